Context: an optimization exercise on an open-source flow, tuned for small area, a short achievable clock period and few clock cycles per item. The choices shown serve that exercise and are no tape-out recipe. Where RTL was checked, it was by simulation tests only, not by an equivalence proof against the original. Order is by start time. A run may have started before the one above it ended, and the first run may already hold edits. Not every run is shown, and edits may drop behaviour that the tests do not exercise. Function not checked in runs 3, 4 and 15: the RTL went through the layout flow alone. No activity file was given, so power comes from the tool's default toggle rates.

[design.v]
`timescale 1ns / 1ps
`default_nettype none
module fpu_expand (
    input wire [31:0] i,
    output reg o_sign,
    output reg [8:0] o_exp,
    output reg [22:0] o_frac,
    output reg o_is_zero,
    output reg o_is_inf,
    output reg o_is_nan
);
    wire [7:0] i_exp = i[30:23];
    assign o_sign = i[31];
    assign o_exp = i_exp - 8'd127;
    assign o_frac = i[22:0];
    wire is_frac_zero = (o_frac == 23'd0);
    wire is_exp_zero = (i_exp == 8'd0);
    wire is_exp_max = (i_exp == 8'hff);
    assign o_is_zero = (is_exp_zero) && (is_frac_zero);
    assign o_is_inf = (is_exp_max) && (is_frac_zero);
    assign o_is_nan = (is_exp_max) && (!is_frac_zero);
endmodule
`timescale 1ns / 1ps
`default_nettype none
module fpu_rsh #(
    parameter WIDTH = 32,
    parameter SWIDTH = 5
) (
    input wire [WIDTH-1:0] data,
    input wire [SWIDTH-1:0] shamt,
    output reg [WIDTH-1:0] shifted
);
    reg [WIDTH-1:0] residual;
    integer i;
    always @(*) begin
        residual[0] = data[0];
        for (i = 1; i < WIDTH; i = i + 1) begin
            residual[i] = residual[i-1] | data[i];
        end
    end
    localparam SWIDTH_BOUNDED = $clog2(WIDTH);
    wire [SWIDTH_BOUNDED-1:0] shamt_bounded = shamt[SWIDTH_BOUNDED-1:0];
    assign shifted = (shamt >= WIDTH) ?
        {{(WIDTH - 1) {1'b0}}, residual[WIDTH-1]} : {data[WIDTH-1:1] >> shamt_bounded, residual[shamt_bounded]};
endmodule
`timescale 1ns / 1ps
`default_nettype none
module fpu_clz #(
    parameter WIDTH = 32,
    localparam SWIDTH = $clog2(WIDTH)
) (
    input wire [WIDTH-1:0] data,
    output reg [SWIDTH-1:0] count
);
    reg [WIDTH-1:0] reversed;
    integer i;
    always @(*) begin
        for (i = 0; i < WIDTH; i = i + 1) reversed[WIDTH-1-i] = data[i];
    end
    wire [WIDTH-1:0] reversed_lsb = reversed & (-reversed);
    /*verilator lint_off WIDTH*/
    always @(*) begin
        count = 0;
        for (i = 0; i < WIDTH; i = i + 1) count |= reversed_lsb[i] ? i : 0;
    end
    /*verilator lint_on WIDTH*/
endmodule
`timescale 1ns / 1ps
`default_nettype none
module fpu_fmul (
    input wire ven,   
    input wire i_valid,
    input wire [4:0] i_tag,
    input wire a_sign,
    input wire [8:0] a_exp,
    input wire [22:0] a_frac,
    input wire a_is_zero,
    input wire a_is_inf,
    input wire a_is_nan,
    input wire b_sign,
    input wire [8:0] b_exp,
    input wire [22:0] b_frac,
    input wire b_is_zero,
    input wire b_is_inf,
    input wire b_is_nan,
    output wire o_valid,
    output wire [4:0] o_tag,
    output wire o_sign,
    output wire [9:0] o_exp,
    output wire [46:0] o_frac,
    output wire o_is_zero,
    output wire o_is_inf,
    output wire o_is_nan,
    output wire invalid
);
    wire signed [9:0] x_exp = $signed(a_exp) + $signed(b_exp);
    wire [47:0] x_frac = {1'b1, a_frac} * {1'b1, b_frac};
    wire [9:0] x_exp_norm = x_exp + (x_frac[47] ? 10'd1 : 10'd0);
    wire [46:0] x_frac_norm = x_frac[47] ? x_frac[46:0] : {x_frac[45:0], 1'b0};
    wire a_is_snan = a_is_nan && a_frac[22];
    wire b_is_snan = b_is_nan && b_frac[22];
    wire invalid_int = a_is_snan || b_is_snan || ((a_is_inf || b_is_inf) && (a_is_zero || b_is_zero));
    assign invalid = invalid_int && ven;
    assign o_valid = i_valid;
    assign o_tag = i_tag;
    assign o_is_nan = a_is_nan || b_is_nan || invalid_int;
    assign o_is_inf = !o_is_nan && (a_is_inf || b_is_inf);
    assign o_is_zero = !o_is_nan && (a_is_zero || b_is_zero);
    assign o_sign = a_sign ^ b_sign;
    assign o_exp = x_exp_norm;   
    assign o_frac = x_frac_norm;
endmodule
`timescale 1ns / 1ps
`default_nettype none
module fpu_fadd (
    input wire ven,   
    input wire i_valid,
    input wire [4:0] i_tag,
    input wire a_sign,
    input wire [9:0] a_exp,
    input wire [24:0] a_frac,
    input wire a_is_zero,
    input wire a_is_inf,
    input wire a_is_nan,
    input wire b_sign,
    input wire [9:0] b_exp,
    input wire [24:0] b_frac,
    input wire b_is_zero,
    input wire b_is_inf,
    input wire b_is_nan,
    output wire o_valid,
    output wire [4:0] o_tag,
    output wire o_sign,
    output wire [10:0] o_exp,
    output wire [24:0] o_frac,
    output wire o_is_zero,
    output wire o_is_inf,
    output wire o_is_nan,
    output wire invalid
);
    wire signed [10:0] exp_diff = $signed(a_exp) - $signed(b_exp);
    wire signed [10:0] neg_exp_diff = -exp_diff;
    wire [25:0] a_frac_ext = {1'b1, a_frac};
    wire [25:0] b_frac_ext = {1'b1, b_frac};
    wire [25:0] a_frac_shifted;
    wire [25:0] b_frac_shifted;
    fpu_rsh #(
        .WIDTH(26),
        .SWIDTH(11)
    ) rsh_a (   
        .data(a_frac_ext),
        .shamt(neg_exp_diff),
        .shifted(a_frac_shifted)
    );
    fpu_rsh #(
        .WIDTH(26),
        .SWIDTH(11)
    ) rsh_b (   
        .data(b_frac_ext),
        .shamt(exp_diff),
        .shifted(b_frac_shifted)
    );
    wire swap_operand = (exp_diff < 0) || ((exp_diff == 0) && (a_frac < b_frac));
    wire [25:0] aa_frac_norm = swap_operand ? b_frac_ext : a_frac_ext;
    wire [25:0] bb_frac_norm = swap_operand ? a_frac_shifted : b_frac_shifted;
    wire same_sign = a_sign == b_sign;
    wire [26:0] frac_sum = same_sign ? (aa_frac_norm + bb_frac_norm) : (aa_frac_norm - bb_frac_norm);
    wire [25:0] frac_sum_truncate = {frac_sum[26:2], frac_sum[1] | frac_sum[0]};
    wire [4:0] frac_shamt;
    fpu_clz #(
        .WIDTH(26)
    ) clz (
        .data(frac_sum_truncate),
        .count(frac_shamt)
    );
    wire [25:0] frac_norm = frac_sum_truncate << frac_shamt;
    wire frac_norm_is_zero = frac_norm == 0;
    wire [10:0] exp_norm = (swap_operand ? b_exp : a_exp) + 1 - frac_shamt;
    wire a_is_snan = a_is_nan && a_frac[22];
    wire b_is_snan = b_is_nan && b_frac[22];
    wire invalid_int = a_is_snan || b_is_snan || (a_is_inf && b_is_inf && !same_sign);
    assign invalid = invalid_int && ven;
    assign o_valid = i_valid;
    assign o_tag = i_tag;
    assign o_sign = a_is_zero ? b_sign : b_is_zero ? a_sign : frac_norm_is_zero ? 1'b0 : swap_operand ? b_sign : a_sign;
    assign o_exp = a_is_zero ? b_exp : b_is_zero ? a_exp : exp_norm;
    assign o_frac = a_is_zero ? b_frac : b_is_zero ? a_frac : frac_norm[24:0];   
    assign o_is_zero = !o_is_nan && ((a_is_zero && b_is_zero) || (frac_norm_is_zero));
    assign o_is_inf = a_is_inf || b_is_inf;   
    assign o_is_nan = a_is_nan || b_is_nan;
endmodule
`timescale 1ns / 1ps
`default_nettype none
module fpu_fcmp (
    input wire ven,
    input wire i_valid,
    input wire a_sign,
    input wire [7:0] a_exp,
    input wire [22:0] a_frac,
    input wire a_is_zero,
    input wire a_is_inf,
    input wire a_is_nan,
    input wire b_sign,
    input wire [7:0] b_exp,
    input wire [22:0] b_frac,
    input wire b_is_zero,
    input wire b_is_inf,
    input wire b_is_nan,
    output wire eq,
    output wire gt,
    output wire invalid,
    output wire unordered
);
    wire exp_eq = a_exp == b_exp;
    wire exp_gt = a_exp > b_exp;
    wire frac_eq = a_frac == b_frac;
    wire frac_gt = a_frac > b_frac;
    wire exp_frac_eq = exp_eq && frac_eq;
    wire exp_frac_gt = exp_gt && frac_gt;
    reg cmp_eq;
    reg cmp_gt;
    always @(*) begin
        cmp_eq = 1'b0;
        cmp_gt = 1'b0;
        if (a_is_zero && b_is_zero) begin
            cmp_eq = 1'b1;
        end else if (a_is_zero) begin
            cmp_gt = b_sign;
        end else if (b_is_zero) begin
            cmp_gt = !a_sign;
        end else if (a_sign != b_sign) begin
            cmp_gt = b_sign;
        end else if (a_is_inf && b_is_inf) begin
            cmp_eq = a_sign == b_sign;
            cmp_gt = a_sign && !b_sign;
        end else if (a_is_inf) begin
            cmp_gt = !a_sign;
        end else if (b_is_inf) begin
            cmp_gt = b_sign;
        end else if (exp_frac_eq) begin
            cmp_eq = 1'b1;
        end else begin
            cmp_gt = exp_frac_gt ^ b_sign;
        end
    end
    wire a_is_snan = a_is_nan && a_frac[22];
    wire b_is_snan = b_is_nan && b_frac[22];
    assign invalid = (a_is_snan || b_is_snan) && ven & i_valid;
    assign unordered = (a_is_nan || b_is_nan) & i_valid;
    assign eq = cmp_eq & i_valid;
    assign gt = cmp_gt & i_valid;
endmodule
`timescale 1ns / 1ps
`default_nettype none
module fpu_round (
    input wire rm,
    input wire i_sign,
    input wire [10:0] i_exp,
    input wire [24:0] i_frac,
    input wire i_is_zero,
    input wire i_is_inf,
    input wire i_is_nan,
    output wire [31:0] o_val,
    output reg overflow,
    output reg underflow,
    output reg inexact
);
    wire signed [11:0] exp_biased = $signed(i_exp) + $signed(11'd127);
    reg o_sign;
    reg [7:0] o_exp;
    reg [22:0] o_frac;
    always @(*) begin
        overflow = 1'b0;
        underflow = 1'b0;
        inexact = 1'b0;
        o_sign = i_sign;
        o_exp = exp_biased[7:0];
        o_frac = i_frac[24:2];
        if (i_is_zero || i_is_inf) begin
        end else if (i_is_nan) begin
            o_exp = 8'hff;
            o_frac = 23'h3fffff;
        end else if (exp_biased[11:8] != 0) begin
            overflow = 1'b1;
            inexact = 1'b1;   
            o_exp = 8'hff;
            o_frac = 23'd0;
        end else if ((o_frac == 23'd0) && (i_frac[1:0] != 0)) begin
            inexact = 1'b1;
            if (o_exp == 8'd127) begin
                underflow = 1'b1;
            end
        end
    end
    assign o_val = {o_sign, o_exp, o_frac};
endmodule
`timescale 1ns / 1ps
`default_nettype none
module fpu_fma (
    input wire clk,
    input wire rst,
    input wire ven,
    input wire i_valid,
    input wire [4:0] i_tag,
    input wire a_sign,
    input wire [8:0] a_exp,
    input wire [22:0] a_frac,
    input wire a_is_zero,
    input wire a_is_inf,
    input wire a_is_nan,
    input wire b_sign,
    input wire [8:0] b_exp,
    input wire [22:0] b_frac,
    input wire b_is_zero,
    input wire b_is_inf,
    input wire b_is_nan,
    input wire c_sign,
    input wire [8:0] c_exp,
    input wire [22:0] c_frac,
    input wire c_is_zero,
    input wire c_is_inf,
    input wire c_is_nan,
    output reg o_valid,
    output reg [4:0] o_tag,
    output reg o_sign,
    output reg [10:0] o_exp,
    output reg [24:0] o_frac,
    output reg o_is_zero,
    output reg o_is_inf,
    output reg o_is_nan,
    output wire invalid
);
    wire mul_invalid;
    wire mul_o_sign;
    wire [9:0] mul_o_exp;
    wire [46:0] mul_o_frac;
    wire mul_o_is_zero;
    wire mul_o_is_inf;
    wire mul_o_is_nan;
    wire mul_o_valid;
    wire [4:0] mul_o_tag;
    fpu_fmul fmul (
        .ven(ven),
        .i_valid(i_valid),
        .i_tag(i_tag),
        .a_sign(a_sign),
        .a_exp(a_exp),
        .a_frac(a_frac),
        .a_is_zero(a_is_zero),
        .a_is_inf(a_is_inf),
        .a_is_nan(a_is_nan),
        .b_sign(b_sign),
        .b_exp(b_exp),
        .b_frac(b_frac),
        .b_is_zero(b_is_zero),
        .b_is_inf(b_is_inf),
        .b_is_nan(b_is_nan),
        .o_valid(mul_o_valid),
        .o_tag(mul_o_tag),
        .o_sign(mul_o_sign),
        .o_exp(mul_o_exp),
        .o_frac(mul_o_frac),
        .o_is_zero(mul_o_is_zero),
        .o_is_inf(mul_o_is_inf),
        .o_is_nan(mul_o_is_nan),
        .invalid(mul_invalid)
    );
    reg adder_a_sign;
    reg [9:0] adder_a_exp;
    reg [24:0] adder_a_frac;
    reg adder_a_is_zero;
    reg adder_a_is_inf;
    reg adder_a_is_nan;
    reg adder_b_sign;
    reg [9:0] adder_b_exp;
    reg [24:0] adder_b_frac;
    reg adder_b_is_zero;
    reg adder_b_is_inf;
    reg adder_b_is_nan;
    reg adder_i_valid;
    reg [4:0] adder_i_tag;
    always @(posedge clk) begin
        adder_i_valid <= mul_o_valid;
        if (mul_o_valid) begin
            adder_a_sign <= mul_o_sign;
            adder_a_exp <= mul_o_exp;
            adder_a_frac <= {mul_o_frac[46:23], |mul_o_frac[22:0]};
            adder_a_is_zero <= mul_o_is_zero;
            adder_a_is_inf <= mul_o_is_inf;
            adder_a_is_nan <= mul_o_is_nan;
            adder_b_sign <= c_sign;
            adder_b_exp <= {c_exp[8], c_exp};
            adder_b_frac <= {c_frac, 2'b0};
            adder_b_is_zero <= c_is_zero;
            adder_b_is_inf <= c_is_inf;
            adder_b_is_nan <= c_is_nan;
            adder_i_tag <= mul_o_tag;
        end
        if (rst) begin
            adder_i_valid <= 1'b0;
        end
    end
    wire adder_o_valid;
    wire [4:0] adder_o_tag;
    wire adder_o_sign;
    wire [10:0] adder_o_exp;
    wire [24:0] adder_o_frac;
    wire adder_o_is_zero;
    wire adder_o_is_inf;
    wire adder_o_is_nan;
    wire adder_invalid;
    fpu_fadd fadd (
        .ven(ven),
        .i_valid(adder_i_valid),
        .i_tag(adder_i_tag),
        .a_sign(adder_a_sign),
        .a_exp(adder_a_exp),
        .a_frac(adder_a_frac),
        .a_is_zero(adder_a_is_zero),
        .a_is_inf(adder_a_is_inf),
        .a_is_nan(adder_a_is_nan),
        .b_sign(adder_b_sign),
        .b_exp(adder_b_exp),
        .b_frac(adder_b_frac),
        .b_is_zero(adder_b_is_zero),
        .b_is_inf(adder_b_is_inf),
        .b_is_nan(adder_b_is_nan),
        .o_valid(adder_o_valid),
        .o_tag(adder_o_tag),
        .o_sign(adder_o_sign),
        .o_exp(adder_o_exp),
        .o_frac(adder_o_frac),
        .o_is_zero(adder_o_is_zero),
        .o_is_inf(adder_o_is_inf),
        .o_is_nan(adder_o_is_nan),
        .invalid(adder_invalid)
    );
    always @(posedge clk) begin
        o_valid <= adder_o_valid;
        if (adder_o_valid) begin
            o_sign <= adder_o_sign;
            o_exp <= adder_o_exp;
            o_frac <= adder_o_frac;
            o_is_zero <= adder_o_is_zero;
            o_is_inf <= adder_o_is_inf;
            o_is_nan <= adder_o_is_nan;
            o_tag <= adder_o_tag;
        end
        if (rst) begin
            o_valid <= 1'b0;
        end
    end
    assign invalid = adder_invalid;   
endmodule
`timescale 1ns / 1ps
`default_nettype none
module fpu (
    input wire clk,
    input wire rst,
    input wire [31:0] fpscr,
    input wire in_valid,
    input wire [15:0] in_raw,
    input wire [3:0] in_fop,
    input wire [31:0] in_frl,
    input wire [31:0] in_frh,
    input wire [31:0] in_fr0,
    output reg out_valid,
    output reg out_t,
    output reg out_t_wen,
    output reg [31:0] out_fpul,
    output reg out_fpul_wen,
    output reg out_wen,
    output reg [3:0] out_wdst,
    output reg out_wbank,
    output reg [31:0] out_wdata
);
    wire fpscr_fr = fpscr[21];
    wire fpscr_v_en = fpscr[11];
    wire fpscr_rm = fpscr[0];
    wire [3:0] rn = in_raw[11:8];
    wire in_l_sign;
    wire [8:0] in_l_exp;
    wire [22:0] in_l_frac;
    wire in_l_is_zero;
    wire in_l_is_inf;
    wire in_l_is_nan;
    wire in_h_sign;
    wire [8:0] in_h_exp;
    wire [22:0] in_h_frac;
    wire in_h_is_zero;
    wire in_h_is_inf;
    wire in_h_is_nan;
    wire in_0_sign;
    wire [8:0] in_0_exp;
    wire [22:0] in_0_frac;
    wire in_0_is_zero;
    wire in_0_is_inf;
    wire in_0_is_nan;
    fpu_expand expand_l (
        .i(in_frl),
        .o_sign(in_l_sign),
        .o_exp(in_l_exp),
        .o_frac(in_l_frac),
        .o_is_zero(in_l_is_zero),
        .o_is_inf(in_l_is_inf),
        .o_is_nan(in_l_is_nan)
    );
    fpu_expand expand_h (
        .i(in_frh),
        .o_sign(in_h_sign),
        .o_exp(in_h_exp),
        .o_frac(in_h_frac),
        .o_is_zero(in_h_is_zero),
        .o_is_inf(in_h_is_inf),
        .o_is_nan(in_h_is_nan)
    );
    fpu_expand expand_0 (
        .i(in_fr0),
        .o_sign(in_0_sign),
        .o_exp(in_0_exp),
        .o_frac(in_0_frac),
        .o_is_zero(in_0_is_zero),
        .o_is_inf(in_0_is_inf),
        .o_is_nan(in_0_is_nan)
    );
    wire const_zero_sign;
    wire [8:0] const_zero_exp;
    wire [22:0] const_zero_frac;
    wire const_zero_is_zero;
    wire const_zero_is_inf;
    wire const_zero_is_nan;
    wire const_one_sign;
    wire [8:0] const_one_exp;
    wire [22:0] const_one_frac;
    wire const_one_is_zero;
    wire const_one_is_inf;
    wire const_one_is_nan;
    fpu_expand const_zero_expand (
        .i(32'h00000000),
        .o_sign(const_zero_sign),
        .o_exp(const_zero_exp),
        .o_frac(const_zero_frac),
        .o_is_zero(const_zero_is_zero),
        .o_is_inf(const_zero_is_inf),
        .o_is_nan(const_zero_is_nan)
    );
    fpu_expand const_one_expand (
        .i(32'h3f800000),
        .o_sign(const_one_sign),
        .o_exp(const_one_exp),
        .o_frac(const_one_frac),
        .o_is_zero(const_one_is_zero),
        .o_is_inf(const_one_is_inf),
        .o_is_nan(const_one_is_nan)
    );
    reg fma_i_valid;
    reg [4:0] fma_i_tag;
    reg fma_a_sign;
    reg [8:0] fma_a_exp;
    reg [22:0] fma_a_frac;
    reg fma_a_is_zero;
    reg fma_a_is_inf;
    reg fma_a_is_nan;
    reg fma_b_sign;
    reg [8:0] fma_b_exp;
    reg [22:0] fma_b_frac;
    reg fma_b_is_zero;
    reg fma_b_is_inf;
    reg fma_b_is_nan;
    reg fma_c_sign;
    reg [8:0] fma_c_exp;
    reg [22:0] fma_c_frac;
    reg fma_c_is_zero;
    reg fma_c_is_inf;
    reg fma_c_is_nan;
    wire fma_o_valid;
    wire [4:0] fma_o_tag;
    wire fma_o_sign;
    wire [10:0] fma_o_exp;
    wire [24:0] fma_o_frac;
    wire fma_o_is_zero;
    wire fma_o_is_inf;
    wire fma_o_is_nan;
    wire fma_invalid;
    fpu_fma fpu_fma (
        .clk(clk),
        .rst(rst),
        .ven(fpscr_v_en),
        .i_valid(fma_i_valid),
        .i_tag(fma_i_tag),
        .a_sign(fma_a_sign),
        .a_exp(fma_a_exp),
        .a_frac(fma_a_frac),
        .a_is_zero(fma_a_is_zero),
        .a_is_inf(fma_a_is_inf),
        .a_is_nan(fma_a_is_nan),
        .b_sign(fma_b_sign),
        .b_exp(fma_b_exp),
        .b_frac(fma_b_frac),
        .b_is_zero(fma_b_is_zero),
        .b_is_inf(fma_b_is_inf),
        .b_is_nan(fma_b_is_nan),
        .c_sign(fma_c_sign),
        .c_exp(fma_c_exp),
        .c_frac(fma_c_frac),
        .c_is_zero(fma_c_is_zero),
        .c_is_inf(fma_c_is_inf),
        .c_is_nan(fma_c_is_nan),
        .o_valid(fma_o_valid),
        .o_tag(fma_o_tag),
        .o_sign(fma_o_sign),
        .o_exp(fma_o_exp),
        .o_frac(fma_o_frac),
        .o_is_zero(fma_o_is_zero),
        .o_is_inf(fma_o_is_inf),
        .o_is_nan(fma_o_is_nan),
        .invalid(fma_invalid)
    );
    wire fma_overflow;
    wire fma_underflow;
    wire fma_inexact;
    wire [31:0] fma_rounded;
    fpu_round fma_round (
        .rm(fpscr_rm),
        .i_sign(fma_o_sign),
        .i_exp(fma_o_exp),
        .i_frac(fma_o_frac),
        .i_is_zero(fma_o_is_zero),
        .i_is_inf(fma_o_is_inf),
        .i_is_nan(fma_o_is_nan),
        .o_val(fma_rounded),
        .overflow(fma_overflow),
        .underflow(fma_underflow),
        .inexact(fma_inexact)
    );
    reg fcmp_i_valid;
    wire fcmp_eq;
    wire fcmp_gt;
    wire fcmp_invalid;
    wire fcmp_unordered;
    fpu_fcmp fpu_fcmp (
        .ven(fpscr_v_en),
        .i_valid(fcmp_i_valid),
        .a_sign(in_h_sign),
        .a_exp(in_h_exp),
        .a_frac(in_h_frac),
        .a_is_zero(in_h_is_zero),
        .a_is_inf(in_h_is_inf),
        .a_is_nan(in_h_is_nan),
        .b_sign(in_l_sign),
        .b_exp(in_l_exp),
        .b_frac(in_l_frac),
        .b_is_zero(in_l_is_zero),
        .b_is_inf(in_l_is_inf),
        .b_is_nan(in_l_is_nan),
        .eq(fcmp_eq),
        .gt(fcmp_gt),
        .invalid(fcmp_invalid),
        .unordered(fcmp_unordered)
    );
    always @(*) begin
        fma_i_valid = 1'b0;
        fma_i_tag = {fpscr_fr, rn};
        fma_a_sign = const_zero_sign;
        fma_a_exp = const_zero_exp;
        fma_a_frac = const_zero_frac;
        fma_a_is_zero = const_zero_is_zero;
        fma_a_is_inf = const_zero_is_inf;
        fma_a_is_nan = const_zero_is_nan;
        fma_b_sign = const_one_sign;
        fma_b_exp = const_one_exp;
        fma_b_frac = const_one_frac;
        fma_b_is_zero = const_one_is_zero;
        fma_b_is_inf = const_one_is_inf;
        fma_b_is_nan = const_one_is_nan;
        fma_c_sign = const_zero_sign;
        fma_c_exp = const_zero_exp;
        fma_c_frac = const_zero_frac;
        fma_c_is_zero = const_zero_is_zero;
        fma_c_is_inf = const_zero_is_inf;
        fma_c_is_nan = const_zero_is_nan;
        out_t = 1'bx;
        out_t_wen = 1'b0;
        fcmp_i_valid = 1'b0;
        if (in_valid) begin
            case (in_fop)
                4'd0: begin
                    fma_i_valid = 1'b1;
                    fma_a_sign = in_h_sign;
                    fma_a_exp = in_h_exp;
                    fma_a_frac = in_h_frac;
                    fma_a_is_zero = in_h_is_zero;
                    fma_a_is_inf = in_h_is_inf;
                    fma_a_is_nan = in_h_is_nan;
                    fma_c_sign = in_l_sign;
                    fma_c_exp = in_l_exp;
                    fma_c_frac = in_l_frac;
                    fma_c_is_zero = in_l_is_zero;
                    fma_c_is_inf = in_l_is_inf;
                    fma_c_is_nan = in_l_is_nan;
                end
                4'd1: begin
                    fcmp_i_valid = 1'b1;
                    out_t = fcmp_eq;
                    out_t_wen = 1'b1;
                end
                4'd2: begin
                    fcmp_i_valid = 1'b1;
                    out_t = fcmp_gt;
                    out_t_wen = 1'b1;
                end
                4'd3: begin
                end
                4'd4: begin
                end
                4'd5: begin
                    fma_i_valid = 1'b1;
                    fma_a_sign = in_0_sign;
                    fma_a_exp = in_0_exp;
                    fma_a_frac = in_0_frac;
                    fma_a_is_zero = in_0_is_zero;
                    fma_a_is_inf = in_0_is_inf;
                    fma_a_is_nan = in_0_is_nan;
                    fma_b_sign = in_l_sign;
                    fma_b_exp = in_l_exp;
                    fma_b_frac = in_l_frac;
                    fma_b_is_zero = in_l_is_zero;
                    fma_b_is_inf = in_l_is_inf;
                    fma_b_is_nan = in_l_is_nan;
                    fma_c_sign = in_h_sign;
                    fma_c_exp = in_h_exp;
                    fma_c_frac = in_h_frac;
                    fma_c_is_zero = in_h_is_zero;
                    fma_c_is_inf = in_h_is_inf;
                    fma_c_is_nan = in_h_is_nan;
                end
                4'd6: begin
                    fma_i_valid = 1'b1;
                    fma_a_sign = in_h_sign;
                    fma_a_exp = in_h_exp;
                    fma_a_frac = in_h_frac;
                    fma_a_is_zero = in_h_is_zero;
                    fma_a_is_inf = in_h_is_inf;
                    fma_a_is_nan = in_h_is_nan;
                    fma_b_sign = in_l_sign;
                    fma_b_exp = in_l_exp;
                    fma_b_frac = in_l_frac;
                    fma_b_is_zero = in_l_is_zero;
                    fma_b_is_inf = in_l_is_inf;
                    fma_b_is_nan = in_l_is_nan;
                    fma_c_sign = fma_a_sign ^ fma_b_sign;   
                end
                4'd7: begin
                end
                4'd8: begin
                    fma_i_valid = 1'b1;
                    fma_a_sign = in_h_sign;
                    fma_a_exp = in_h_exp;
                    fma_a_frac = in_h_frac;
                    fma_a_is_zero = in_h_is_zero;
                    fma_a_is_inf = in_h_is_inf;
                    fma_a_is_nan = in_h_is_nan;
                    fma_c_sign = in_l_sign;
                    fma_c_exp = in_l_exp;
                    fma_c_frac = in_l_frac;
                    fma_c_is_zero = in_l_is_zero;
                    fma_c_is_inf = in_l_is_inf;
                    fma_c_is_nan = in_l_is_nan;
                    fma_c_sign = !fma_c_sign;   
                end
                4'd9: begin
                end
                4'd10: begin
                end
                4'd11: begin
                end
                4'd12: begin
                end
                4'd13: begin
                end
                default: begin
                end
            endcase
        end
    end
    always @(*) begin
        out_fpul_wen = 1'b0;
        out_fpul = 32'b0;
        out_valid = fma_o_valid;
        out_wen = 1'b1;
        out_wdst = fma_o_tag[3:0];
        out_wbank = fma_o_tag[4];
        out_wdata = fma_rounded;
    end
endmodule
[run.sh]
#!/bin/bash
# synth_recipe.tcl (not shown) runs the flow's synth.tcl, then flattens the netlist and writes it again
# the make line also repeats each setting of config.mk as NAME=value (left out here)
make -C /OpenROAD-flow-scripts/flow DESIGN_CONFIG=/design/flow/config.mk WORK_HOME=/design/flow/orfs CLKGATE_MAP_FILE= SYNTH_SCRIPT=/design/flow/synth_recipe.tcl finish
[config.mk]
export PLATFORM = sky130hd
export DESIGN_NAME = fpu
export DESIGN_NICKNAME = fpu
export VERILOG_FILES = /design/flow/design.v
export SDC_FILE = /design/flow/constraint.sdc
export NUM_CORES = 4
export LEC_CHECK = 0
export CAP_MARGIN = 20
export CORE_MARGIN = 2
export CORE_UTILIZATION = 40
export PLACE_DENSITY = 0.6
export SLEW_MARGIN = 20
[constraint.sdc]
create_clock -name core_clock -period 25.0 [get_ports {clk}]
set_input_delay 5.0000 -clock core_clock [delete_from_list [all_inputs] [get_ports {clk}]]
set_output_delay 5.0000 -clock core_clock [all_outputs]
set_load 0.01 [all_outputs]
==> results of run 1 <==
==> through the flow <==
step           setup slack, ns  instances  power, W  hold WS [ns]  instance area, sq um
2_1_floorplan             7.02       4284   0.00103         0.400                 35300
3_3_place_gp              6.96       5425   0.00136         0.403                 37700
3_5_place_dp              6.83       5425   0.00136         0.407                 37700
4_1_cts                   7.28       5457   0.00162         0.424                 38300
5_1_grt                   6.45       5458   0.00174         0.430                 38300
6_report                  7.17       5461   0.00164         0.421                 38300
==> metal layers <==
metal | up-vias | wire (um)
met5 | - | 70
met4 | 10 | 6230
met3 | 303 | 12300
met2 | 1435 | 57200
met1 | 15300 | 51300
li1 | 14200 | -
==> worst reg2reg max path: cells and delay by family (launching register included) <==
kind                       cells  cell delay (ns)
DFF                            1             0.45
and+or+nand+nor                8             1.86
xor gates and xnor gates       3             0.54
muxes                          3             0.86
adders and majority gates      8             3.14
AOI/OAI and AO/OA             18             4.21
buffers and inverters          7             1.96
==> registers in the layout, summed over array words and instances (netlist names) <==
signal	cells
fpu_fma.adder_a_is_zero	1
fpu_fma.o_frac	23
fpu_fma.adder_a_is_nan	1
fpu_fma.o_is_inf	1
fpu_fma.adder_i_valid	1
fpu_fma.adder_b_is_zero	1
fpu_fma.adder_b_sign	1
fpu_fma.adder_i_tag	5
fpu_fma.adder_a_exp	10
fpu_fma.adder_b_is_nan	1
fpu_fma.adder_b_exp	9
fpu_fma.adder_b_is_inf	1
fpu_fma.adder_b_frac	23
fpu_fma.adder_a_frac	25
fpu_fma.adder_a_sign	1
fpu_fma.o_valid	1
fpu_fma.adder_a_is_inf	1
fpu_fma.o_is_zero	1
fpu_fma.o_exp	11
fpu_fma.o_sign	1
fpu_fma.o_tag	5
fpu_fma.o_is_nan	1
==> worst max path at each step <==
stage | from | to | slack (ns)
5_1_grt | in_fop[0] | fpu_fma.adder_a_exp[8]$_DFFE_PP_ | 6.45
4_1_cts | in_fop[0] | fpu_fma.adder_a_exp[8]$_DFFE_PP_ | 7.28
2_1_floorplan | in_fop[2] | fpu_fma.adder_a_exp[8]$_DFFE_PP_ | 7.02
3_5_place_dp | in_fop[0] | fpu_fma.adder_a_exp[8]$_DFFE_PP_ | 6.83
3_3_place_gp | in_fop[0] | fpu_fma.adder_a_exp[8]$_DFFE_PP_ | 6.96
6_report | in_fop[0] | fpu_fma.adder_a_exp[8]$_DFFE_PP_ | 7.17
==> Yosys cell counts (6+ instances only) <==
cell type	n
nor3_1	58
nor4_1	34
o211ai_1	22
or3_1	22
a21o_1	63
and2_1	23
nand4_1	29
buf_4	43
o22ai_1	20
nor3b_1	7
nor2_1	403
clkbuf_1	147
inv_1	628
edfxtp_1	123
a22oi_1	48
mux2i_1	96
mux4_2	16
o21ai_0	188
o31ai_1	13
xnor2_1	80
buf_1	22
mux2_2	50
xor2_1	55
a21oi_1	183
ha_1	297
nor2b_1	32
fa_1	487
o21a_1	16
o31a_1	7
o2111ai_1	7
and3_1	23
a221o_1	7
nand2_1	614
a31oi_1	19
buf_2	15
o211a_1	9
a22o_1	28
nand3b_1	6
a221oi_1	18
a211oi_1	22
a211o_1	8
o21bai_1	12
nand3_1	70
nand2b_1	33
or2_2	18
==> power groups by stage <==
stage	clock [W]	sequential, W	combinational (W)
floorplan	0	0.000270	0.000760
global placement	0	0.000275	0.00109
detailed placement	0	0.000276	0.00108
CTS	0.000255	0.000272	0.00109
global route	0.000264	0.000273	0.00120
finish	0.000250	0.000272	0.00112
==> cell families (layout without fill, tap and decap cells) <==
family / after synthesis / after routing / share of synthesized area
AOI/OAI and AO/OA: 774 / 774 / 0.147
xor gates and xnor gates: 137 / 137 / 0.0346
adders and majority gates: 784 / 784 / 0.383
buffers and inverters: 864 / 883 / 0.0985
DFF: 125 / 125 / 0.106
muxes: 163 / 163 / 0.0540
other: 2 / 37 / 0.000214
and+or+nand+nor: 1403 / 1403 / 0.176
==> area by class of cell <==
| type | instances | share of cell area |
|---|---|---|
| Antenna cell | 3 | 0.000196 |
| Timing Repair Buffer | 220 | 0.0529 |
| Multi-Input combinational cell | 3295 | 0.734 |
| Sequential cell | 125 | 0.0974 |
| Inverter | 631 | 0.0619 |
| Clock buffer | 19 | 0.0116 |
| Tap cell | 1155 | 0.0377 |
| Clock inverter | 13 | 0.00402 |
==> flow_metrics.tcl, run 1 <==
set metrics [dict create \
    status "timing/DRC/antenna clean" \
    max_cap_violations 0 \
    slowest_delay_ns 0.86 \
    routed_via_density 5.72 \
    insertion_delay_ns 0.44 \
    cts_root_buf "clkbuf_16" \
    cts-hold-fix-buffers 0 \
    seq_area_frac_synth 0.106 \
    p_leak_nw 17.0 \
    period_share 0.713 \
    fin_setup_tns_ns 0 \
    grt_start_max_net_pins 71 \
    grt_pass1_vias 31000 \
    die_area_sq_um 90300 \
    async_flop_share 0 \
    grt_overflow 0 \
    clock_path_buffers 2 \
    r2r_setup_slack_ns 11.75 \
    drc 0 \
    r2r-start "fpu_fma.adder_a_exp[0]$_DFFE_PP_" \
    min_period_ns 17.83 \
    cp-start-kind "primary input" \
    clk_pin_slew_worst_paths_ns 0.06 \
    p_comb_frac 0.681 \
    final_common_cell "inv_1" \
    synth.avg_cell_area_sq_um 8.27 \
    rows 108 \
    slowest_stage "inv_1" \
    p_per_area_nw_per_um2 42.7 \
    timing.fmax_ghz 0.0561 \
    critical_path_required_ns 25.19 \
    synth_warnings 15 \
    final_cell_mix "627 x inv_1, 614 x nand2_1, 487 x fa_1, 400 x nor2_1, 296 x ha_1" \
    dr.pass1.iters 6 \
    cts-resized-gates 0 \
    power.share.switching 0.507 \
    grt_usage 0.281 \
    crit_cells 45 \
    cts.htree.levels 4 \
    drtAntennaViolNets 0 \
    post_cts_buffers 0 \
    hold_class "reg2reg" \
    internal_power_w 0.000808 \
    final_layout_size_suffix_gt1_frac 0.0567 \
    grt_pass1_wl_mm 192 \
    cts_tree "built" \
    place_congestion 1.02 \
    setup_viol 0 \
    ys_seq_elements 125 \
    met2_usage 0.449 \
    hold_viol 0 \
    min_path_cells 0 \
    end_kind "flop" \
    finClkSkew_ns 0.0195 \
    hold_end "fpu_fma.o_tag[1]$_DFFE_PP_" \
    relSlewSlack 0.184 \
    critPathKind "in2reg" \
    clock-sinks 125 \
    peakVddDrop_v 0.0000648 \
    dp_hpwl_mm 104 \
    ys_types 109 \
    seq_area_sq_um 3730 \
    rsz0062_at_grt "false" \
    cp_top_family "adder cells" \
    synthTopCellsByArea "fa_1 28%, ha_1 11%, edfxtp_1 11%, inv_1 6.7%, nand2_1 6.6%" \
    maxSlewViolCount 0 \
    grt_antenna_before_repair 10 \
    io_buffers 147 \
    wire_per_inst_um 23.3 \
    synthFlopType "edfxtp_1" \
    syn_to_final_growth_pct 9.04 \
    drt-initial-drc-count 3017 \
    holdCritStartpoint "fpu_fma.adder_i_tag[1]$_DFFE_PP_" \
    busiest_layer "met2" \
    arrival_ns 18.02 \
    finalWirelength_mm 127 \
    synth_top_cell_by_area "fa_1" \
    path_common_cell "fa_1" \
    synth_cells 4252 \
    path_buf_inv 8 \
    vias 31200 \
    synth-edff-count 123 \
    numCtsBuffers 17 \
    p_clk_frac 0.153 \
    p_seq_frac 0.166 \
    met3_usage 0.0651 \
    finish.utilization 0.441 \
    finalNetCount 5225 \
    met1_usage 0.367 \
    p_switching_w 0.000829 \
    fillers 8779 \
    core_area_sq_um 86900 \
    syn_area_sq_um 35200 \
    die_w_um 300 \
    max_slew.worst_pin.slew_ns 1.22 \
    rr_worst_depth 47 \
    fp.dieH_um 300 \
    rr_endpoint "fpu_fma.o_exp[9]$_DFFE_PP_" \
    start_util 0.405 \
    io_pins 225 \
    multi_input_area_sq_um 28100 \
    worstPathMaxFanout 23 \
    synth_top_area_frac 0.277 \
]
Testbench counts, summed over its fixed seeds: cycles 4,104, ops 2,048.
==> inputs of run 2 (changes only) <==
--- a/design.v
+++ b/design.v
@@ -383,3 +383,3 @@
         adder_i_valid <= mul_o_valid;
-        if (mul_o_valid) begin
+        begin
             adder_a_sign <= mul_o_sign;
@@ -437,16 +437,11 @@
     );
-    always @(posedge clk) begin
-        o_valid <= adder_o_valid;
-        if (adder_o_valid) begin
-            o_sign <= adder_o_sign;
-            o_exp <= adder_o_exp;
-            o_frac <= adder_o_frac;
-            o_is_zero <= adder_o_is_zero;
-            o_is_inf <= adder_o_is_inf;
-            o_is_nan <= adder_o_is_nan;
-            o_tag <= adder_o_tag;
-        end
-        if (rst) begin
-            o_valid <= 1'b0;
-        end
+    always @(*) begin
+        o_valid = adder_i_valid;
+        o_sign = adder_o_sign;
+        o_exp = adder_o_exp;
+        o_frac = adder_o_frac;
+        o_is_zero = adder_o_is_zero;
+        o_is_inf = adder_o_is_inf;
+        o_is_nan = adder_o_is_nan;
+        o_tag = adder_o_tag;
     end
==> flow_metrics.tcl, run 2 <==
set metrics [dict create \
    reg_top3 "fpu_fma.adder_a_frac: 25 flops, fpu_fma.adder_b_frac: 23 flops, fpu_fma.adder_a_exp: 10 flops" \
    yosys.area_share.adder 0.408 \
    ys_seq_elements 81 \
    clk_pin_slew_worst_paths_ns 0.07 \
    dr.pass1.iters 6 \
    largest_register "fpu_fma.adder_a_frac" \
    io_buffers 147 \
    timing.fmax_ghz 0.0475 \
    synth_mux_area_frac 0.0470 \
    hold_class "in2reg" \
    max_cap_violations 0 \
    cts_tree "built" \
    routed_via_density 5.75 \
    synth_top_family_by_area "adder cells" \
    min_path_cells 1 \
    grt_pass1_vias 30700 \
    fillers 8345 \
    status "timing/DRC/antenna clean" \
    clock-sinks 81 \
    path_common_cell "ha_1" \
    final_cell_mix "646 x nand2_1, 636 x inv_1, 486 x fa_1, 403 x nor2_1, 296 x ha_1" \
    rows 105 \
    synth_cells 4241 \
    fp.dieH_um 291 \
    drt-initial-drc-count 2624 \
    end_kind "primary output" \
    synthTopCellsByArea "fa_1 30%, ha_1 11%, nand2_1 7.4%, inv_1 7.2%, dfxtp_1 4.9%" \
    numCtsBuffers 9 \
    critPathKind "reg2out" \
    grt_overflow 0 \
    final_layout_size_suffix_gt1_frac 0.0467 \
    maxSlewViolCount 0 \
    synth-simple-area-share 0.188 \
    cp-start-kind "flop" \
    ys_types 99 \
    grt_antenna_before_repair 7 \
    synth_warnings 15 \
    fin_setup_tns_ns 0 \
    cts_root_buf "clkbuf_16" \
    p_per_area_nw_per_um2 26.3 \
    synth_top_cell_by_area "fa_1" \
    hold_viol 0 \
    place_congestion 1.01 \
    power_w 0.000940 \
    start_util 0.403 \
    seq_area_sq_um 1620 \
    synth_top_area_frac 0.296 \
    finalWirelength_mm 119 \
    rsz0062_at_grt "false" \
    finish.utilization 0.436 \
    holdCritStartpoint "in_raw[11]" \
    io_pins 225 \
    drc 0 \
    drtAntennaViolNets 0 \
    final_common_cell "nand2_1" \
    finalNetCount 5194 \
    setup_viol 0 \
    min_period_ns 21.05 \
    die_w_um 291 \
    die_area_sq_um 84700 \
    cts-resized-gates 0 \
    grt_start_max_net_pins 60 \
    syn_to_final_growth_pct 8.24 \
    p_leak_nw 16.0 \
    period_share 0.842 \
    peakVddDrop_v 0.0000371 \
    synth-edff-count 0 \
    syn_area_sq_um 33000 \
    clock_path_buffers 2 \
    arrival_ns 16.05 \
    hold_ws_ns 5.08 \
    wire_per_inst_um 22.4 \
    async_flop_share 0 \
    hold_end "fpu_fma.adder_i_tag[3]$_DFF_P_" \
    largest_reg_flops 25 \
    relSlewSlack 0.167 \
    post_cts_buffers 0 \
    synth.avg_cell_area_sq_um 7.77 \
    synthFlopType "dfxtp_1" \
    worstPathMaxFanout 49 \
    dp_hpwl_mm 96.1 \
    synth_compound_area_frac 0.164 \
    synthXorXnorAreaFrac 0.0357 \
    slowest_stage "a211oi_4" \
    seq_area_frac_synth 0.0492 \
    cts.htree.levels 3 \
    yosysMostFrequentCell "nand2_1" \
    slowest_delay_ns 0.80 \
    grt_usage 0.283 \
    max_slew.worst_pin.slew_ns 1.25 \
    critical_path_required_ns 20.00 \
    grt_pass1_wl_mm 184 \
    core_area_sq_um 81800 \
    multi_input_area_sq_um 28000 \
    synth_commonest_cells "646 x nand2_1, 636 x inv_1, 487 x fa_1" \
    vias 30700 \
    cts-hold-fix-buffers 0 \
]
run 2: final cells by class:
class	count	area share
multi-input cells	3303	0.783
inverters	640	0.0674
repair buffers	224	0.0574
flip-flops and latches	81	0.0455
well taps	1070	0.0375
clock buffers	9	0.00631
clock inverters	7	0.00214
diodes	5	0.000351
run 2: logic make-up after synthesis:
kind of cell	count (synthesis)
AOI/OAI and AO/OA	806
muxes	123
xor gates and xnor gates	131
and+or+nand+nor	1425
adders and majority gates	784
DFF	81
other	2
buffers and inverters	889
run 2: worst max path at each step:
| stage | endpoint | slack (ns) | startpoint |
|---|---|---|---|
| after floorplan | out_wdata[18] | 8.39 | fpu_fma.adder_a_exp[0]$_DFF_P_ |
| after global placement | out_wdata[15] | 4.59 | fpu_fma.adder_b_exp[0]$_SDFF_PN1_ |
| after detailed placement | out_wdata[15] | 4.57 | fpu_fma.adder_b_exp[0]$_SDFF_PN1_ |
| after CTS | out_wdata[15] | 4.15 | fpu_fma.adder_b_exp[0]$_SDFF_PN1_ |
| after global routing | out_wdata[15] | 2.90 | fpu_fma.adder_b_exp[0]$_SDFF_PN1_ |
| final | out_wdata[15] | 3.95 | fpu_fma.adder_b_exp[0]$_SDFF_PN1_ |
run 2: per-layer routing:
metal  global-route usage  wire [um]  up-vias
li1                     -          -    14000
met1                0.368      48600    15000
met2                0.456      54100     1405
met3               0.0324       8710      341
met4                0.163       7950        2
met5                    0         13        -
run 2: critical path, delay by kind of cell, from the launching register on:
kind                       cells  cell delay, ns
muxes                          1            0.20
AOI/OAI and AO/OA             19            5.15
xor gates and xnor gates       3            0.59
and+or+nand+nor               15            4.22
adders and majority gates      8            2.75
buffers and inverters          7            2.36
DFF                            1            0.37
run 2: where the power goes:
group	internal, W	total (W)	leakage [nW]	switching (W)
Combinational	0.000232	0.000658	15.2	0.000426
Sequential	0.000136	0.000149	0.660	0.0000133
Clock	0.0000710	0.000132	0.149	0.0000614
run 2: metrics by stage:
stage / instances / setup WS [ns] / instance area, sq um
after global routing: 5338 / 2.90 / 35700
after floorplan: 4273 / 8.39 / 33100
final: 5339 / 3.95 / 35700
after CTS: 5332 / 4.15 / 35700
after detailed placement: 5316 / 4.57 / 35400
after global placement: 5314 / 4.59 / 35300
Testbench counts for the RTL of run 2, summed over its fixed seeds: cycles 2,056, ops 2,048.
==> run 3: too many edits to list; what changed since run 2 <==
design.v: 790 -> 4017 lines; modules unchanged: 1
  fpu_rsh: edited, 21 -> 15 lines
  fpu_clz: edited, 20 -> 43 lines
  fpu_mul: new, 3634 lines, shown in part
  fpu_fadd: edited, 77 -> 73 lines
  fpu_fcmp: edited, 59 -> 37 lines
  fpu_padd: new, 40 lines
  fpu_lt: new, 20 lines
  fpu: edited, 339 -> 119 lines
  removed: fpu_fmul, fpu_round, fpu_fma
  code outside the modules changed too, not shown
==> module fpu_rsh as of run 3 <==
module fpu_rsh (
    input wire [25:0] data,
    input wire [4:0] shamt,
    output wire [25:0] shifted
);
    wire [25:0] sh = data >> shamt;
    wire [25:0] mask;   
    genvar i;
    generate
        for (i = 0; i < 26; i = i + 1) begin : m
            assign mask[i] = (shamt >= i);
        end
    endgenerate
    assign shifted = {sh[25:1], |(data & mask)};
endmodule
==> module fpu_clz as of run 3 <==
module fpu_clz (
    input wire [25:0] data,
    output wire [4:0] count,
    output wire zero
);
    wire [31:0] d = {data, 6'b0};
    wire [15:0] v1;
    wire [15:0] c1;
    genvar i;
    generate
        for (i = 0; i < 16; i = i + 1) begin : l1
            assign v1[i] = d[2*i+1] | d[2*i];
            assign c1[i] = !d[2*i+1];
        end
    endgenerate
    wire [7:0] v2;
    wire [15:0] c2;
    generate
        for (i = 0; i < 8; i = i + 1) begin : l2
            assign v2[i] = v1[2*i+1] | v1[2*i];
            assign c2[2*i+:2] = v1[2*i+1] ? {1'b0, c1[2*i+1]} : {1'b1, c1[2*i]};
        end
    endgenerate
    wire [3:0] v3;
    wire [11:0] c3;
    generate
        for (i = 0; i < 4; i = i + 1) begin : l3
            assign v3[i] = v2[2*i+1] | v2[2*i];
            assign c3[3*i+:3] = v2[2*i+1] ? {1'b0, c2[4*i+2+:2]} : {1'b1, c2[4*i+:2]};
        end
    endgenerate
    wire [1:0] v4;
    wire [7:0] c4;
    generate
        for (i = 0; i < 2; i = i + 1) begin : l4
            assign v4[i] = v3[2*i+1] | v3[2*i];
            assign c4[4*i+:4] = v3[2*i+1] ? {1'b0, c3[6*i+3+:3]} : {1'b1, c3[6*i+:3]};
        end
    endgenerate
    wire [4:0] c5 = v4[1] ? {1'b0, c4[7:4]} : {1'b1, c4[3:0]};
    assign zero = !(v4[1] | v4[0]);
    assign count = zero ? 5'd0 : c5;
endmodule
==> module fpu_mul as of run 3, first 117 of 3634 lines <==
module fpu_mul (
    input wire [23:0] a,
    input wire [23:0] b,
    output wire [25:0] hi,
    output wire sticky
);
    wire pp1;
    wire pp2;
    wire pp3;
    wire pp4;
    wire pp5;
    wire pp6;
    wire pp7;
    wire pp8;
    wire pp9;
    wire pp10;
    wire pp11;
    wire pp12;
    wire pp13;
    wire pp14;
    wire pp15;
    wire pp16;
    wire pp17;
    wire pp18;
    wire pp19;
    wire pp20;
    wire pp21;
    wire pp22;
    wire pp23;
    wire pp24;
    wire pp25;
    wire pp26;
    wire pp27;
    wire pp28;
    wire pp29;
    wire pp30;
    wire pp31;
    wire pp32;
    wire pp33;
    wire pp34;
    wire pp35;
    wire pp36;
    wire pp37;
    wire pp38;
    wire pp39;
    wire pp40;
    wire pp41;
    wire pp42;
    wire pp43;
    wire pp44;
    wire pp45;
    wire pp46;
    wire pp47;
    wire pp48;
    wire pp49;
    wire pp50;
    wire pp51;
    wire pp52;
    wire pp53;
    wire pp54;
    wire pp55;
    wire pp56;
    wire pp57;
    wire pp58;
    wire pp59;
    wire pp60;
    wire pp61;
    wire pp62;
    wire pp63;
    wire pp64;
    wire pp65;
    wire pp66;
    wire pp67;
    wire pp68;
    wire pp69;
    wire pp70;
    wire pp71;
    wire pp72;
    wire pp73;
    wire pp74;
    wire pp75;
    wire pp76;
    wire pp77;
    wire pp78;
    wire pp79;
    wire pp80;
    wire pp81;
    wire pp82;
    wire pp83;
    wire pp84;
    wire pp85;
    wire pp86;
    wire pp87;
    wire pp88;
    wire pp89;
    wire pp90;
    wire pp91;
    wire pp92;
    wire pp93;
    wire pp94;
    wire pp95;
    wire pp96;
    wire pp97;
    wire pp98;
    wire pp99;
    wire pp100;
    wire pp101;
    wire pp102;
    wire pp103;
    wire pp104;
    wire pp105;
    wire pp106;
    wire pp107;
    wire pp108;
    wire pp109;
    wire pp110;
    wire pp111;
==> module fpu_fadd as of run 3 <==
module fpu_fadd (
    input wire [25:0] xh,       
    input wire xs,              
    input wire [9:0] me,        
    input wire ms,
    input wire mz,
    input wire mi,
    input wire mn,
    input wire cs,
    input wire [8:0] ce,
    input wire [22:0] cf,
    input wire cz,
    input wire ci,
    input wire cn,
    input wire neg0,            
    input wire neg1,            
    input wire ez0,             
    input wire ez1,
    input wire [4:0] sh0,       
    input wire [4:0] sh1,
    output wire [31:0] result
);
    wire x47 = xh[25];
    wire [24:0] af = x47 ? {xh[24:1], xh[0] | xs} : {xh[23:0], xs};
    wire [9:0] ae = me + {9'd0, x47};
    wire [9:0] be = {ce[8], ce};
    wire neg = x47 ? neg1 : neg0;
    wire ez = x47 ? ez1 : ez0;
    wire [4:0] sh = x47 ? sh1 : sh0;
    wire [25:0] a_ext = {1'b1, af};
    wire [25:0] b_ext = {1'b1, cf, 2'b00};
    wire flt, feq_unused;
    fpu_lt #(.W(25)) cmp (.a(af), .b({cf, 2'b00}), .lt(flt), .eq(feq_unused));
    wire swap = neg | (ez & flt);
    wire [25:0] shd;
    fpu_rsh rsh (.data(neg ? a_ext : b_ext), .shamt(sh), .shifted(shd));
    wire [25:0] aa = swap ? b_ext : a_ext;
    wire [25:0] bb = (ez & flt) ? a_ext : shd;
    wire same = (ms == cs);
    wire [26:0] sum;
    wire cout_unused;
    fpu_padd #(.W(27)) add (
        .a({1'b0, aa}),
        .b(same ? {1'b0, bb} : {1'b1, ~bb}),
        .cin(!same),
        .s(sum),
        .cout(cout_unused)
    );
    wire [25:0] trunc = {sum[26:2], sum[1] | sum[0]};
    wire [4:0] cnt;
    wire normzero;
    fpu_clz clz (.data(trunc), .count(cnt), .zero(normzero));
    wire [25:0] norm = trunc << cnt;
    wire [9:0] base = swap ? be : ae;
    wire signed [12:0] tg = $signed({3'b0, base}) + 13'sd1 - $signed({8'b0, cnt});
    wire ovf_g = tg > 13'sd128;
    wire [7:0] exp_g = base[7:0] + 8'd128 - {3'd0, cnt};
    wire ovf_b = be > 10'd128;
    wire ovf_a = ae > 10'd128;
    wire [7:0] exp_b = be[7:0] + 8'd127;
    wire [7:0] exp_a = ae[7:0] + 8'd127;
    wire sign = mz ? cs : cz ? ms : normzero ? 1'b0 : swap ? cs : ms;
    wire [7:0] exp8 = mz ? exp_b : cz ? exp_a : exp_g;
    wire [22:0] frac = mz ? cf : cz ? af[24:2] : norm[24:2];
    wire ovf = mz ? ovf_b : cz ? ovf_a : ovf_g;
    wire is_nan = mn | cn;
    wire is_inf = mi | ci;
    wire is_zero = !is_nan && ((mz && cz) || normzero);
    assign result = (is_zero || is_inf) ? {sign, exp8, frac} :
                    is_nan ? {sign, 8'hff, 23'h3fffff} :
                    ovf ? {sign, 8'hff, 23'h0} :
                    {sign, exp8, frac};
endmodule
==> module fpu_fcmp as of run 3 <==
module fpu_fcmp (
    input wire [31:0] a,
    input wire [31:0] b,
    output wire eq,
    output wire gt
);
    wire sa = a[31];
    wire sb = b[31];
    wire [7:0] ea = a[30:23];
    wire [7:0] eb = b[30:23];
    wire [22:0] fa = a[22:0];
    wire [22:0] fb = b[22:0];
    wire fa_zero = (fa == 23'd0);
    wire fb_zero = (fb == 23'd0);
    wire az = (ea == 8'd0) && fa_zero;
    wire bz = (eb == 8'd0) && fb_zero;
    wire ai = (ea == 8'hff) && fa_zero;
    wire bi = (eb == 8'hff) && fb_zero;
    wire ha = ea[7] | (ea[6:0] == 7'h7f);
    wire hb = eb[7] | (eb[6:0] == 7'h7f);
    wire e_lt, e_eq, f_lt, f_eq;
    fpu_lt #(.W(8)) cmp_e (.a(eb), .b(ea), .lt(e_lt), .eq(e_eq));     
    fpu_lt #(.W(23)) cmp_f (.a(fb), .b(fa), .lt(f_lt), .eq(f_eq));    
    wire exp_gt = (ha != hb) ? hb : e_lt;
    wire exp_frac_gt = exp_gt && f_lt;
    wire same = e_eq && f_eq;
    assign eq = (az && bz) || ((sa == sb) && same);
    assign gt = (az && bz) ? 1'b0 :
                az ? sb :
                bz ? !sa :
                (sa != sb) ? sb :
                (ai && bi) ? 1'b0 :
                ai ? !sa :
                bi ? sb :
                same ? 1'b0 :
                (exp_frac_gt ^ sb);
endmodule
==> module fpu_padd as of run 3 <==
module fpu_padd #(
    parameter W = 8
) (
    input wire [W-1:0] a,
    input wire [W-1:0] b,
    input wire cin,
    output wire [W-1:0] s,
    output wire cout
);
    localparam N = W + 1;   
    localparam L = $clog2(N);
    wire [N-1:0] g0 = {a & b, cin};
    wire [N-1:0] p0 = {a ^ b, 1'b0};
    wire [N-1:0] c;   
    genvar l, i;
    generate
        for (l = 0; l <= L; l = l + 1) begin : lv
            for (i = 0; i < N; i = i + 1) begin : bt
                wire g;
                wire p;
                if (l == 0) begin : init
                    assign g = g0[i];
                    assign p = p0[i];
                end else if (((i >> (l - 1)) & 1) == 1) begin : cmb
                    localparam integer J = ((i >> (l - 1)) << (l - 1)) - 1;
                    assign g = lv[l-1].bt[i].g | (lv[l-1].bt[i].p & lv[l-1].bt[J].g);
                    assign p = lv[l-1].bt[i].p & lv[l-1].bt[J].p;
                end else begin : pas
                    assign g = lv[l-1].bt[i].g;
                    assign p = lv[l-1].bt[i].p;
                end
                if (l == L) begin : out
                    assign c[i] = g;
                end
            end
        end
    endgenerate
    assign s = p0[W:1] ^ c[W-1:0];
    assign cout = c[W];
endmodule
==> module fpu_lt as of run 3 <==
module fpu_lt #(
    parameter W = 8
) (
    input wire [W-1:0] a,
    input wire [W-1:0] b,
    output wire lt,
    output wire eq
);
    wire [W-1:0] s_unused;
    wire c;
    fpu_padd #(.W(W)) add (
        .a(a),
        .b(~b),
        .cin(1'b1),
        .s(s_unused),
        .cout(c)
    );
    assign lt = !c;
    assign eq = (a == b);
endmodule
==> module fpu as of run 3 <==
module fpu (
    input wire clk,
    input wire rst,
    input wire [31:0] fpscr,
    input wire in_valid,
    input wire [15:0] in_raw,
    input wire [3:0] in_fop,
    input wire [31:0] in_frl,
    input wire [31:0] in_frh,
    input wire [31:0] in_fr0,
    output reg out_valid,
    output reg out_t,
    output reg out_t_wen,
    output reg [31:0] out_fpul,
    output reg out_fpul_wen,
    output reg out_wen,
    output reg [3:0] out_wdst,
    output reg out_wbank,
    output reg [31:0] out_wdata
);
    wire arith = in_valid && ((in_fop == 4'd0) || (in_fop == 4'd5) ||
                              (in_fop == 4'd6) || (in_fop == 4'd8));
    wire sel_fmac = in_fop[0];
    wire sel_fmul = in_fop[1];
    wire sel_mul = in_fop[2];    
    wire sel_sub = in_fop[3];
    wire cmp_eq, cmp_gt;
    fpu_fcmp fcmp (.a(in_frh), .b(in_frl), .eq(cmp_eq), .gt(cmp_gt));
    always @(*) begin
        out_t_wen = in_valid && ((in_fop == 4'd1) || (in_fop == 4'd2));
        out_t = in_fop[0] ? cmp_eq : cmp_gt;
        out_fpul_wen = 1'b0;
        out_fpul = 32'b0;
        out_wen = 1'b1;
    end
    wire [31:0] wa = sel_fmac ? in_fr0 : in_frh;
    wire [31:0] wc = sel_fmac ? in_frh : in_frl;
    wire [7:0] a_e = wa[30:23];
    wire [7:0] b_e = sel_mul ? in_frl[30:23] : 8'd127;
    wire [22:0] b_f = sel_mul ? in_frl[22:0] : 23'd0;
    wire a_fz = (wa[22:0] == 23'd0);
    wire b_fz = (b_f == 23'd0);
    wire a_z = (a_e == 8'd0) && a_fz;
    wire a_i = (a_e == 8'hff) && a_fz;
    wire a_n = (a_e == 8'hff) && !a_fz;
    wire b_z = (b_e == 8'd0) && b_fz;
    wire b_i = (b_e == 8'hff) && b_fz;
    wire b_n = (b_e == 8'hff) && !b_fz;
    wire [25:0] p_hi;
    wire p_st;
    fpu_mul mul (.a({1'b1, wa[22:0]}), .b({1'b1, b_f}), .hi(p_hi), .sticky(p_st));
    wire p_n = a_n || b_n || ((a_i || b_i) && (a_z || b_z));
    wire p_i = !p_n && (a_i || b_i);
    wire p_z = !p_n && (a_z || b_z);
    wire p_s = wa[31] ^ (sel_mul & in_frl[31]);
    wire [9:0] p_e = {2'b0, a_e} + {2'b0, b_e} - 10'd254;
    wire c_s = sel_fmul ? p_s : (wc[31] ^ sel_sub);
    wire [7:0] c_e = sel_fmul ? 8'd0 : wc[30:23];
    wire [22:0] c_f = sel_fmul ? 23'd0 : wc[22:0];
    wire c_fz = (c_f == 23'd0);
    wire c_z = (c_e == 8'd0) && c_fz;
    wire c_i = (c_e == 8'hff) && c_fz;
    wire c_n = (c_e == 8'hff) && !c_fz;
    wire [8:0] c_e9 = {1'b0, c_e} - 9'd127;
    wire signed [10:0] d0 = $signed({p_e[9], p_e}) - $signed({{2{c_e9[8]}}, c_e9});
    wire signed [10:0] d1 = d0 + 11'sd1;
    wire [10:0] ad0 = d0[10] ? -d0 : d0;
    wire [10:0] ad1 = d1[10] ? -d1 : d1;
    wire [4:0] s0 = (ad0 > 11'd31) ? 5'd31 : ad0[4:0];
    wire [4:0] s1 = (ad1 > 11'd31) ? 5'd31 : ad1[4:0];
    reg r_valid;
    reg [4:0] r_tag;
    reg [25:0] r_xh;
    reg r_xs;
    reg [9:0] r_me;
    reg r_ms, r_mz, r_mi, r_mn;
    reg r_cs;
    reg [8:0] r_ce;
    reg [22:0] r_cf;
    reg r_cz, r_ci, r_cn;
    reg r_neg0, r_neg1, r_ez0, r_ez1;
    reg [4:0] r_sh0, r_sh1;
    always @(posedge clk) begin
        r_valid <= arith && !rst;
        r_tag <= {fpscr[21], in_raw[11:8]};
        r_xh <= p_hi;
        r_xs <= p_st;
        r_me <= p_e;
        r_ms <= p_s;
        r_mz <= p_z;
        r_mi <= p_i;
        r_mn <= p_n;
        r_cs <= c_s;
        r_ce <= c_e9;
        r_cf <= c_f;
        r_cz <= c_z;
        r_ci <= c_i;
        r_cn <= c_n;
        r_neg0 <= d0[10];
        r_neg1 <= d1[10];
        r_ez0 <= (d0 == 11'sd0);
        r_ez1 <= (d1 == 11'sd0);
        r_sh0 <= s0;
        r_sh1 <= s1;
    end
    wire [31:0] result;
    fpu_fadd fadd (
        .xh(r_xh), .xs(r_xs), .me(r_me), .ms(r_ms), .mz(r_mz), .mi(r_mi), .mn(r_mn),
        .cs(r_cs), .ce(r_ce), .cf(r_cf), .cz(r_cz), .ci(r_ci), .cn(r_cn),
        .neg0(r_neg0), .neg1(r_neg1), .ez0(r_ez0), .ez1(r_ez1), .sh0(r_sh0), .sh1(r_sh1),
        .result(result)
    );
    always @(*) begin
        out_valid = r_valid;
        out_wdst = r_tag[3:0];
        out_wbank = r_tag[4];
        out_wdata = result;
    end
endmodule
--- a/config.mk
+++ b/config.mk
@@ -7,2 +7,3 @@
 export LEC_CHECK = 0
+export ABC_AREA = 1
 export CAP_MARGIN = 20
==> flow_metrics.tcl, run 3 <==
set metrics [dict create \
    status "timing/DRC/antenna clean" \
    synth_top_cell_by_area "fa_1" \
    start_util 0.405 \
    dp_hpwl_mm 87.7 \
    max_slew.worst_pin.slew_ns 0.954 \
    fin_setup_tns_ns 0 \
    place_congestion 1.02 \
    clock-sinks 97 \
    hold_class "in2reg" \
    period_share 0.651 \
    worstPathMaxFanout 48 \
    post_cts_buffers 0 \
    place_area_sq_um 33300 \
    seq_area_frac_synth 0.0629 \
    syn_area_sq_um 30900 \
    arrival_ns 11.28 \
    dr.pass1.iters 5 \
    maxSlewViolCount 0 \
    numCtsBuffers 9 \
    synthTopCellsByArea "fa_1 32%, nand2_1 11%, inv_1 11%, ha_1 9.7%, dfxtp_1 6.3%" \
    rsz0062_at_grt "false" \
    final_cell_mix "945 x nand2_1, 906 x inv_1, 493 x fa_1, 467 x nor2_1, 240 x ha_1" \
    cts_root_buf "clkbuf_16" \
    setup_viol 0 \
    synth_top_area_frac 0.319 \
    cts-resized-gates 0 \
    critical_path_required_ns 20.00 \
    io_pins 225 \
    grt_pass1_wl_mm 172 \
    cp-start-kind "flop" \
    grt_antenna_before_repair 6 \
    timing.fmax_ghz 0.0614 \
    yosysMostFrequentCell "nand2_1" \
    syn_to_final_growth_pct 8.90 \
    final_common_cell "nand2_1" \
    synth_commonest_cells "945 x nand2_1, 906 x inv_1, 493 x fa_1" \
    fp.dieH_um 282 \
    fillers 8000 \
    min_path_cells 1 \
    ys_types 64 \
    synth-edff-count 0 \
    cp_top_family "simple AND/OR/NAND/NOR gates" \
    path_buf_inv 11 \
    max_cap_violations 0 \
    drtAntennaViolNets 0 \
    synthFlopType "dfxtp_1" \
    rows 101 \
    final_layout_size_suffix_gt1_frac 0.0382 \
    reg_top3 "r_xh: 26 flops, r_cf: 23 flops, r_me: 10 flops" \
    routed_via_density 5.25 \
    core_area_sq_um 76200 \
    async_flop_share 0 \
    largest_register "r_xh" \
    wire_per_inst_um 20.1 \
    hold_viol 0 \
    io_buffers 147 \
    grt_usage 0.284 \
    design_area_sq_um 33600 \
    finish.utilization 0.441 \
    grt_overflow 0 \
    cts.htree.levels 3 \
    relSlewSlack 0.357 \
    vias 29000 \
    cts-hold-fix-buffers 0 \
    end_kind "primary output" \
    drt-initial-drc-count 2374 \
    critPathKind "reg2out" \
    ys_seq_elements 97 \
    grt_start_max_net_pins 49 \
    min_period_ns 16.28 \
    slowest_delay_ns 0.59 \
    clk_pin_slew_worst_paths_ns 0.07 \
    synth_warnings 1 \
    drc 0 \
    synth.avg_cell_area_sq_um 7.01 \
    finalNetCount 5360 \
    finalWirelength_mm 111 \
    slowest_stage "clkdlybuf4s50_1" \
    synth_cells 4407 \
    die_w_um 282 \
    grt_pass1_vias 29300 \
    die_area_sq_um 79500 \
    clock_path_buffers 2 \
    largest_reg_flops 26 \
    path_common_cell "nand2_1" \
    cts_tree "built" \
    crit_cells 59 \
]
[run 3: cell count changes in the layout (fill, tap and decap cells not counted), moves of 54 or more]
cell and change:
mux2i_1 -59, ha_1 -56, o21ai_1 +54, nand3_1 +144, a21oi_1 -65, inv_1 +270, nor2_1 +64, nand2_1 +299
[run 3: per-layer routing]
layer,wire length (um),track usage,up-vias
li1,-,-,13500
met1,44700,0.363,13800
met2,51600,0.473,1281
met3,8600,0.0378,329
met4,6060,0.139,2
met5,12,0,-
[run 3: cell type report]
cell class	instances	area (sq um)	area share
clock inverters	7	70.1	0.00208
multi-input cells	3217	24600	0.732
flip-flops and latches	97	1940	0.0577
diodes	5	12.5	0.000372
inverters	942	3540	0.105
repair buffers	209	1940	0.0576
well taps	1030	1290	0.0383
clock buffers	9	225	0.00669
[run 3: cells by family (layout without fill, tap and decap cells)]
kind of cell / count (synthesis) / after routing / share of synthesized area
flops: 97 / 97 / 0.0629
buf+inv: 1125 / 1167 / 0.144
xor+xnor: 113 / 113 / 0.0320
other cells: 2 / 39 / 0.000243
compound gates: 518 / 518 / 0.0955
mux: 1 / 1 / 0.000324
simple gates: 1817 / 1817 / 0.248
fa+ha+maj: 734 / 734 / 0.417
[run 3: worst paths after layout]
| kind | startpoint | endpoint | slack (ns) |
|---|---|---|---|
| setup / recovery | r_xh[25]$_DFF_P_ | out_wdata[22] | 8.72 |
| hold / removal | fpscr[21] | r_tag[4]$_DFF_P_ | 5.07 |
[run 3: stage by stage]
| step | instances | hold slack (ns) | setup WS (ns) |
|---|---|---|---|
| after detailed placement | 5495 | 5.45 | 9.22 |
| after global placement | 5495 | 5.45 | 9.29 |
| after CTS | 5511 | 5.05 | 8.80 |
| final | 5516 | 5.07 | 8.72 |
| after floorplan | 4439 | 5.03 | 11.92 |
| after global routing | 5516 | 5.06 | 7.46 |
Power of run 3 is not shown: the default activity estimate is doubtful for this run.
==> inputs of run 4 (changes only) <==
--- a/config.mk
+++ b/config.mk
@@ -10,4 +10,4 @@
 export CORE_MARGIN = 2
-export CORE_UTILIZATION = 40
-export PLACE_DENSITY = 0.6
+export CORE_UTILIZATION = 65
+export PLACE_DENSITY = 0.75
 export SLEW_MARGIN = 20
==> flow_metrics.tcl, run 4 <==
set metrics [dict create \
    wl_met1_mm 37.6 \
    max_cap_violations 0 \
    drc 0 \
    dr.pass1.iters 8 \
    clock_path_buffers 2 \
    grt_pass1_vias 29800 \
    path_common_cell "nand2_1" \
    synthXorXnorAreaFrac 0.0320 \
    synth-simple-area-share 0.248 \
    routed.top_layer "met5" \
    status "timing/DRC/antenna clean" \
    cts-resized-gates 0 \
    place_congestion 1.02 \
    cts.htree.levels 3 \
    cts_tree "built" \
    grt_start_max_net_pins 49 \
    yosysMostFrequentCell "nand2_1" \
    final_layout_size_suffix_gt1_frac 0.0377 \
    rows 79 \
    drt-initial-drc-count 3055 \
    largest_register "r_xh" \
    syn_to_final_growth_pct 7.16 \
    io_buffers 147 \
    largest_reg_flops 26 \
    min_period_ns 16.84 \
    synth_top_family_by_area "adder cells" \
    die_w_um 222 \
    maxSlewViolCount 0 \
    setup_viol 0 \
    async_flop_share 0 \
    ys_seq_elements 97 \
    reg_top3 "r_xh: 26 flops, r_cf: 23 flops, r_me: 10 flops" \
    syn_area_sq_um 30900 \
    timing.fmax_ghz 0.0594 \
    synth-edff-count 0 \
    hold_viol 0 \
    die_area_sq_um 49300 \
    synthTopCellsByArea "fa_1 32%, nand2_1 11%, inv_1 11%, ha_1 9.7%, dfxtp_1 6.3%" \
    seq_area_sq_um 1940 \
    synth_cells 4407 \
    max_slew.worst_pin.slew_ns 0.848 \
    fillers 4041 \
    wire_per_inst_um 20.9 \
    slowest_delay_ns 0.78 \
    clk_pin_slew_worst_paths_ns 0.08 \
    critPathKind "reg2out" \
    wl_met2_mm 48.2 \
    synth_top_cell_by_area "fa_1" \
    fp.dieH_um 222 \
    start_util 0.661 \
    core_area_sq_um 46800 \
    hold_class "in2reg" \
    grt_usage 0.435 \
    relSlewSlack 0.431 \
    synth_warnings 1 \
    seq_area_frac_synth 0.0629 \
    synth_compound_area_frac 0.0955 \
    synth_top_area_frac 0.319 \
    grt_antenna_before_repair 2 \
    critical_path_required_ns 20.00 \
    grt_pass1_wl_mm 165 \
    period_share 0.673 \
    io_pins 225 \
    end_kind "primary output" \
    finalNetCount 5360 \
    arrival_ns 11.84 \
    post_cts_buffers 0 \
    synth.avg_cell_area_sq_um 7.01 \
    cts-hold-fix-buffers 0 \
    slowest_stage "clkinv_1" \
    cts_root_buf "clkbuf_16" \
    dp_hpwl_mm 82.1 \
    cp-start-kind "flop" \
    numCtsBuffers 9 \
    synth_mux_area_frac 0.000324 \
    ys_types 64 \
    wl_met3_mm 11.7 \
    grt_overflow 0 \
    fin_setup_tns_ns 0 \
    clock-sinks 97 \
    multi_input_area_sq_um 24600 \
    final_cell_mix "945 x nand2_1, 906 x inv_1, 493 x fa_1, 467 x nor2_1, 240 x ha_1" \
    routed_via_density 5.88 \
    yosys.area_share.adder 0.417 \
    worstPathMaxFanout 48 \
    finalWirelength_mm 106 \
    rsz0062_at_grt "false" \
    vias 29900 \
    drtAntennaViolNets 0 \
    synthFlopType "dfxtp_1" \
    synth_commonest_cells "945 x nand2_1, 906 x inv_1, 493 x fa_1" \
    final_common_cell "nand2_1" \
]
==> run 4: cell counts after synthesis <==
Identical to the previous run, type by type.
==> run 4: final cells by class <==
type | count | area share
Clock buffer | 9 | 0.00680
Sequential cell | 97 | 0.0587
Clock inverter | 7 | 0.00212
Tap cell | 607 | 0.0229
Timing Repair Buffer | 209 | 0.0587
Inverter | 942 | 0.107
Antenna cell | 2 | 0.000151
Multi-Input combinational cell | 3217 | 0.744
==> run 4: worst paths after layout <==
check | start | to | slack [ns] | depth (start not counted)
max | r_xh[25]$_DFF_P_ | out_wdata[22] | 8.16 | 57
min | in_raw[9] | r_tag[1]$_DFF_P_ | 5.06 | 1
==> run 4: per-layer routing <==
metal | track usage | vias up
li1 | - | 13600
met1 | 0.520 | 13900
met2 | 0.716 | 1862
met3 | 0.0930 | 603
met4 | 0.280 | 4
met5 | 0 | -
==> run 4: critical path: cells and delay by family, from the launching register on <==
kind                       cells  cell delay [ns]
AOI/OAI and AO/OA             15             3.17
DFF                            1             0.31
buffers and inverters         10             3.34
adders and majority gates      3             1.08
and+or+nand+nor               29             3.50
==> run 4: stage by stage <==
stage | util | hold WS (ns) | cells | instance area [sq um] | worst slack [ns]
2_1_floorplan | - | 5.03 | 4439 | 31000 | 11.92
3_3_place_gp | 0.701 | 5.45 | 5071 | 32800 | 8.88
3_5_place_dp | 0.701 | 5.46 | 5071 | 32800 | 8.73
4_1_cts | 0.708 | 5.05 | 5087 | 33100 | 8.32
5_1_grt | 0.708 | 5.06 | 5088 | 33100 | 7.02
6_report | 0.708 | 5.06 | 5090 | 33100 | 8.16
==> run 4: cells by family after synthesis <==
logic type	after synthesis
AOI/OAI and AO/OA	518
xor gates and xnor gates	113
adders and majority gates	734
buffers and inverters	1125
DFF	97
muxes	1
other	2
and+or+nand+nor	1817
Power of run 4 is not shown: the default activity estimate is doubtful for this run.
==> inputs of run 5 (changes only) <==
--- a/design.v
+++ b/design.v
@@ -3721,5 +3721,4 @@
 module fpu_fadd (
-    input wire [25:0] xh,       
-    input wire xs,              
-    input wire [9:0] me,        
+    input wire [24:0] af,       
+    input wire [9:0] ae,        
     input wire ms,
@@ -3734,36 +3733,35 @@
     input wire cn,
-    input wire neg0,            
-    input wire neg1,            
-    input wire ez0,             
-    input wire ez1,
-    input wire [4:0] sh0,       
-    input wire [4:0] sh1,
+    input wire neg,             
+    input wire ez,              
+    input wire [4:0] sh,        
     output wire [31:0] result
 );
-    wire x47 = xh[25];
-    wire [24:0] af = x47 ? {xh[24:1], xh[0] | xs} : {xh[23:0], xs};
-    wire [9:0] ae = me + {9'd0, x47};
     wire [9:0] be = {ce[8], ce};
-    wire neg = x47 ? neg1 : neg0;
-    wire ez = x47 ? ez1 : ez0;
-    wire [4:0] sh = x47 ? sh1 : sh0;
     wire [25:0] a_ext = {1'b1, af};
     wire [25:0] b_ext = {1'b1, cf, 2'b00};
-    wire flt, feq_unused;
-    fpu_lt #(.W(25)) cmp (.a(af), .b({cf, 2'b00}), .lt(flt), .eq(feq_unused));
-    wire swap = neg | (ez & flt);
     wire [25:0] shd;
     fpu_rsh rsh (.data(neg ? a_ext : b_ext), .shamt(sh), .shifted(shd));
-    wire [25:0] aa = swap ? b_ext : a_ext;
-    wire [25:0] bb = (ez & flt) ? a_ext : shd;
+    wire [25:0] aa = neg ? b_ext : a_ext;
     wire same = (ms == cs);
-    wire [26:0] sum;
-    wire cout_unused;
-    fpu_padd #(.W(27)) add (
+    wire [26:0] sum1;
+    wire co1_unused;
+    fpu_padd #(.W(27)) add1 (
         .a({1'b0, aa}),
-        .b(same ? {1'b0, bb} : {1'b1, ~bb}),
+        .b(same ? {1'b0, shd} : {1'b1, ~shd}),
         .cin(!same),
-        .s(sum),
-        .cout(cout_unused)
+        .s(sum1),
+        .cout(co1_unused)
     );
+    wire [26:0] sum2;
+    wire co2_unused;
+    fpu_padd #(.W(27)) add2 (
+        .a({1'b0, b_ext}),
+        .b({1'b1, ~a_ext}),
+        .cin(1'b1),
+        .s(sum2),
+        .cout(co2_unused)
+    );
+    wire flip = ez & !same & sum1[26];
+    wire swap = neg | flip;
+    wire [26:0] sum = flip ? sum2 : sum1;
     wire [25:0] trunc = {sum[26:2], sum[1] | sum[0]};
@@ -3773,3 +3771,3 @@
     wire [25:0] norm = trunc << cnt;
-    wire [9:0] base = swap ? be : ae;
+    wire [9:0] base = neg ? be : ae;
     wire signed [12:0] tg = $signed({3'b0, base}) + 13'sd1 - $signed({8'b0, cnt});
@@ -3968,7 +3966,10 @@
     wire [4:0] s1 = (ad1 > 11'd31) ? 5'd31 : ad1[4:0];
+    wire x47 = p_hi[25];
+    wire [24:0] p_f = x47 ? {p_hi[24:1], p_hi[0] | p_st} : {p_hi[23:0], p_st};
+    wire [9:0] p_e1 = p_e + 10'd1;
+    wire [9:0] p_en = x47 ? p_e1 : p_e;
     reg r_valid;
     reg [4:0] r_tag;
-    reg [25:0] r_xh;
-    reg r_xs;
-    reg [9:0] r_me;
+    reg [24:0] r_af;
+    reg [9:0] r_ae;
     reg r_ms, r_mz, r_mi, r_mn;
@@ -3978,4 +3979,4 @@
     reg r_cz, r_ci, r_cn;
-    reg r_neg0, r_neg1, r_ez0, r_ez1;
-    reg [4:0] r_sh0, r_sh1;
+    reg r_neg, r_ez;
+    reg [4:0] r_sh;
     always @(posedge clk) begin
@@ -3983,5 +3984,4 @@
         r_tag <= {fpscr[21], in_raw[11:8]};
-        r_xh <= p_hi;
-        r_xs <= p_st;
-        r_me <= p_e;
+        r_af <= p_f;
+        r_ae <= p_en;
         r_ms <= p_s;
@@ -3996,8 +3996,5 @@
         r_cn <= c_n;
-        r_neg0 <= d0[10];
-        r_neg1 <= d1[10];
-        r_ez0 <= (d0 == 11'sd0);
-        r_ez1 <= (d1 == 11'sd0);
-        r_sh0 <= s0;
-        r_sh1 <= s1;
+        r_neg <= x47 ? d1[10] : d0[10];
+        r_ez <= x47 ? (d1 == 11'sd0) : (d0 == 11'sd0);
+        r_sh <= x47 ? s1 : s0;
     end
@@ -4005,5 +4002,5 @@
     fpu_fadd fadd (
-        .xh(r_xh), .xs(r_xs), .me(r_me), .ms(r_ms), .mz(r_mz), .mi(r_mi), .mn(r_mn),
+        .af(r_af), .ae(r_ae), .ms(r_ms), .mz(r_mz), .mi(r_mi), .mn(r_mn),
         .cs(r_cs), .ce(r_ce), .cf(r_cf), .cz(r_cz), .ci(r_ci), .cn(r_cn),
-        .neg0(r_neg0), .neg1(r_neg1), .ez0(r_ez0), .ez1(r_ez1), .sh0(r_sh0), .sh1(r_sh1),
+        .neg(r_neg), .ez(r_ez), .sh(r_sh),
         .result(result)
--- a/config.mk
+++ b/config.mk
@@ -10,4 +10,4 @@
 export CORE_MARGIN = 2
-export CORE_UTILIZATION = 65
-export PLACE_DENSITY = 0.75
+export CORE_UTILIZATION = 40
+export PLACE_DENSITY = 0.6
 export SLEW_MARGIN = 20
==> flow_metrics.tcl, run 5 <==
set metrics [dict create \
    status "timing/DRC/antenna clean" \
    synth.avg_cell_area_sq_um 7.01 \
    grt_pass1_wl_mm 168 \
    io_pins 225 \
    synth_warnings 1 \
    clock-sinks 88 \
    die_w_um 282 \
    cp_top_family "simple AND/OR/NAND/NOR gates" \
    fp.dieH_um 282 \
    grt_antenna_before_repair 0 \
    final_layout_size_suffix_gt1_frac 0.0395 \
    fin_setup_tns_ns 0 \
    path_buf_inv 8 \
    rows 102 \
    final_common_cell "nand2_1" \
    core_area_sq_um 77100 \
    maxSlewViolCount 0 \
    finalWirelength_mm 109 \
    yosysMostFrequentCell "nand2_1" \
    synth_top_cell_by_area "fa_1" \
    path_common_cell "nor2_1" \
    wire_per_inst_um 19.7 \
    cts-hold-fix-buffers 0 \
    cts_root_buf "clkbuf_16" \
    critPathKind "reg2out" \
    grt_start_max_net_pins 70 \
    met2_usage 0.463 \
    start_util 0.402 \
    vias 28900 \
    cts_tree "built" \
    synth_top_area_frac 0.320 \
    cp-start-kind "flop" \
    hold_class "in2reg" \
    routed_via_density 5.22 \
    seq_area_frac_synth 0.0568 \
    dr.pass1.iters 6 \
    rsz0062_at_grt "false" \
    final_cell_mix "921 x nand2_1, 916 x inv_1, 496 x fa_1, 473 x nor2_1, 241 x ha_1" \
    hold_viol 0 \
    relSlewSlack 0.295 \
    syn_area_sq_um 31000 \
    ys_types 66 \
    drc 0 \
    worstPathMaxFanout 69 \
    busiest_layer "met2" \
    cts-resized-gates 0 \
    grt_usage 0.277 \
    synth_cells 4423 \
    dp_hpwl_mm 85.9 \
    setup_viol 0 \
    io_buffers 147 \
    cts.htree.levels 3 \
    end_kind "primary output" \
    grt_pass1_vias 28900 \
    min_period_ns 16.22 \
    ys_seq_elements 88 \
    arrival_ns 11.22 \
    max_cap_violations 0 \
    met1_usage 0.362 \
    met3_usage 0.0413 \
    post_cts_buffers 0 \
    die_area_sq_um 79800 \
    period_share 0.649 \
    clock_path_buffers 2 \
    synth_commonest_cells "921 x nand2_1, 916 x inv_1, 496 x fa_1" \
    design_area_sq_um 33700 \
    grt_overflow 0 \
    synthTopCellsByArea "fa_1 32%, nand2_1 11%, inv_1 11%, ha_1 9.7%, nor2_1 5.7%" \
    critical_path_required_ns 20.00 \
    slowest_delay_ns 0.68 \
    place_area_sq_um 33400 \
    syn_to_final_growth_pct 8.59 \
    timing.fmax_ghz 0.0616 \
    finalNetCount 5369 \
    synthFlopType "dfxtp_1" \
    drt-initial-drc-count 2309 \
    fillers 8077 \
    drtAntennaViolNets 0 \
    async_flop_share 0 \
    place_congestion 1.01 \
    clk_pin_slew_worst_paths_ns 0.07 \
    numCtsBuffers 9 \
    largest_reg_flops 25 \
    reg_top3 "r_af: 25 flops, r_cf: 23 flops, r_ae: 10 flops" \
    largest_register "r_af" \
    synth-edff-count 0 \
    slowest_stage "o21ai_1" \
    max_slew.worst_pin.slew_ns 1.05 \
]
run 5: metrics by stage:
step	hold WS [ns]	utilization	setup slack, ns	std cells
floorplan	5.03	-	12.80	4455
global placement	5.45	0.433	9.31	5510
detailed placement	5.45	0.433	9.25	5510
CTS	5.05	0.437	8.83	5526
global route	5.06	0.437	7.75	5526
finish	5.07	0.437	8.78	5527
run 5: per-layer routing:
layer  wire [um]  share of wire
met5           0              0
met2       50700           0.47
met4        4310          0.040
met1       44800           0.41
met3        8910          0.082
run 5: worst paths after layout:
check                startpoint          endpoint  slack [ns]  cells after the start
setup / recovery  r_neg$_DFF_P_      out_wdata[6]        8.78                     54
hold / removal       in_raw[11]  r_tag[3]$_DFF_P_        5.07                      1
run 5: area by class of cell:
class	count	area, sq um	share of cell area
Clock buffer	9	225	0.00669
Clock inverter	7	72.6	0.00215
Antenna cell	1	2.50	0.0000743
Sequential cell	88	1760	0.0523
Multi-Input combinational cell	3224	24800	0.737
Tap cell	1040	1300	0.0386
Timing Repair Buffer	204	1900	0.0564
Inverter	954	3590	0.107
run 5: logic make-up (layout without fill, tap and decap cells):
group,Yosys count,count (layout),synth area share
DFF,88,88,0.0568
AOI/OAI and AO/OA,523,523,0.0958
other,2,35,0.000242
buffers and inverters,1143,1174,0.148
xor gates and xnor gates,129,129,0.0364
and+or+nand+nor,1791,1791,0.243
adders and majority gates,737,737,0.417
muxes,10,10,0.00323
Testbench counts for the RTL of run 5, summed over its fixed seeds: cycles 2,056, ops 2,048.
Power of run 5 is not shown: the default activity estimate is doubtful for this run.
==> inputs of run 6 (changes only) <==
==> flow/run.sh (new file) <==
#!/bin/bash
set -euo pipefail
bash standard.sh SETUP_SLACK_MARGIN=12 finish > standard_flow.log 2>&1
==> standard.sh (new file) <==
#!/bin/bash
# synth_recipe.tcl (not shown) runs the flow's synth.tcl, then flattens the netlist and writes it again
# the make line also repeats each setting of config.mk as NAME=value (left out here)
make -C /OpenROAD-flow-scripts/flow DESIGN_CONFIG=/design/flow/config.mk WORK_HOME=/design/flow/orfs CLKGATE_MAP_FILE= SYNTH_SCRIPT=/design/flow/synth_recipe.tcl "${@:-finish}"
removed: run.sh
==> flow_metrics.tcl, run 6 <==
set metrics [dict create \
    status "timing/DRC/antenna clean" \
    place_area_sq_um 33400 \
    place_congestion 1.01 \
    grt_pass1_vias 29700 \
    vias 30300 \
    drtAntennaViolNets 0 \
    critical_path_required_ns 20.00 \
    arrival_ns 7.87 \
    syn_area_sq_um 31000 \
    cp-start-kind "primary input" \
    grt_antenna_before_repair 0 \
    grt_pass1_wl_mm 175 \
    finalNetCount 5544 \
    grt_start_max_net_pins 41 \
    fin_setup_tns_ns 0 \
    syn_to_final_growth_pct 17.9 \
    cts-hold-fix-buffers 0 \
    drt-initial-drc-count 2615 \
    drc 0 \
    rsz0062_at_grt "true" \
    rows 102 \
    core_area_sq_um 77100 \
    design_area_sq_um 36600 \
    synth.avg_cell_area_sq_um 7.01 \
    setup_viol 0 \
    yosysMostFrequentCell "nand2_1" \
    clock-sinks 88 \
    reg_top3 "r_af: 25 flops, r_cf: 23 flops, r_ae: 10 flops" \
    worstPathMaxFanout 3 \
    largest_reg_flops 25 \
    period_share 0.515 \
    dp_hpwl_mm 85.9 \
    synth_top_area_frac 0.320 \
    start_util 0.402 \
    synth_top_cell_by_area "fa_1" \
    synthTopCellsByArea "fa_1 32%, nand2_1 11%, inv_1 11%, ha_1 9.7%, nor2_1 5.7%" \
    synth_warnings 1 \
    synth-edff-count 0 \
    cts_root_buf "clkbuf_16" \
    fp.dieH_um 282 \
    seq_area_frac_synth 0.0568 \
    clk_pin_slew_worst_paths_ns 0.07 \
    dr.pass1.iters 8 \
    hold_class "in2reg" \
    final_cell_mix "882 x inv_1, 875 x nand2_1, 494 x fa_1, 455 x nor2_1, 234 x ha_1" \
    hold_viol 0 \
    die_w_um 282 \
    grt_overflow 0 \
    async_flop_share 0 \
    io_pins 225 \
    synth_cells 4423 \
    end_kind "primary output" \
    ys_seq_elements 88 \
    final_layout_size_suffix_gt1_frac 0.130 \
    ys_types 66 \
    synth_commonest_cells "921 x nand2_1, 916 x inv_1, 496 x fa_1" \
    relSlewSlack 0.369 \
    finalWirelength_mm 116 \
    grt_usage 0.289 \
    timing.fmax_ghz 0.0777 \
    min_period_ns 12.87 \
    io_buffers 147 \
    wire_per_inst_um 20.3 \
    max_slew.worst_pin.slew_ns 0.944 \
    clock_path_buffers 2 \
    cts_tree "built" \
    largest_register "r_af" \
    critPathKind "in2out" \
    maxSlewViolCount 0 \
    synthFlopType "dfxtp_1" \
    max_cap_violations 0 \
    numCtsBuffers 9 \
    final_common_cell "inv_1" \
    routed_via_density 5.31 \
    cts.htree.levels 3 \
    die_area_sq_um 79800 \
]
## run 6: changes by cell type in the layout (fill, tap and decap cells not counted), moves of 20 or more
cell,previous run,this run
buf_4,57,177
o21ai_0,200,147
clkdlybuf4s50_1,147,95
nand2_1,921,875
inv_1,916,882
clkinvlp_4,1,33
o21ai_2,8,40
nand2_2,10,40
buf_6,0,22
clkinv_1,28,8
## run 6: what timing repair did
item | CTS | global route
gates cloned | 16 | 2
hold endpoints to repair | 0 | 0
gates resized for setup | 268 | 278
pin swaps | 34 | 90
buffers inserted | 66 | 90
setup endpoints to repair | 75 | 68
## run 6: stage by stage
stage	cells	utilization	hold WS, ns	setup WS [ns]
finish	5702	0.474	5.07	12.13
global route	5701	0.474	5.06	11.86
CTS	5608	0.454	5.05	12.00
detailed placement	5510	0.433	5.45	9.25
global placement	5510	0.433	5.45	9.31
floorplan	4455	-	5.03	12.80
## run 6: path summary, 6_finish.rpt
check                   from          endpoint  slack (ns)  depth (start not counted)
setup / recovery  in_frh[14]             out_t       12.13                         16
hold / removal    in_raw[11]  r_tag[3]$_DFF_P_        5.07                          1
## run 6: logic make-up after synthesis
| logic type | count (synthesis) | share of synthesized area |
|---|---|---|
| and+or+nand+nor | 1791 | 0.243 |
| muxes | 10 | 0.00323 |
| buffers and inverters | 1143 | 0.148 |
| DFF | 88 | 0.0568 |
| xor gates and xnor gates | 129 | 0.0364 |
| adders and majority gates | 737 | 0.417 |
| other | 2 | 0.000242 |
| AOI/OAI and AO/OA | 523 | 0.0958 |
## run 6: final cells by class
class	instances	area, sq um
antenna	1	2.50
clock buffer	9	225
clock inverter	7	72.6
fill	7871	40500
inverter	954	3800
multi-input combinational	3230	25900
sequential	88	1790
tap	1040	1300
timing repair buffer	365	3390
timing repair inverter	8	76.3
## run 6: worst max-delay path: stages
cell,delay [ns]
clkdlybuf4s50_1,0.58
inv_1,0.10
ha_1,0.32
nand4_1,0.14
nor3_2,0.08
nand2_2,0.09
o2111ai_4,0.12
a2111oi_4,0.38
xor2_1,0.11
o21ai_1,0.08
nand2_1,0.08
a211oi_2,0.24
a21oi_1,0.08
o2111ai_1,0.19
o21ai_1,0.11
buf_2,0.15
## run 6: per-layer routing
layer	global-route usage	up-vias	wire length, um
met4	0.131	0	6450
met2	0.481	1481	53600
li1	-	13900	-
met5	0	-	0
met3	0.0392	378	9740
met1	0.373	14500	46100
Power of run 6 is not shown: the default activity estimate is doubtful for this run.
==> inputs of run 7 (changes only) <==
--- a/design.v
+++ b/design.v
@@ -3721,15 +3721,16 @@
 module fpu_fadd (
-    input wire [24:0] af,       
-    input wire [9:0] ae,        
-    input wire ms,
-    input wire mz,
-    input wire mi,
-    input wire mn,
-    input wire cs,
-    input wire [8:0] ce,
-    input wire [22:0] cf,
-    input wire cz,
-    input wire ci,
-    input wire cn,
-    input wire neg,             
+    input wire [24:0] big,      
+    input wire [24:0] sml,    
+    input wire [9:0] base,      
+    input wire [7:0] zexp,      
+    input wire zovf,            
+    input wire zsign,           
+    input wire zbig,            
+    input wire sbig,            
+    input wire cs,              
+    input wire same,            
+    input wire spec,            
+    input wire nan,             
+    input wire inf,             
+    input wire zz,              
     input wire ez,              
@@ -3738,9 +3739,6 @@
 );
-    wire [9:0] be = {ce[8], ce};
-    wire [25:0] a_ext = {1'b1, af};
-    wire [25:0] b_ext = {1'b1, cf, 2'b00};
+    wire [25:0] b_ext = {1'b1, big};
+    wire [25:0] s_ext = {1'b1, sml};
     wire [25:0] shd;
-    fpu_rsh rsh (.data(neg ? a_ext : b_ext), .shamt(sh), .shifted(shd));
-    wire [25:0] aa = neg ? b_ext : a_ext;
-    wire same = (ms == cs);
+    fpu_rsh rsh (.data(s_ext), .shamt(sh), .shifted(shd));
     wire [26:0] sum1;
@@ -3748,3 +3746,3 @@
     fpu_padd #(.W(27)) add1 (
-        .a({1'b0, aa}),
+        .a({1'b0, b_ext}),
         .b(same ? {1'b0, shd} : {1'b1, ~shd}),
@@ -3757,4 +3755,4 @@
     fpu_padd #(.W(27)) add2 (
-        .a({1'b0, b_ext}),
-        .b({1'b1, ~a_ext}),
+        .a({1'b0, s_ext}),
+        .b({1'b1, ~b_ext}),
         .cin(1'b1),
@@ -3764,3 +3762,2 @@
     wire flip = ez & !same & sum1[26];
-    wire swap = neg | flip;
     wire [26:0] sum = flip ? sum2 : sum1;
@@ -3771,3 +3768,2 @@
     wire [25:0] norm = trunc << cnt;
-    wire [9:0] base = neg ? be : ae;
     wire signed [12:0] tg = $signed({3'b0, base}) + 13'sd1 - $signed({8'b0, cnt});
@@ -3775,15 +3771,9 @@
     wire [7:0] exp_g = base[7:0] + 8'd128 - {3'd0, cnt};
-    wire ovf_b = be > 10'd128;
-    wire ovf_a = ae > 10'd128;
-    wire [7:0] exp_b = be[7:0] + 8'd127;
-    wire [7:0] exp_a = ae[7:0] + 8'd127;
-    wire sign = mz ? cs : cz ? ms : normzero ? 1'b0 : swap ? cs : ms;
-    wire [7:0] exp8 = mz ? exp_b : cz ? exp_a : exp_g;
-    wire [22:0] frac = mz ? cf : cz ? af[24:2] : norm[24:2];
-    wire ovf = mz ? ovf_b : cz ? ovf_a : ovf_g;
-    wire is_nan = mn | cn;
-    wire is_inf = mi | ci;
-    wire is_zero = !is_nan && ((mz && cz) || normzero);
-    assign result = (is_zero || is_inf) ? {sign, exp8, frac} :
-                    is_nan ? {sign, 8'hff, 23'h3fffff} :
+    wire sign = spec ? zsign : normzero ? 1'b0 : flip ? cs : sbig;
+    wire [7:0] exp8 = spec ? zexp : exp_g;
+    wire [22:0] frac = spec ? (zbig ? big[24:2] : sml[24:2]) : norm[24:2];
+    wire ovf = spec ? zovf : ovf_g;
+    wire is_zero = !nan && (zz || normzero);
+    assign result = (is_zero || inf) ? {sign, exp8, frac} :
+                    nan ? {sign, 8'hff, 23'h3fffff} :
                     ovf ? {sign, 8'hff, 23'h0} :
@@ -3918,5 +3908,7 @@
                               (in_fop == 4'd6) || (in_fop == 4'd8));
-    wire sel_fmac = in_fop[0];
+    wire sel_fmac_a = in_fop[0];                  
+    wire sel_fmac_c = in_fop[2] & !in_fop[1];     
     wire sel_fmul = in_fop[1];
-    wire sel_mul = in_fop[2];    
+    wire sel_mul = in_fop[2];                     
+    wire sel_mul_e = in_fop[0] | in_fop[1];       
     wire sel_sub = in_fop[3];
@@ -3931,6 +3923,6 @@
     end
-    wire [31:0] wa = sel_fmac ? in_fr0 : in_frh;
-    wire [31:0] wc = sel_fmac ? in_frh : in_frl;
+    wire [31:0] wa = sel_fmac_a ? in_fr0 : in_frh;
+    wire [31:0] wc = sel_fmac_c ? in_frh : in_frl;
     wire [7:0] a_e = wa[30:23];
-    wire [7:0] b_e = sel_mul ? in_frl[30:23] : 8'd127;
+    wire [7:0] b_e = sel_mul_e ? in_frl[30:23] : 8'd127;
     wire [22:0] b_f = sel_mul ? in_frl[22:0] : 23'd0;
@@ -3950,3 +3942,3 @@
     wire p_z = !p_n && (a_z || b_z);
-    wire p_s = wa[31] ^ (sel_mul & in_frl[31]);
+    wire p_s = wa[31] ^ (sel_mul_e & in_frl[31]);
     wire [9:0] p_e = {2'b0, a_e} + {2'b0, b_e} - 10'd254;
@@ -3970,12 +3962,24 @@
     wire [9:0] p_en = x47 ? p_e1 : p_e;
+    wire [9:0] be = {c_e9[8], c_e9};
+    wire neg = x47 ? d1[10] : d0[10];    
+    wire ez = x47 ? (d1 == 11'sd0) : (d0 == 11'sd0);
+    wire [24:0] c_fx = {c_f, 2'b00};
+    wire [24:0] big = neg ? c_fx : p_f;
+    wire [24:0] sml = neg ? p_f : c_fx;
+    wire [9:0] base = neg ? be : p_en;
+    wire [9:0] z_e0 = p_z ? be : p_e;
+    wire [9:0] z_e1 = p_z ? be : p_e1;
+    wire [7:0] z_exp = x47 ? z_e1[7:0] + 8'd127 : z_e0[7:0] + 8'd127;
+    wire z_ovf = x47 ? (z_e1 > 10'd128) : (z_e0 > 10'd128);
+    wire z_sign = p_z ? c_s : p_s;
+    wire z_big = (p_z == neg);            
     reg r_valid;
     reg [4:0] r_tag;
-    reg [24:0] r_af;
-    reg [9:0] r_ae;
-    reg r_ms, r_mz, r_mi, r_mn;
-    reg r_cs;
-    reg [8:0] r_ce;
-    reg [22:0] r_cf;
-    reg r_cz, r_ci, r_cn;
-    reg r_neg, r_ez;
+    reg [24:0] r_big, r_sml;
+    reg [9:0] r_base;
+    reg [7:0] r_zexp;
+    reg r_zovf, r_zsign, r_zbig;
+    reg r_sbig, r_cs, r_same;
+    reg r_spec, r_nan, r_inf, r_zz;
+    reg r_ez;
     reg [4:0] r_sh;
@@ -3984,16 +3988,17 @@
         r_tag <= {fpscr[21], in_raw[11:8]};
-        r_af <= p_f;
-        r_ae <= p_en;
-        r_ms <= p_s;
-        r_mz <= p_z;
-        r_mi <= p_i;
-        r_mn <= p_n;
+        r_big <= big;
+        r_sml <= sml;
+        r_base <= base;
+        r_zexp <= z_exp;
+        r_zovf <= z_ovf;
+        r_zsign <= z_sign;
+        r_zbig <= z_big;
+        r_sbig <= neg ? c_s : p_s;
         r_cs <= c_s;
-        r_ce <= c_e9;
-        r_cf <= c_f;
-        r_cz <= c_z;
-        r_ci <= c_i;
-        r_cn <= c_n;
-        r_neg <= x47 ? d1[10] : d0[10];
-        r_ez <= x47 ? (d1 == 11'sd0) : (d0 == 11'sd0);
+        r_same <= (p_s == c_s);
+        r_spec <= p_z | c_z;
+        r_nan <= p_n | c_n;
+        r_inf <= p_i | c_i;
+        r_zz <= p_z & c_z;
+        r_ez <= ez;
         r_sh <= x47 ? s1 : s0;
@@ -4002,5 +4007,7 @@
     fpu_fadd fadd (
-        .af(r_af), .ae(r_ae), .ms(r_ms), .mz(r_mz), .mi(r_mi), .mn(r_mn),
-        .cs(r_cs), .ce(r_ce), .cf(r_cf), .cz(r_cz), .ci(r_ci), .cn(r_cn),
-        .neg(r_neg), .ez(r_ez), .sh(r_sh),
+        .big(r_big), .sml(r_sml), .base(r_base),
+        .zexp(r_zexp), .zovf(r_zovf), .zsign(r_zsign), .zbig(r_zbig),
+        .sbig(r_sbig), .cs(r_cs), .same(r_same),
+        .spec(r_spec), .nan(r_nan), .inf(r_inf), .zz(r_zz),
+        .ez(r_ez), .sh(r_sh),
         .result(result)
==> flow/run.sh (replaced) <==
#!/bin/bash
# 1. the standard synthesis.
# 2. polarity.py flips full adders (a full adder is self-dual) to remove
#    most inverters between them; registers and their names are untouched.
set -euo pipefail
R=orfs/results/$FLOW_PLATFORM/fpu/base
bash standard.sh synth > synth.log 2>&1
python3 flow/polarity.py $R/1_2_yosys.v polar.v > polarity.log 2>&1
mkdir -p synth_std
cp $R/1_2_yosys.v synth_std/
rm -rf orfs
bash standard.sh SYNTH_NETLIST_FILES=$PWD/polar.v SETUP_SLACK_MARGIN=12 finish > standard_flow.log 2>&1
==> flow/polarity.py (new file) <==
#!/usr/bin/env python3
"""Remove inverters around full-adder cells of a flat sky130 netlist written by
Yosys.  A full adder is self-dual: FA(~a,~b,~c) = (~sum, ~cout).  Each fa cell
may be flipped (inputs and outputs complemented); a greedy search picks the
flips that leave the fewest inverters, then the netlist is rewritten with one
inverter per signal that still needs its complement.
usage: polarity.py IN.v OUT.v"""
import re
import sys
from collections import defaultdict

INV = re.compile(r'sky130_fd_sc_hd__(clk)?inv_\d+$')
FA = re.compile(r'sky130_fd_sc_hd__fa_\d+$')
OUTPINS = {'X', 'Y', 'Q', 'Q_N', 'SUM', 'COUT', 'HI', 'LO'}

text = re.sub(r"\(\*.*?\*\)", "", open(sys.argv[1]).read())
# split the module body into statements
m = re.search(r'(module\s+\w+\s*\(.*?\);)(.*)(endmodule)', text, re.S)
head, body, tail = m.group(1), m.group(2), m.group(3)
stmts = [s.strip() for s in re.split(r';\s*\n', body) if s.strip()]

cells = []   # [type, name, {pin: net}]
other = []   # declarations, assigns
cell_re = re.compile(r'^(sky130_fd_sc_hd__\w+)\s+(\S+)\s*\((.*)\)$', re.S)
pin_re = re.compile(r'\.(\w+)\(\s*((?:\\\S+\s*)|[^()]*?)\s*\)')
for s in stmts:
    mm = cell_re.match(s)
    if mm:
        pins = {p: n.strip() for p, n in pin_re.findall(mm.group(3))}
        cells.append([mm.group(1), mm.group(2), pins])
    else:
        other.append(s)

# drivers
driver = {}
for i, (t, n, pins) in enumerate(cells):
    for p, net in pins.items():
        if p in OUTPINS:
            driver[net] = i

def is_inv(i):
    return INV.match(cells[i][0]) is not None

def base(net):
    """(base net, parity) following inverter chains"""
    par = 0
    seen = 0
    while net in driver and is_inv(driver[net]) and seen < 10:
        net = cells[driver[net]][2]['A']
        par ^= 1
        seen += 1
    return net, par

# loads: for every non-inverter cell input pin, the (base, parity) it wants
# nets read by assigns or ports are kept with their polarity
demand = defaultdict(lambda: [0, 0])   # base -> [count wanting +, count wanting -]
pins_of = []   # (cell index, pin, base, parity)
for i, (t, n, pins) in enumerate(cells):
    if is_inv(i):
        continue
    for p, net in pins.items():
        if p in OUTPINS:
            continue
        b, par = base(net)
        pins_of.append((i, p, b, par))

# nets used outside cells (assigns, module ports) keep their exact net
kept = set()
for s in other:
    if s.startswith('assign'):
        for tok in re.findall(r'\\\S+|[A-Za-z_][\w$]*(?:\[\d+\])?', s[6:]):
            kept.add(tok)
portnames = set()
for s in other:
    mm = re.match(r'^(input|output)\s+(\[\d+:\d+\]\s*)?(\S+)$', s)
    if mm:
        portnames.add(mm.group(3))

def netname_base(net):
    return re.sub(r'\[\d+\]$', '', net)

ext = []  # (base, parity) demands from outside cells
for net in kept:
    if net in driver or True:
        b, par = base(net)
        if b != net:
            ext.append((b, par))
for net in list(driver):
    if netname_base(net) in portnames and is_inv(driver[net]):
        b, par = base(net)
        ext.append((b, par))

fas = [i for i, c in enumerate(cells) if FA.match(c[0])]
flip = {i: 0 for i in fas}
out_of = {}
for i in fas:
    for p in ('SUM', 'COUT'):
        if p in cells[i][2]:
            out_of[cells[i][2][p]] = i

def eff(i, b, par):
    """parity wanted by pin after flips: flip of the reading FA and of the FA driving b"""
    if i in flip:
        par ^= flip[i]
    if b in out_of:
        par ^= flip[out_of[b]]
    return par

def build_cost():
    need = defaultdict(lambda: [0, 0])
    for (i, p, b, par) in pins_of:
        need[b][eff(i, b, par)] += 1
    for (b, par) in ext:
        pp = par ^ (flip[out_of[b]] if b in out_of else 0)
        need[b][pp] += 1
    return need

need = build_cost()
def cost():
    return sum(1 for b, v in need.items() if v[1] > 0)
start = cost()

# incidence for local moves
touch = defaultdict(list)  # fa -> list of (pin record or ext) affected
for k, (i, p, b, par) in enumerate(pins_of):
    if i in flip:
        touch[i].append(('p', k))
    if b in out_of:
        touch[out_of[b]].append(('p', k))
for k, (b, par) in enumerate(ext):
    if b in out_of:
        touch[out_of[b]].append(('e', k))

def rec_par(kind, k):
    if kind == 'p':
        i, p, b, par = pins_of[k]
        return b, eff(i, b, par)
    b, par = ext[k]
    return b, par ^ (flip[out_of[b]] if b in out_of else 0)

def delta(f):
    affected = {}
    for kind, k in touch[f]:
        b, pp = rec_par(kind, k)
        affected.setdefault(b, list(need[b]))
    before = sum(1 for b in affected if need[b][1] > 0)
    tmp = {b: list(v) for b, v in affected.items()}
    for kind, k in touch[f]:
        b, pp = rec_par(kind, k)
        tmp[b][pp] -= 1
    flip[f] ^= 1
    for kind, k in touch[f]:
        b, pp = rec_par(kind, k)
        tmp[b][pp] += 1
    flip[f] ^= 1
    after = sum(1 for b in tmp if tmp[b][1] > 0)
    return after - before, tmp

import random
random.seed(1)
def apply(f, tmp):
    flip[f] ^= 1
    for b, v in tmp.items():
        need[b] = v
cur = cost()
best = cur
best_flip = dict(flip)
T = 1.0
steps = 200000
for step in range(steps):
    f = random.choice(fas)
    d, tmp = delta(f)
    if d <= 0 or random.random() < pow(2.718, -d / T):
        apply(f, tmp)
        cur += d
        if cur < best:
            best = cur
            best_flip = dict(flip)
    T = max(0.05, 1.0 * (1 - step / steps))
flip.update(best_flip)
need = build_cost()
improved = True
while improved:
    improved = False
    for f in fas:
        d, tmp = delta(f)
        if d < 0:
            apply(f, tmp)
            improved = True
end = cost()
old_inv = sum(1 for i in range(len(cells)) if is_inv(i))
sys.stderr.write(f'polarity: {old_inv} inverters before, {start} signals needing one, {end} after {sum(flip.values())} flips\n')

# rewrite: nets of flipped FA outputs now carry the complement
newcells = []
invnet = {}
counter = [0]
decls = []
def comp_of(b):
    """net carrying ~b (b is the name of a base net's logical signal)"""
    if b not in invnet:
        counter[0] += 1
        nn = f'_pol{counter[0]}_'
        decls.append(f'  wire {nn};')
        newcells.append(['sky130_fd_sc_hd__inv_1', f'_polinv{counter[0]}_', {'A': b, 'Y': nn}])
        invnet[b] = nn
    return invnet[b]

def net_for(b, par):
    # the net b itself carries b' = b ^ (flip of its driver); want b ^ par (in original terms)
    pp = par ^ (flip[out_of[b]] if b in out_of else 0)
    return b if pp == 0 else comp_of(b)

for i, (t, n, pins) in enumerate(cells):
    if is_inv(i):
        continue
    newpins = dict(pins)
    for p, net in pins.items():
        if p in OUTPINS:
            continue
        b, par = base(net)
        newpins[p] = net_for(b, par ^ flip.get(i, 0))
    newcells.append([t, n, newpins])

# nets that were inverter outputs and are still used by assigns/ports: drive them again
used_outside = set(kept)
for net, i in driver.items():
    if is_inv(i) and (net in used_outside or netname_base(net) in portnames):
        b, par = base(net)
        src = net_for(b, par ^ 0)
        # net must equal original signal 'net' = b ^ par
        src = net_for(b, par)
        newcells.append(['sky130_fd_sc_hd__buf_1', f'_polbuf_{len(newcells)}_', {'A': src, 'X': net}])
# a net that had a flipped FA output and is read outside keeps its original value
for b, i in out_of.items():
    if flip[i] and (b in used_outside or netname_base(b) in portnames):
        sys.stderr.write(f'warning: flipped output {b} used outside\n')

out = [head]
for s in other:
    out.append('  ' + s + ' ;')
out.extend(decls)
for t, n, pins in newcells:
    ps = ',\n'.join(f'    .{p}({net}{" " if net.startswith(chr(92)) else ""})' for p, net in pins.items())
    out.append(f'  {t} {n} (\n{ps}\n  );')
out.append(tail)
open(sys.argv[2], 'w').write('\n'.join(out) + '\n')
==> flow_metrics.tcl, run 7 <==
set metrics [dict create \
    status "timing/DRC/antenna clean" \
    finalWirelength_mm 123 \
    wire_per_inst_um 22.6 \
    final_layout_size_suffix_gt1_frac 0.149 \
    wl_met1_mm 50.1 \
    worstPathMaxFanout 3 \
    core_area_sq_um 74600 \
    arrival_ns 7.85 \
    drt-initial-drc-count 3284 \
    cts_root_buf "clkbuf_16" \
    grt_overflow 0 \
    cts-hold-fix-buffers 0 \
    path_common_cell "nand3_1" \
    finalNetCount 5347 \
    grt_usage 0.307 \
    min_period_ns 12.86 \
    fin_setup_tns_ns 0 \
    syn_area_sq_um 30100 \
    clk_pin_slew_worst_paths_ns 0.07 \
    cts_tree "built" \
    numCtsBuffers 9 \
    slowest_delay_ns 0.52 \
    critPathKind "in2out" \
    drtAntennaViolNets 0 \
    synth_cells 4157 \
    relSlewSlack 0.282 \
    clock_path_buffers 2 \
    setup_viol 0 \
    grt_pass1_wl_mm 180 \
    clock-sinks 90 \
    start_util 0.404 \
    grt_pass1_vias 29400 \
    grt_antenna_before_repair 8 \
    slowest_stage "clkdlybuf4s50_1" \
    syn_to_final_growth_pct 20.4 \
    rsz0062_at_grt "true" \
    max_cap_violations 0 \
    fp.dieH_um 278 \
    reg_top3 "r_big: 25 flops, r_sml: 25 flops, r_base: 10 flops" \
    die_w_um 278 \
    final_cell_mix "877 x nand2_1, 540 x inv_1, 493 x fa_1, 442 x nor2_1, 235 x ha_1" \
    place_congestion 0.977 \
    io_pins 225 \
    routed.top_layer "met5" \
    final_common_cell "nand2_1" \
    timing.fmax_ghz 0.0778 \
    fin_ws_ns 12.15 \
    pre_cts_ws_ns 9.29 \
    hold_viol 0 \
    max_slew.worst_pin.slew_ns 1.08 \
    maxSlewViolCount 0 \
    wl_met3_mm 13.9 \
    cp-start-kind "primary input" \
    vias 30400 \
    dp_hpwl_mm 91.3 \
    path_cells "clkdlybuf4s50_1 > inv_1 > ha_1 > nand2_1 > o21ai_0 > a311oi_2 > nand3_1 > xor2_1 > o21a_1 > o211ai_1 > nand3_1 > a32o_1 > dlygate4sd2_1" \
    io_buffers 147 \
    dr.pass1.iters 6 \
    grt_start_max_net_pins 53 \
    hold_class "in2reg" \
    end_kind "primary output" \
    rows 100 \
    synth_warnings 0 \
    period_share 0.514 \
    die_area_sq_um 77600 \
    wl_met2_mm 52.8 \
    routed_via_density 5.59 \
    cts.htree.levels 3 \
    synth.avg_cell_area_sq_um 7.25 \
    drc 0 \
    finish.utilization 0.487 \
    critical_path_required_ns 20.00 \
]
## run 7: final timing paths
check / startpoint / end / slack (ns) / cells past startpoint
setup / recovery: in_frh[18] / out_t / 12.15 / 13
hold / removal: in_fop[0] / r_valid$_DFF_P_ / 5.09 / 4
## run 7: repair_timing
action	CTS	global route
setup buffers	108	111
endpoints found under the setup margin	110	107
pin swaps	23	84
gates resized for setup	265	288
gates cloned	8	15
## run 7: cell type report
type | count | area (sq um)
multi-input cells | 3315 | 26200
flip-flops and latches | 90 | 1810
repair inverters | 2 | 15.0
inverters | 595 | 2420
clock buffers | 9 | 225
repair buffers | 445 | 4290
well taps | 969 | 1210
clock inverters | 7 | 86.3
fillers | 7475 | 38300
diodes | 4 | 10.0
## run 7: routing by layer
metal | GRT usage | vias up
met3 | 0.0672 | 341
li1 | - | 13700
met4 | 0.117 | 2
met2 | 0.469 | 1740
met1 | 0.423 | 14700
met5 | 0 | -
## run 7: worst max-delay path: cells and delay by family
| family | cells | cell delay (ns) |
|---|---|---|
| buffers and inverters | 3 | 0.93 |
| adders and majority gates | 1 | 0.31 |
| AOI/OAI and AO/OA | 5 | 1.02 |
| xor gates and xnor gates | 1 | 0.17 |
| and+or+nand+nor | 3 | 0.41 |
## run 7: through the flow
step           std cells  hold WS (ns)  area, sq um
2_1_floorplan       4189          5.03        30300
3_3_place_gp        5174          5.45        32500
3_5_place_dp        5174          5.45        32500
4_1_cts             5306          5.10        34300
5_1_grt             5434          5.09        36300
6_report            5436          5.09        36300
Testbench counts for the RTL of run 7, summed over its fixed seeds: cycles 2,056, ops 2,048.
Power of run 7 is not shown: the default activity estimate is doubtful for this run.
==> inputs of run 8 (changes only) <==
==> flow/run.sh (replaced) <==
#!/bin/bash
set -euo pipefail
bash standard.sh SETUP_SLACK_MARGIN=13.5 "BUFFER_PORTS_ARGS=-buffer_cell sky130_fd_sc_hd__buf_4" finish > standard_flow.log 2>&1
removed: flow/polarity.py
==> flow_metrics.tcl, run 8 <==
set metrics [dict create \
    status "timing/DRC/antenna clean" \
    synth_top_cell_by_area "fa_1" \
    cp-start-kind "flop" \
    place_congestion 0.976 \
    cts.htree.levels 3 \
    crit_end "out_wdata[16]" \
    start_util 0.405 \
    synth_commonest_cells "939 x nand2_1, 874 x inv_1, 497 x fa_1" \
    setup_viol 0 \
    grt_pass1_vias 31800 \
    die_area_sq_um 80600 \
    grt_start_max_net_pins 70 \
    max_slew.worst_pin.slew_ns 1.11 \
    rows 102 \
    synthXorXnorAreaFrac 0.0386 \
    synthFlopType "dfxtp_1" \
    core_area_sq_um 77500 \
    drc 0 \
    period_share 0.499 \
    clk_pin_slew_worst_paths_ns 0.07 \
    ys_seq_elements 90 \
    synth-simple-area-share 0.250 \
    grt_pass1_wl_mm 194 \
    reg_top3 "r_big: 25 flops, r_sml: 25 flops, r_base: 10 flops" \
    io_buffers 147 \
    arrival_ns 7.47 \
    final_layout_size_suffix_gt1_frac 0.227 \
    seq_area_frac_synth 0.0575 \
    dp_hpwl_mm 92.1 \
    synth_compound_area_frac 0.0982 \
    fp.dieH_um 284 \
    cts-hold-fix-buffers 0 \
    relSlewSlack 0.258 \
    min_period_ns 12.47 \
    synth_warnings 1 \
    syn_area_sq_um 31300 \
    critical_path_required_ns 20.00 \
    numCtsBuffers 9 \
    worstSetupStartpoint "r_sh[1]$_DFF_P_" \
    wire_per_inst_um 22.2 \
    synth-edff-count 0 \
    worstPathMaxFanout 25 \
    finalWirelength_mm 131 \
    pre_cts_ws_ns 9.40 \
    timing.fmax_ghz 0.0802 \
    routed_via_density 5.51 \
    synth_cells 4476 \
    hold_viol 0 \
    rsz0062_at_grt "true" \
    yosysMostFrequentCell "nand2_1" \
    maxSlewViolCount 0 \
    hold_class "in2reg" \
    io_pins 225 \
    final_common_cell "inv_1" \
    drtAntennaViolNets 0 \
    die_w_um 284 \
    clock_path_buffers 2 \
    design_area_sq_um 39800 \
    place_area_sq_um 33600 \
    grt_usage 0.317 \
    ys_types 69 \
    synth_top_family_by_area "adder cells" \
    cts_root_buf "clkbuf_16" \
    syn_to_final_growth_pct 27.1 \
    grt_overflow 0 \
    clock-sinks 90 \
    fin_setup_tns_ns 0 \
    yosys.area_share.adder 0.414 \
    slowest_delay_ns 0.41 \
    dr.pass1.iters 7 \
    critPathKind "reg2out" \
    drt-initial-drc-count 3374 \
    synthTopCellsByArea "fa_1 32%, nand2_1 11%, inv_1 10%, ha_1 9.6%, dfxtp_1 5.7%" \
    finalNetCount 5746 \
    cts_tree "built" \
    fin_ws_ns 12.53 \
    grt_antenna_before_repair 5 \
    slowest_stage "fa_2" \
    end_kind "primary output" \
    synth_mux_area_frac 0.00160 \
    max_cap_violations 0 \
    final_cell_mix "813 x inv_1, 806 x nand2_1, 474 x fa_1, 432 x nor2_1, 367 x buf_4" \
    vias 32500 \
    async_flop_share 0 \
    synth_top_area_frac 0.317 \
    synth.avg_cell_area_sq_um 7.00 \
]
-- run 8: final cells by class --
class                           instances  area [sq um]
Fill cell                            7482         37600
Clock buffer                           10           239
Antenna cell                            4          10.0
Clock inverter                          6          56.3
Multi-Input combinational cell       3329         27700
Tap cell                             1040          1300
Timing Repair inverter                 13           168
Sequential cell                        90          1810
Timing Repair Buffer                  500          4790
Inverter                              914          3730
-- run 8: how the worst min path moves through the flow --
stage / from / end / slack, ns / cells after the start
6_report: fpscr[21] / r_tag[4]$_DFF_P_ / 4.76 / 1
5_1_grt: fpscr[21] / r_tag[4]$_DFF_P_ / 4.75 / 1
3_3_place_gp: in_raw[8] / r_tag[0]$_DFF_P_ / 5.10 / 1
3_5_place_dp: fpscr[21] / r_tag[4]$_DFF_P_ / 5.11 / 1
2_1_floorplan: in_raw[8] / r_tag[0]$_DFF_P_ / 5.03 / 0
4_1_cts: fpscr[21] / r_tag[4]$_DFF_P_ / 4.75 / 1
-- run 8: routing by layer --
layer / GRT usage / up-vias / share of wire
met1: 0.406 / 15600 / 0.38
met2: 0.497 / 1901 / 0.44
met5: 0 / - / 0.00033
met4: 0.173 / 6 / 0.070
met3: 0.0732 / 522 / 0.11
li1: - / 14500 / -
-- run 8: cells by family (layout without fill, tap and decap cells) --
| logic type | after synthesis | after routing |
|---|---|---|
| buffers and inverters | 1108 | 1443 |
| AOI/OAI and AO/OA | 554 | 557 |
| other | 2 | 38 |
| adders and majority gates | 739 | 739 |
| xor gates and xnor gates | 138 | 138 |
| and+or+nand+nor | 1840 | 1856 |
| muxes | 5 | 5 |
| DFF | 90 | 90 |
-- run 8: worst max-delay path, delay by kind of cell (launching register included) --
| family | cells | cell delay [ns] |
|---|---|---|
| AOI/OAI and AO/OA | 13 | 1.56 |
| xor gates and xnor gates | 1 | 0.22 |
| adders and majority gates | 3 | 0.97 |
| buffers and inverters | 10 | 1.11 |
| DFF | 1 | 0.38 |
| and+or+nand+nor | 26 | 2.83 |
-- run 8: what timing repair did --
action / 4_1_cts / 5_1_grt
buffers inserted: 211 / 78
resized for setup: 475 / 297
pin swaps: 134 / 132
gates cloned: 42 / 0
setup endpoints to repair: 110 / 109
-- run 8: stage by stage --
stage / hold slack, ns / cells / utilization
floorplan: 5.03 / 4508 / -
global placement: 5.10 / 5555 / 0.434
detailed placement: 5.11 / 5555 / 0.434
CTS: 4.75 / 5824 / 0.492
global route: 4.75 / 5902 / 0.514
finish: 4.76 / 5906 / 0.514
Power of run 8 is not shown: the default activity estimate is doubtful for this run.
==> inputs of run 9 (changes only) <==
==> flow/run.sh (replaced) <==
#!/bin/bash
set -euo pipefail
bash standard.sh SETUP_SLACK_MARGIN=12.5 "BUFFER_PORTS_ARGS=-buffer_cell sky130_fd_sc_hd__buf_4" finish > standard_flow.log 2>&1
==> flow_metrics.tcl, run 9 <==
set metrics [dict create \
    min_period_ns 12.59 \
    synth_warnings 1 \
    wire_per_inst_um 21.7 \
    status "timing/DRC/antenna clean" \
    synthTopCellsByArea "fa_1 32%, nand2_1 11%, inv_1 10%, ha_1 9.6%, dfxtp_1 5.7%" \
    vias 32000 \
    final_cell_mix "847 x nand2_1, 830 x inv_1, 486 x fa_1, 438 x nor2_1, 385 x buf_4" \
    core_area_sq_um 77500 \
    io_pins 225 \
    routed_via_density 5.44 \
    period_share 0.504 \
    synth_top_cell_by_area "fa_1" \
    fp.dieH_um 284 \
    grt_pass1_vias 30800 \
    cp-start-kind "flop" \
    grt_overflow 0 \
    synth.avg_cell_area_sq_um 7.00 \
    synth_cells 4476 \
    slowest_delay_ns 0.43 \
    cts_tree "built" \
    worstPathMaxFanout 8 \
    path_common_cell "buf_4" \
    reg_top3 "r_big: 25 flops, r_sml: 25 flops, r_base: 10 flops" \
    finalNetCount 5718 \
    ys_seq_elements 90 \
    relSlewSlack 0.149 \
    timing.fmax_ghz 0.0794 \
    synthFlopType "dfxtp_1" \
    drtAntennaViolNets 0 \
    numCtsBuffers 9 \
    dp_hpwl_mm 91.2 \
    synth_top_area_frac 0.317 \
    start_util 0.405 \
    final_common_cell "nand2_1" \
    grt_usage 0.304 \
    clock-sinks 90 \
    max_slew.worst_pin.slew_ns 1.26 \
    seq_area_sq_um 1810 \
    async_flop_share 0 \
    yosysMostFrequentCell "nand2_1" \
    fin_setup_tns_ns 0 \
    place_congestion 0.977 \
    grt_start_max_net_pins 52 \
    dr.pass1.iters 5 \
    cts-hold-fix-buffers 0 \
    place_area_sq_um 33400 \
    arrival_ns 7.59 \
    drt-initial-drc-count 3626 \
    synth-edff-count 0 \
    maxSlewViolCount 0 \
    max_cap_violations 0 \
    synth_commonest_cells "939 x nand2_1, 874 x inv_1, 497 x fa_1" \
    fillers 7615 \
    grt_antenna_before_repair 3 \
    hold_class "in2reg" \
    critPathKind "reg2out" \
    multi_input_area_sq_um 26900 \
    rsz0062_at_grt "true" \
    setup_viol 0 \
    seq_area_frac_synth 0.0575 \
    ys_types 69 \
    finalWirelength_mm 128 \
    end_kind "primary output" \
    clk_pin_slew_worst_paths_ns 0.08 \
    clock_path_buffers 2 \
    die_area_sq_um 80600 \
    cts.htree.levels 3 \
    critical_path_required_ns 20.00 \
    syn_area_sq_um 31300 \
    rows 102 \
    syn_to_final_growth_pct 23.4 \
    slowest_stage "dfxtp_4" \
    io_buffers 147 \
    die_w_um 284 \
    design_area_sq_um 38700 \
    drc 0 \
    cts_root_buf "clkbuf_16" \
    final_layout_size_suffix_gt1_frac 0.198 \
    grt_pass1_wl_mm 187 \
    hold_viol 0 \
]
run 9: cell counts after synthesis:
Identical to the previous run, type by type.
run 9: critical path: cells and delay by family, from the launching register on:
kind / cells / cell delay [ns]
buffers and inverters: 31 / 3.71
AO/OA/AOI/OAI: 9 / 1.39
AND/OR/NAND/NOR: 14 / 1.19
flip-flops: 1 / 0.43
adder cells (fa/ha/maj): 1 / 0.29
XOR/XNOR: 1 / 0.20
run 9: timing repair:
action / in CTS / in global routing
gates cloned: 18 / 13
pin swaps: 71 / 126
resized for setup: 265 / 411
buffers inserted: 144 / 120
setup endpoints to repair: 109 / 107
hold endpoints to repair: 0 / 0
run 9: final cells by class:
class / instances / area share
repair inverters: 2 / 0.000388
inverters: 914 / 0.0948
clock inverters: 7 / 0.00188
repair buffers: 497 / 0.122
well taps: 1040 / 0.0336
flip-flops and latches: 90 / 0.0468
clock buffers: 9 / 0.00582
multi-input cells: 3315 / 0.695
diodes: 1 / 0.0000647
run 9: worst paths after layout:
check | startpoint | to | slack [ns] | cells past startpoint
max | r_sh[0]$_DFF_P_ | out_wdata[22] | 12.41 | 56
min | in_raw[9] | r_tag[1]$_DFF_P_ | 4.75 | 1
run 9: cell families (layout without fill, tap and decap cells):
family          after synthesis  count (layout)  synth area share
simple gates               1840            1843             0.250
buf+inv                    1108            1429             0.140
fa+ha+maj                   739             739             0.414
compound gates              554             556            0.0982
xor+xnor                    138             138            0.0386
flops                        90              90            0.0575
mux                           5               5           0.00160
other cells                   2              35          0.000240
run 9: layer usage:
metal / vias to the layer above / part of all wire / GRT usage
met3: 395 / 0.11 / 0.0666
met2: 1830 / 0.43 / 0.467
met4: 2 / 0.054 / 0.132
met5: - / 0.00013 / 0
li1: 14400 / - / -
met1: 15300 / 0.40 / 0.410
run 9: stage by stage:
stage	cells	hold WS, ns	worst slack, ns	utilization
floorplan	4508	5.03	12.50	-
global placement	5563	5.10	9.66	0.431
detailed placement	5563	5.11	9.59	0.431
CTS	5741	4.73	12.48	0.467
global route	5874	4.74	12.07	0.499
finish	5875	4.75	12.41	0.499
Power of run 9 is not shown: the default activity estimate is doubtful for this run.
==> inputs of run 10 (changes only) <==
==> flow/run.sh (replaced) <==
#!/bin/bash
set -euo pipefail
bash standard.sh SETUP_SLACK_MARGIN=12 finish > standard_flow.log 2>&1
==> flow_metrics.tcl, run 10 <==
set metrics [dict create \
    synth.avg_cell_area_sq_um 7.00 \
    hold_viol 0 \
    vias 30600 \
    grt_overflow 0 \
    rows 102 \
    syn_to_final_growth_pct 15.3 \
    slowest_delay_ns 0.56 \
    period_share 0.514 \
    ys_seq_elements 90 \
    critical_path_required_ns 20.00 \
    cts_root_buf "clkbuf_16" \
    die_area_sq_um 80600 \
    end_kind "primary output" \
    rsz0062_at_grt "true" \
    min_period_ns 12.85 \
    fin_ws_ns 12.15 \
    path_common_cell "nand3_1" \
    hold_end "r_tag[1]$_DFF_P_" \
    hold_class "in2reg" \
    finalWirelength_mm 121 \
    synth_warnings 1 \
    grt_pass1_wl_mm 181 \
    relSlewSlack 0.235 \
    reg_top3 "r_big: 25 flops, r_sml: 25 flops, r_base: 10 flops" \
    die_w_um 284 \
    path_buf_inv 3 \
    io_pins 225 \
    finalNetCount 5548 \
    fin_setup_tns_ns 0 \
    clock-sinks 90 \
    syn_area_sq_um 31300 \
    slowest_stage "clkdlybuf4s50_1" \
    synth_top_area_frac 0.317 \
    min_path_cells 1 \
    clock_path_buffers 2 \
    multi_input_area_sq_um 26000 \
    ys_types 69 \
    synth-edff-count 0 \
    fp.dieH_um 284 \
    wire_per_inst_um 21.2 \
    setup_viol 0 \
    final_common_cell "nand2_1" \
    place_congestion 0.993 \
    final_cell_mix "910 x nand2_1, 851 x inv_1, 494 x fa_1, 448 x nor2_1, 233 x ha_1" \
    worstPathMaxFanout 4 \
    timing.fmax_ghz 0.0778 \
    final_layout_size_suffix_gt1_frac 0.105 \
    start_util 0.405 \
    status "timing/DRC/antenna clean" \
    holdCritStartpoint "in_raw[9]" \
    clk_pin_slew_worst_paths_ns 0.07 \
    cts.htree.levels 3 \
    yosysMostFrequentCell "nand2_1" \
    numCtsBuffers 9 \
    io_buffers 147 \
    path_cells "clkdlybuf4s50_1 > inv_1 > ha_2 > nand4_1 > nor4b_2 > nand3_1 > o21a_1 > o211ai_1 > nand3_1 > a32o_2 > buf_2" \
    async_flop_share 0 \
    cts_tree "built" \
    cp-start-kind "primary input" \
    cp_top_family "simple AND/OR/NAND/NOR gates" \
    dp_hpwl_mm 91.4 \
    grt_start_max_net_pins 48 \
    drc 0 \
    arrival_ns 7.85 \
    seq_area_frac_synth 0.0575 \
    fillers 7999 \
    core_area_sq_um 77500 \
    routed_via_density 5.36 \
    grt_antenna_before_repair 1 \
    maxSlewViolCount 0 \
    diodes 0 \
    synthFlopType "dfxtp_1" \
    max_cap_violations 0 \
    critPathKind "in2out" \
    grt_usage 0.295 \
    synthTopCellsByArea "fa_1 32%, nand2_1 11%, inv_1 10%, ha_1 9.6%, dfxtp_1 5.7%" \
    pre_cts_ws_ns 8.94 \
    synth_top_cell_by_area "fa_1" \
    seq_area_sq_um 1810 \
    cts-hold-fix-buffers 0 \
    grt_pass1_vias 29700 \
    synth_commonest_cells "939 x nand2_1, 874 x inv_1, 497 x fa_1" \
    drtAntennaViolNets 0 \
    dr.pass1.iters 6 \
    drt-initial-drc-count 3033 \
    synth_cells 4476 \
    max_slew.worst_pin.slew_ns 1.14 \
]
-- run 10: cell counts after synthesis --
No cell type changed its count.
-- run 10: how the worst max path moves through the flow --
stage / start / end / slack (ns) / cells after the start
final: in_frh[27] / out_t / 12.15 / 11
after global routing: r_sh[0]$_DFF_P_ / out_wdata[15] / 11.89 / 47
after CTS: in_frl[2] / out_t / 12.00 / 16
after detailed placement: in_fop[0] / r_sml[16]$_DFF_P_ / 8.94 / 40
after global placement: in_fop[0] / r_sml[19]$_DFF_P_ / 8.99 / 40
after floorplan: in_fop[2] / r_zexp[6]$_DFF_P_ / 12.01 / 43
-- run 10: stage by stage --
stage	cells	cell area, sq um	hold WS [ns]	utilization
after floorplan	4508	31500	5.03	-
after global placement	5566	33800	5.45	0.436
after detailed placement	5566	33800	5.46	0.436
after CTS	5652	35300	5.08	0.456
after global routing	5704	36100	5.08	0.466
final	5704	36100	5.09	0.466
-- run 10: cell type report --
class | instances | area share
clock buffers | 9 | 0.00623
clock inverters | 7 | 0.00236
inverters | 914 | 0.100
multi-input cells | 3316 | 0.719
flip-flops and latches | 90 | 0.0501
well taps | 1040 | 0.0360
repair buffers | 327 | 0.0858
repair inverters | 1 | 0.000173
-- run 10: cell families (layout without fill, tap and decap cells) --
kind of cell | count (synthesis) | count (layout) | share of synthesized area
AND/OR/NAND/NOR | 1840 | 1845 | 0.250
buffers and inverters | 1108 | 1258 | 0.140
adder cells (fa/ha/maj) | 739 | 739 | 0.414
AO/OA/AOI/OAI | 554 | 555 | 0.0982
XOR/XNOR | 138 | 138 | 0.0386
flip-flops | 90 | 90 | 0.0575
multiplexers | 5 | 5 | 0.00160
other | 2 | 34 | 0.000240
-- run 10: routing by layer --
layer	share of wire	GRT usage
met2	0.44	0.460
met4	0.043	0.107
met3	0.10	0.0621
met1	0.42	0.402
met5	0.00052	0.00417
-- run 10: repair_timing --
action,in CTS,in global routing
setup buffers,61,47
resized for setup,236,190
setup endpoints to repair,109,106
pin swaps,21,59
cloned,9,5
Power of run 10 is not shown: the default activity estimate is doubtful for this run.
==> inputs of run 11 (changes only) <==
--- a/flow/run.sh
+++ b/flow/run.sh
@@ -1,2 +1,3 @@
 #!/bin/bash
+
 set -euo pipefail
--- a/config.mk
+++ b/config.mk
@@ -7,3 +7,2 @@
 export LEC_CHECK = 0
-export ABC_AREA = 1
 export CAP_MARGIN = 20
==> flow_metrics.tcl, run 11 <==
set metrics [dict create \
    status "timing/DRC/antenna clean" \
    yosysMostFrequentCell "inv_1" \
    synth_cells 4149 \
    die_w_um 289 \
    drt-initial-drc-count 3224 \
    cp-start-kind "flop" \
    max_slew.worst_pin.slew_ns 1.16 \
    clock_path_buffers 2 \
    setup_viol 0 \
    arrival_ns 8.30 \
    synthFlopType "dfxtp_1" \
    core_area_sq_um 80500 \
    numCtsBuffers 9 \
    worstPathMaxFanout 8 \
    seq_area_frac_synth 0.0553 \
    rows 104 \
    io_buffers 147 \
    cts_root_buf "clkbuf_16" \
    dp_hpwl_mm 98.2 \
    vias 31700 \
    fin_setup_tns_ns 0 \
    synth_top_area_frac 0.305 \
    place_congestion 0.995 \
    ys_seq_elements 90 \
    dr.pass1.iters 9 \
    slowest_stage "or4_4" \
    hold_viol 0 \
    cts-hold-fix-buffers 0 \
    reg_top3 "r_big: 25 flops, r_sml: 25 flops, r_base: 10 flops" \
    final_common_cell "inv_1" \
    final_layout_size_suffix_gt1_frac 0.188 \
    cts.htree.levels 3 \
    synth_commonest_cells "671 x inv_1, 529 x nor2_1, 497 x fa_1" \
    synth_top_cell_by_area "fa_1" \
    grt_overflow 0 \
    synth.avg_cell_area_sq_um 7.85 \
    die_area_sq_um 83800 \
    synth_warnings 1 \
    clk_pin_slew_worst_paths_ns 0.07 \
    grt_start_max_net_pins 77 \
    end_kind "primary output" \
    critPathKind "reg2out" \
    finish.utilization 0.496 \
    path_common_cell "buf_4" \
    cts_tree "built" \
    fp.dieH_um 289 \
    synthTopCellsByArea "fa_1 31%, ha_1 9.3%, inv_1 7.7%, nor2_1 6.1%, dfxtp_1 5.5%" \
    grt_usage 0.313 \
    slowest_delay_ns 0.59 \
    finalWirelength_mm 134 \
    grt_antenna_before_repair 4 \
    worstSetupStartpoint "r_sh[0]$_DFF_P_" \
    final_cell_mix "625 x inv_1, 518 x nor2_1, 473 x fa_1, 410 x nand2_1, 230 x buf_4" \
    routed_via_density 5.75 \
    maxSlewViolCount 0 \
    start_util 0.405 \
    clock-sinks 90 \
    grt_pass1_vias 30800 \
    syn_to_final_growth_pct 22.5 \
    hold_class "in2reg" \
    grt_pass1_wl_mm 195 \
    rsz0062_at_grt "true" \
    period_share 0.532 \
    syn_area_sq_um 32600 \
    ys_types 102 \
    async_flop_share 0 \
    synth-edff-count 0 \
    finalNetCount 5335 \
    crit_end "out_wdata[20]" \
    drc 0 \
    critical_path_required_ns 20.00 \
    wire_per_inst_um 24.3 \
    relSlewSlack 0.221 \
    io_pins 225 \
    max_cap_violations 0 \
    drtAntennaViolNets 0 \
    min_period_ns 13.30 \
    timing.fmax_ghz 0.0752 \
]
run 11: critical path: cells and delay by family, from the launching register on:
family                   cells  cell delay (ns)
AO/OA/AOI/OAI               14             2.78
XOR/XNOR                     2             0.50
adder cells (fa/ha/maj)      2             0.48
buffers and inverters       10             1.64
flip-flops                   1             0.37
multiplexers                 2             0.25
AND/OR/NAND/NOR             10             1.91
run 11: worst min-delay path by stage:
stage / from / end / cells past startpoint
6_report: in_raw[9] / r_tag[1]$_DFF_P_ / 1
2_1_floorplan: in_raw[8] / r_tag[0]$_DFF_P_ / 0
5_1_grt: in_raw[9] / r_tag[1]$_DFF_P_ / 1
3_5_place_dp: in_raw[10] / r_tag[2]$_DFF_P_ / 1
3_3_place_gp: fpscr[21] / r_tag[4]$_DFF_P_ / 1
4_1_cts: in_raw[10] / r_tag[2]$_DFF_P_ / 1
run 11: cell type report:
cell class                      count  area, sq um
Antenna cell                        4         10.0
Clock inverter                      6         97.6
Timing Repair inverter              1         8.76
Fill cell                        7765        40600
Multi-Input combinational cell   3171        28900
Sequential cell                    90         1810
Clock buffer                       10          229
Timing Repair Buffer              473         4700
Inverter                          700         2870
Tap cell                         1060         1330
run 11: cell families after synthesis:
group                      Yosys count  synth area share
AOI/OAI and AO/OA                  669             0.136
xor gates and xnor gates           153            0.0411
adders and majority gates          740             0.398
buffers and inverters              921             0.113
DFF                                 90            0.0553
muxes                              215            0.0690
other                                2          0.000230
and+or+nand+nor                   1359             0.188
run 11: layer usage:
layer	part of all wire	global-route usage
met5	0	0
met4	0.051	0.134
met3	0.12	0.0757
met1	0.41	0.430
met2	0.42	0.469
run 11: what timing repair did:
item | CTS | global route
gates resized for setup | 697 | 240
endpoints found under the setup margin | 110 | 103
setup buffers | 167 | 76
gates cloned | 10 | 7
pin swaps | 115 | 120
run 11: per-stage QoR:
stage | hold WS [ns] | setup WS [ns] | cells | area, sq um
after floorplan | 5.03 | 12.00 | 4181 | 32900
after CTS | 5.07 | 11.74 | 5428 | 38500
final | 5.08 | 11.70 | 5515 | 39900
after global placement | 5.45 | 7.70 | 5235 | 35100
after global routing | 5.08 | 11.36 | 5512 | 39900
after detailed placement | 5.45 | 7.62 | 5235 | 35100
Power of run 11 is not shown: the default activity estimate is doubtful for this run.
==> inputs of run 12 (changes only) <==
==> flow/run.sh (replaced) <==
#!/bin/bash
set -euo pipefail
bash standard.sh SETUP_SLACK_MARGIN=11 finish > standard_flow.log 2>&1
--- a/config.mk
+++ b/config.mk
@@ -7,2 +7,3 @@
 export LEC_CHECK = 0
+export ABC_AREA = 1
 export CAP_MARGIN = 20
==> flow_metrics.tcl, run 12 <==
set metrics [dict create \
    status "timing/DRC/antenna clean" \
    final_cell_mix "928 x nand2_1, 860 x inv_1, 497 x fa_1, 452 x nor2_1, 241 x ha_1" \
    finalWirelength_mm 119 \
    rows 102 \
    drc 0 \
    routed_via_density 5.35 \
    syn_area_sq_um 31300 \
    finalNetCount 5485 \
    dr.pass1.iters 6 \
    grt_pass1_vias 29400 \
    numCtsBuffers 9 \
    async_flop_share 0 \
    cts.htree.levels 3 \
    synth_cells 4476 \
    dp_cells 5563 \
    synthFlopType "dfxtp_1" \
    place_congestion 0.981 \
    core_area_sq_um 77500 \
    fp.dieH_um 284 \
    hold_end "r_tag[2]$_DFF_P_" \
    max_cap_violations 0 \
    drtAntennaViolNets 0 \
    cp-start-kind "primary input" \
    grt_overflow 0 \
    rsz0062_at_grt "false" \
    hold_class "in2reg" \
    dp_hpwl_mm 92.8 \
    hold_viol 0 \
    maxSlewViolCount 0 \
    synth.avg_cell_area_sq_um 7.00 \
    min_period_ns 13.83 \
    grt_start_max_net_pins 69 \
    ys_types 69 \
    end_kind "primary output" \
    cts_tree "built" \
    grt_usage 0.293 \
    io_pins 225 \
    io_buffers 147 \
    grt_antenna_before_repair 3 \
    synth_top_cell_by_area "fa_1" \
    setup_viol 0 \
    start_util 0.405 \
    synthTopCellsByArea "fa_1 32%, nand2_1 11%, inv_1 10%, ha_1 9.6%, dfxtp_1 5.7%" \
    critPathKind "in2out" \
    critical_path_required_ns 20.00 \
    die_w_um 284 \
    timing.fmax_ghz 0.0723 \
    drt-initial-drc-count 3051 \
    clk_pin_slew_worst_paths_ns 0.07 \
    wire_per_inst_um 21.1 \
    seq_area_frac_synth 0.0575 \
    final_common_cell "nand2_1" \
    holdCritStartpoint "in_raw[10]" \
    synth_top_area_frac 0.317 \
    yosysMostFrequentCell "nand2_1" \
    reg_top3 "r_big: 25 flops, r_sml: 25 flops, r_base: 10 flops" \
    hold_ws_ns 5.09 \
    vias 30200 \
    cts_root_buf "clkbuf_16" \
    min_path_cells 1 \
    arrival_ns 8.83 \
    synth_commonest_cells "939 x nand2_1, 874 x inv_1, 497 x fa_1" \
    period_share 0.553 \
    clock_path_buffers 2 \
    ys_seq_elements 90 \
    synth_warnings 1 \
    grt_pass1_wl_mm 180 \
    synth-edff-count 0 \
    relSlewSlack 0.282 \
    cts-hold-fix-buffers 0 \
    die_area_sq_um 80600 \
    clock-sinks 90 \
    fin_setup_tns_ns 0 \
    max_slew.worst_pin.slew_ns 1.07 \
    syn_to_final_growth_pct 12.0 \
    worstPathMaxFanout 3 \
    finalNonFillerCells 5642 \
    final_layout_size_suffix_gt1_frac 0.0682 \
]
## run 12: changes by cell type in the layout (fill, tap and decap cells not counted), sizes merged, moves of 143 or more
cell	change
nand2	+520
buf	-243
o21ai	+143
mux2i	-173
inv	+220
nand3	+196
## run 12: critical path, cell delays in order
cell and delay [ns]:
clkdlybuf4s50_1 0.62, inv_1 0.14, ha_1 0.31, nand2_1 0.21
nor2_1 0.07, a211oi_1 0.19, o221ai_1 0.22, a21oi_1 0.37
o221ai_1 0.17, nand2_1 0.10, nand3_1 0.12, xor2_1 0.17
o21a_1 0.10, o211ai_1 0.16, nand3_1 0.09, a32o_1 0.28
clkdlybuf4s50_1 0.50
## run 12: worst max-delay path by stage
stage | cells after the start | slack (ns) | startpoint | endpoint
3_5_place_dp | 40 | 9.21 | in_fop[0] | r_sml[20]$_DFF_P_
4_1_cts | 44 | 11.01 | r_sh[3]$_DFF_P_ | out_wdata[15]
5_1_grt | 49 | 11.00 | r_sh[1]$_DFF_P_ | out_wdata[23]
6_report | 17 | 11.17 | in_frh[2] | out_t
3_3_place_gp | 40 | 9.29 | in_fop[0] | r_sml[19]$_DFF_P_
2_1_floorplan | 43 | 11.33 | in_fop[2] | r_zexp[6]$_DFF_P_
## run 12: final cells by class
class	instances	area [sq um]
repair buffers	265	2540
well taps	1040	1300
multi-input cells	3315	25600
inverters	914	3550
repair inverters	1	8.76
diodes	1	2.50
flip-flops and latches	90	1800
clock buffers	9	225
clock inverters	7	95.1
fillers	8116	42400
## run 12: layer usage
layer	track usage	vias to the layer above	part of all wire	routed length, um
li1	-	13900	-	-
met1	0.410	14400	0.42	50400
met2	0.447	1514	0.42	50600
met3	0.0555	325	0.10	12400
met4	0.108	4	0.048	5700
met5	0	-	0.00020	24
## run 12: repair_timing
action / 4_1_cts / 5_1_grt
setup buffers: 22 / 34
pin swaps: 8 / 6
gates cloned: 4 / 2
setup endpoints to repair: 109 / 102
gates resized for setup: 60 / 103
## run 12: metrics by stage
stage / instance area, sq um / worst slack [ns] / util
2_1_floorplan: 31500 / 11.33 / -
3_3_place_gp: 33700 / 9.29 / 0.436
3_5_place_dp: 33700 / 9.21 / 0.436
4_1_cts: 34500 / 11.01 / 0.445
5_1_grt: 35100 / 11.00 / 0.453
6_report: 35100 / 11.17 / 0.453
## run 12: logic make-up (layout without fill, tap and decap cells)
family	Yosys count	count (layout)	synth area share
simple gates	1840	1844	0.250
other cells	2	35	0.000240
fa+ha+maj	739	739	0.414
buf+inv	1108	1196	0.140
xor+xnor	138	138	0.0386
mux	5	5	0.00160
flops	90	90	0.0575
compound gates	554	555	0.0982
Power of run 12 is not shown: the default activity estimate is doubtful for this run.
==> inputs of run 13 (changes only) <==
==> flow/run.sh (replaced) <==
#!/bin/bash
set -euo pipefail
bash standard.sh SETUP_SLACK_MARGIN=12 finish > standard_flow.log 2>&1
--- a/config.mk
+++ b/config.mk
@@ -10,4 +10,4 @@
 export CORE_MARGIN = 2
-export CORE_UTILIZATION = 40
-export PLACE_DENSITY = 0.6
+export CORE_UTILIZATION = 55
+export PLACE_DENSITY = 0.7
 export SLEW_MARGIN = 20
==> flow_metrics.tcl, run 13 <==
set metrics [dict create \
    status "timing/DRC/antenna clean" \
    cts_root_buf "clkbuf_16" \
    drt-initial-drc-count 3402 \
    synth-edff-count 0 \
    worstPathMaxFanout 24 \
    max_cap_violations 0 \
    io_pins 225 \
    grt_usage 0.400 \
    fp.dieH_um 243 \
    die_w_um 243 \
    seq_area_frac_synth 0.0575 \
    period_share 0.517 \
    finalNetCount 5604 \
    final_layout_size_suffix_gt1_frac 0.123 \
    slowest_delay_ns 0.55 \
    core_area_sq_um 56400 \
    final_common_cell "nand2_1" \
    fillers 5126 \
    yosysMostFrequentCell "nand2_1" \
    final_cell_mix "890 x nand2_1, 841 x inv_1, 493 x fa_1, 443 x nor2_1, 230 x ha_1" \
    synth_warnings 1 \
    dp_hpwl_mm 88.9 \
    synthFlopType "dfxtp_1" \
    critPathKind "in2reg" \
    grt_start_max_net_pins 69 \
    rsz0062_at_grt "true" \
    path_common_cell "fa_1" \
    dr.pass1.iters 6 \
    clk_pin_slew_worst_paths_ns 0.07 \
    synth_top_cell_by_area "fa_1" \
    synth_cells 4476 \
    wire_per_inst_um 22.0 \
    drc 0 \
    finish.utilization 0.647 \
    die_area_sq_um 58900 \
    syn_area_sq_um 31300 \
    arrival_ns 13.14 \
    synth.avg_cell_area_sq_um 7.00 \
    vias 31700 \
    multi_input_area_sq_um 26200 \
    io_buffers 147 \
    end_kind "flop" \
    hold_viol 0 \
    finalNonFillerCells 5483 \
    maxSlewViolCount 0 \
    max_slew.worst_pin.slew_ns 1.01 \
    hold_class "in2reg" \
    grt_overflow 0 \
    cts_tree "built" \
    dp_cells 5275 \
    synth_top_area_frac 0.317 \
    setup_viol 0 \
    grt_antenna_before_repair 6 \
    place_congestion 1.02 \
    syn_to_final_growth_pct 16.5 \
    cts-hold-fix-buffers 0 \
    fin_setup_tns_ns 0 \
    grt_pass1_vias 30300 \
    reg_top3 "r_big: 25 flops, r_sml: 25 flops, r_base: 10 flops" \
    ys_seq_elements 90 \
    async_flop_share 0 \
    numCtsBuffers 9 \
    clock-sinks 90 \
    clock_path_buffers 2 \
    synth_commonest_cells "939 x nand2_1, 874 x inv_1, 497 x fa_1" \
    rows 87 \
    finalWirelength_mm 121 \
    drtAntennaViolNets 0 \
    routed_via_density 5.77 \
    cts.htree.levels 3 \
    relSlewSlack 0.325 \
    grt_pass1_wl_mm 178 \
    cp-start-kind "primary input" \
    synthTopCellsByArea "fa_1 32%, nand2_1 11%, inv_1 10%, ha_1 9.6%, dfxtp_1 5.7%" \
    critical_path_required_ns 25.21 \
    hold_ws_ns 5.10 \
    start_util 0.556 \
    slowest_stage "fa_1" \
    min_period_ns 12.94 \
    ys_types 69 \
    timing.fmax_ghz 0.0773 \
    seq_area_sq_um 1810 \
]
## run 13: cell types whose count changed in the layout (fill, tap and decap cells not counted), moves of 10 or more
cell	before	now
buf_6	5	35
ha_1	241	230
buf_4	102	174
clkdlybuf4s50_1	116	99
dlymetal6s2s_1	29	13
nand2_1	928	890
inv_1	860	841
nand2_2	24	48
dlygate4sd2_1	0	12
inv_2	7	18
clkbuf_2	0	13
nand3_1	231	221
o21ai_0	236	223
nand2_4	5	19
## run 13: repair_timing
action	4_1_cts	5_1_grt
cloned	9	10
pin swaps	28	84
resized for setup	225	234
endpoints found under the setup margin	109	95
buffers inserted	85	80
## run 13: final cells by class
type                       instances  share of cell area
timing repair inverter             3            0.000651
clock buffer                       9             0.00617
clock inverter                     7             0.00192
multi-input combinational       3316               0.717
sequential                        90              0.0496
antenna                            7            0.000480
tap                              756              0.0259
timing repair buffer             381              0.0987
inverter                         914              0.0991
## run 13: per-stage QoR
step,cell area (sq um),setup WS [ns]
5_1_grt,36500,11.89
4_1_cts,35000,12.01
3_5_place_dp,33400,9.50
3_3_place_gp,33400,9.43
2_1_floorplan,31500,12.01
6_report,36500,12.07
## run 13: kinds of logic after synthesis
| kind of cell | synth area share |
|---|---|
| compound gates | 0.0982 |
| other cells | 0.000240 |
| flops | 0.0575 |
| buf+inv | 0.140 |
| mux | 0.00160 |
| simple gates | 0.250 |
| xor+xnor | 0.0386 |
| fa+ha+maj | 0.414 |
## run 13: final timing paths
check                 depth (start not counted)       start           endpoint  slack [ns]
worst min-delay path                          1  in_raw[11]   r_tag[3]$_DFF_P_        5.10
worst max-delay path                         41   in_fop[0]  r_zexp[6]$_DFF_P_       12.07
## run 13: worst max-delay path: cells and delay by family
kind                       cells  cell delay [ns]
AOI/OAI and AO/OA              9             1.44
xor gates and xnor gates       1             0.14
adders and majority gates      8             3.51
buffers and inverters         12             1.53
and+or+nand+nor               11             1.44
## run 13: metal layers
layer / track usage / vias to the layer above / wire length, um
li1: - / 14200 / -
met1: 0.496 / 14800 / 43400
met2: 0.610 / 2150 / 51200
met3: 0.119 / 551 / 16600
met4: 0.256 / 2 / 9390
met5: 0 / - / 7
Power of run 13 is not shown: the default activity estimate is doubtful for this run.
==> inputs of run 14 (changes only) <==
==> flow/run.sh (replaced) <==
#!/bin/bash
set -euo pipefail
bash standard.sh SETUP_SLACK_MARGIN=12.5 finish > standard_flow.log 2>&1
--- a/config.mk
+++ b/config.mk
@@ -10,4 +10,4 @@
 export CORE_MARGIN = 2
-export CORE_UTILIZATION = 55
-export PLACE_DENSITY = 0.7
+export CORE_UTILIZATION = 40
+export PLACE_DENSITY = 0.6
 export SLEW_MARGIN = 20
==> flow_metrics.tcl, run 14 <==
set metrics [dict create \
    fp.dieH_um 284 \
    synth_warnings 1 \
    reg_top3 "r_big: 25 flops, r_sml: 25 flops, r_base: 10 flops" \
    drc 0 \
    crit_end "out_wdata[8]" \
    vias 32100 \
    final_common_cell "nand2_1" \
    routed_via_density 5.46 \
    final_cell_mix "852 x nand2_1, 828 x inv_1, 486 x fa_1, 434 x nor2_1, 251 x buf_4" \
    end_kind "primary output" \
    synth_top_cell_by_area "fa_1" \
    numCtsBuffers 9 \
    synth_commonest_cells "939 x nand2_1, 874 x inv_1, 497 x fa_1" \
    clk_pin_slew_worst_paths_ns 0.07 \
    relSlewSlack 0.215 \
    cts_root_buf "clkbuf_16" \
    synth.avg_cell_area_sq_um 7.00 \
    worstSetupStartpoint "r_sh[0]$_DFF_P_" \
    rows 102 \
    clock-sinks 90 \
    die_w_um 284 \
    yosysMostFrequentCell "nand2_1" \
    grt_usage 0.307 \
    synth_cells 4476 \
    place_congestion 0.980 \
    hold_viol 0 \
    ys_seq_elements 90 \
    final_layout_size_suffix_gt1_frac 0.180 \
    synthFlopType "dfxtp_1" \
    cts-hold-fix-buffers 0 \
    cp-start-kind "flop" \
    period_share 0.505 \
    path_common_cell "nor2_1" \
    min_period_ns 12.61 \
    hold_ws_ns 5.10 \
    place_area_sq_um 33700 \
    slowest_stage "dfxtp_4" \
    synthTopCellsByArea "fa_1 32%, nand2_1 11%, inv_1 10%, ha_1 9.6%, dfxtp_1 5.7%" \
    rsz0062_at_grt "true" \
    finalNetCount 5717 \
    met1_usage 0.413 \
    grt_antenna_before_repair 6 \
    cts.htree.levels 3 \
    slowest_delay_ns 0.45 \
    synth-edff-count 0 \
    seq_area_frac_synth 0.0575 \
    arrival_ns 7.61 \
    grt_pass1_vias 30700 \
    critPathKind "reg2out" \
    synth_top_area_frac 0.317 \
    dp_hpwl_mm 92.4 \
    die_area_sq_um 80600 \
    clock_path_buffers 2 \
    max_cap_violations 0 \
    fin_ws_ns 12.39 \
    pre_cts_ws_ns 8.86 \
    drtAntennaViolNets 0 \
    start_util 0.405 \
    ys_types 69 \
    drt-initial-drc-count 3448 \
    hold_class "in2reg" \
    met2_usage 0.473 \
    fin_setup_tns_ns 0 \
    dr.pass1.iters 8 \
    core_area_sq_um 77500 \
    status "timing/DRC/antenna clean" \
    async_flop_share 0 \
    max_slew.worst_pin.slew_ns 1.17 \
    maxSlewViolCount 0 \
    design_area_sq_um 38900 \
    timing.fmax_ghz 0.0793 \
    setup_viol 0 \
    critical_path_required_ns 20.00 \
    grt_pass1_wl_mm 188 \
    io_pins 225 \
    syn_to_final_growth_pct 24.0 \
    grt_overflow 0 \
    syn_area_sq_um 31300 \
    finalWirelength_mm 129 \
    met3_usage 0.0743 \
    grt_start_max_net_pins 49 \
    busiest_layer "met2" \
    cts_tree "built" \
    worstPathMaxFanout 13 \
    io_buffers 147 \
    wire_per_inst_um 22.1 \
    diodes 0 \
]
run 14: cell types whose count changed in the layout (fill, tap and decap cells not counted), moves of 20 or more:
cell / change
nand2_1: -38
buf_2: +20
buf_4: +77
clkdlybuf4s50_1: -47
o21ai_0: -57
buf_12: +20
o21ai_2: +38
run 14: cells by family after synthesis:
kind of cell,synth area share
and+or+nand+nor,0.250
muxes,0.00160
other,0.000240
adders and majority gates,0.414
xor gates and xnor gates,0.0386
buffers and inverters,0.140
DFF,0.0575
AOI/OAI and AO/OA,0.0982
run 14: area by class of cell:
| type | instances | area, sq um |
|---|---|---|
| fillers | 7682 | 38600 |
| multi-input cells | 3325 | 27100 |
| inverters | 914 | 3640 |
| clock inverters | 4 | 98.8 |
| flip-flops and latches | 90 | 1810 |
| clock buffers | 11 | 253 |
| repair inverters | 3 | 23.8 |
| well taps | 1040 | 1300 |
| repair buffers | 485 | 4680 |
run 14: worst min-delay path by stage:
stage,start,end,depth (start not counted),slack [ns]
5_1_grt,in_raw[8],r_tag[0]$_DFF_P_,1,5.09
3_3_place_gp,fpscr[21],r_tag[4]$_DFF_P_,1,5.45
4_1_cts,in_raw[8],r_tag[0]$_DFF_P_,1,5.09
2_1_floorplan,in_raw[8],r_tag[0]$_DFF_P_,0,5.03
3_5_place_dp,in_raw[8],r_tag[0]$_DFF_P_,1,5.45
6_report,fpscr[21],r_tag[4]$_DFF_P_,1,5.10
run 14: what timing repair did:
item,4_1_cts,5_1_grt
buffers inserted,158,102
cloned,21,15
endpoints found under the setup margin,110,108
resized for setup,525,412
pin swaps,100,144
run 14: critical path: cells and delay by family, from the launching register on:
family | cells | cell delay (ns)
adders and majority gates | 2 | 0.65
DFF | 1 | 0.45
AOI/OAI and AO/OA | 11 | 1.52
and+or+nand+nor | 28 | 2.95
xor gates and xnor gates | 1 | 0.17
buffers and inverters | 12 | 1.51
run 14: per-layer routing:
layer  vias to the layer above  wire [um]
li1                      14400          -
met1                     15400      51300
met2                      1872      56100
met3                       397      14900
met4                         6       7080
met5                         -         36
run 14: through the flow:
step           std cells  utilization
4_1_cts             5755        0.475
2_1_floorplan       4508            -
3_3_place_gp        5561        0.436
3_5_place_dp        5561        0.436
5_1_grt             5872        0.502
6_report            5872        0.502
Power of run 14 is not shown: the default activity estimate is doubtful for this run.
==> inputs of run 15 (changes only) <==
--- a/design.v
+++ b/design.v
@@ -3803,5 +3803,9 @@
     wire hb = eb[7] | (eb[6:0] == 7'h7f);
-    wire e_lt, e_eq, f_lt, f_eq;
-    fpu_lt #(.W(8)) cmp_e (.a(eb), .b(ea), .lt(e_lt), .eq(e_eq));     
-    fpu_lt #(.W(23)) cmp_f (.a(fb), .b(fa), .lt(f_lt), .eq(f_eq));    
+    wire e_gt, f_gt;
+    fpu_gt #(.W(8)) cmp_e (.a(ea), .b(eb), .gt(e_gt));
+    fpu_gt #(.W(23)) cmp_f (.a(fa), .b(fb), .gt(f_gt));
+    wire e_lt = e_gt;
+    wire f_lt = f_gt;
+    wire e_eq = (ea == eb);
+    wire f_eq = (fa == fb);
     wire exp_gt = (ha != hb) ? hb : e_lt;
@@ -3820,2 +3824,31 @@
 endmodule
+module fpu_gt #(
+    parameter W = 8
+) (
+    input wire [W-1:0] a,
+    input wire [W-1:0] b,
+    output wire gt
+);
+    localparam L = $clog2(W);
+    genvar l, i;
+    generate
+        for (l = 0; l <= L; l = l + 1) begin : lv
+            for (i = 0; i < (W >> l) + ((W % (1 << l)) != 0); i = i + 1) begin : nd
+                wire g;
+                wire p;
+                if (l == 0) begin : leaf
+                    assign g = a[i] & !b[i];
+                    assign p = a[i] | !b[i];
+                end else if (2 * i + 1 < (W >> (l - 1)) + ((W % (1 << (l - 1))) != 0)) begin : cmb
+                    assign g = lv[l-1].nd[2*i+1].g | (lv[l-1].nd[2*i+1].p & lv[l-1].nd[2*i].g);
+                    assign p = lv[l-1].nd[2*i+1].p & lv[l-1].nd[2*i].p;
+                end else begin : pas
+                    assign g = lv[l-1].nd[2*i].g;
+                    assign p = lv[l-1].nd[2*i].p;
+                end
+            end
+        end
+    endgenerate
+    assign gt = lv[L].nd[0].g;
+endmodule
 `timescale 1ns / 1ps
==> flow/run.sh (replaced) <==
#!/bin/bash
set -euo pipefail
bash standard.sh SETUP_SLACK_MARGIN=12 finish > standard_flow.log 2>&1
==> flow_metrics.tcl, run 15 <==
set metrics [dict create \
    slowest_delay_ns 0.59 \
    routed_via_density 5.38 \
    reg_top3 "r_big: 25 flops, r_sml: 25 flops, r_base: 10 flops" \
    finalNonFillerCells 5872 \
    synth_cells 4583 \
    dp_hpwl_mm 94.4 \
    seq_area_frac_synth 0.0566 \
    final_cell_mix "904 x nand2_1, 894 x inv_1, 492 x fa_1, 486 x nor2_1, 263 x ha_1" \
    cts.htree.levels 3 \
    synthTopCellsByArea "fa_1 31%, nand2_1 11%, inv_1 11%, ha_1 11%, nor2_1 5.9%" \
    hold_class "in2reg" \
    grt_pass1_vias 30400 \
    ys_types 62 \
    drc 0 \
    timing.fmax_ghz 0.0773 \
    end_kind "primary output" \
    synth_commonest_cells "932 x nand2_1, 921 x inv_1, 501 x nor2_1" \
    grt_antenna_before_repair 8 \
    hold_viol 0 \
    die_w_um 286 \
    critPathKind "in2out" \
    async_flop_share 0 \
    maxSlewViolCount 0 \
    syn_to_final_growth_pct 16.3 \
    vias 31600 \
    critical_path_required_ns 20.00 \
    finalNetCount 5732 \
    fp.dieH_um 286 \
    cts_root_buf "clkbuf_16" \
    arrival_ns 7.93 \
    slowest_stage "clkdlybuf4s50_1" \
    grt_start_max_net_pins 48 \
    synth_warnings 1 \
    rows 103 \
    clock-sinks 90 \
    min_period_ns 12.93 \
    io_buffers 147 \
    synth_top_cell_by_area "fa_1" \
    cp_top_family "simple AND/OR/NAND/NOR gates" \
    yosysMostFrequentCell "nand2_1" \
    wire_per_inst_um 21.3 \
    period_share 0.517 \
    fin_setup_tns_ns 0 \
    dr.pass1.iters 6 \
    start_util 0.404 \
    drt-initial-drc-count 3310 \
    rsz0062_at_grt "false" \
    grt_usage 0.298 \
    io_pins 225 \
    finalWirelength_mm 125 \
    status "timing/DRC/antenna clean" \
    final_layout_size_suffix_gt1_frac 0.109 \
    numCtsBuffers 9 \
    synthFlopType "dfxtp_1" \
    clk_pin_slew_worst_paths_ns 0.06 \
    dp_cells 5679 \
    core_area_sq_um 78900 \
    path_common_cell "o211ai_1" \
    final_common_cell "nand2_1" \
    clock_path_buffers 2 \
    path_buf_inv 3 \
    grt_pass1_wl_mm 184 \
    synth_top_area_frac 0.312 \
    die_area_sq_um 81900 \
    place_congestion 0.993 \
    finish.utilization 0.470 \
    synth-edff-count 0 \
    syn_area_sq_um 31800 \
    max_cap_violations 0 \
    setup_viol 0 \
    cts_tree "built" \
    relSlewSlack 0.342 \
    cp-start-kind "primary input" \
    path_cells "clkdlybuf4s50_1 > inv_1 > nand4_1 > nor4_4 > nand3_1 > or3_1 > o2111ai_2 > xor2_1 > a21oi_1 > o211ai_1 > o211ai_1 > nand2_2 > buf_4" \
    synth.avg_cell_area_sq_um 6.95 \
    drtAntennaViolNets 0 \
    ys_seq_elements 90 \
    worstPathMaxFanout 3 \
    max_slew.worst_pin.slew_ns 0.986 \
    grt_overflow 0 \
]
run 15: layout make-up:
cell class                 count  area (sq um)
fill                        8085         41800
timing repair buffer         373          3480
antenna                        4          10.0
sequential                    90          1820
tap                         1050          1310
multi-input combinational   3375         26300
clock buffer                  12           256
timing repair inverter         4          30.0
clock inverter                 3          23.8
inverter                     961          3790
run 15: kinds of logic (layout without fill, tap and decap cells):
kind of cell / Yosys count / after routing / synth area share
compound gates: 573 / 573 / 0.0977
fa+ha+maj: 767 / 767 / 0.418
mux: 4 / 4 / 0.00126
buf+inv: 1157 / 1353 / 0.144
xor+xnor: 137 / 137 / 0.0377
simple gates: 1853 / 1860 / 0.244
flops: 90 / 90 / 0.0566
other cells: 2 / 38 / 0.000236
run 15: path summary, 6_finish.rpt:
kind	startpoint	endpoint	slack [ns]	depth (start not counted)
setup / recovery	in_frl[12]	out_t	12.07	13
hold / removal	in_raw[11]	r_tag[3]$_DFF_P_	5.10	1
run 15: per-stage QoR:
step                cell area [sq um]  hold slack (ns)  setup WS, ns
floorplan                       32000             5.03         12.60
global placement                34300             5.45          8.36
detailed placement              34300             5.45          8.26
CTS                             36000             5.09         11.98
global route                    37000             5.10         11.94
finish                          37100             5.10         12.07
run 15: repair_timing:
| action | CTS | global route |
|---|---|---|
| buffers inserted | 83 | 68 |
| hold buffers | 0 | 0 |
| setup endpoints to repair | 109 | 101 |
| gates resized for setup | 228 | 178 |
| cloned | 14 | 9 |
| pin swaps | 27 | 64 |
run 15: layer usage:
layer  vias up  part of all wire  GRT usage
li1      14400                 -          -
met1     15100              0.40      0.402
met2      1665              0.43      0.464
met3       341              0.10     0.0525
met4         8             0.060      0.142
met5         -           0.00071          0
Power of run 15 is not shown: the default activity estimate is doubtful for this run.
==> inputs of run 16 (changes only) <==
--- a/design.v
+++ b/design.v
@@ -3803,9 +3803,5 @@
     wire hb = eb[7] | (eb[6:0] == 7'h7f);
-    wire e_gt, f_gt;
-    fpu_gt #(.W(8)) cmp_e (.a(ea), .b(eb), .gt(e_gt));
-    fpu_gt #(.W(23)) cmp_f (.a(fa), .b(fb), .gt(f_gt));
-    wire e_lt = e_gt;
-    wire f_lt = f_gt;
-    wire e_eq = (ea == eb);
-    wire f_eq = (fa == fb);
+    wire e_lt, e_eq, f_lt, f_eq;
+    fpu_lt #(.W(8)) cmp_e (.a(eb), .b(ea), .lt(e_lt), .eq(e_eq));     
+    fpu_lt #(.W(23)) cmp_f (.a(fb), .b(fa), .lt(f_lt), .eq(f_eq));    
     wire exp_gt = (ha != hb) ? hb : e_lt;
@@ -3824,31 +3820,2 @@
 endmodule
-module fpu_gt #(
-    parameter W = 8
-) (
-    input wire [W-1:0] a,
-    input wire [W-1:0] b,
-    output wire gt
-);
-    localparam L = $clog2(W);
-    genvar l, i;
-    generate
-        for (l = 0; l <= L; l = l + 1) begin : lv
-            for (i = 0; i < (W >> l) + ((W % (1 << l)) != 0); i = i + 1) begin : nd
-                wire g;
-                wire p;
-                if (l == 0) begin : leaf
-                    assign g = a[i] & !b[i];
-                    assign p = a[i] | !b[i];
-                end else if (2 * i + 1 < (W >> (l - 1)) + ((W % (1 << (l - 1))) != 0)) begin : cmb
-                    assign g = lv[l-1].nd[2*i+1].g | (lv[l-1].nd[2*i+1].p & lv[l-1].nd[2*i].g);
-                    assign p = lv[l-1].nd[2*i+1].p & lv[l-1].nd[2*i].p;
-                end else begin : pas
-                    assign g = lv[l-1].nd[2*i].g;
-                    assign p = lv[l-1].nd[2*i].p;
-                end
-            end
-        end
-    endgenerate
-    assign gt = lv[L].nd[0].g;
-endmodule
 `timescale 1ns / 1ps
==> flow/run.sh (replaced) <==
#!/bin/bash
set -euo pipefail
bash standard.sh SETUP_SLACK_MARGIN=11.75 finish > standard_flow.log 2>&1
==> flow_metrics.tcl, run 16 <==
set metrics [dict create \
    status "timing/DRC/antenna clean" \
    arrival_ns 8.13 \
    die_area_sq_um 80600 \
    synth_top_area_frac 0.317 \
    cts.htree.levels 3 \
    grt_antenna_before_repair 5 \
    ys_types 69 \
    clock_path_buffers 2 \
    syn_area_sq_um 31300 \
    clock-sinks 90 \
    synth_commonest_cells "939 x nand2_1, 874 x inv_1, 497 x fa_1" \
    period_share 0.525 \
    critical_path_required_ns 20.00 \
    seq_area_frac_synth 0.0575 \
    grt_start_max_net_pins 53 \
    relSlewSlack 0.203 \
    max_slew.worst_pin.slew_ns 1.19 \
    finalWirelength_mm 121 \
    synth_top_family_by_area "adder cells" \
    drc 0 \
    slowest_stage "clkdlybuf4s50_1" \
    grt_overflow 0 \
    ys_seq_elements 90 \
    max_cap_violations 0 \
    synth_mux_area_frac 0.00160 \
    fillers 8032 \
    synth_compound_area_frac 0.0982 \
    syn_to_final_growth_pct 14.4 \
    worstPathMaxFanout 3 \
    path_buf_inv 2 \
    fp.dieH_um 284 \
    path_cells "clkdlybuf4s50_1 > ha_1 > nand4_1 > o221ai_2 > a21oi_2 > o221ai_1 > nand2_1 > nand3_1 > xor2_1 > o21a_1 > o211ai_1 > nand3_1 > a32o_2 > dlygate4sd2_1" \
    end_kind "primary output" \
    synth-simple-area-share 0.250 \
    dp_hpwl_mm 92.5 \
    finalNetCount 5530 \
    reg_top3 "r_big: 25 flops, r_sml: 25 flops, r_base: 10 flops" \
    rows 102 \
    grt_pass1_wl_mm 181 \
    io_pins 225 \
    cp-start-kind "primary input" \
    io_buffers 147 \
    wire_per_inst_um 21.2 \
    grt_pass1_vias 30000 \
    clk_pin_slew_worst_paths_ns 0.07 \
    maxSlewViolCount 0 \
    hold_class "in2reg" \
    pre_cts_ws_ns 8.97 \
    die_w_um 284 \
    rsz0062_at_grt "true" \
    grt_usage 0.293 \
    critPathKind "in2out" \
    synth_cells 4476 \
    slowest_delay_ns 0.62 \
    fin_ws_ns 11.87 \
    final_layout_size_suffix_gt1_frac 0.0973 \
    cts_tree "built" \
    min_period_ns 13.13 \
    synthFlopType "dfxtp_1" \
    final_common_cell "nand2_1" \
    async_flop_share 0 \
    hold_viol 0 \
    core_area_sq_um 77500 \
    yosys.area_share.adder 0.414 \
    synth.avg_cell_area_sq_um 7.00 \
    path_common_cell "nand3_1" \
    dr.pass1.iters 7 \
    routed_via_density 5.38 \
    place_congestion 0.992 \
    timing.fmax_ghz 0.0761 \
    final_cell_mix "914 x nand2_1, 847 x inv_1, 493 x fa_1, 447 x nor2_1, 236 x ha_1" \
    numCtsBuffers 9 \
    cp_top_family "compound AO/OA/AOI/OAI gates" \
    yosysMostFrequentCell "nand2_1" \
    synth_top_cell_by_area "fa_1" \
    synthTopCellsByArea "fa_1 32%, nand2_1 11%, inv_1 10%, ha_1 9.6%, dfxtp_1 5.7%" \
    drtAntennaViolNets 0 \
    cts_root_buf "clkbuf_16" \
    synth_warnings 1 \
    synth-edff-count 0 \
    cts-hold-fix-buffers 0 \
    setup_viol 0 \
    synthXorXnorAreaFrac 0.0386 \
    drt-initial-drc-count 2963 \
    fin_setup_tns_ns 0 \
    vias 30600 \
    start_util 0.405 \
]
## run 16: changes by cell type in the layout (fill, tap and decap cells not counted), sizes merged, moves of 13 or more
| cell | previous run | this run |
|---|---|---|
| inv | 917 | 863 |
| nand3 | 219 | 239 |
| nor2 | 512 | 474 |
| buf | 223 | 154 |
| nand2 | 947 | 962 |
| ha | 270 | 241 |
| o21ai | 311 | 291 |
| xor2 | 92 | 105 |
## run 16: what timing repair did
item | CTS | global route
setup buffers | 43 | 52
cloned | 6 | 7
gates resized for setup | 166 | 201
setup endpoints to repair | 109 | 109
pin swaps | 17 | 37
## run 16: logic make-up after synthesis
family,after synthesis
other,2
AOI/OAI and AO/OA,554
buffers and inverters,1108
DFF,90
adders and majority gates,739
muxes,5
xor gates and xnor gates,138
and+or+nand+nor,1840
## run 16: per-stage QoR
stage               utilization  hold WS (ns)  cells  cell area [sq um]
finish                    0.463          5.10   5687              35900
global route              0.463          5.09   5686              35900
CTS                       0.449          5.09   5627              34800
detailed placement        0.435          5.45   5562              33700
global placement          0.435          5.45   5562              33700
floorplan                     -          5.03   4508              31500
## run 16: worst paths after layout
path  startpoint          endpoint  slack, ns  depth (start not counted)
max    in_frl[5]             out_t      11.87                         14
min    in_raw[9]  r_tag[1]$_DFF_P_       5.10                          1
## run 16: area by class of cell
cell class                      instances  area [sq um]  share of cell area
Clock inverter                          4          51.3             0.00143
Timing Repair Buffer                  308          2870              0.0802
Multi-Input combinational cell       3317         25900               0.723
Tap cell                             1040          1300              0.0363
Timing Repair inverter                  1          6.26            0.000174
Clock buffer                           12           246             0.00687
Sequential cell                        90          1810              0.0504
Inverter                              914          3630               0.101
Antenna cell                            1          2.50           0.0000698
## run 16: layer usage
metal / vias up / share of wire / track usage
met3: 321 / 0.11 / 0.0618
met4: 0 / 0.050 / 0.122
li1: 14000 / - / -
met5: - / 0 / 0
met2: 1568 / 0.43 / 0.447
met1: 14700 / 0.42 / 0.403
Testbench counts for the RTL of run 16, summed over its fixed seeds: cycles 2,056, ops 2,048.
Power of run 16 is not shown: the default activity estimate is doubtful for this run.
==> inputs of run 17 (changes only) <==
==> flow/run.sh (replaced) <==
#!/bin/bash
set -euo pipefail
bash standard.sh SETUP_SLACK_MARGIN=12 finish > standard_flow.log 2>&1
--- a/config.mk
+++ b/config.mk
@@ -10,4 +10,4 @@
 export CORE_MARGIN = 2
-export CORE_UTILIZATION = 40
-export PLACE_DENSITY = 0.6
+export CORE_UTILIZATION = 30
+export PLACE_DENSITY = 0.5
 export SLEW_MARGIN = 20
==> flow_metrics.tcl, run 17 <==
set metrics [dict create \
    status "timing/DRC/antenna clean" \
    fin_setup_tns_ns 0 \
    reg_top3 "r_big: 25 flops, r_sml: 25 flops, r_base: 10 flops" \
    synthFlopType "dfxtp_1" \
    grt_pass1_vias 30400 \
    drc 0 \
    grt_overflow 0 \
    grt_pass1_wl_mm 194 \
    path_cells "clkdlybuf4s50_1 > inv_1 > ha_1 > nand4_1 > o221ai_2 > nand2_1 > nand3_1 > xor2_1 > o21a_1 > o211ai_1 > nand3_1 > a32o_1 > dlygate4sd2_1" \
    ys_types 69 \
    hold_viol 0 \
    setup_viol 0 \
    clk_pin_slew_worst_paths_ns 0.07 \
    dp_hpwl_mm 100 \
    clock-sinks 90 \
    numCtsBuffers 9 \
    maxSlewViolCount 0 \
    fp.dieH_um 327 \
    worstSetupStartpoint "in_frh[11]" \
    die_area_sq_um 107000 \
    cts_root_buf "clkbuf_16" \
    core_area_sq_um 104000 \
    critPathKind "in2out" \
    start_util 0.302 \
    synth_commonest_cells "939 x nand2_1, 874 x inv_1, 497 x fa_1" \
    cts_tree "built" \
    worstPathMaxFanout 3 \
    final_layout_size_suffix_gt1_frac 0.133 \
    grt_antenna_before_repair 7 \
    seq_area_frac_synth 0.0575 \
    cp_top_family "buffers and inverters" \
    path_common_cell "nand3_1" \
    synth-edff-count 0 \
    finalNonFillerCells 6124 \
    period_share 0.517 \
    final_cell_mix "887 x nand2_1, 846 x inv_1, 495 x fa_1, 443 x nor2_1, 234 x ha_1" \
    routed_via_density 5.07 \
    clock_path_buffers 2 \
    fillers 11200 \
    wire_per_inst_um 21.6 \
    critical_path_required_ns 20.00 \
    rsz0062_at_grt "true" \
    synth_warnings 1 \
    vias 31100 \
    seq_area_sq_um 1820 \
    synth_top_area_frac 0.317 \
    dr.pass1.iters 6 \
    grt_usage 0.241 \
    path_buf_inv 3 \
    multi_input_area_sq_um 26300 \
    crit_end "out_t" \
    crit_cells 13 \
    cts.htree.levels 3 \
    io_pins 225 \
    place_congestion 0.941 \
    yosysMostFrequentCell "nand2_1" \
    finalWirelength_mm 132 \
    finalNetCount 5627 \
    relSlewSlack 0.307 \
    cts-hold-fix-buffers 0 \
    synthTopCellsByArea "fa_1 32%, nand2_1 11%, inv_1 10%, ha_1 9.6%, dfxtp_1 5.7%" \
    drt-initial-drc-count 2891 \
    synth.avg_cell_area_sq_um 7.00 \
    arrival_ns 7.91 \
    die_w_um 327 \
    ys_seq_elements 90 \
    final_common_cell "nand2_1" \
    synth_top_cell_by_area "fa_1" \
    min_period_ns 12.91 \
    rows 118 \
    dp_cells 5910 \
    cp-start-kind "primary input" \
    max_slew.worst_pin.slew_ns 1.04 \
    max_cap_violations 0 \
    slowest_delay_ns 0.79 \
    hold_class "in2reg" \
    timing.fmax_ghz 0.0774 \
    slowest_stage "clkdlybuf4s50_1" \
    io_buffers 147 \
    end_kind "primary output" \
    syn_to_final_growth_pct 20.0 \
    syn_area_sq_um 31300 \
    drtAntennaViolNets 0 \
    synth_cells 4476 \
    async_flop_share 0 \
    grt_start_max_net_pins 68 \
]
## run 17: area by class of cell
cell class / instances / share of cell area
repair buffers: 401 / 0.0996
flip-flops and latches: 90 / 0.0484
diodes: 1 / 0.0000666
repair inverters: 3 / 0.000899
inverters: 914 / 0.0972
multi-input cells: 3319 / 0.700
well taps: 1380 / 0.0459
clock inverters: 6 / 0.00153
clock buffers: 10 / 0.00609
## run 17: cells by family after synthesis
family / share of synthesized area
AND/OR/NAND/NOR: 0.250
other: 0.000240
AO/OA/AOI/OAI: 0.0982
buffers and inverters: 0.140
multiplexers: 0.00160
XOR/XNOR: 0.0386
adder cells (fa/ha/maj): 0.414
flip-flops: 0.0575
## run 17: worst min path at each step
stage | endpoint | depth (start not counted) | slack, ns | from
after floorplan | r_tag[0]$_DFF_P_ | 0 | 5.03 | in_raw[8]
after global placement | r_tag[3]$_DFF_P_ | 1 | 5.45 | in_raw[11]
after detailed placement | r_tag[0]$_DFF_P_ | 1 | 5.46 | in_raw[8]
after CTS | r_tag[0]$_DFF_P_ | 1 | 5.06 | in_raw[8]
after global routing | r_tag[0]$_DFF_P_ | 1 | 5.08 | in_raw[8]
final | r_tag[3]$_DFF_P_ | 1 | 5.07 | in_raw[11]
## run 17: repair_timing
item / 4_1_cts / 5_1_grt
buffers inserted: 88 / 88
endpoints found under the hold margin: 0 / 0
endpoints found under the setup margin: 109 / 108
pin swaps: 26 / 97
gates resized for setup: 274 / 298
gates cloned: 12 / 9
## run 17: metrics by stage
stage | instance area (sq um) | worst slack (ns) | hold WS [ns] | util
floorplan | 31500 | 12.01 | 5.03 | -
global placement | 34200 | 9.08 | 5.45 | 0.330
detailed placement | 34200 | 9.03 | 5.46 | 0.330
CTS | 35900 | 12.00 | 5.06 | 0.347
global route | 37600 | 11.82 | 5.08 | 0.363
finish | 37600 | 12.09 | 5.07 | 0.363
## run 17: per-layer routing
metal / part of all wire / GRT usage / up-vias
met3: 0.087 / 0.0381 / 242
met4: 0.037 / 0.0810 / 2
met1: 0.44 / 0.340 / 15100
met2: 0.44 / 0.375 / 1438
met5: 0.000053 / 0 / -
li1: - / - / 14200
Power of run 17 is not shown: the default activity estimate is doubtful for this run.
==> inputs of run 18 (changes only) <==
==> flow/run.sh (replaced) <==
#!/bin/bash
# 1. the standard synthesis.
# 2. polarity.py flips full adders (a full adder is self-dual) to remove
#    most inverters between them; registers and their names are untouched.
set -euo pipefail
R=orfs/results/$FLOW_PLATFORM/fpu/base
bash standard.sh synth > synth.log 2>&1
python3 flow/polarity.py $R/1_2_yosys.v polar.v > polarity.log 2>&1
mkdir -p synth_std
cp $R/1_2_yosys.v synth_std/
rm -rf orfs
bash standard.sh SYNTH_NETLIST_FILES=$PWD/polar.v SETUP_SLACK_MARGIN=12.4 finish > standard_flow.log 2>&1
==> flow/polarity.py: back to that of run 7 <==
--- a/config.mk
+++ b/config.mk
@@ -10,4 +10,4 @@
 export CORE_MARGIN = 2
-export CORE_UTILIZATION = 30
-export PLACE_DENSITY = 0.5
+export CORE_UTILIZATION = 40
+export PLACE_DENSITY = 0.6
 export SLEW_MARGIN = 20
==> flow_metrics.tcl, run 18 <==
set metrics [dict create \
    slowest_delay_ns 0.40 \
    hold_viol 0 \
    rsz0062_at_grt "true" \
    arrival_ns 7.75 \
    rows 100 \
    cts-hold-fix-buffers 0 \
    grt_antenna_before_repair 5 \
    io_pins 225 \
    reg_top3 "r_big: 25 flops, r_sml: 25 flops, r_base: 10 flops" \
    end_kind "primary output" \
    timing.fmax_ghz 0.0784 \
    synth_cells 4157 \
    die_w_um 278 \
    cts_tree "built" \
    critPathKind "reg2out" \
    start_util 0.404 \
    dr.pass1.iters 6 \
    clock_path_buffers 2 \
    cts_root_buf "clkbuf_16" \
    place_congestion 0.987 \
    maxSlewViolCount 0 \
    finalNetCount 5438 \
    met1_usage 0.434 \
    cp-start-kind "flop" \
    routed_via_density 5.71 \
    grt_usage 0.324 \
    grt_pass1_wl_mm 189 \
    grt_overflow 0 \
    final_common_cell "nand2_1" \
    met2_usage 0.480 \
    synth.avg_cell_area_sq_um 7.25 \
    synth_warnings 0 \
    clk_pin_slew_worst_paths_ns 0.08 \
    hold_class "in2reg" \
    syn_area_sq_um 30100 \
    core_area_sq_um 74600 \
    drt-initial-drc-count 3977 \
    max_cap_violations 0 \
    relSlewSlack 0.233 \
    critical_path_required_ns 20.00 \
    busiest_layer "met2" \
    syn_to_final_growth_pct 25.7 \
    fin_setup_tns_ns 0 \
    io_buffers 147 \
    grt_start_max_net_pins 50 \
    grt_pass1_vias 30200 \
    vias 31500 \
    drc 0 \
    finalWirelength_mm 130 \
    die_area_sq_um 77600 \
    min_period_ns 12.75 \
    drtAntennaViolNets 0 \
    path_common_cell "nand2_1" \
    slowest_stage "or3b_4" \
    clock-sinks 90 \
    final_layout_size_suffix_gt1_frac 0.197 \
    status "timing/DRC/antenna clean" \
    worstPathMaxFanout 7 \
    final_cell_mix "850 x nand2_1, 525 x inv_1, 487 x fa_1, 441 x nor2_1, 279 x buf_4" \
    fp.dieH_um 278 \
    cts.htree.levels 3 \
    dp_hpwl_mm 90.6 \
    period_share 0.510 \
    setup_viol 0 \
    max_slew.worst_pin.slew_ns 1.14 \
    wire_per_inst_um 23.5 \
    numCtsBuffers 9 \
    met3_usage 0.0867 \
]
## run 18: cell count changes in the layout (fill, tap and decap cells not counted), moves of 18 or more
cell,change
o21ai_1,+27
nand2_1,-37
buf_4,+85
clkdlybuf4s50_1,-26
buf_12,+29
inv_1,-321
o21ai_2,+25
nand2_4,+18
clkinvlp_4,+21
o21ai_0,-50
## run 18: worst paths after layout
| path | startpoint | end | slack, ns | cells after the start |
|---|---|---|---|---|
| setup / recovery | r_sh[1]$_DFF_P_ | out_wdata[17] | 12.25 | 53 |
| hold / removal | fpscr[21] | r_tag[4]$_DFF_P_ | 5.08 | 1 |
## run 18: critical path, delay by kind of cell (launching register included)
kind                     cells  cell delay, ns
AND/OR/NAND/NOR             23            2.41
AO/OA/AOI/OAI               14            2.03
buffers and inverters       13            1.73
adder cells (fa/ha/maj)      2            0.60
flip-flops                   1            0.39
XOR/XNOR                     1            0.20
## run 18: repair_timing
action	in CTS	in global routing
gates cloned	19	11
resized for setup	519	366
setup endpoints to repair	110	108
pin swaps	78	111
buffers inserted	216	91
## run 18: per-layer routing
layer | part of all wire | vias up
met5 | 0.00065 | -
met4 | 0.067 | 4
met3 | 0.12 | 538
met2 | 0.42 | 2031
met1 | 0.39 | 15100
li1 | - | 13800
## run 18: final cells by class
class	count	area [sq um]
fill	7234	36700
multi-input combinational	3317	26900
timing repair buffer	534	5240
inverter	595	2400
sequential	90	1820
tap	969	1210
clock buffer	9	225
clock inverter	7	76.3
timing repair inverter	2	15.0
antenna	1	2.50
## run 18: through the flow
stage	hold slack [ns]	worst slack, ns	std cells	area [sq um]	utilization
2_1_floorplan	5.03	12.40	4189	30300	-
3_3_place_gp	5.45	8.59	5170	32400	0.435
6_report	5.08	12.25	5524	37900	0.508
3_5_place_dp	5.45	8.59	5170	32400	0.435
4_1_cts	5.08	12.36	5421	36000	0.483
5_1_grt	5.08	11.88	5523	37900	0.508
Power of run 18 is not shown: the default activity estimate is doubtful for this run.

-- afterwards: timing with drivers on the ports --
How much do the figures lean on ideal ports? The routed layouts below were timed once more, with nothing changed but the port constraints. Step 1 sets driving cells, clkbuf_16 on the clock port and buf_2 on the other inputs (assumed; they add their load-dependent delay and slew). Step 2, shift: input delay + t, output delay - t, t = (earliest + latest rising clock arrival at the registers) / 2. This alone moves slack from input paths to output paths. Slacks: ideal ports / drivers / drivers and shift; pairs: ideal ports / drivers.
run	t (ns)	slack for setup (ns)	worst slew at a driven data input, ns	pins driven straight from the clock port
run 1	0.482	7.169 / 7.190 / 6.708	0.17	1
run 2	0.407	3.948 / 3.896 / 4.304	0.15	1
run 3	0.411	8.716 / 8.670 / 9.081	0.13	1
run 4	0.415	8.164 / 8.113 / 8.528	0.06	1
run 5	0.418	8.776 / 8.729 / 9.147	0.06	1
run 6	0.422	12.132 / 12.080 / 12.025	0.06	1
run 7	0.374	12.145 / 12.068 / 11.853	0.16	1
run 8	0.383	12.530 / 12.484 / 12.111	0.19	1
run 9	0.386	12.409 / 12.366 / 12.005	0.18	1
run 10	0.387	12.146 / 12.113 / 11.914	0.14	1
run 11	0.387	11.701 / 11.660 / 11.475	0.33	1
run 12	0.385	11.172 / 11.150 / 11.036	0.13	1
run 13	0.379	12.065 / 12.083 / 11.704	0.11	1
run 14	0.374	12.388 / 12.348 / 12.173	0.15	1
run 15	0.371	12.071 / 12.048 / 11.866	0.15	1
run 16	0.373	11.867 / 11.847 / 11.641	0.14	1
run 17	0.409	12.086 / 12.047 / 11.884	0.18	1
run 18	0.400	12.251 / 12.202 / 11.907	0.12	1
After both steps setup and hold are still met in every run listed. The setup slack of run 1, which loses most, moves by +0.021 ns with the drivers and by -0.461 ns with both steps.
